This design comes from an exercise in tuning for small area, a short achievable clock period and few clock cycles on the open sky130 flow, not from production work.
Where RTL was checked, it was by simulation tests only, not by an equivalence proof against the original.
Runs are listed by start time; runs that overlapped did not see each other's results, and the first one shown may already differ from the original design.
The series may have gaps, and a smaller design here may also do less where the tests do not look.
No functional check of the RTL was part of runs 2 to 6, 9 to 11, 13 and 16.

===== flow/config.mk =====
export PLATFORM = sky130hd
export DESIGN_NAME = a2_add_b2
export DESIGN_NICKNAME = a2_add_b2
export VERILOG_FILES = /design/flow/design.v
export SDC_FILE = /design/flow/constraint.sdc
export NUM_CORES = 4
export LEC_CHECK = 0
export CAP_MARGIN = 20
export CORE_MARGIN = 2
export CORE_UTILIZATION = 40
export PLACE_DENSITY = 0.6
export SLEW_MARGIN = 20

===== flow/constraint.sdc =====
create_clock -name core_clock -period 6.5 [get_ports {clk}]
set_input_delay 1.3000 -clock core_clock [delete_from_list [all_inputs] [get_ports {clk}]]
set_output_delay 1.3000 -clock core_clock [all_outputs]
set_load 0.01 [all_outputs]

===== flow/design.v =====
module sqrt(
	input				clk			,
	input				rst_n		,
	input 				sqrt_en		,  
	input   	[15:0]	din			,  
	output	reg 		valid		,
	output 	reg [7:0]  	sqrt_out	,
	output  reg [15:0]  remain_out
);
reg [3:0] state;
reg [15:0] remain_tmp;
reg [7:0] sqrt_tmp;
always@(posedge clk or negedge rst_n) begin
	if(~rst_n) begin
		state <= 'd0;
		sqrt_tmp <= 'd0;
		remain_tmp <= 'd0;
	end
	else if(sqrt_en) begin
		remain_tmp <= din;
		state <= 1'b1;
		sqrt_tmp <= 'd0;
	end
	else begin
		case(state)
			1 : begin 
				if(remain_tmp[15:14] >= 2'b01) begin  
					sqrt_tmp <= {sqrt_tmp[6:0],1'b1};
					remain_tmp <= remain_tmp - {2'b01,14'h0};
				end
				else begin
					sqrt_tmp <= {sqrt_tmp[6:0],1'b0};
					remain_tmp <= remain_tmp;
				end
				state <= state + 1'b1;
			end
			2 : begin 
				if(remain_tmp[15:12] >= {sqrt_tmp[0],2'b01}) begin  
					sqrt_tmp <= {sqrt_tmp[6:0],1'b1};
					remain_tmp <= remain_tmp - {sqrt_tmp[0],2'b01,12'h0};
				end
				else begin
					sqrt_tmp <= {sqrt_tmp[6:0],1'b0};
					remain_tmp <= remain_tmp;
				end
				state <= state + 1'b1;
			end
			3 : begin 
				if(remain_tmp[15:10] >= {sqrt_tmp[1:0],2'b01}) begin 
					sqrt_tmp <= {sqrt_tmp[6:0],1'b1};
					remain_tmp <= remain_tmp - {sqrt_tmp[1:0],2'b01,10'h0};
				end
				else begin
					sqrt_tmp <= {sqrt_tmp[6:0],1'b0};
					remain_tmp <= remain_tmp;
				end
				state <= state + 1'b1;
			end
			4 : begin 
				if(remain_tmp[15:8] >= {sqrt_tmp[2:0],2'b01}) begin 
					sqrt_tmp <= {sqrt_tmp[6:0],1'b1};
					remain_tmp <= remain_tmp - {sqrt_tmp[2:0],2'b01,8'h0};
				end
				else begin
					sqrt_tmp <= {sqrt_tmp[6:0],1'b0};
					remain_tmp <= remain_tmp;
				end
				state <= state + 1'b1;
			end
			5 : begin 
				if(remain_tmp[15:6] >= {sqrt_tmp[3:0],2'b01}) begin 
					sqrt_tmp <= {sqrt_tmp[6:0],1'b1};
					remain_tmp <= remain_tmp - {sqrt_tmp[3:0],2'b01,6'h0};
				end
				else begin
					sqrt_tmp <= {sqrt_tmp[6:0],1'b0};
					remain_tmp <= remain_tmp;
				end
				state <= state + 1'b1;
			end
			6 : begin 
				if(remain_tmp[15:4] >= {sqrt_tmp[4:0],2'b01}) begin 
					sqrt_tmp <= {sqrt_tmp[6:0],1'b1};
					remain_tmp <= remain_tmp - {sqrt_tmp[4:0],2'b01,4'h0};
				end
				else begin
					sqrt_tmp <= {sqrt_tmp[6:0],1'b0};
					remain_tmp <= remain_tmp;
				end
				state <= state + 1'b1;
			end
			7 : begin 
				if(remain_tmp[15:2] >= {sqrt_tmp[5:0],2'b01}) begin 
					sqrt_tmp <= {sqrt_tmp[6:0],1'b1};
					remain_tmp <= remain_tmp - {sqrt_tmp[5:0],2'b01,2'h0};
				end
				else begin
					sqrt_tmp <= {sqrt_tmp[6:0],1'b0};
					remain_tmp <= remain_tmp;
				end
				state <= state + 1'b1;
			end
			8: begin 
				if(remain_tmp[15:0] >= {sqrt_tmp[6:0],2'b01}) begin 
					sqrt_tmp <= {sqrt_tmp[6:0],1'b1};
					remain_tmp <= remain_tmp - {sqrt_tmp[6:0],2'b01};
				end
				else begin
					sqrt_tmp <= {sqrt_tmp[6:0],1'b0};
					remain_tmp <= remain_tmp;
				end
				state <= state + 1;
			end
			9: state <= 'd0;
		endcase
	end
end
always@(posedge clk or negedge rst_n) begin
	if(~rst_n) begin
		valid <= 1'b0;
		sqrt_out <= 'd0;
		remain_out <= 'd0;
	end
	else if(state == 'd9) begin
		valid <= 1'b1;
		sqrt_out <= sqrt_tmp;
		remain_out <= remain_tmp;
	end
	else begin
		valid <= 1'b0;
		sqrt_out <= 'd0;
		remain_out <= 'd0;
	end
end
endmodule
module a2_add_b2(
	input 				clk 	,
	input 				rst_n	,
	input 		[7:0]	a		,  
	input 		[7:0]	b		,  
	input 				i_vld	,
	output				o_vld	,
	output		[7:0]	sqrt	,
	output		[15:0]  remain
);
	reg [7:0] a_tmp;
	reg [7:0] b_tmp;
	wire [7:0] ua;
	wire [7:0] ub;
	wire [6:0] f_a;
	wire [6:0] f_b;
	reg [14:0] a_tmp_2;  
	reg [14:0] b_tmp_2;  
	wire [15:0] add;
	reg vld_d0;
	reg sqrt_en;
	assign ua = {1'b0,a_tmp[6:0]};
	assign ub = {1'b0,b_tmp[6:0]};
	assign f_a = ~(a_tmp[6:0])+1'b1;
	assign f_b = ~(b_tmp[6:0])+1'b1;
	always@(posedge clk or negedge rst_n) begin  
		if(~rst_n) begin
			a_tmp <= 'd0;
			b_tmp <= 'd0;
		end
		else if(i_vld) begin
			a_tmp <= a;
			b_tmp <= b;
		end	
	end
	always@(posedge clk or negedge rst_n) begin  
		if(~rst_n) begin
			a_tmp_2 <= 'd0;
			b_tmp_2 <= 'd0;
		end
		else begin  
			if(a_tmp == 8'b10000000 )
				a_tmp_2 <= ({1'b1,f_a}) * ({1'b1,f_a});
			else if(a_tmp[7] == 1)
				a_tmp_2 <= (f_a) * (f_a);
			else
				a_tmp_2 <= ua * ua;
			if(b_tmp == 8'b10000000 )
				b_tmp_2 <= ({1'b1,f_b}) * ({1'b1,f_b});
			else if(b_tmp[7] == 1)
				b_tmp_2 <= (f_b) * (f_b);
			else
				b_tmp_2 <= ub * ub;
		end	
	end
	always@(posedge clk or negedge rst_n) begin  
		if(~rst_n) begin
			vld_d0 <= 1'b0;
			sqrt_en <= 1'b0;
		end
		else begin
			vld_d0 <= i_vld;
			sqrt_en <= vld_d0;
		end		
	end
	assign add = a_tmp_2 + b_tmp_2;
	sqrt u_sqrt(
	.clk			(clk		),
	.rst_n			(rst_n		),
	.sqrt_en		(sqrt_en	),  
	.din			(add		),  
	.valid			(o_vld		),
	.sqrt_out		(sqrt	),
	.remain_out     (remain )
);
endmodule

===== flow/run.sh =====
#!/bin/bash
# synth_recipe.tcl (not shown) runs the flow's synth.tcl, then flattens the netlist and writes it again
# the make line also repeats each setting of config.mk as NAME=value (left out here)
make -C /OpenROAD-flow-scripts/flow DESIGN_CONFIG=/design/flow/config.mk WORK_HOME=/design/flow/orfs CLKGATE_MAP_FILE= SYNTH_SCRIPT=/design/flow/synth_recipe.tcl finish

==> out/results.ini, run 1 <==
[run_status]
outcome = complete, no violations

[cells_and_area]
layout.nets = 2081
fillers = 3625
design_area_sq_mm = 0.0159
multiInputGateArea_sq_mm = 0.0111
syn_to_final_growth_pct = 8.78
seq_area_sq_mm = 0.00248
drive_above_1_share = 0.0501
diodes = 0

[floorplan]
die_h_microns = 195
die_w_microns = 195
num_io_pins = 44
die_area_sq_mm = 0.0380
start_util = 0.408
rows = 69
core_sq_mm = 0.0357

[timing]
setup-violations-final = 0
tns_ns = 0
worst_pin_slew_ns = 1.08
period_share = 0.933
final_max_slew_viol_count = 0
final-hold-violation-count = 0
fin_skew_ns = 0.0161
finalHoldWorstSlack_ns = 0.371
max-slew-margin-rel = 0.279
finalCriticalPeriod_ns = 6.07
rsz0062_at_grt = no
max_freq_mhz = 165

[worst_setup_path]
slowest_delay_ns = 0.70
timing.rr.end = b_tmp_2[12]
crit_required_ns = 6.71
worstPathCellList = inv_1, ha_1, and2_1, inv_1, fa_1, fa_1, inv_1, fa_1, inv_1, fa_1, inv_1, ha_1, and2_1, o2111a_1, o31ai_1, a21oi_1, mux2i_1, a21oi_1, o21ai_0, o21ai_0
worstPathMaxFanout = 19
regToRegSetupSlack_ns = 0.43
reg2reg_from = b_tmp[0]
r2r_cells = 20
cp-start-kind = flip-flop
crit_top_cell = inv_1
critPathSlowestCell = dfrtp_1
crit_type = reg2reg
critPathArrivalTime_ns = 6.28
end_kind = flip-flop

[synth]
syn_area_sq_mm = 0.0146
ys_seq_area_frac = 0.170
syn_avg_cell_area_sq_um = 8.44
ys_ff_latch = 99
ys.flop_type = dfrtp_1
ys_async_sr_fraction = 1.00
synth_xor_area_frac = 0.0787
synth_edf_count = 0
synthAdderAreaFrac = 0.316
synthSimpleGateAreaFrac = 0.175
yosys.cell_types.count = 90
ys.warnings.count = 2
synth_compound_area_frac = 0.170
synth_top_family_by_area = adder cells
syn_inst = 1728
muxShareOfSynthArea = 0.0199

[routing]
dr.pass1.iters = 5
wl_per_cell_microns = 17.7
drt_wl_total_mm = 39.3
ant_nets = 0
drt-initial-drc-count = 854
vias = 12300
via_per_inst = 5.52
drc = 0

[min_path]
worstHoldStart = vld_d0
timing.hold.worst_endpoint = sqrt_en
hold_path_class = reg2reg
min_delay_path_depth = 0

[grt]
globalRouteTotalUtil = 0.212
grt_overflow = 0
antenna_found_initial = 0
grt_max_degree = 58
grt_pass1_vias = 12200
grt_pass1_wl_mm = 64.7

[clock_network]
clkSinkCount = 99
clk_path_buf_depth = 2
htree_num_levels = 3
cts_buffers = 9
cts_tree = built
cts.clk_slew.worst_paths_ns = 0.08
cts-root-buf = clkbuf_16
insertion_delay_ns = 0.39

[placed_design]
place.gp.congestion = 0.942
place_area_sq_mm = 0.0155
dp_hpwl_mm = 31.3
io_buffers = 43

[run]
max-cap-violations = 0

[worst max-delay path, delay by kind of cell, from the launching register on]
kind / cells / cell delay, ns
AOI/OAI and AO/OA: 6 / 1.06
DFF: 1 / 0.70
buffers and inverters: 5 / 0.42
and+or+nand+nor: 2 / 0.49
adders and majority gates: 6 / 3.06
muxes: 1 / 0.17
[metal layers]
metal,part of all wire,track usage,wire length (microns),up-vias
met5,0,0,0,-
met4,0.016,0.0461,610,0
met3,0.049,0.0307,1910,42
met2,0.47,0.355,18500,324
met1,0.47,0.291,18300,5908
li1,-,-,-,5976
[through the flow]
stage                     setup slack, ns  cells   util
after floorplan                     0.607   1731      -
after global placement              0.548   2202  0.435
after detailed placement            0.271   2202  0.435
after CTS                           0.258   2218  0.443
after global routing               0.0150   2218  0.444
final                               0.433   2218  0.444
[how the worst max path moves through the flow]
stage,from,to,slack (ns),cells past startpoint
6_report,b_tmp[0],b_tmp_2[12],0.43,20
5_1_grt,a_tmp[1],a_tmp_2[13],0.02,22
4_1_cts,a_tmp[1],a_tmp_2[13],0.26,22
3_5_place_dp,a_tmp[1],a_tmp_2[13],0.27,22
3_3_place_gp,b_tmp[0],b_tmp_2[12],0.55,20
2_1_floorplan,a_tmp[0],a_tmp_2[13],0.61,23
[timing repair]
| action | CTS | global route |
|---|---|---|
| setup endpoints to repair | 0 | 1 |
| resized for setup | 0 | 1 |
| hold buffers | 0 | 0 |
| setup buffers | 0 | 0 |
[cell usage after synthesis (all sizes together) (33+ instances only)]
| cell | number | share of area |
|---|---|---|
| nor3 | 37 | 0.013 |
| and2 | 57 | 0.024 |
| nand2b | 33 | 0.014 |
| a21oi | 104 | 0.036 |
| clkbuf | 42 | 0.011 |
| fa | 97 | 0.13 |
| xnor2 | 87 | 0.052 |
| ha | 213 | 0.18 |
| nor2 | 140 | 0.036 |
| xor2 | 44 | 0.026 |
| dfrtp | 99 | 0.17 |
| inv | 213 | 0.055 |
| o21ai | 85 | 0.030 |
| nand2 | 128 | 0.033 |
[cells by family after synthesis]
family,after synthesis
fa+ha+maj,310
buf+inv,269
mux,27
other cells,1
xor+xnor,131
flops,99
compound gates,376
simple gates,515
[state kept, by name, indices dropped and copies added (netlist names), 4 cells and up]
signal,count
a_tmp,8
a_tmp_2,14
u_sqrt.state,4
u_sqrt.sqrt_tmp,8
b_tmp,8
u_sqrt.sqrt_out,8
u_sqrt.remain_out,16
u_sqrt.remain_tmp,16
b_tmp_2,14
[cell usage in the layout, fill, tap and decap left out, types with 6 or more instances in the layout]
master | netlist | layout
or2_2 | 10 | 10
buf_4 | 3 | 24
xor2_1 | 44 | 44
dfrtp_1 | 99 | 99
fa_1 | 97 | 97
a31oi_1 | 20 | 20
o221ai_1 | 6 | 6
mux2i_1 | 11 | 11
a21o_1 | 14 | 14
a211oi_1 | 16 | 16
nor2b_1 | 22 | 22
o31ai_1 | 14 | 14
o21bai_1 | 8 | 8
o21ai_0 | 80 | 80
and2_1 | 57 | 57
nor3_1 | 35 | 35
nor2_1 | 140 | 140
clkbuf_16 | 0 | 9
xnor2_1 | 87 | 87
o21a_1 | 14 | 14
a21oi_1 | 104 | 104
nand3_1 | 31 | 31
a2111oi_0 | 7 | 6
mux2_2 | 15 | 15
nand2_1 | 128 | 128
ha_1 | 213 | 213
o211ai_1 | 15 | 15
o22ai_1 | 7 | 7
nor4_1 | 9 | 9
or3_1 | 18 | 18
clkdlybuf4s50_1 | 0 | 42
inv_1 | 212 | 212
nand2b_1 | 32 | 32
[layout make-up]
cell class / instances / area share
Timing Repair Buffer: 66 / 0.0379
Clock buffer: 9 / 0.0142
Tap cell: 461 / 0.0364
Sequential cell: 99 / 0.156
Inverter: 213 / 0.0504
Clock inverter: 7 / 0.00576
Multi-Input combinational cell: 1363 / 0.699
Testbench counts, summed over its fixed seeds: cycles 49,152.
Power of run 1 is not shown: the default activity estimate is doubtful for this run.
==> run 2, diff against run 1 <==
==> flow/design.v (replaced) <==
module sqrt #(parameter FIRST = 0, parameter LAST = 8) (
	input  [15:0] s,
	input  [7:0]  q_in,
	input  [9:0]  r_in,
	output [7:0]  q_out,
	output [9:0]  r_out
);
	wire [7:0] Q [0:8];
	wire [9:0] R [0:8];
	assign Q[FIRST] = q_in;
	assign R[FIRST] = r_in;
	genvar k;
	generate for (k = FIRST; k < LAST; k = k + 1) begin : stg
		wire [k+2:0] rr = {R[k][k:0], s[15-2*k:14-2*k]};
		wire [k+3:0] t;
		if (k == 0) begin : first
			assign t = {1'b0, rr} - 4'b0001;
		end else begin : next
			assign t = {1'b0, rr} - {2'b00, Q[k][k-1:0], 2'b01};
		end
		wire bit_ = ~t[k+3];
		wire [k+1:0] rn = bit_ ? t[k+1:0] : rr[k+1:0];
		assign Q[k+1] = {Q[k][6:0], bit_};
		assign R[k+1] = rn;
	end endgenerate
	assign q_out = Q[LAST];
	assign r_out = R[LAST];
endmodule
module a2_add_b2(
	input 				clk 	,
	input 				rst_n	,
	input 		[7:0]	a		,
	input 		[7:0]	b		,
	input 				i_vld	,
	output				o_vld	,
	output		[7:0]	sqrt	,
	output		[15:0]  remain
);
	localparam CUT = 3;
	wire signed [7:0] sa = a;
	wire signed [7:0] sb = b;
	wire [15:0] s_in = sa*sa + sb*sb;
	wire [7:0] q_mid;
	wire [9:0] r_mid;
	wire [15:0] s_mid;
	sqrt #(.FIRST(0), .LAST(CUT)) u_front (
		.s(s_in), .q_in(8'd0), .r_in(10'd0), .q_out(q_mid), .r_out(r_mid));
	reg [7:0] q_r;
	reg [9:0] r_r;
	reg [15:0] s_r;
	reg vld_r;
	always @(posedge clk) begin
		q_r <= q_mid;
		r_r <= r_mid;
		s_r <= s_in;
	end
	always @(posedge clk or negedge rst_n) begin
		if (~rst_n) vld_r <= 1'b0;
		else        vld_r <= i_vld;
	end
	wire [7:0] q_end;
	wire [9:0] r_end;
	sqrt #(.FIRST(CUT), .LAST(8)) u_back (
		.s(s_r), .q_in(q_r), .r_in(r_r), .q_out(q_end), .r_out(r_end));
	assign o_vld  = vld_r;
	assign sqrt   = q_end;
	assign remain = {7'd0, r_end[8:0]};
endmodule
==> run 2 against run 1 <==
Net effect:
- now fails the layout checks on negative setup slack
- synthesized cell count down 54%
- global-route usage down 1.8 points
- sequential share of layout area down 12 points
- critical path depth up 20
- first-iteration DRC count down 83%
==> out/results.ini, run 2 <==
[grt]
grt_max_degree = 11  ; -81%
grt_pass1_wl_mm = 29.5  ; -54%
antenna_found_initial = 0  ; unchanged
grt_pass1_vias = 6673  ; -45%
grt_overflow = 0  ; unchanged
globalRouteTotalUtil = 0.194  ; -0.0179

[worst_setup_path]
crit_top_cell = ha_4
slowest_delay_ns = 0.49  ; -0.21 ns
worstPathMaxFanout = 6  ; -13
crit_type = reg2out
end_kind = primary output
crit_required_ns = 5.20  ; -1.51 ns
cp-start-kind = flip-flop
critPathArrivalTime_ns = 7.97  ; +1.69 ns
critPathSlowestCell = or4_4

[cells_and_area]
diodes = 0  ; unchanged
seq_area_sq_um = 370  ; -85%
fin_cells = 1309  ; -41%
fillers = 1482  ; -59%
final_cell_mix = buf_4, inv_1, fa_1
largest_reg_flops = 10
final_common_cell = buf_4
syn_to_final_growth_pct = 49.9
drive_above_1_share = 0.431  ; +0.381
multiInputGateArea_sq_mm = 0.00671  ; -40%
layout.nets = 1303  ; -37%

[floorplan]
rows = 48  ; -30%
core_sq_mm = 0.0173  ; -52%
die_area_sq_mm = 0.0188  ; -51%
num_io_pins = 44  ; unchanged
die_w_microns = 137  ; -30%
die_h_microns = 137  ; -30%
start_util = 0.409  ; +0.00128

[clock_network]
clk_path_buf_depth = 2  ; unchanged
cts_buffers = 3  ; -6
cts.clk_slew.worst_paths_ns = 0.05  ; -0.03 ns
cts_tree = built
ctsHoldBuffers = 0  ; unchanged
clkSinkCount = 18  ; -82%
cts-root-buf = clkbuf_16
htree_num_levels = 1  ; -2

[run]
max-cap-violations = 0  ; unchanged

[synth]
yosysMostFrequentCell = inv_1
ys_async_sr_fraction = 0.0556  ; -0.944
syn_inst = 795  ; -54%
yosysTopAreaCellShare = 0.328  ; +0.145
ys.flop_type = dfxtp_1
synth_area_leader_cell = fa_1
synth_top_family_by_area = adder cells
syn_area_sq_mm = 0.00708  ; -51%
muxShareOfSynthArea = 0.0276  ; +0.00767
synthSimpleGateAreaFrac = 0.151  ; -0.0235
ys_ff_latch = 18  ; -82%
synth_edf_count = 0  ; unchanged
synth_compound_area_frac = 0.106  ; -0.0635
synthAdderAreaFrac = 0.475  ; +0.159
ys.warnings.count = 3  ; +1
yosys-top-cells-count = inv_1, fa_1, ha_1
ys_seq_area_frac = 0.0516  ; -0.118
syn_avg_cell_area_sq_um = 8.90  ; +5.5%
yosys.cell_types.count = 75  ; -17%
synth_xor_area_frac = 0.0693  ; -0.00940
synth.area.top_cells = fa_1, ha_1, inv_1, xnor2_1, dfxtp_1

[placed_design]
dp.cells = 1260  ; -43%
place.gp.congestion = 0.883  ; -6.3%
dp_hpwl_mm = 14.4  ; -54%
io_buffers = 36  ; -16%

[timing]
final_max_slew_viol_count = 0  ; unchanged
rsz0062_at_grt = yes
setup_slack_ns = -2.77  ; -3.21 ns
setup-violations-final = 18  ; +18
max_freq_mhz = 108  ; -35%
finalCriticalPeriod_ns = 9.27  ; +3.21 ns
period_share = 1.43  ; +0.493
final-hold-violation-count = 0  ; unchanged

[routing]
via_per_inst = 4.65  ; -16%
dr.pass1.iters = 4  ; -1
wl_per_cell_microns = 13.0  ; -27%
drt_wl_total_mm = 17.0  ; -57%
ant_nets = 0  ; unchanged
drt-initial-drc-count = 141  ; -83%
vias = 6083  ; -50%
drc = 0  ; unchanged

[run_status]
outcome = finished with violations
violations = negative setup slack

[min_path]
hold_path_class = in2async

## run 2: changes by cell type after synthesis, moves of 34 or more
| cell | before | now |
|---|---|---|
| ha_1 | 213 | 83 |
| nor2_1 | 140 | 23 |
| dfrtp_1 | 99 | 1 |
| nand2_1 | 128 | 47 |
| a21oi_1 | 104 | 30 |
| o21ai_0 | 80 | 16 |
| xnor2_1 | 87 | 40 |
| clkbuf_1 | 42 | 8 |
## run 2: cells by family (layout without fill, tap and decap cells)
| logic type | after synthesis | count (layout) |
|---|---|---|
| buffers and inverters | 209 | 492 |
| adders and majority gates | 199 | 199 |
| and+or+nand+nor | 193 | 193 |
| AOI/OAI and AO/OA | 102 | 102 |
| xor gates and xnor gates | 56 | 56 |
| DFF | 18 | 18 |
| muxes | 17 | 17 |
| other | 1 | 7 |
## run 2: area by class of cell
type | instances | area share
Multi-Input combinational cell | 574 | 0.632
Clock buffer | 4 | 0.00838
Tap cell | 225 | 0.0265
Inverter | 187 | 0.0678
Sequential cell | 18 | 0.0349
Timing Repair Buffer | 301 | 0.230
## run 2: repair_timing
item	CTS	global route
pin swaps	55	81
buffers inserted	30	21
gates resized for setup	146	128
setup endpoints to repair	18	19
endpoints found under the hold margin	0	0
## run 2: metrics by stage
stage	hold slack [ns]	instance area (sq um)	setup TNS, ns	util	setup WS (ns)
global route	1.19	10600	-41.15	0.613	-3.15
CTS	1.18	10000	-35.51	0.581	-2.71
global placement	1.45	9570	-40.10	0.553	-2.72
finish	1.19	10600	-35.13	0.613	-2.77
floorplan	1.00	7470	-33.37	-	-2.70
detailed placement	1.46	9570	-42.38	0.553	-2.91
## run 2: worst max path at each step
stage | from | end | slack, ns | cells past startpoint
floorplan | q_r[1] | remain[4] | -2.70 | 39
global placement | q_r[1] | remain[6] | -2.72 | 38
detailed placement | q_r[1] | remain[5] | -2.91 | 39
CTS | q_r[1] | remain[2] | -2.71 | 40
global route | q_r[1] | remain[7] | -3.15 | 40
finish | q_r[1] | remain[5] | -2.77 | 40
## run 2: layer usage
| metal | global-route usage | part of all wire | vias up |
|---|---|---|---|
| met5 | 0 | 0 | - |
| met4 | 0.0246 | 0.011 | 0 |
| met3 | 0.0189 | 0.015 | 18 |
| met2 | 0.364 | 0.53 | 55 |
| met1 | 0.247 | 0.44 | 2934 |
| li1 | - | - | 3076 |
## run 2: critical path: cells and delay by family, from the launching register on
family | cells | cell delay, ns
AO/OA/AOI/OAI | 12 | 2.23
XOR/XNOR | 1 | 0.07
adder cells (fa/ha/maj) | 5 | 1.38
buffers and inverters | 7 | 0.70
flip-flops | 1 | 0.35
multiplexers | 3 | 0.96
AND/OR/NAND/NOR | 12 | 2.02
Power of run 2 is not shown: default switching activity piles up to over one toggle a cycle in this logic, so the estimate is an artifact.
==> run 3, diff against run 2 <==
--- a/flow/design.v
+++ b/flow/design.v
@@ -38,3 +38,3 @@
 );
-	localparam CUT = 3;
+	localparam CUT = 0;
 	wire signed [7:0] sa = a;
==> run 3 against run 2 <==
Net effect:
- sequential share of layout area is essentially flat
- wire length fell by 0.39%
- synthesized cell count grew 0.63%
- critical path depth grew 15
- via count decreased by 2.2%
- critical endpoint is now remain[6]
- the layout still fails its checks (negative setup slack)
- highest routed layer unchanged
- non-clock buffer count down 14
- hold slack worse by 0.0082 ns
==> out/results.ini, run 3 <==
[cells_and_area]
final_common_cell = buf_4
multiInputGateArea_sq_mm = 0.00640  ; -4.5%
diodes = 0  ; unchanged
fin_cells = 1297  ; -0.92%
fillers = 1553  ; +4.8%
final_cell_mix = buf_4, inv_1, fa_1
layout.nets = 1295  ; -0.61%
utilization = 0.581  ; -0.0326
syn_to_final_growth_pct = 42.1
largest_reg_flops = 16  ; +6
design_area_sq_mm = 0.0100  ; -5.3%
drive_above_1_share = 0.376  ; -0.0549
seq_area_sq_um = 350  ; -5.4%

[timing]
final-hold-violation-count = 0  ; unchanged
period_share = 1.66  ; +0.235
worst_pin_slew_ns = 0.532
max_freq_mhz = 92.6  ; -14%
finalCriticalPeriod_ns = 10.80  ; +1.53 ns
setup-violations-final = 12  ; -6
setup_slack_ns = -4.30  ; -1.53 ns
max-slew-margin-rel = 0.644
final_max_slew_viol_count = 0  ; unchanged
finalHoldWorstSlack_ns = 1.18  ; -0.00821 ns
rsz0062_at_grt = yes

[min_path]
hold_path_class = in2async

[synth]
synth.area.top_cells = fa_1, ha_1, inv_1, xnor2_1, dfxtp_1
ys_ff_latch = 17  ; -1
ys.warnings.count = 3  ; unchanged
yosysMostFrequentCell = inv_1
yosys-top-cells-count = inv_1, fa_1, ha_1
syn_inst = 800  ; +0.63%
synth_area_leader_cell = fa_1
ys_seq_area_frac = 0.0489  ; -0.00274
ys_async_sr_fraction = 0.0588  ; +0.00327
yosys.cell_types.count = 67  ; -11%
ys.flop_type = dfxtp_1
syn_area_sq_mm = 0.00706  ; -0.18%
synth_edf_count = 0  ; unchanged
yosysTopAreaCellShare = 0.329  ; +0.000581
syn_avg_cell_area_sq_um = 8.83  ; -0.80%

[placed_design]
place_area_sq_mm = 0.00925  ; -3.3%
dp_hpwl_mm = 14.2  ; -1.2%
dp.cells = 1245  ; -1.2%
place.gp.congestion = 0.851  ; -3.6%
io_buffers = 36  ; unchanged

[grt]
globalRouteTotalUtil = 0.186  ; -0.00873
grt_pass1_vias = 6043  ; -9.4%
grt_pass1_wl_mm = 28.1  ; -4.9%
grt_max_degree = 13  ; +2
antenna_found_initial = 0  ; unchanged
grt_overflow = 0  ; unchanged

[clock_network]
cts_buffers = 3  ; unchanged
cts-root-buf = clkbuf_16
clkSinkCount = 17  ; -1
cts_tree = built
cts.clk_slew.worst_paths_ns = 0.06  ; about the same
htree_num_levels = 1  ; unchanged
clk_path_buf_depth = 2  ; unchanged

[floorplan]
num_io_pins = 44  ; unchanged
die_area_sq_mm = 0.0187  ; -0.17%
rows = 48  ; unchanged
start_util = 0.408  ; -0.000723
die_w_microns = 137  ; about the same
die_h_microns = 137  ; about the same
core_sq_mm = 0.0173  ; unchanged

[worst_setup_path]
critPathSlowestCell = or4b_4
crit_type = reg2out
crit_required_ns = 5.20  ; about the same
worstPathMaxFanout = 5  ; -1
cp-start-kind = flip-flop
critPathArrivalTime_ns = 9.50  ; +1.53 ns
slowest_delay_ns = 0.57  ; +0.08 ns
end_kind = primary output

[routing]
drt-initial-drc-count = 191  ; +35%
ant_nets = 0  ; unchanged
via_per_inst = 4.59  ; -1.3%
drt_wl_total_mm = 16.9  ; -0.39%
dr.pass1.iters = 4  ; unchanged
wl_per_cell_microns = 13.1  ; +0.53%
drc = 0  ; unchanged
vias = 5950  ; -2.2%

[run_status]
outcome = finished with violations
violations = negative setup slack

[run]
max-cap-violations = 0  ; unchanged

==> run 3: cell types whose count changed after synthesis, sizes merged, moves of 5 or more <==
| cell | previous run | this run |
|---|---|---|
| nand4 | 5 | 0 |
| mux2i | 9 | 3 |
| a21o | 5 | 10 |
| a21oi | 30 | 42 |
| o21bai | 4 | 11 |
| nor3 | 17 | 10 |
==> run 3: final cells by class <==
class,count,share of cell area
clock inverter,1,0.000498
clock buffer,3,0.00748
sequential,17,0.0349
multi-input combinational,573,0.638
tap,225,0.0280
timing repair buffer,287,0.219
inverter,191,0.0729
==> run 3: worst paths after layout <==
| path | cells after the start | slack [ns] | end | start |
|---|---|---|---|---|
| min in group core_clock | 1 | 1.48 | vld_r | i_vld |
| max in group asynchronous | 1 | 5.22 | vld_r | rst_n |
| max | 55 | -4.30 | remain[6] | s_r[12] |
| min | 1 | 1.18 | vld_r | rst_n |
==> run 3: per-stage QoR <==
stage,setup TNS (ns),worst slack (ns)
floorplan,-48.30,-4.51
global route,-51.31,-4.78
detailed placement,-50.73,-4.56
finish,-45.74,-4.30
CTS,-44.34,-4.19
global placement,-47.58,-4.35
==> run 3: timing repair <==
item | 4_1_cts | 5_1_grt
endpoints found under the setup margin | 16 | 17
hold endpoints to repair | 0 | 0
gates cloned | 1 | 1
gates resized for setup | 101 | 101
buffers inserted | 28 | 20
pin swaps | 66 | 88
hold buffers | 0 | 0
==> run 3: worst max-delay path: cells and delay by family (launching register included) <==
family / cells / cell delay [ns]
and+or+nand+nor: 14 / 1.82
adders and majority gates: 7 / 1.97
AOI/OAI and AO/OA: 21 / 3.23
buffers and inverters: 9 / 0.89
DFF: 1 / 0.35
muxes: 3 / 0.83
xor gates and xnor gates: 1 / 0.16
==> run 3: metal layers <==
metal	share of wire	GRT usage
met5	0	0
met4	0.010	0.0355
met3	0.0069	0.00519
met2	0.50	0.318
met1	0.49	0.265
==> run 3: kinds of logic after synthesis <==
family	after synthesis	share of synthesized area
multiplexers	7	0.0117
flip-flops	17	0.0489
adder cells (fa/ha/maj)	203	0.483
AND/OR/NAND/NOR	173	0.129
other	1	0.000531
buffers and inverters	216	0.125
XOR/XNOR	55	0.0693
AO/OA/AOI/OAI	128	0.133
Power of run 3 is left out for the same reason.
==> run 4, diff against run 3 <==
--- a/flow/design.v
+++ b/flow/design.v
@@ -38,3 +38,3 @@
 );
-	localparam CUT = 0;
+	localparam CUT = 8;
 	wire signed [7:0] sa = a;
==> run 4 against run 3 <==
Net effect:
- design area is 5.4% higher
- sequential share of layout area hardly changed
- fmax is 26% lower
- the layout still fails its checks (negative setup slack)
- setup slack worse by 3.8 ns
- core utilization is 3.1 points higher
==> out/results.ini, run 4 <==
[timing]
finalCriticalPeriod_ns = 14.57  ; +3.77 ns
rsz0062_at_grt = yes
worst_pin_slew_ns = 0.625  ; +0.0924 ns
tns_ns = -98.05  ; -52.32 ns
setup_slack_ns = -8.07  ; -3.77 ns
max-slew-margin-rel = 0.573  ; -0.0715
final_max_slew_viol_count = 0  ; unchanged
max_freq_mhz = 68.6  ; -26%
setup-violations-final = 15  ; +3
period_share = 2.24  ; +0.581
final-hold-violation-count = 0  ; unchanged

[clock_network]
cts_buffers = 3  ; unchanged
htree_num_levels = 1  ; unchanged
cts-root-buf = clkbuf_16
clk_path_buf_depth = 2  ; unchanged
cts_tree = built
cts.clk_slew.worst_paths_ns = 0.06  ; about the same
clkSinkCount = 18  ; +1

[worst_setup_path]
crit_buf_inv = 9  ; unchanged
slowest_delay_ns = 0.55  ; -0.02 ns
cp-start-kind = primary input
crit_type = in2reg
cp_top_family = adder cells
critPathSlowestCell = fa_2
worstPathMaxFanout = 8  ; +3
end_kind = flip-flop
crit_top_cell = ha_1
crit_required_ns = 6.64  ; +1.44 ns
critPathArrivalTime_ns = 14.71  ; +5.21 ns

[run_status]
outcome = finished with violations
violations = negative setup slack

[cells_and_area]
utilization = 0.612  ; +0.0315
layout.nets = 1312  ; +1.3%
syn_to_final_growth_pct = 49.8
largest_reg_flops = 9  ; -7
diodes = 0  ; unchanged
fillers = 1462  ; -5.9%
fin_cells = 1315  ; +1.4%
final_common_cell = buf_4
drive_above_1_share = 0.416  ; +0.0397
final_cell_mix = buf_4, inv_1, fa_1

[synth]
ys.warnings.count = 3  ; unchanged
synth_edf_count = 0  ; unchanged
ys_seq_area_frac = 0.0517  ; +0.00281
syn_avg_cell_area_sq_um = 8.99  ; +1.8%
yosysMostFrequentCell = inv_1
yosys.cell_types.count = 67  ; unchanged
yosys-top-cells-count = inv_1, fa_1, ha_1
yosysTopAreaCellShare = 0.314  ; -0.0143
ys_async_sr_fraction = 0.0556  ; -0.00327
syn_area_sq_mm = 0.00707  ; about the same
syn_inst = 786  ; -1.8%
synth.area.top_cells = fa_1, ha_1, inv_1, xnor2_1, dfxtp_1
ys_ff_latch = 18  ; +1
synth_area_leader_cell = fa_1
ys.flop_type = dfxtp_1

[routing]
vias = 6383  ; +7.3%
drt-initial-drc-count = 196  ; +2.6%
drc = 0  ; unchanged
drt_wl_total_mm = 17.2  ; +1.9%
wl_per_cell_microns = 13.1  ; +0.48%
ant_nets = 0  ; unchanged
via_per_inst = 4.85  ; +5.8%
dr.pass1.iters = 4  ; unchanged

[floorplan]
die_h_microns = 137  ; about the same
rows = 48  ; unchanged
num_io_pins = 44  ; unchanged
core_sq_mm = 0.0173  ; unchanged
die_w_microns = 137  ; about the same
die_area_sq_mm = 0.0187  ; about the same
start_util = 0.409  ; about the same

[grt]
globalRouteTotalUtil = 0.192  ; +0.00657
grt_pass1_wl_mm = 29.5  ; +5.0%
grt_overflow = 0  ; unchanged
grt_pass1_vias = 6737  ; +11%
grt_max_degree = 11  ; -2
antenna_found_initial = 0  ; unchanged

[placed_design]
dp.cells = 1242  ; -0.24%
io_buffers = 36  ; unchanged
place.gp.congestion = 0.872  ; +2.5%
preCtsSetupSlack_ns = -8.76  ; -4.20 ns
dp_hpwl_mm = 13.9  ; -2.3%

[run]
max-cap-violations = 0  ; unchanged

[min_path]
hold_path_class = in2async

-- run 4: layout make-up --
| cell class | instances | area, sq um | share of cell area |
|---|---|---|---|
| Multi-Input combinational cell | 585 | 6660 | 0.629 |
| Timing Repair Buffer | 314 | 2540 | 0.240 |
| Inverter | 169 | 657 | 0.0621 |
| Sequential cell | 18 | 365 | 0.0345 |
| Tap cell | 225 | 282 | 0.0266 |
| Clock buffer | 4 | 88.8 | 0.00839 |
-- run 4: worst max path at each step --
stage                     start  endpoint  slack [ns]  cells after the start
final                      b[2]  r_end[3]       -8.07                     69
after global routing       a[6]  r_end[3]       -8.76                     67
after CTS                  a[2]  r_end[7]       -7.88                     72
after detailed placement   a[6]  r_end[5]       -8.76                     71
after global placement     a[2]  r_end[5]       -8.53                     66
after floorplan            b[7]  r_end[5]       -8.45                     68
-- run 4: repair_timing --
action,4_1_cts,5_1_grt
resized for setup,126,78
setup endpoints to repair,17,17
hold buffers,0,0
cloned,1,0
setup buffers,46,26
pin swaps,55,65
-- run 4: cells by family (layout without fill, tap and decap cells) --
family / count (synthesis) / in the layout / share of synthesized area
XOR/XNOR: 52 / 52 / 0.0685
AND/OR/NAND/NOR: 171 / 171 / 0.128
buffers and inverters: 189 / 487 / 0.105
AO/OA/AOI/OAI: 132 / 132 / 0.138
flip-flops: 18 / 18 / 0.0517
other: 1 / 7 / 0.000531
adder cells (fa/ha/maj): 202 / 202 / 0.475
multiplexers: 21 / 21 / 0.0327
-- run 4: through the flow --
| step | area [sq um] | hold WS [ns] |
|---|---|---|
| 3_5_place_dp | 9470 | 1.46 |
| 6_report | 10600 | 1.18 |
| 5_1_grt | 10600 | 1.19 |
| 4_1_cts | 10100 | 1.18 |
| 3_3_place_gp | 9470 | 1.45 |
| 2_1_floorplan | 7450 | 1.00 |
-- run 4: metal layers --
metal	vias up	share of wire	GRT usage
met2	87	0.51	0.357
met4	0	0.014	0.0326
met3	22	0.024	0.0111
li1	3173	-	-
met1	3101	0.45	0.248
met5	-	0	0
Power of run 4 is left out for the same reason.
==> run 5, diff against run 4 <==
==> flow/design.v (replaced) <==
module sqtab(input [9:0] h, output reg [4:0] q, output reg [5:0] r);
always @(*) begin
	case (h)
	10'd0: begin q = 5'd0; r = 6'd0; end
	10'd1: begin q = 5'd1; r = 6'd0; end
	10'd2: begin q = 5'd1; r = 6'd1; end
	10'd3: begin q = 5'd1; r = 6'd2; end
	10'd4: begin q = 5'd2; r = 6'd0; end
	10'd5: begin q = 5'd2; r = 6'd1; end
	10'd6: begin q = 5'd2; r = 6'd2; end
	10'd7: begin q = 5'd2; r = 6'd3; end
	10'd8: begin q = 5'd2; r = 6'd4; end
	10'd9: begin q = 5'd3; r = 6'd0; end
	10'd10: begin q = 5'd3; r = 6'd1; end
	10'd11: begin q = 5'd3; r = 6'd2; end
	10'd12: begin q = 5'd3; r = 6'd3; end
	10'd13: begin q = 5'd3; r = 6'd4; end
	10'd14: begin q = 5'd3; r = 6'd5; end
	10'd15: begin q = 5'd3; r = 6'd6; end
	10'd16: begin q = 5'd4; r = 6'd0; end
	10'd17: begin q = 5'd4; r = 6'd1; end
	10'd18: begin q = 5'd4; r = 6'd2; end
	10'd19: begin q = 5'd4; r = 6'd3; end
	10'd20: begin q = 5'd4; r = 6'd4; end
	10'd21: begin q = 5'd4; r = 6'd5; end
	10'd22: begin q = 5'd4; r = 6'd6; end
	10'd23: begin q = 5'd4; r = 6'd7; end
	10'd24: begin q = 5'd4; r = 6'd8; end
	10'd25: begin q = 5'd5; r = 6'd0; end
	10'd26: begin q = 5'd5; r = 6'd1; end
	10'd27: begin q = 5'd5; r = 6'd2; end
	10'd28: begin q = 5'd5; r = 6'd3; end
	10'd29: begin q = 5'd5; r = 6'd4; end
	10'd30: begin q = 5'd5; r = 6'd5; end
	10'd31: begin q = 5'd5; r = 6'd6; end
	10'd32: begin q = 5'd5; r = 6'd7; end
	10'd33: begin q = 5'd5; r = 6'd8; end
	10'd34: begin q = 5'd5; r = 6'd9; end
	10'd35: begin q = 5'd5; r = 6'd10; end
	10'd36: begin q = 5'd6; r = 6'd0; end
	10'd37: begin q = 5'd6; r = 6'd1; end
	10'd38: begin q = 5'd6; r = 6'd2; end
	10'd39: begin q = 5'd6; r = 6'd3; end
	10'd40: begin q = 5'd6; r = 6'd4; end
	10'd41: begin q = 5'd6; r = 6'd5; end
	10'd42: begin q = 5'd6; r = 6'd6; end
	10'd43: begin q = 5'd6; r = 6'd7; end
	10'd44: begin q = 5'd6; r = 6'd8; end
	10'd45: begin q = 5'd6; r = 6'd9; end
	10'd46: begin q = 5'd6; r = 6'd10; end
	10'd47: begin q = 5'd6; r = 6'd11; end
	10'd48: begin q = 5'd6; r = 6'd12; end
	10'd49: begin q = 5'd7; r = 6'd0; end
	10'd50: begin q = 5'd7; r = 6'd1; end
	10'd51: begin q = 5'd7; r = 6'd2; end
	10'd52: begin q = 5'd7; r = 6'd3; end
	10'd53: begin q = 5'd7; r = 6'd4; end
	10'd54: begin q = 5'd7; r = 6'd5; end
	10'd55: begin q = 5'd7; r = 6'd6; end
	10'd56: begin q = 5'd7; r = 6'd7; end
	10'd57: begin q = 5'd7; r = 6'd8; end
	10'd58: begin q = 5'd7; r = 6'd9; end
	10'd59: begin q = 5'd7; r = 6'd10; end
	10'd60: begin q = 5'd7; r = 6'd11; end
	10'd61: begin q = 5'd7; r = 6'd12; end
	10'd62: begin q = 5'd7; r = 6'd13; end
	10'd63: begin q = 5'd7; r = 6'd14; end
	10'd64: begin q = 5'd8; r = 6'd0; end
	10'd65: begin q = 5'd8; r = 6'd1; end
	10'd66: begin q = 5'd8; r = 6'd2; end
	10'd67: begin q = 5'd8; r = 6'd3; end
	10'd68: begin q = 5'd8; r = 6'd4; end
	10'd69: begin q = 5'd8; r = 6'd5; end
	10'd70: begin q = 5'd8; r = 6'd6; end
	10'd71: begin q = 5'd8; r = 6'd7; end
	10'd72: begin q = 5'd8; r = 6'd8; end
	10'd73: begin q = 5'd8; r = 6'd9; end
	10'd74: begin q = 5'd8; r = 6'd10; end
	10'd75: begin q = 5'd8; r = 6'd11; end
	10'd76: begin q = 5'd8; r = 6'd12; end
	10'd77: begin q = 5'd8; r = 6'd13; end
	10'd78: begin q = 5'd8; r = 6'd14; end
	10'd79: begin q = 5'd8; r = 6'd15; end
	10'd80: begin q = 5'd8; r = 6'd16; end
	10'd81: begin q = 5'd9; r = 6'd0; end
	10'd82: begin q = 5'd9; r = 6'd1; end
	10'd83: begin q = 5'd9; r = 6'd2; end
	10'd84: begin q = 5'd9; r = 6'd3; end
	10'd85: begin q = 5'd9; r = 6'd4; end
	10'd86: begin q = 5'd9; r = 6'd5; end
	10'd87: begin q = 5'd9; r = 6'd6; end
	10'd88: begin q = 5'd9; r = 6'd7; end
	10'd89: begin q = 5'd9; r = 6'd8; end
	10'd90: begin q = 5'd9; r = 6'd9; end
	10'd91: begin q = 5'd9; r = 6'd10; end
	10'd92: begin q = 5'd9; r = 6'd11; end
	10'd93: begin q = 5'd9; r = 6'd12; end
	10'd94: begin q = 5'd9; r = 6'd13; end
	10'd95: begin q = 5'd9; r = 6'd14; end
	10'd96: begin q = 5'd9; r = 6'd15; end
	10'd97: begin q = 5'd9; r = 6'd16; end
	10'd98: begin q = 5'd9; r = 6'd17; end
	10'd99: begin q = 5'd9; r = 6'd18; end
	10'd100: begin q = 5'd10; r = 6'd0; end
	10'd101: begin q = 5'd10; r = 6'd1; end
	10'd102: begin q = 5'd10; r = 6'd2; end
	10'd103: begin q = 5'd10; r = 6'd3; end
	10'd104: begin q = 5'd10; r = 6'd4; end
	10'd105: begin q = 5'd10; r = 6'd5; end
	10'd106: begin q = 5'd10; r = 6'd6; end
	10'd107: begin q = 5'd10; r = 6'd7; end
	10'd108: begin q = 5'd10; r = 6'd8; end
	10'd109: begin q = 5'd10; r = 6'd9; end
	10'd110: begin q = 5'd10; r = 6'd10; end
	10'd111: begin q = 5'd10; r = 6'd11; end
	10'd112: begin q = 5'd10; r = 6'd12; end
	10'd113: begin q = 5'd10; r = 6'd13; end
	10'd114: begin q = 5'd10; r = 6'd14; end
	10'd115: begin q = 5'd10; r = 6'd15; end
	10'd116: begin q = 5'd10; r = 6'd16; end
	10'd117: begin q = 5'd10; r = 6'd17; end
	10'd118: begin q = 5'd10; r = 6'd18; end
	10'd119: begin q = 5'd10; r = 6'd19; end
	10'd120: begin q = 5'd10; r = 6'd20; end
	10'd121: begin q = 5'd11; r = 6'd0; end
	10'd122: begin q = 5'd11; r = 6'd1; end
	10'd123: begin q = 5'd11; r = 6'd2; end
	10'd124: begin q = 5'd11; r = 6'd3; end
	10'd125: begin q = 5'd11; r = 6'd4; end
	10'd126: begin q = 5'd11; r = 6'd5; end
	10'd127: begin q = 5'd11; r = 6'd6; end
	10'd128: begin q = 5'd11; r = 6'd7; end
	10'd129: begin q = 5'd11; r = 6'd8; end
	10'd130: begin q = 5'd11; r = 6'd9; end
	10'd131: begin q = 5'd11; r = 6'd10; end
	10'd132: begin q = 5'd11; r = 6'd11; end
	10'd133: begin q = 5'd11; r = 6'd12; end
	10'd134: begin q = 5'd11; r = 6'd13; end
	10'd135: begin q = 5'd11; r = 6'd14; end
	10'd136: begin q = 5'd11; r = 6'd15; end
	10'd137: begin q = 5'd11; r = 6'd16; end
	10'd138: begin q = 5'd11; r = 6'd17; end
	10'd139: begin q = 5'd11; r = 6'd18; end
	10'd140: begin q = 5'd11; r = 6'd19; end
	10'd141: begin q = 5'd11; r = 6'd20; end
	10'd142: begin q = 5'd11; r = 6'd21; end
	10'd143: begin q = 5'd11; r = 6'd22; end
	10'd144: begin q = 5'd12; r = 6'd0; end
	10'd145: begin q = 5'd12; r = 6'd1; end
	10'd146: begin q = 5'd12; r = 6'd2; end
	10'd147: begin q = 5'd12; r = 6'd3; end
	10'd148: begin q = 5'd12; r = 6'd4; end
	10'd149: begin q = 5'd12; r = 6'd5; end
	10'd150: begin q = 5'd12; r = 6'd6; end
	10'd151: begin q = 5'd12; r = 6'd7; end
	10'd152: begin q = 5'd12; r = 6'd8; end
	10'd153: begin q = 5'd12; r = 6'd9; end
	10'd154: begin q = 5'd12; r = 6'd10; end
	10'd155: begin q = 5'd12; r = 6'd11; end
	10'd156: begin q = 5'd12; r = 6'd12; end
	10'd157: begin q = 5'd12; r = 6'd13; end
	10'd158: begin q = 5'd12; r = 6'd14; end
	10'd159: begin q = 5'd12; r = 6'd15; end
	10'd160: begin q = 5'd12; r = 6'd16; end
	10'd161: begin q = 5'd12; r = 6'd17; end
	10'd162: begin q = 5'd12; r = 6'd18; end
	10'd163: begin q = 5'd12; r = 6'd19; end
	10'd164: begin q = 5'd12; r = 6'd20; end
	10'd165: begin q = 5'd12; r = 6'd21; end
	10'd166: begin q = 5'd12; r = 6'd22; end
	10'd167: begin q = 5'd12; r = 6'd23; end
	10'd168: begin q = 5'd12; r = 6'd24; end
	10'd169: begin q = 5'd13; r = 6'd0; end
	10'd170: begin q = 5'd13; r = 6'd1; end
	10'd171: begin q = 5'd13; r = 6'd2; end
	10'd172: begin q = 5'd13; r = 6'd3; end
	10'd173: begin q = 5'd13; r = 6'd4; end
	10'd174: begin q = 5'd13; r = 6'd5; end
	10'd175: begin q = 5'd13; r = 6'd6; end
	10'd176: begin q = 5'd13; r = 6'd7; end
	10'd177: begin q = 5'd13; r = 6'd8; end
	10'd178: begin q = 5'd13; r = 6'd9; end
	10'd179: begin q = 5'd13; r = 6'd10; end
	10'd180: begin q = 5'd13; r = 6'd11; end
	10'd181: begin q = 5'd13; r = 6'd12; end
	10'd182: begin q = 5'd13; r = 6'd13; end
	10'd183: begin q = 5'd13; r = 6'd14; end
	10'd184: begin q = 5'd13; r = 6'd15; end
	10'd185: begin q = 5'd13; r = 6'd16; end
	10'd186: begin q = 5'd13; r = 6'd17; end
	10'd187: begin q = 5'd13; r = 6'd18; end
	10'd188: begin q = 5'd13; r = 6'd19; end
	10'd189: begin q = 5'd13; r = 6'd20; end
	10'd190: begin q = 5'd13; r = 6'd21; end
	10'd191: begin q = 5'd13; r = 6'd22; end
	10'd192: begin q = 5'd13; r = 6'd23; end
	10'd193: begin q = 5'd13; r = 6'd24; end
	10'd194: begin q = 5'd13; r = 6'd25; end
	10'd195: begin q = 5'd13; r = 6'd26; end
	10'd196: begin q = 5'd14; r = 6'd0; end
	10'd197: begin q = 5'd14; r = 6'd1; end
	10'd198: begin q = 5'd14; r = 6'd2; end
	10'd199: begin q = 5'd14; r = 6'd3; end
	10'd200: begin q = 5'd14; r = 6'd4; end
	10'd201: begin q = 5'd14; r = 6'd5; end
	10'd202: begin q = 5'd14; r = 6'd6; end
	10'd203: begin q = 5'd14; r = 6'd7; end
	10'd204: begin q = 5'd14; r = 6'd8; end
	10'd205: begin q = 5'd14; r = 6'd9; end
	10'd206: begin q = 5'd14; r = 6'd10; end
	10'd207: begin q = 5'd14; r = 6'd11; end
	10'd208: begin q = 5'd14; r = 6'd12; end
	10'd209: begin q = 5'd14; r = 6'd13; end
	10'd210: begin q = 5'd14; r = 6'd14; end
	10'd211: begin q = 5'd14; r = 6'd15; end
	10'd212: begin q = 5'd14; r = 6'd16; end
	10'd213: begin q = 5'd14; r = 6'd17; end
	10'd214: begin q = 5'd14; r = 6'd18; end
	10'd215: begin q = 5'd14; r = 6'd19; end
	10'd216: begin q = 5'd14; r = 6'd20; end
	10'd217: begin q = 5'd14; r = 6'd21; end
	10'd218: begin q = 5'd14; r = 6'd22; end
	10'd219: begin q = 5'd14; r = 6'd23; end
	10'd220: begin q = 5'd14; r = 6'd24; end
	10'd221: begin q = 5'd14; r = 6'd25; end
	10'd222: begin q = 5'd14; r = 6'd26; end
	10'd223: begin q = 5'd14; r = 6'd27; end
	10'd224: begin q = 5'd14; r = 6'd28; end
	10'd225: begin q = 5'd15; r = 6'd0; end
	10'd226: begin q = 5'd15; r = 6'd1; end
	10'd227: begin q = 5'd15; r = 6'd2; end
	10'd228: begin q = 5'd15; r = 6'd3; end
	10'd229: begin q = 5'd15; r = 6'd4; end
	10'd230: begin q = 5'd15; r = 6'd5; end
	10'd231: begin q = 5'd15; r = 6'd6; end
	10'd232: begin q = 5'd15; r = 6'd7; end
	10'd233: begin q = 5'd15; r = 6'd8; end
	10'd234: begin q = 5'd15; r = 6'd9; end
	10'd235: begin q = 5'd15; r = 6'd10; end
	10'd236: begin q = 5'd15; r = 6'd11; end
	10'd237: begin q = 5'd15; r = 6'd12; end
	10'd238: begin q = 5'd15; r = 6'd13; end
	10'd239: begin q = 5'd15; r = 6'd14; end
	10'd240: begin q = 5'd15; r = 6'd15; end
	10'd241: begin q = 5'd15; r = 6'd16; end
	10'd242: begin q = 5'd15; r = 6'd17; end
	10'd243: begin q = 5'd15; r = 6'd18; end
	10'd244: begin q = 5'd15; r = 6'd19; end
	10'd245: begin q = 5'd15; r = 6'd20; end
	10'd246: begin q = 5'd15; r = 6'd21; end
	10'd247: begin q = 5'd15; r = 6'd22; end
	10'd248: begin q = 5'd15; r = 6'd23; end
	10'd249: begin q = 5'd15; r = 6'd24; end
	10'd250: begin q = 5'd15; r = 6'd25; end
	10'd251: begin q = 5'd15; r = 6'd26; end
	10'd252: begin q = 5'd15; r = 6'd27; end
	10'd253: begin q = 5'd15; r = 6'd28; end
	10'd254: begin q = 5'd15; r = 6'd29; end
	10'd255: begin q = 5'd15; r = 6'd30; end
	10'd256: begin q = 5'd16; r = 6'd0; end
	10'd257: begin q = 5'd16; r = 6'd1; end
	10'd258: begin q = 5'd16; r = 6'd2; end
	10'd259: begin q = 5'd16; r = 6'd3; end
	10'd260: begin q = 5'd16; r = 6'd4; end
	10'd261: begin q = 5'd16; r = 6'd5; end
	10'd262: begin q = 5'd16; r = 6'd6; end
	10'd263: begin q = 5'd16; r = 6'd7; end
	10'd264: begin q = 5'd16; r = 6'd8; end
	10'd265: begin q = 5'd16; r = 6'd9; end
	10'd266: begin q = 5'd16; r = 6'd10; end
	10'd267: begin q = 5'd16; r = 6'd11; end
	10'd268: begin q = 5'd16; r = 6'd12; end
	10'd269: begin q = 5'd16; r = 6'd13; end
	10'd270: begin q = 5'd16; r = 6'd14; end
	10'd271: begin q = 5'd16; r = 6'd15; end
	10'd272: begin q = 5'd16; r = 6'd16; end
	10'd273: begin q = 5'd16; r = 6'd17; end
	10'd274: begin q = 5'd16; r = 6'd18; end
	10'd275: begin q = 5'd16; r = 6'd19; end
	10'd276: begin q = 5'd16; r = 6'd20; end
	10'd277: begin q = 5'd16; r = 6'd21; end
	10'd278: begin q = 5'd16; r = 6'd22; end
	10'd279: begin q = 5'd16; r = 6'd23; end
	10'd280: begin q = 5'd16; r = 6'd24; end
	10'd281: begin q = 5'd16; r = 6'd25; end
	10'd282: begin q = 5'd16; r = 6'd26; end
	10'd283: begin q = 5'd16; r = 6'd27; end
	10'd284: begin q = 5'd16; r = 6'd28; end
	10'd285: begin q = 5'd16; r = 6'd29; end
	10'd286: begin q = 5'd16; r = 6'd30; end
	10'd287: begin q = 5'd16; r = 6'd31; end
	10'd288: begin q = 5'd16; r = 6'd32; end
	10'd289: begin q = 5'd17; r = 6'd0; end
	10'd290: begin q = 5'd17; r = 6'd1; end
	10'd291: begin q = 5'd17; r = 6'd2; end
	10'd292: begin q = 5'd17; r = 6'd3; end
	10'd293: begin q = 5'd17; r = 6'd4; end
	10'd294: begin q = 5'd17; r = 6'd5; end
	10'd295: begin q = 5'd17; r = 6'd6; end
	10'd296: begin q = 5'd17; r = 6'd7; end
	10'd297: begin q = 5'd17; r = 6'd8; end
	10'd298: begin q = 5'd17; r = 6'd9; end
	10'd299: begin q = 5'd17; r = 6'd10; end
	10'd300: begin q = 5'd17; r = 6'd11; end
	10'd301: begin q = 5'd17; r = 6'd12; end
	10'd302: begin q = 5'd17; r = 6'd13; end
	10'd303: begin q = 5'd17; r = 6'd14; end
	10'd304: begin q = 5'd17; r = 6'd15; end
	10'd305: begin q = 5'd17; r = 6'd16; end
	10'd306: begin q = 5'd17; r = 6'd17; end
	10'd307: begin q = 5'd17; r = 6'd18; end
	10'd308: begin q = 5'd17; r = 6'd19; end
	10'd309: begin q = 5'd17; r = 6'd20; end
	10'd310: begin q = 5'd17; r = 6'd21; end
	10'd311: begin q = 5'd17; r = 6'd22; end
	10'd312: begin q = 5'd17; r = 6'd23; end
	10'd313: begin q = 5'd17; r = 6'd24; end
	10'd314: begin q = 5'd17; r = 6'd25; end
	10'd315: begin q = 5'd17; r = 6'd26; end
	10'd316: begin q = 5'd17; r = 6'd27; end
	10'd317: begin q = 5'd17; r = 6'd28; end
	10'd318: begin q = 5'd17; r = 6'd29; end
	10'd319: begin q = 5'd17; r = 6'd30; end
	10'd320: begin q = 5'd17; r = 6'd31; end
	10'd321: begin q = 5'd17; r = 6'd32; end
	10'd322: begin q = 5'd17; r = 6'd33; end
	10'd323: begin q = 5'd17; r = 6'd34; end
	10'd324: begin q = 5'd18; r = 6'd0; end
	10'd325: begin q = 5'd18; r = 6'd1; end
	10'd326: begin q = 5'd18; r = 6'd2; end
	10'd327: begin q = 5'd18; r = 6'd3; end
	10'd328: begin q = 5'd18; r = 6'd4; end
	10'd329: begin q = 5'd18; r = 6'd5; end
	10'd330: begin q = 5'd18; r = 6'd6; end
	10'd331: begin q = 5'd18; r = 6'd7; end
	10'd332: begin q = 5'd18; r = 6'd8; end
	10'd333: begin q = 5'd18; r = 6'd9; end
	10'd334: begin q = 5'd18; r = 6'd10; end
	10'd335: begin q = 5'd18; r = 6'd11; end
	10'd336: begin q = 5'd18; r = 6'd12; end
	10'd337: begin q = 5'd18; r = 6'd13; end
	10'd338: begin q = 5'd18; r = 6'd14; end
	10'd339: begin q = 5'd18; r = 6'd15; end
	10'd340: begin q = 5'd18; r = 6'd16; end
	10'd341: begin q = 5'd18; r = 6'd17; end
	10'd342: begin q = 5'd18; r = 6'd18; end
	10'd343: begin q = 5'd18; r = 6'd19; end
	10'd344: begin q = 5'd18; r = 6'd20; end
	10'd345: begin q = 5'd18; r = 6'd21; end
	10'd346: begin q = 5'd18; r = 6'd22; end
	10'd347: begin q = 5'd18; r = 6'd23; end
	10'd348: begin q = 5'd18; r = 6'd24; end
	10'd349: begin q = 5'd18; r = 6'd25; end
	10'd350: begin q = 5'd18; r = 6'd26; end
	10'd351: begin q = 5'd18; r = 6'd27; end
	10'd352: begin q = 5'd18; r = 6'd28; end
	10'd353: begin q = 5'd18; r = 6'd29; end
	10'd354: begin q = 5'd18; r = 6'd30; end
	10'd355: begin q = 5'd18; r = 6'd31; end
	10'd356: begin q = 5'd18; r = 6'd32; end
	10'd357: begin q = 5'd18; r = 6'd33; end
	10'd358: begin q = 5'd18; r = 6'd34; end
	10'd359: begin q = 5'd18; r = 6'd35; end
	10'd360: begin q = 5'd18; r = 6'd36; end
	10'd361: begin q = 5'd19; r = 6'd0; end
	10'd362: begin q = 5'd19; r = 6'd1; end
	10'd363: begin q = 5'd19; r = 6'd2; end
	10'd364: begin q = 5'd19; r = 6'd3; end
	10'd365: begin q = 5'd19; r = 6'd4; end
	10'd366: begin q = 5'd19; r = 6'd5; end
	10'd367: begin q = 5'd19; r = 6'd6; end
	10'd368: begin q = 5'd19; r = 6'd7; end
	10'd369: begin q = 5'd19; r = 6'd8; end
	10'd370: begin q = 5'd19; r = 6'd9; end
	10'd371: begin q = 5'd19; r = 6'd10; end
	10'd372: begin q = 5'd19; r = 6'd11; end
	10'd373: begin q = 5'd19; r = 6'd12; end
	10'd374: begin q = 5'd19; r = 6'd13; end
	10'd375: begin q = 5'd19; r = 6'd14; end
	10'd376: begin q = 5'd19; r = 6'd15; end
	10'd377: begin q = 5'd19; r = 6'd16; end
	10'd378: begin q = 5'd19; r = 6'd17; end
	10'd379: begin q = 5'd19; r = 6'd18; end
	10'd380: begin q = 5'd19; r = 6'd19; end
	10'd381: begin q = 5'd19; r = 6'd20; end
	10'd382: begin q = 5'd19; r = 6'd21; end
	10'd383: begin q = 5'd19; r = 6'd22; end
	10'd384: begin q = 5'd19; r = 6'd23; end
	10'd385: begin q = 5'd19; r = 6'd24; end
	10'd386: begin q = 5'd19; r = 6'd25; end
	10'd387: begin q = 5'd19; r = 6'd26; end
	10'd388: begin q = 5'd19; r = 6'd27; end
	10'd389: begin q = 5'd19; r = 6'd28; end
	10'd390: begin q = 5'd19; r = 6'd29; end
	10'd391: begin q = 5'd19; r = 6'd30; end
	10'd392: begin q = 5'd19; r = 6'd31; end
	10'd393: begin q = 5'd19; r = 6'd32; end
	10'd394: begin q = 5'd19; r = 6'd33; end
	10'd395: begin q = 5'd19; r = 6'd34; end
	10'd396: begin q = 5'd19; r = 6'd35; end
	10'd397: begin q = 5'd19; r = 6'd36; end
	10'd398: begin q = 5'd19; r = 6'd37; end
	10'd399: begin q = 5'd19; r = 6'd38; end
	10'd400: begin q = 5'd20; r = 6'd0; end
	10'd401: begin q = 5'd20; r = 6'd1; end
	10'd402: begin q = 5'd20; r = 6'd2; end
	10'd403: begin q = 5'd20; r = 6'd3; end
	10'd404: begin q = 5'd20; r = 6'd4; end
	10'd405: begin q = 5'd20; r = 6'd5; end
	10'd406: begin q = 5'd20; r = 6'd6; end
	10'd407: begin q = 5'd20; r = 6'd7; end
	10'd408: begin q = 5'd20; r = 6'd8; end
	10'd409: begin q = 5'd20; r = 6'd9; end
	10'd410: begin q = 5'd20; r = 6'd10; end
	10'd411: begin q = 5'd20; r = 6'd11; end
	10'd412: begin q = 5'd20; r = 6'd12; end
	10'd413: begin q = 5'd20; r = 6'd13; end
	10'd414: begin q = 5'd20; r = 6'd14; end
	10'd415: begin q = 5'd20; r = 6'd15; end
	10'd416: begin q = 5'd20; r = 6'd16; end
	10'd417: begin q = 5'd20; r = 6'd17; end
	10'd418: begin q = 5'd20; r = 6'd18; end
	10'd419: begin q = 5'd20; r = 6'd19; end
	10'd420: begin q = 5'd20; r = 6'd20; end
	10'd421: begin q = 5'd20; r = 6'd21; end
	10'd422: begin q = 5'd20; r = 6'd22; end
	10'd423: begin q = 5'd20; r = 6'd23; end
	10'd424: begin q = 5'd20; r = 6'd24; end
	10'd425: begin q = 5'd20; r = 6'd25; end
	10'd426: begin q = 5'd20; r = 6'd26; end
	10'd427: begin q = 5'd20; r = 6'd27; end
	10'd428: begin q = 5'd20; r = 6'd28; end
	10'd429: begin q = 5'd20; r = 6'd29; end
	10'd430: begin q = 5'd20; r = 6'd30; end
	10'd431: begin q = 5'd20; r = 6'd31; end
	10'd432: begin q = 5'd20; r = 6'd32; end
	10'd433: begin q = 5'd20; r = 6'd33; end
	10'd434: begin q = 5'd20; r = 6'd34; end
	10'd435: begin q = 5'd20; r = 6'd35; end
	10'd436: begin q = 5'd20; r = 6'd36; end
	10'd437: begin q = 5'd20; r = 6'd37; end
	10'd438: begin q = 5'd20; r = 6'd38; end
	10'd439: begin q = 5'd20; r = 6'd39; end
	10'd440: begin q = 5'd20; r = 6'd40; end
	10'd441: begin q = 5'd21; r = 6'd0; end
	10'd442: begin q = 5'd21; r = 6'd1; end
	10'd443: begin q = 5'd21; r = 6'd2; end
	10'd444: begin q = 5'd21; r = 6'd3; end
	10'd445: begin q = 5'd21; r = 6'd4; end
	10'd446: begin q = 5'd21; r = 6'd5; end
	10'd447: begin q = 5'd21; r = 6'd6; end
	10'd448: begin q = 5'd21; r = 6'd7; end
	10'd449: begin q = 5'd21; r = 6'd8; end
	10'd450: begin q = 5'd21; r = 6'd9; end
	10'd451: begin q = 5'd21; r = 6'd10; end
	10'd452: begin q = 5'd21; r = 6'd11; end
	10'd453: begin q = 5'd21; r = 6'd12; end
	10'd454: begin q = 5'd21; r = 6'd13; end
	10'd455: begin q = 5'd21; r = 6'd14; end
	10'd456: begin q = 5'd21; r = 6'd15; end
	10'd457: begin q = 5'd21; r = 6'd16; end
	10'd458: begin q = 5'd21; r = 6'd17; end
	10'd459: begin q = 5'd21; r = 6'd18; end
	10'd460: begin q = 5'd21; r = 6'd19; end
	10'd461: begin q = 5'd21; r = 6'd20; end
	10'd462: begin q = 5'd21; r = 6'd21; end
	10'd463: begin q = 5'd21; r = 6'd22; end
	10'd464: begin q = 5'd21; r = 6'd23; end
	10'd465: begin q = 5'd21; r = 6'd24; end
	10'd466: begin q = 5'd21; r = 6'd25; end
	10'd467: begin q = 5'd21; r = 6'd26; end
	10'd468: begin q = 5'd21; r = 6'd27; end
	10'd469: begin q = 5'd21; r = 6'd28; end
	10'd470: begin q = 5'd21; r = 6'd29; end
	10'd471: begin q = 5'd21; r = 6'd30; end
	10'd472: begin q = 5'd21; r = 6'd31; end
	10'd473: begin q = 5'd21; r = 6'd32; end
	10'd474: begin q = 5'd21; r = 6'd33; end
	10'd475: begin q = 5'd21; r = 6'd34; end
	10'd476: begin q = 5'd21; r = 6'd35; end
	10'd477: begin q = 5'd21; r = 6'd36; end
	10'd478: begin q = 5'd21; r = 6'd37; end
	10'd479: begin q = 5'd21; r = 6'd38; end
	10'd480: begin q = 5'd21; r = 6'd39; end
	10'd481: begin q = 5'd21; r = 6'd40; end
	10'd482: begin q = 5'd21; r = 6'd41; end
	10'd483: begin q = 5'd21; r = 6'd42; end
	10'd484: begin q = 5'd22; r = 6'd0; end
	10'd485: begin q = 5'd22; r = 6'd1; end
	10'd486: begin q = 5'd22; r = 6'd2; end
	10'd487: begin q = 5'd22; r = 6'd3; end
	10'd488: begin q = 5'd22; r = 6'd4; end
	10'd489: begin q = 5'd22; r = 6'd5; end
	10'd490: begin q = 5'd22; r = 6'd6; end
	10'd491: begin q = 5'd22; r = 6'd7; end
	10'd492: begin q = 5'd22; r = 6'd8; end
	10'd493: begin q = 5'd22; r = 6'd9; end
	10'd494: begin q = 5'd22; r = 6'd10; end
	10'd495: begin q = 5'd22; r = 6'd11; end
	10'd496: begin q = 5'd22; r = 6'd12; end
	10'd497: begin q = 5'd22; r = 6'd13; end
	10'd498: begin q = 5'd22; r = 6'd14; end
	10'd499: begin q = 5'd22; r = 6'd15; end
	10'd500: begin q = 5'd22; r = 6'd16; end
	10'd501: begin q = 5'd22; r = 6'd17; end
	10'd502: begin q = 5'd22; r = 6'd18; end
	10'd503: begin q = 5'd22; r = 6'd19; end
	10'd504: begin q = 5'd22; r = 6'd20; end
	10'd505: begin q = 5'd22; r = 6'd21; end
	10'd506: begin q = 5'd22; r = 6'd22; end
	10'd507: begin q = 5'd22; r = 6'd23; end
	10'd508: begin q = 5'd22; r = 6'd24; end
	10'd509: begin q = 5'd22; r = 6'd25; end
	10'd510: begin q = 5'd22; r = 6'd26; end
	10'd511: begin q = 5'd22; r = 6'd27; end
	10'd512: begin q = 5'd22; r = 6'd28; end
	default: begin q = 5'bx; r = 6'bx; end
	endcase
end
endmodule
module sumsq(input [7:0] a, input [7:0] b, output [15:0] s);
	wire n1, n2;
	assign {n2, n1} = (a[1] & a[6]) + (a[2] & a[5]) + (a[3] & a[4]);
	wire n3, n4;
	assign {n4, n3} = a[4] + (a[7] & ~a[0]);
	wire n5, n6;
	assign {n6, n5} = (a[0] & a[5]) + (a[1] & a[4]) + (a[2] & a[3]);
	wire n7, n8;
	assign {n8, n7} = (a[0] & a[6]) + (a[1] & a[5]);
	wire n9, n10;
	assign {n10, n9} = a[7] + (b[1] & b[6]) + (b[2] & b[5]);
	wire n11, n12;
	assign {n12, n11} = (b[3] & b[4]) + b[4] + (b[7] & ~b[0]);
	wire n13, n14;
	assign {n14, n13} = (a[2] & a[6]) + (a[3] & a[5]) + (a[7] & ~a[1]);
	wire n15, n16;
	assign {n16, n15} = (b[2] & b[6]) + (b[3] & b[5]) + (b[7] & ~b[1]);
	wire n17, n18;
	assign {n18, n17} = (a[3] & a[6]) + (a[4] & a[5]) + a[5];
	wire n19, n20;
	assign {n20, n19} = (a[7] & ~a[2]) + (b[3] & b[6]) + (b[4] & b[5]);
	wire n21, n22;
	assign {n22, n21} = (a[0] & a[3]) + (a[1] & a[2]) + a[2];
	wire n23, n24;
	assign {n24, n23} = (a[0] & a[4]) + (a[1] & a[3]);
	wire n25, n26;
	assign {n26, n25} = a[3] + (b[0] & b[5]) + (b[1] & b[4]);
	wire n27, n28;
	assign {n28, n27} = (b[2] & b[3]) + b[3];
	wire n29, n30;
	assign {n30, n29} = (a[2] & a[4]) + (b[0] & b[6]) + (b[1] & b[5]);
	wire n31, n32;
	assign {n32, n31} = (b[2] & b[4]) + n6 + n7;
	wire n33, n34;
	assign {n34, n33} = b[7] + n1 + n3;
	wire n35, n36;
	assign {n36, n35} = n8 + n9 + n11;
	wire n37, n38;
	assign {n38, n37} = n2 + n4 + n10;
	wire n39, n40;
	assign {n40, n39} = n12 + n13 + n15;
	wire n41, n42;
	assign {n42, n41} = b[5] + (b[7] & ~b[2]) + n14;
	wire n43, n44;
	assign {n44, n43} = n16 + n17 + n19;
	wire n45, n46;
	assign {n46, n45} = (a[4] & a[6]) + (a[7] & ~a[3]) + (b[4] & b[6]);
	wire n47, n48;
	assign {n48, n47} = (b[7] & ~b[3]) + n18 + n20;
	wire n49, n50;
	assign {n50, n49} = (a[5] & a[6]) + a[6] + (a[7] & ~a[4]);
	wire n51, n52;
	assign {n52, n51} = (b[5] & b[6]) + b[6] + (b[7] & ~b[4]);
	wire n53, n54;
	assign {n54, n53} = (a[0] & a[1]) + a[1];
	wire n55, n56;
	assign {n56, n55} = (b[0] & b[3]) + (b[1] & b[2]);
	wire n57, n58;
	assign {n58, n57} = (b[0] & b[4]) + (b[1] & b[3]) + n22;
	wire n59, n60;
	assign {n60, n59} = n5 + n24 + n25;
	wire n61, n62;
	assign {n62, n61} = n26 + n28 + n29;
	wire n63, n64;
	assign {n64, n63} = n30 + n32 + n33;
	wire n65, n66;
	assign {n66, n65} = n34 + n36 + n37;
	wire n67, n68;
	assign {n68, n67} = n38 + n40 + n41;
	wire n69, n70;
	assign {n70, n69} = n42 + n44 + n45;
	wire n71, n72;
	assign {n72, n71} = n46 + n48 + n49;
	wire n73, n74;
	assign {n74, n73} = (a[7] & ~a[5]) + (b[7] & ~b[5]) + n50;
	wire n75, n76;
	assign {n76, n75} = (a[7] & ~a[6]) + a[7] + (b[7] & ~b[6]);
	wire n77, n78;
	assign {n78, n77} = (b[0] & b[1]) + b[1];
	wire n79, n80;
	assign {n80, n79} = (a[0] & a[2]) + (b[0] & b[2]) + n54;
	wire n81, n82;
	assign {n82, n81} = b[2] + n21 + n55;
	wire n83, n84;
	assign {n84, n83} = n23 + n56 + n57;
	wire n85, n86;
	assign {n86, n85} = n27 + n58 + n59;
	wire n87, n88;
	assign {n88, n87} = n31 + n60 + n61;
	wire n89, n90;
	assign {n90, n89} = n35 + n62 + n63;
	wire n91, n92;
	assign {n92, n91} = n39 + n64 + n65;
	wire n93, n94;
	assign {n94, n93} = n43 + n66 + n67;
	wire n95, n96;
	assign {n96, n95} = n47 + n68 + n69;
	wire n97, n98;
	assign {n98, n97} = n51 + n70 + n71;
	wire n99, n100;
	assign {n100, n99} = n52 + n72 + n73;
	wire n101, n102;
	assign {n102, n101} = b[7] + n74 + n75;
	wire n103, n104;
	assign {n104, n103} = a[7] + b[7] + n76;
	wire [15:0] r0 = {n102, n100, n98, n96, n94, n92, n90, n88, n86, n84, n82, n80, n78, n53, 1'b0, a[0]};
	wire [15:0] r1 = {n103, n101, n99, n97, n95, n93, n91, n89, n87, n85, n83, n81, n79, n77, 1'b0, b[0]};
	assign s = r0 + r1;
endmodule
module sqrt #(parameter FIRST = 0, parameter LAST = 8) (
	input  [15:0] s,
	input  [7:0]  q_in,
	input  [9:0]  r_in,
	output [7:0]  q_out,
	output [9:0]  r_out
);
	wire [7:0] Q [0:8];
	wire [9:0] R [0:8];
	assign Q[FIRST] = q_in;
	assign R[FIRST] = r_in;
	genvar k;
	generate for (k = FIRST; k < LAST; k = k + 1) begin : stg
		wire [k+2:0] rr = {R[k][k:0], s[15-2*k:14-2*k]};
		wire [k+3:0] t;
		if (k == 0) begin : first
			assign t = {1'b0, rr} - 4'b0001;
		end else begin : next
			assign t = {1'b0, rr} - {2'b00, Q[k][k-1:0], 2'b01};
		end
		wire bit_ = ~t[k+3];
		wire [k+1:0] rn = bit_ ? t[k+1:0] : rr[k+1:0];
		assign Q[k+1] = {Q[k][6:0], bit_};
		assign R[k+1] = rn;
	end endgenerate
	assign q_out = Q[LAST];
	assign r_out = R[LAST];
endmodule
module a2_add_b2(
	input 				clk 	,
	input 				rst_n	,
	input 		[7:0]	a		,
	input 		[7:0]	b		,
	input 				i_vld	,
	output				o_vld	,
	output		[7:0]	sqrt	,
	output		[15:0]  remain
);
	localparam N = 5;
	wire [15:0] s_in;
	sumsq u_sumsq (.a(a), .b(b), .s(s_in));
	wire [N-1:0] q_hi;
	wire [N:0] r_hi;
	sqtab u_tab (.h(s_in[15:16-2*N]), .q(q_hi), .r(r_hi));
	reg [N-1:0] q_r;
	reg [N:0] r_r;
	reg [15-2*N:0] s_r;
	reg vld_r;
	always @(posedge clk) begin
		q_r <= q_hi;
		r_r <= r_hi;
		s_r <= s_in[15-2*N:0];
	end
	always @(posedge clk or negedge rst_n) begin
		if (~rst_n) vld_r <= 1'b0;
		else        vld_r <= i_vld;
	end
	wire [7:0] q_end;
	wire [9:0] r_end;
	sqrt #(.FIRST(N), .LAST(8)) u_back (
		.s({{(2*N){1'b0}}, s_r}), .q_in({{(8-N){1'b0}}, q_r}), .r_in({{(9-N){1'b0}}, r_r}),
		.q_out(q_end), .r_out(r_end));
	assign o_vld  = vld_r;
	assign sqrt   = q_end;
	assign remain = {7'd0, r_end[8:0]};
endmodule
==> run 5 against run 4 <==
Net effect:
- the run now fails in synthesis (1_2_yosys)
==> out/results.ini, run 5 <==
[run_status]
run.stop_error = ERROR: TCL interpreter returned an error: Source files actually used in the design:
outcome = stopped before the end
lastStage = synthesis (1_2_yosys)

[synth]
ys.warnings.count = 3  ; unchanged

==> run 6, diff against run 5 <==
==> flow/design.v (replaced) <==
module sqtab(input [7:0] h, output reg [3:0] q, output reg [4:0] r);
always @(*) begin
	case (h)
	8'd0: begin q = 4'd0; r = 5'd0; end
	8'd1: begin q = 4'd1; r = 5'd0; end
	8'd2: begin q = 4'd1; r = 5'd1; end
	8'd3: begin q = 4'd1; r = 5'd2; end
	8'd4: begin q = 4'd2; r = 5'd0; end
	8'd5: begin q = 4'd2; r = 5'd1; end
	8'd6: begin q = 4'd2; r = 5'd2; end
	8'd7: begin q = 4'd2; r = 5'd3; end
	8'd8: begin q = 4'd2; r = 5'd4; end
	8'd9: begin q = 4'd3; r = 5'd0; end
	8'd10: begin q = 4'd3; r = 5'd1; end
	8'd11: begin q = 4'd3; r = 5'd2; end
	8'd12: begin q = 4'd3; r = 5'd3; end
	8'd13: begin q = 4'd3; r = 5'd4; end
	8'd14: begin q = 4'd3; r = 5'd5; end
	8'd15: begin q = 4'd3; r = 5'd6; end
	8'd16: begin q = 4'd4; r = 5'd0; end
	8'd17: begin q = 4'd4; r = 5'd1; end
	8'd18: begin q = 4'd4; r = 5'd2; end
	8'd19: begin q = 4'd4; r = 5'd3; end
	8'd20: begin q = 4'd4; r = 5'd4; end
	8'd21: begin q = 4'd4; r = 5'd5; end
	8'd22: begin q = 4'd4; r = 5'd6; end
	8'd23: begin q = 4'd4; r = 5'd7; end
	8'd24: begin q = 4'd4; r = 5'd8; end
	8'd25: begin q = 4'd5; r = 5'd0; end
	8'd26: begin q = 4'd5; r = 5'd1; end
	8'd27: begin q = 4'd5; r = 5'd2; end
	8'd28: begin q = 4'd5; r = 5'd3; end
	8'd29: begin q = 4'd5; r = 5'd4; end
	8'd30: begin q = 4'd5; r = 5'd5; end
	8'd31: begin q = 4'd5; r = 5'd6; end
	8'd32: begin q = 4'd5; r = 5'd7; end
	8'd33: begin q = 4'd5; r = 5'd8; end
	8'd34: begin q = 4'd5; r = 5'd9; end
	8'd35: begin q = 4'd5; r = 5'd10; end
	8'd36: begin q = 4'd6; r = 5'd0; end
	8'd37: begin q = 4'd6; r = 5'd1; end
	8'd38: begin q = 4'd6; r = 5'd2; end
	8'd39: begin q = 4'd6; r = 5'd3; end
	8'd40: begin q = 4'd6; r = 5'd4; end
	8'd41: begin q = 4'd6; r = 5'd5; end
	8'd42: begin q = 4'd6; r = 5'd6; end
	8'd43: begin q = 4'd6; r = 5'd7; end
	8'd44: begin q = 4'd6; r = 5'd8; end
	8'd45: begin q = 4'd6; r = 5'd9; end
	8'd46: begin q = 4'd6; r = 5'd10; end
	8'd47: begin q = 4'd6; r = 5'd11; end
	8'd48: begin q = 4'd6; r = 5'd12; end
	8'd49: begin q = 4'd7; r = 5'd0; end
	8'd50: begin q = 4'd7; r = 5'd1; end
	8'd51: begin q = 4'd7; r = 5'd2; end
	8'd52: begin q = 4'd7; r = 5'd3; end
	8'd53: begin q = 4'd7; r = 5'd4; end
	8'd54: begin q = 4'd7; r = 5'd5; end
	8'd55: begin q = 4'd7; r = 5'd6; end
	8'd56: begin q = 4'd7; r = 5'd7; end
	8'd57: begin q = 4'd7; r = 5'd8; end
	8'd58: begin q = 4'd7; r = 5'd9; end
	8'd59: begin q = 4'd7; r = 5'd10; end
	8'd60: begin q = 4'd7; r = 5'd11; end
	8'd61: begin q = 4'd7; r = 5'd12; end
	8'd62: begin q = 4'd7; r = 5'd13; end
	8'd63: begin q = 4'd7; r = 5'd14; end
	8'd64: begin q = 4'd8; r = 5'd0; end
	8'd65: begin q = 4'd8; r = 5'd1; end
	8'd66: begin q = 4'd8; r = 5'd2; end
	8'd67: begin q = 4'd8; r = 5'd3; end
	8'd68: begin q = 4'd8; r = 5'd4; end
	8'd69: begin q = 4'd8; r = 5'd5; end
	8'd70: begin q = 4'd8; r = 5'd6; end
	8'd71: begin q = 4'd8; r = 5'd7; end
	8'd72: begin q = 4'd8; r = 5'd8; end
	8'd73: begin q = 4'd8; r = 5'd9; end
	8'd74: begin q = 4'd8; r = 5'd10; end
	8'd75: begin q = 4'd8; r = 5'd11; end
	8'd76: begin q = 4'd8; r = 5'd12; end
	8'd77: begin q = 4'd8; r = 5'd13; end
	8'd78: begin q = 4'd8; r = 5'd14; end
	8'd79: begin q = 4'd8; r = 5'd15; end
	8'd80: begin q = 4'd8; r = 5'd16; end
	8'd81: begin q = 4'd9; r = 5'd0; end
	8'd82: begin q = 4'd9; r = 5'd1; end
	8'd83: begin q = 4'd9; r = 5'd2; end
	8'd84: begin q = 4'd9; r = 5'd3; end
	8'd85: begin q = 4'd9; r = 5'd4; end
	8'd86: begin q = 4'd9; r = 5'd5; end
	8'd87: begin q = 4'd9; r = 5'd6; end
	8'd88: begin q = 4'd9; r = 5'd7; end
	8'd89: begin q = 4'd9; r = 5'd8; end
	8'd90: begin q = 4'd9; r = 5'd9; end
	8'd91: begin q = 4'd9; r = 5'd10; end
	8'd92: begin q = 4'd9; r = 5'd11; end
	8'd93: begin q = 4'd9; r = 5'd12; end
	8'd94: begin q = 4'd9; r = 5'd13; end
	8'd95: begin q = 4'd9; r = 5'd14; end
	8'd96: begin q = 4'd9; r = 5'd15; end
	8'd97: begin q = 4'd9; r = 5'd16; end
	8'd98: begin q = 4'd9; r = 5'd17; end
	8'd99: begin q = 4'd9; r = 5'd18; end
	8'd100: begin q = 4'd10; r = 5'd0; end
	8'd101: begin q = 4'd10; r = 5'd1; end
	8'd102: begin q = 4'd10; r = 5'd2; end
	8'd103: begin q = 4'd10; r = 5'd3; end
	8'd104: begin q = 4'd10; r = 5'd4; end
	8'd105: begin q = 4'd10; r = 5'd5; end
	8'd106: begin q = 4'd10; r = 5'd6; end
	8'd107: begin q = 4'd10; r = 5'd7; end
	8'd108: begin q = 4'd10; r = 5'd8; end
	8'd109: begin q = 4'd10; r = 5'd9; end
	8'd110: begin q = 4'd10; r = 5'd10; end
	8'd111: begin q = 4'd10; r = 5'd11; end
	8'd112: begin q = 4'd10; r = 5'd12; end
	8'd113: begin q = 4'd10; r = 5'd13; end
	8'd114: begin q = 4'd10; r = 5'd14; end
	8'd115: begin q = 4'd10; r = 5'd15; end
	8'd116: begin q = 4'd10; r = 5'd16; end
	8'd117: begin q = 4'd10; r = 5'd17; end
	8'd118: begin q = 4'd10; r = 5'd18; end
	8'd119: begin q = 4'd10; r = 5'd19; end
	8'd120: begin q = 4'd10; r = 5'd20; end
	8'd121: begin q = 4'd11; r = 5'd0; end
	8'd122: begin q = 4'd11; r = 5'd1; end
	8'd123: begin q = 4'd11; r = 5'd2; end
	8'd124: begin q = 4'd11; r = 5'd3; end
	8'd125: begin q = 4'd11; r = 5'd4; end
	8'd126: begin q = 4'd11; r = 5'd5; end
	8'd127: begin q = 4'd11; r = 5'd6; end
	8'd128: begin q = 4'd11; r = 5'd7; end
	default: begin q = 4'bx; r = 5'bx; end
	endcase
end
endmodule
module sumsq(input [7:0] a, input [7:0] b, output [15:0] s);
	wire n1, n2;
	assign {n2, n1} = (a[1] & a[6]) + (a[2] & a[5]) + (a[3] & a[4]);
	wire n3, n4;
	assign {n4, n3} = a[4] + (a[7] & ~a[0]);
	wire n5, n6;
	assign {n6, n5} = (a[0] & a[5]) + (a[1] & a[4]) + (a[2] & a[3]);
	wire n7, n8;
	assign {n8, n7} = (a[0] & a[6]) + (a[1] & a[5]);
	wire n9, n10;
	assign {n10, n9} = a[7] + (b[1] & b[6]) + (b[2] & b[5]);
	wire n11, n12;
	assign {n12, n11} = (b[3] & b[4]) + b[4] + (b[7] & ~b[0]);
	wire n13, n14;
	assign {n14, n13} = (a[2] & a[6]) + (a[3] & a[5]) + (a[7] & ~a[1]);
	wire n15, n16;
	assign {n16, n15} = (b[2] & b[6]) + (b[3] & b[5]) + (b[7] & ~b[1]);
	wire n17, n18;
	assign {n18, n17} = (a[3] & a[6]) + (a[4] & a[5]) + a[5];
	wire n19, n20;
	assign {n20, n19} = (a[7] & ~a[2]) + (b[3] & b[6]) + (b[4] & b[5]);
	wire n21, n22;
	assign {n22, n21} = (a[0] & a[3]) + (a[1] & a[2]) + a[2];
	wire n23, n24;
	assign {n24, n23} = (a[0] & a[4]) + (a[1] & a[3]);
	wire n25, n26;
	assign {n26, n25} = a[3] + (b[0] & b[5]) + (b[1] & b[4]);
	wire n27, n28;
	assign {n28, n27} = (b[2] & b[3]) + b[3];
	wire n29, n30;
	assign {n30, n29} = (a[2] & a[4]) + (b[0] & b[6]) + (b[1] & b[5]);
	wire n31, n32;
	assign {n32, n31} = (b[2] & b[4]) + n6 + n7;
	wire n33, n34;
	assign {n34, n33} = b[7] + n1 + n3;
	wire n35, n36;
	assign {n36, n35} = n8 + n9 + n11;
	wire n37, n38;
	assign {n38, n37} = n2 + n4 + n10;
	wire n39, n40;
	assign {n40, n39} = n12 + n13 + n15;
	wire n41, n42;
	assign {n42, n41} = b[5] + (b[7] & ~b[2]) + n14;
	wire n43, n44;
	assign {n44, n43} = n16 + n17 + n19;
	wire n45, n46;
	assign {n46, n45} = (a[4] & a[6]) + (a[7] & ~a[3]) + (b[4] & b[6]);
	wire n47, n48;
	assign {n48, n47} = (b[7] & ~b[3]) + n18 + n20;
	wire n49, n50;
	assign {n50, n49} = (a[5] & a[6]) + a[6] + (a[7] & ~a[4]);
	wire n51, n52;
	assign {n52, n51} = (b[5] & b[6]) + b[6] + (b[7] & ~b[4]);
	wire n53, n54;
	assign {n54, n53} = (a[0] & a[1]) + a[1];
	wire n55, n56;
	assign {n56, n55} = (b[0] & b[3]) + (b[1] & b[2]);
	wire n57, n58;
	assign {n58, n57} = (b[0] & b[4]) + (b[1] & b[3]) + n22;
	wire n59, n60;
	assign {n60, n59} = n5 + n24 + n25;
	wire n61, n62;
	assign {n62, n61} = n26 + n28 + n29;
	wire n63, n64;
	assign {n64, n63} = n30 + n32 + n33;
	wire n65, n66;
	assign {n66, n65} = n34 + n36 + n37;
	wire n67, n68;
	assign {n68, n67} = n38 + n40 + n41;
	wire n69, n70;
	assign {n70, n69} = n42 + n44 + n45;
	wire n71, n72;
	assign {n72, n71} = n46 + n48 + n49;
	wire n73, n74;
	assign {n74, n73} = (a[7] & ~a[5]) + (b[7] & ~b[5]) + n50;
	wire n75, n76;
	assign {n76, n75} = (a[7] & ~a[6]) + a[7] + (b[7] & ~b[6]);
	wire n77, n78;
	assign {n78, n77} = (b[0] & b[1]) + b[1];
	wire n79, n80;
	assign {n80, n79} = (a[0] & a[2]) + (b[0] & b[2]) + n54;
	wire n81, n82;
	assign {n82, n81} = b[2] + n21 + n55;
	wire n83, n84;
	assign {n84, n83} = n23 + n56 + n57;
	wire n85, n86;
	assign {n86, n85} = n27 + n58 + n59;
	wire n87, n88;
	assign {n88, n87} = n31 + n60 + n61;
	wire n89, n90;
	assign {n90, n89} = n35 + n62 + n63;
	wire n91, n92;
	assign {n92, n91} = n39 + n64 + n65;
	wire n93, n94;
	assign {n94, n93} = n43 + n66 + n67;
	wire n95, n96;
	assign {n96, n95} = n47 + n68 + n69;
	wire n97, n98;
	assign {n98, n97} = n51 + n70 + n71;
	wire n99, n100;
	assign {n100, n99} = n52 + n72 + n73;
	wire n101, n102;
	assign {n102, n101} = b[7] + n74 + n75;
	wire n103, n104;
	assign {n104, n103} = a[7] + b[7] + n76;
	wire [15:0] r0 = {n102, n100, n98, n96, n94, n92, n90, n88, n86, n84, n82, n80, n78, n53, 1'b0, a[0]};
	wire [15:0] r1 = {n103, n101, n99, n97, n95, n93, n91, n89, n87, n85, n83, n81, n79, n77, 1'b0, b[0]};
	assign s = r0 + r1;
endmodule
module sqrt #(parameter FIRST = 0, parameter LAST = 8) (
	input  [15:0] s,
	input  [7:0]  q_in,
	input  [9:0]  r_in,
	output [7:0]  q_out,
	output [9:0]  r_out
);
	wire [7:0] Q [0:8];
	wire [9:0] R [0:8];
	assign Q[FIRST] = q_in;
	assign R[FIRST] = r_in;
	genvar k;
	generate for (k = FIRST; k < LAST; k = k + 1) begin : stg
		wire [k+2:0] rr = {R[k][k:0], s[15-2*k:14-2*k]};
		wire [k+3:0] t;
		if (k == 0) begin : first
			assign t = {1'b0, rr} - 4'b0001;
		end else begin : next
			assign t = {1'b0, rr} - {2'b00, Q[k][k-1:0], 2'b01};
		end
		wire bit_ = ~t[k+3];
		wire [k+1:0] rn = bit_ ? t[k+1:0] : rr[k+1:0];
		assign Q[k+1] = {Q[k][6:0], bit_};
		assign R[k+1] = rn;
	end endgenerate
	assign q_out = Q[LAST];
	assign r_out = R[LAST];
endmodule
module a2_add_b2(
	input 				clk 	,
	input 				rst_n	,
	input 		[7:0]	a		,
	input 		[7:0]	b		,
	input 				i_vld	,
	output				o_vld	,
	output		[7:0]	sqrt	,
	output		[15:0]  remain
);
	localparam N = 4;
	wire [15:0] s_in;
	sumsq u_sumsq (.a(a), .b(b), .s(s_in));
	wire [N-1:0] q_hi;
	wire [N:0] r_hi;
	sqtab u_tab (.h(s_in[15:16-2*N]), .q(q_hi), .r(r_hi));
	reg [N-1:0] q_r;
	reg [N:0] r_r;
	reg [15-2*N:0] s_r;
	reg vld_r;
	always @(posedge clk) begin
		q_r <= q_hi;
		r_r <= r_hi;
		s_r <= s_in[15-2*N:0];
	end
	always @(posedge clk or negedge rst_n) begin
		if (~rst_n) vld_r <= 1'b0;
		else        vld_r <= i_vld;
	end
	wire [7:0] q_end;
	wire [9:0] r_end;
	sqrt #(.FIRST(N), .LAST(8)) u_back (
		.s({{(2*N){1'b0}}, s_r}), .q_in({{(8-N){1'b0}}, q_r}), .r_in({{(9-N){1'b0}}, r_r}),
		.q_out(q_end), .r_out(r_end));
	assign o_vld  = vld_r;
	assign sqrt   = q_end;
	assign remain = {7'd0, r_end[8:0]};
endmodule
==> run 6 against run 5 <==
Net effect:
- the layout now fails its checks (negative setup slack)
==> out/results.ini, run 6 <==
[run_status]
outcome = finished with violations
violations = negative setup slack

[synth]
syn_inst = 603
synth.area.top_cells = fa_1, ha_1, dfxtp_1, inv_1, xnor2_1
ys_ff_latch = 18
ys_async_sr_fraction = 0.0556
ys.flop_type = dfxtp_1
ys.warnings.count = 3  ; unchanged
yosysTopAreaCellShare = 0.189
yosys-top-cells-count = inv_1, nor2_1, ha_1
syn_area_sq_mm = 0.00476
yosysMostFrequentCell = inv_1
yosys.cell_types.count = 75
ys_seq_area_frac = 0.0768
synth_area_leader_cell = fa_1
synth_edf_count = 0
syn_avg_cell_area_sq_um = 7.89

[routing]
dr.pass1.iters = 20
wl_per_cell_microns = 14.4
drt-initial-drc-count = 191
via_per_inst = 5.19
vias = 4866
drc = 0
drt_wl_total_mm = 13.5
ant_nets = 0

[cells_and_area]
drive_above_1_share = 0.331
final_common_cell = buf_4
syn_to_final_growth_pct = 45.3
layout.nets = 908
largest_reg_flops = 8
fillers = 1029
seq_area_sq_um = 369
final_cell_mix = buf_4, inv_1, nor2_1
multiInputGateArea_sq_mm = 0.00428
diodes = 0

[timing]
finalCriticalPeriod_ns = 7.60
worst_pin_slew_ns = 0.728
rsz0062_at_grt = yes
setup-violations-final = 10
max_freq_mhz = 132
final-hold-violation-count = 0
period_share = 1.17
final_max_slew_viol_count = 0
max-slew-margin-rel = 0.511
setup_slack_ns = -1.10

[floorplan]
die_area_sq_mm = 0.0128
die_w_microns = 113
core_sq_mm = 0.0115
rows = 39
start_util = 0.413
die_h_microns = 113
num_io_pins = 44

[worst_setup_path]
crit_type = reg2out
critPathSlowestCell = or4_4
slowest_delay_ns = 0.56
cp-start-kind = flip-flop
worstPathMaxFanout = 8
critPathArrivalTime_ns = 6.30
end_kind = primary output
crit_top_cell = a21o_1
crit_required_ns = 5.20

[grt]
grt_overflow = 0
grt_pass1_vias = 4946
globalRouteTotalUtil = 0.220
antenna_found_initial = 0
grt_pass1_wl_mm = 23.2
grt_max_degree = 21

[clock_network]
clk_path_buf_depth = 2
htree_num_levels = 1
cts-root-buf = clkbuf_16
clkSinkCount = 18
cts.clk_slew.worst_paths_ns = 0.05
cts_tree = built
cts_buffers = 3

[min_path]
hold_path_class = in2async

[placed_design]
io_buffers = 36
dp_hpwl_mm = 11.1
place.gp.congestion = 0.919
preCtsSetupSlack_ns = -1.33

[run]
max-cap-violations = 0

## run 6: per-stage QoR
stage | hold WS, ns | cells | TNS [ns] | util | cell area (sq um)
floorplan | 1.00 | 609 | -8.67 | - | 4910
global placement | 1.45 | 906 | -11.42 | 0.554 | 6380
detailed placement | 1.45 | 906 | -12.72 | 0.554 | 6380
CTS | 1.18 | 935 | -10.00 | 0.588 | 6770
global route | 1.19 | 938 | -13.04 | 0.600 | 6910
finish | 1.18 | 938 | -10.23 | 0.600 | 6910
## run 6: final timing paths
check,startpoint,end,slack (ns),cells past startpoint
max,q_r[2],remain[3],-1.10,32
min,rst_n,vld_r,1.18,1
max in group asynchronous,rst_n,vld_r,5.22,1
min in group core_clock,i_vld,vld_r,1.48,1
## run 6: what timing repair did
| item | 4_1_cts | 5_1_grt |
|---|---|---|
| setup buffers | 26 | 5 |
| hold buffers | 0 | 0 |
| setup endpoints to repair | 10 | 12 |
| pin swaps | 32 | 18 |
| gates resized for setup | 74 | 22 |
## run 6: kinds of logic (layout without fill, tap and decap cells)
logic type / after synthesis / count (layout) / share of synthesized area
compound gates: 135 / 135 / 0.202
xor+xnor: 43 / 43 / 0.0792
fa+ha+maj: 93 / 93 / 0.316
buf+inv: 106 / 292 / 0.0963
flops: 18 / 18 / 0.0768
mux: 12 / 12 / 0.0300
other cells: 1 / 7 / 0.000789
simple gates: 195 / 195 / 0.199
## run 6: layout make-up
cell class | count | share of cell area
multi-input combinational | 485 | 0.619
timing repair buffer | 208 | 0.243
sequential | 18 | 0.0534
inverter | 80 | 0.0453
tap | 143 | 0.0259
clock buffer | 4 | 0.0129
## run 6: worst max-delay path, delay by kind of cell, from the launching register on
| kind | cells | cell delay (ns) |
|---|---|---|
| DFF | 1 | 0.33 |
| xor gates and xnor gates | 1 | 0.14 |
| adders and majority gates | 4 | 1.01 |
| and+or+nand+nor | 5 | 1.06 |
| AOI/OAI and AO/OA | 16 | 2.81 |
| muxes | 1 | 0.29 |
| buffers and inverters | 5 | 0.39 |
## run 6: layer usage
layer,track usage,up-vias,wire length (microns),part of all wire
met5,0,-,0,0
met3,0.0171,18,379,0.028
met2,0.392,76,6760,0.50
met4,0.0423,0,167,0.012
li1,-,2416,-,-
met1,0.294,2356,6180,0.46
Power of run 6 is left out for the same reason.
==> run 7, diff against run 6 <==
--- a/flow/design.v
+++ b/flow/design.v
@@ -245,29 +245,18 @@
 endmodule
-module sqrt #(parameter FIRST = 0, parameter LAST = 8) (
-	input  [15:0] s,
-	input  [7:0]  q_in,
-	input  [9:0]  r_in,
-	output [7:0]  q_out,
-	output [9:0]  r_out
+module sq4 #(parameter J = 4) (
+	input  [J-1:0] q,
+	input  [J:0]   r,
+	input  [3:0]   s4,
+	output [J+1:0] qn,
+	output [J+2:0] rn
 );
-	wire [7:0] Q [0:8];
-	wire [9:0] R [0:8];
-	assign Q[FIRST] = q_in;
-	assign R[FIRST] = r_in;
-	genvar k;
-	generate for (k = FIRST; k < LAST; k = k + 1) begin : stg
-		wire [k+2:0] rr = {R[k][k:0], s[15-2*k:14-2*k]};
-		wire [k+3:0] t;
-		if (k == 0) begin : first
-			assign t = {1'b0, rr} - 4'b0001;
-		end else begin : next
-			assign t = {1'b0, rr} - {2'b00, Q[k][k-1:0], 2'b01};
-		end
-		wire bit_ = ~t[k+3];
-		wire [k+1:0] rn = bit_ ? t[k+1:0] : rr[k+1:0];
-		assign Q[k+1] = {Q[k][6:0], bit_};
-		assign R[k+1] = rn;
-	end endgenerate
-	assign q_out = Q[LAST];
-	assign r_out = R[LAST];
+	wire [J+4:0] rr = {r, s4};
+	wire [J+5:0] d1 = {1'b0, rr} - {q, 3'b001};
+	wire [J+5:0] d2 = {1'b0, rr} - {q, 4'b0100};
+	wire [J+5:0] d3 = {1'b0, rr} - {q, 4'b0000} - {q, 3'b000} - 9;
+	wire g1 = ~d1[J+5];
+	wire g2 = ~d2[J+5];
+	wire g3 = ~d3[J+5];
+	assign qn = {q, g2, g3 | (g1 & ~g2)};
+	assign rn = g3 ? d3[J+2:0] : g2 ? d2[J+2:0] : g1 ? d1[J+2:0] : rr[J+2:0];
 endmodule
@@ -283,11 +272,10 @@
 );
-	localparam N = 4;
 	wire [15:0] s_in;
 	sumsq u_sumsq (.a(a), .b(b), .s(s_in));
-	wire [N-1:0] q_hi;
-	wire [N:0] r_hi;
-	sqtab u_tab (.h(s_in[15:16-2*N]), .q(q_hi), .r(r_hi));
-	reg [N-1:0] q_r;
-	reg [N:0] r_r;
-	reg [15-2*N:0] s_r;
+	wire [3:0] q_hi;
+	wire [4:0] r_hi;
+	sqtab u_tab (.h(s_in[15:8]), .q(q_hi), .r(r_hi));
+	reg [3:0] q_r;
+	reg [4:0] r_r;
+	reg [7:0] s_r;
 	reg vld_r;
@@ -296,3 +284,3 @@
 		r_r <= r_hi;
-		s_r <= s_in[15-2*N:0];
+		s_r <= s_in[7:0];
 	end
@@ -302,10 +290,11 @@
 	end
-	wire [7:0] q_end;
-	wire [9:0] r_end;
-	sqrt #(.FIRST(N), .LAST(8)) u_back (
-		.s({{(2*N){1'b0}}, s_r}), .q_in({{(8-N){1'b0}}, q_r}), .r_in({{(9-N){1'b0}}, r_r}),
-		.q_out(q_end), .r_out(r_end));
+	wire [5:0] q6;
+	wire [6:0] r6;
+	sq4 #(.J(4)) u_s4 (.q(q_r), .r(r_r), .s4(s_r[7:4]), .qn(q6), .rn(r6));
+	wire [7:0] q8;
+	wire [8:0] r8;
+	sq4 #(.J(6)) u_s6 (.q(q6), .r(r6), .s4(s_r[3:0]), .qn(q8), .rn(r8));
 	assign o_vld  = vld_r;
-	assign sqrt   = q_end;
-	assign remain = {7'd0, r_end[8:0]};
+	assign sqrt   = q8;
+	assign remain = {7'd0, r8};
 endmodule
==> run 7 against run 6 <==
Net effect:
- the run now finishes clean
- design area is 0.72% lower
- critical path depth is 11 lower
- sequential share of layout area barely moved
- synthesized cell count is 17% higher
- via count increased by 8.7%
- setup slack improved by 1.3 ns
- first-iteration DRC count increased by 9.9%
- non-clock buffer count fell by 113
- global-route usage fell by 2.4 points
- largest cell class unchanged
- hold slack gained 0.0017 ns
- area after synthesis increased by 21%
- core utilization shrank 11 points
==> out/results.ini, run 7 <==
[worst_setup_path]
crit_required_ns = 5.20  ; about the same
cp-start-kind = flip-flop
crit_type = reg2out
critPathArrivalTime_ns = 5.03  ; -1.27 ns
end_kind = primary output
worstPathMaxFanout = 7  ; -1

[grt]
grt_pass1_wl_mm = 24.5  ; +5.8%
grt_pass1_vias = 5367  ; +8.5%
antenna_found_initial = 0  ; unchanged
globalRouteTotalUtil = 0.196  ; -0.0236
grt_overflow = 0  ; unchanged
grt_max_degree = 21  ; unchanged

[floorplan]
rows = 43  ; +10%
num_io_pins = 44  ; unchanged
core_sq_mm = 0.0139  ; +21%
die_area_sq_mm = 0.0153  ; +20%
start_util = 0.412  ; -0.000474
die_w_microns = 124  ; +9.6%
die_h_microns = 124  ; +9.6%

[min_path]
hold_path_class = in2async

[timing]
period_share = 0.974  ; -0.196
finalCriticalPeriod_ns = 6.33  ; -1.27 ns
final_max_slew_viol_count = 0  ; unchanged
setup_slack_ns = 0.172  ; +1.27 ns
setup-violations-final = 0  ; -10
max_freq_mhz = 158  ; +20%
worst_pin_slew_ns = 0.662  ; -0.0663 ns
final-hold-violation-count = 0  ; unchanged
max-slew-margin-rel = 0.556  ; +0.0445

[synth]
syn_inst = 704  ; +17%
ys_seq_area_frac = 0.0636  ; -0.0133
ys_async_sr_fraction = 0.0556  ; unchanged
yosys.cell_types.count = 81  ; +8.0%
synth_area_leader_cell = fa_1
synth.area.top_cells = fa_1, ha_1, inv_1, dfxtp_1, xnor2_1
yosys-top-cells-count = inv_1, ha_1, fa_1
syn_area_sq_mm = 0.00575  ; +21%
yosysTopAreaCellShare = 0.192  ; +0.00213
yosysMostFrequentCell = inv_1
ys.flop_type = dfxtp_1
syn_avg_cell_area_sq_um = 8.16  ; +3.5%
ys_ff_latch = 18  ; unchanged
synth_edf_count = 0  ; unchanged
ys.warnings.count = 2  ; -1

[run_status]
outcome = complete, no violations

[placed_design]
dp_hpwl_mm = 12.4  ; +12%
place.gp.congestion = 0.901  ; -2.0%
preCtsSetupSlack_ns = -0.330  ; +1.00 ns
io_buffers = 36  ; unchanged

[cells_and_area]
final_common_cell = inv_1
fillers = 1330  ; +29%
largest_reg_flops = 8  ; unchanged
multiInputGateArea_sq_mm = 0.00500  ; +17%
drive_above_1_share = 0.140  ; -0.191
final_cell_mix = inv_1, ha_1, buf_4
seq_area_sq_um = 365  ; -1.0%
layout.nets = 937  ; +3.2%
diodes = 0  ; unchanged
syn_to_final_growth_pct = 19.4

[routing]
ant_nets = 0  ; unchanged
drc = 0  ; unchanged
dr.pass1.iters = 4  ; -80%
drt-initial-drc-count = 210  ; +9.9%
vias = 5289  ; +8.7%
wl_per_cell_microns = 15.0  ; +4.2%
drt_wl_total_mm = 14.5  ; +7.2%
via_per_inst = 5.48  ; +5.7%

[clock_network]
clkSinkCount = 18  ; unchanged
cts.clk_slew.worst_paths_ns = 0.05  ; about the same
htree_num_levels = 1  ; unchanged
cts_buffers = 3  ; unchanged
clk_path_buf_depth = 2  ; unchanged
cts_tree = built
cts-root-buf = clkbuf_16

[run]
max-cap-violations = 0  ; unchanged

## run 7: cell count changes after synthesis, moves of 8 or more
cell / previous run / this run
fa_1: 45 / 55
nor2_1: 58 / 36
o21ai_0: 19 / 29
inv_1: 78 / 103
mux2i_1: 3 / 11
ha_1: 48 / 77
clkbuf_1: 11 / 3
## run 7: cells by family (layout without fill, tap and decap cells)
kind of cell	count (synthesis)	in the layout	synth area share
AND/OR/NAND/NOR	194	194	0.175
AO/OA/AOI/OAI	179	179	0.227
flip-flops	18	18	0.0636
XOR/XNOR	37	37	0.0564
buffers and inverters	129	204	0.0934
other	1	7	0.000652
multiplexers	13	13	0.0231
adder cells (fa/ha/maj)	133	133	0.361
## run 7: metal layers
layer	up-vias	track usage	routed length, microns
met3	37	0.0151	434
met4	0	0.0561	419
met5	-	0	0
li1	2587	-	-
met2	106	0.361	7330
met1	2559	0.244	6270
## run 7: area by class of cell
cell class / count / area share
multi-input combinational: 563 / 0.728
inverter: 105 / 0.0574
tap: 180 / 0.0328
timing repair buffer: 95 / 0.115
clock buffer: 4 / 0.0129
sequential: 18 / 0.0532
## run 7: what timing repair did
| item | in CTS | in global routing |
|---|---|---|
| resized for setup | 16 | 37 |
| setup endpoints to repair | 14 | 19 |
| setup buffers | 1 | 1 |
| hold buffers | 0 | 0 |
| pin swaps | 0 | 7 |
## run 7: worst max-delay path by stage
| stage | start | endpoint | slack (ns) | cells past startpoint |
|---|---|---|---|---|
| floorplan | q_r[2] | remain[5] | 0.03 | 21 |
| global placement | a[4] | q_r[2] | -0.05 | 18 |
| detailed placement | a[5] | q_r[2] | -0.33 | 18 |
| CTS | q_r[2] | sqrt[0] | 0.01 | 22 |
| global route | q_r[2] | remain[5] | -0.07 | 21 |
| finish | q_r[2] | remain[5] | 0.17 | 21 |
## run 7: worst max-delay path, cell delays in order, from the launching register on
cell and delay, ns:
dfxtp_1 0.33, inv_1 0.06, ha_1 0.33, fa_1 0.47, ha_1 0.26, nor4_2 0.33
a21oi_2 0.08, nand2_1 0.11, o21ai_2 0.08, buf_4 0.17, ha_1 0.28, ha_1 0.27
inv_1 0.04, ha_1 0.33, a21oi_2 0.18, o21bai_1 0.13, a21oi_2 0.19, nor2b_1 0.08
o31a_1 0.31, or4_1 0.48, o211ai_1 0.10, clkbuf_2 0.16
## run 7: through the flow
step / area, sq um / hold slack, ns / utilization / TNS, ns / instances
floorplan: 5770 / 1.00 / - / 0 / 710
global placement: 6640 / 1.45 / 0.477 / -0.201 / 959
detailed placement: 6640 / 1.45 / 0.477 / -2.43 / 959
CTS: 6750 / 1.18 / 0.485 / 0 / 964
global route: 6860 / 1.19 / 0.492 / -0.389 / 965
finish: 6860 / 1.19 / 0.492 / 0 / 965
Testbench counts for the RTL of run 7, summed over its fixed seeds: cycles 4,096.
Power of run 7 is left out for the same reason.
==> run 8, diff against run 7 <==
--- a/flow/config.mk
+++ b/flow/config.mk
@@ -7,2 +7,3 @@
 export LEC_CHECK = 0
+export ABC_AREA = 1
 export CAP_MARGIN = 20
==> run 8 against run 7 <==
Net effect:
- still clean on timing, DRC and antenna
- die area grew 3.8%
- synthesized cell count is 30% higher
- area after synthesis up 3.9%
- non-clock buffer count down 36
- setup slack gained 0.16 ns
- largest cell class unchanged
- highest routed layer unchanged
==> out/results.ini, run 8 <==
[worst_setup_path]
critPathArrivalTime_ns = 4.87  ; -0.16 ns
crit_buf_inv = 6  ; +2
crit_top_cell = nand2_1
cp_top_family = adder cells
end_kind = primary output
critPathSlowestCell = clkdlybuf4s50_1
slowest_delay_ns = 0.53  ; +0.05 ns
cp-start-kind = flip-flop
worstPathMaxFanout = 10  ; +3
crit_required_ns = 5.20  ; about the same
crit_type = reg2out

[synth]
syn_inst = 912  ; +30%
yosys.cell_types.count = 45  ; -44%
ys.flop_type = dfxtp_1
ys.warnings.count = 2  ; unchanged
yosysMostFrequentCell = nand2_1
synth_area_leader_cell = fa_1
synth.area.top_cells = fa_1, ha_1, nand2_1, inv_1, nand3_1
syn_avg_cell_area_sq_um = 6.55  ; -20%
syn_area_sq_mm = 0.00597  ; +3.9%
synth_edf_count = 0  ; unchanged
yosys-top-cells-count = nand2_1, inv_1, ha_1
ys_async_sr_fraction = 0.0556  ; unchanged
yosysTopAreaCellShare = 0.184  ; -0.00722
ys_seq_area_frac = 0.0612  ; -0.00240
ys_ff_latch = 18  ; unchanged

[cells_and_area]
diodes = 0  ; unchanged
fin_cells = 1147  ; +19%
syn_to_final_growth_pct = 13.4
largest_reg_flops = 8  ; unchanged
utilization = 0.464  ; -0.0283
layout.nets = 1115  ; +19%
design_area_sq_mm = 0.00677  ; -1.3%
drive_above_1_share = 0.0820  ; -0.0581
final_cell_mix = nand2_1, inv_1, ha_1
final_common_cell = nand2_1

[grt]
grt_max_degree = 17  ; -19%
grt_pass1_wl_mm = 25.4  ; +3.6%
globalRouteTotalUtil = 0.189  ; -0.00705
grt_pass1_vias = 5359  ; -0.15%
grt_overflow = 0  ; unchanged
antenna_found_initial = 0  ; unchanged

[timing]
final_max_slew_viol_count = 0  ; unchanged
max_freq_mhz = 162  ; +2.5%
rsz0062_at_grt = yes
period_share = 0.950  ; -0.0239
setup-violations-final = 0  ; unchanged
setup_slack_ns = 0.327  ; +0.155 ns
finalCriticalPeriod_ns = 6.17  ; -0.155 ns
final-hold-violation-count = 0  ; unchanged

[floorplan]
die_w_microns = 126  ; +1.9%
core_sq_mm = 0.0146  ; +4.7%
die_h_microns = 126  ; +1.9%
die_area_sq_mm = 0.0159  ; +3.8%
rows = 44  ; +2.3%
start_util = 0.409  ; -0.00306
num_io_pins = 44  ; unchanged

[clock_network]
clk_path_buf_depth = 2  ; unchanged
clkSinkCount = 18  ; unchanged
cts.clk_slew.worst_paths_ns = 0.05  ; about the same
htree_num_levels = 1  ; unchanged
ctsHoldBuffers = 0  ; unchanged
cts_buffers = 3  ; unchanged
cts_tree = built
cts-root-buf = clkbuf_16

[placed_design]
preCtsSetupSlack_ns = 0.244  ; +0.575 ns
place_area_sq_mm = 0.00664  ; about the same
place.gp.congestion = 0.853  ; -5.3%
dp.cells = 1142  ; +19%
io_buffers = 36  ; unchanged
dp_hpwl_mm = 12.6  ; +1.2%

[min_path]
hold_path_class = in2async

[routing]
drc = 0  ; unchanged
dr.pass1.iters = 5  ; +1
wl_per_cell_microns = 12.6  ; -16%
drt_wl_total_mm = 14.5  ; +0.26%
ant_nets = 0  ; unchanged
vias = 5585  ; +5.6%
via_per_inst = 4.87  ; -11%
drt-initial-drc-count = 315  ; +50%

[run_status]
outcome = complete, no violations

[run]
max-cap-violations = 0  ; unchanged

## run 8: per-stage QoR
stage               hold WS, ns  TNS [ns]
floorplan                  1.00         0
global placement           1.45         0
detailed placement         1.45         0
CTS                        1.19         0
global route               1.19   -0.0218
finish                     1.19         0
## run 8: final cells by class
type,instances,area [sq um]
clock buffer,4,88.8
fill,1520,7820
inverter,201,754
multi-input combinational,681,4790
sequential,18,367
tap,184,230
timing repair buffer,59,541
## run 8: worst max path at each step
stage / start / end / slack [ns] / cells after the start
floorplan: q_r[2] / remain[4] / 0.50 / 23
global placement: a[1] / r_r[1] / 0.27 / 26
detailed placement: a[1] / r_r[1] / 0.24 / 26
CTS: q_r[2] / remain[5] / 0.10 / 22
global route: q_r[2] / remain[8] / -0.02 / 24
finish: q_r[2] / remain[5] / 0.33 / 25
## run 8: kinds of logic (layout without fill, tap and decap cells)
logic type,Yosys count,in the layout,share of synthesized area
AND/OR/NAND/NOR,417,417,0.306
buffers and inverters,219,264,0.145
adder cells (fa/ha/maj),132,132,0.346
AO/OA/AOI/OAI,91,91,0.0911
XOR/XNOR,34,34,0.0499
flip-flops,18,18,0.0612
other,1,7,0.000628
## run 8: repair_timing
item                                    CTS  global route
resized for setup                         0            12
endpoints found under the setup margin    0             9
setup buffers                             0             1
## run 8: routing by layer
metal | track usage | part of all wire | vias to the layer above
met5 | 0 | 0 | -
met4 | 0.0252 | 0.0077 | 0
met3 | 0.0106 | 0.038 | 10
met2 | 0.313 | 0.46 | 127
met1 | 0.279 | 0.49 | 2535
li1 | - | - | 2913
Power of run 8 is left out for the same reason.
==> run 9, diff against run 8 <==
--- a/flow/design.v
+++ b/flow/design.v
@@ -243,3 +243,57 @@
 	wire [15:0] r1 = {n103, n101, n99, n97, n95, n93, n91, n89, n87, n85, n83, n81, n79, n77, 1'b0, b[0]};
-	assign s = r0 + r1;
+	wire [15:0] g0 = r0 & r1, p0 = r0 ^ r1;
+	wire bg1 = g0[1] | (p0[1] & g0[0]);
+	wire bp1 = p0[1] & p0[0];
+	wire bg2 = g0[3] | (p0[3] & g0[2]);
+	wire bp2 = p0[3] & p0[2];
+	wire bg3 = g0[5] | (p0[5] & g0[4]);
+	wire bp3 = p0[5] & p0[4];
+	wire bg4 = g0[7] | (p0[7] & g0[6]);
+	wire bp4 = p0[7] & p0[6];
+	wire bg5 = g0[9] | (p0[9] & g0[8]);
+	wire bp5 = p0[9] & p0[8];
+	wire bg6 = g0[11] | (p0[11] & g0[10]);
+	wire bp6 = p0[11] & p0[10];
+	wire bg7 = g0[13] | (p0[13] & g0[12]);
+	wire bp7 = p0[13] & p0[12];
+	wire bg8 = g0[15] | (p0[15] & g0[14]);
+	wire bp8 = p0[15] & p0[14];
+	wire bg9 = bg2 | (bp2 & bg1);
+	wire bp9 = bp2 & bp1;
+	wire bg10 = bg4 | (bp4 & bg3);
+	wire bp10 = bp4 & bp3;
+	wire bg11 = bg6 | (bp6 & bg5);
+	wire bp11 = bp6 & bp5;
+	wire bg12 = bg8 | (bp8 & bg7);
+	wire bp12 = bp8 & bp7;
+	wire bg13 = bg10 | (bp10 & bg9);
+	wire bp13 = bp10 & bp9;
+	wire bg14 = bg12 | (bp12 & bg11);
+	wire bp14 = bp12 & bp11;
+	wire bg15 = bg14 | (bp14 & bg13);
+	wire bp15 = bp14 & bp13;
+	wire bg16 = bg11 | (bp11 & bg13);
+	wire bp16 = bp11 & bp13;
+	wire bg17 = bg3 | (bp3 & bg9);
+	wire bp17 = bp3 & bp9;
+	wire bg18 = bg5 | (bp5 & bg13);
+	wire bp18 = bp5 & bp13;
+	wire bg19 = bg7 | (bp7 & bg16);
+	wire bp19 = bp7 & bp16;
+	wire bg20 = g0[2] | (p0[2] & bg1);
+	wire bp20 = p0[2] & bp1;
+	wire bg21 = g0[4] | (p0[4] & bg9);
+	wire bp21 = p0[4] & bp9;
+	wire bg22 = g0[6] | (p0[6] & bg17);
+	wire bp22 = p0[6] & bp17;
+	wire bg23 = g0[8] | (p0[8] & bg13);
+	wire bp23 = p0[8] & bp13;
+	wire bg24 = g0[10] | (p0[10] & bg18);
+	wire bp24 = p0[10] & bp18;
+	wire bg25 = g0[12] | (p0[12] & bg16);
+	wire bp25 = p0[12] & bp16;
+	wire bg26 = g0[14] | (p0[14] & bg19);
+	wire bp26 = p0[14] & bp19;
+	wire [15:0] c = {bg26, bg19, bg25, bg16, bg24, bg18, bg23, bg13, bg22, bg17, bg21, bg9, bg20, bg1, g0[0], 1'b0};
+	assign s = p0 ^ c;
 endmodule
==> run 9 against run 8 <==
Net effect:
- wire length down 6.9%
- largest cell class unchanged
- first-iteration DRC count down 43%
- area after synthesis down 6.1%
- critical path depth down 3
- flip-flop and latch count unchanged
- fmax down 0.59%
- setup slack worse by 0.037 ns
- critical path type unchanged
- hold slack worse by 0.0049 ns
- via count down 8.7%
- synthesized cell count down 10%
- die area down 5.9%
- design area down 1.9%
==> out/results.ini, run 9 <==
[clock_network]
cts-root-buf = clkbuf_16
cts_tree = built
clkSinkCount = 18  ; unchanged
htree_num_levels = 1  ; unchanged
ctsHoldBuffers = 0  ; unchanged
cts.clk_slew.worst_paths_ns = 0.05  ; about the same
cts_buffers = 3  ; unchanged
clk_path_buf_depth = 2  ; unchanged

[cells_and_area]
drive_above_1_share = 0.0990  ; +0.0170
diodes = 0  ; unchanged
syn_to_final_growth_pct = 18.5
largest_reg_flops = 8  ; unchanged
fillers = 1426  ; -6.2%
design_area_sq_mm = 0.00664  ; -1.9%
layout.nets = 1046  ; -6.2%
final_cell_mix = inv_1, nand2_1, ha_1
final_common_cell = inv_1

[worst_setup_path]
crit_required_ns = 5.20  ; about the same
critPathArrivalTime_ns = 4.91  ; +0.04 ns
worstPathMaxFanout = 6  ; -4
crit_type = reg2out
cp-start-kind = flip-flop
end_kind = primary output

[floorplan]
num_io_pins = 44  ; unchanged
die_w_microns = 122  ; -3.0%
core_sq_mm = 0.0138  ; -5.6%
start_util = 0.407  ; -0.00228
rows = 43  ; -2.3%
die_h_microns = 122  ; -3.0%
die_area_sq_mm = 0.0150  ; -5.9%

[routing]
dr.pass1.iters = 4  ; -1
wl_per_cell_microns = 12.6  ; about the same
drt-initial-drc-count = 181  ; -43%
drt_wl_total_mm = 13.5  ; -6.9%
via_per_inst = 4.77  ; -2.1%
drc = 0  ; unchanged
ant_nets = 0  ; unchanged
vias = 5098  ; -8.7%

[placed_design]
place_area_sq_mm = 0.00643  ; -3.1%
io_buffers = 36  ; unchanged
place.gp.congestion = 0.854  ; about the same
dp_hpwl_mm = 11.8  ; -5.9%

[timing]
period_share = 0.955  ; +0.00563
rsz0062_at_grt = no
setup-violations-final = 0  ; unchanged
final_max_slew_viol_count = 0  ; unchanged
tns_ns = 0  ; unchanged
finalHoldWorstSlack_ns = 1.18  ; -0.00492 ns
finalCriticalPeriod_ns = 6.21  ; +0.0366 ns
final-hold-violation-count = 0  ; unchanged
max_freq_mhz = 161  ; -0.59%

[synth]
ys_seq_area_frac = 0.0651  ; +0.00398
yosys-top-cells-count = nand2_1, inv_1, ha_1
syn_area_sq_mm = 0.00561  ; -6.1%
synth_area_leader_cell = fa_1
syn_avg_cell_area_sq_um = 6.85  ; +4.5%
synth.area.top_cells = fa_1, ha_1, nand2_1, inv_1, dfxtp_1
ys_ff_latch = 18  ; unchanged
synth_edf_count = 0  ; unchanged
yosysMostFrequentCell = nand2_1
ys.warnings.count = 2  ; unchanged
ys_async_sr_fraction = 0.0556  ; unchanged
yosysTopAreaCellShare = 0.218  ; +0.0334
syn_inst = 819  ; -10%
ys.flop_type = dfxtp_1
yosys.cell_types.count = 46  ; +2.2%

[grt]
grt_busiest_layer = met2
grt_util_met1 = 0.245  ; -0.0348
grt_pass1_vias = 4949  ; -7.7%
grt_use_met2 = 0.340  ; +0.0272
antenna_found_initial = 0  ; unchanged
grt_pass1_wl_mm = 22.6  ; -11%
use_met3 = 0.00836  ; -0.00226
grt_max_degree = 16  ; -1
grt_overflow = 0  ; unchanged
globalRouteTotalUtil = 0.187  ; -0.00234

[min_path]
hold_path_class = in2async

[run]
max-cap-violations = 0  ; unchanged

[run_status]
outcome = complete, no violations

run 9: final timing paths:
kind                           end   start  slack, ns
min                          vld_r   rst_n       1.18
max in group asynchronous    vld_r   rst_n       5.22
min in group core_clock      vld_r   i_vld       1.53
max                        sqrt[0]  q_r[1]       0.29
run 9: layout make-up:
type | count | area [sq um] | share of cell area
multi-input cells | 595 | 4510 | 0.679
inverters | 193 | 733 | 0.110
flip-flops and latches | 18 | 368 | 0.0554
clock buffers | 4 | 88.8 | 0.0134
repair buffers | 79 | 719 | 0.108
well taps | 180 | 225 | 0.0339
run 9: worst max-delay path, cell delays in order, from the launching register on:
cell and delay, ns:
dfxtp_2 0.35, ha_1 0.30, inv_1 0.13, fa_1 0.44
ha_2 0.39, inv_2 0.05, nor3_2 0.13, nand2_1 0.10
nand3_4 0.07, inv_2 0.05, nand2_2 0.15, o21ai_2 0.10
fa_1 0.53, inv_1 0.05, ha_1 0.32, inv_1 0.12
o31ai_2 0.32, nand2_1 0.08, nand2_1 0.11, a31oi_4 0.06
buf_6 0.16, o21ai_4 0.07, clkdlybuf4s50_1 0.56
run 9: repair_timing:
action	in CTS	in global routing
pin swaps	0	1
buffers inserted	0	0
gates resized for setup	1	31
endpoints found under the setup margin	2	17
run 9: per-stage QoR:
step,instances,util,worst slack [ns]
2_1_floorplan,825,-,0.557
6_report,1069,0.482,0.291
3_3_place_gp,1065,0.467,-0.0365
4_1_cts,1069,0.474,0.0416
3_5_place_dp,1065,0.467,-0.0428
5_1_grt,1069,0.482,0.0127
run 9: layer usage:
metal / share of wire / routed length, microns / vias to the layer above
met2: 0.51 / 6850 / 55
li1: - / - / 2652
met5: 0 / 0 / -
met1: 0.46 / 6260 / 2382
met3: 0.017 / 228 / 9
met4: 0.012 / 161 / 0
run 9: logic make-up after synthesis:
kind of cell	Yosys count	share of synthesized area
simple gates	309	0.237
buf+inv	212	0.149
fa+ha+maj	137	0.387
compound gates	112	0.114
xor+xnor	30	0.0469
flops	18	0.0651
other cells	1	0.000669
Power of run 9 is left out for the same reason.
==> run 10, diff against run 9 <==
==> flow/flow/run.sh (new file) <==
#!/bin/bash
# The standard layout flow, with one change: synthesis leaves adders as
# plain gates for ABC instead of mapping them to the library's full- and
# half-adder cells (ADDER_MAP_FILE empty). Registers are unaffected.
set -o pipefail
bash standard.sh ADDER_MAP_FILE= finish 2>&1 | tee standard.log
==> flow/standard.sh (new file) <==
#!/bin/bash
# synth_recipe.tcl (not shown) runs the flow's synth.tcl, then flattens the netlist and writes it again
# the make line also repeats each setting of config.mk as NAME=value (left out here)
make -C /OpenROAD-flow-scripts/flow DESIGN_CONFIG=/design/flow/config.mk WORK_HOME=/design/flow/orfs CLKGATE_MAP_FILE= SYNTH_SCRIPT=/design/flow/synth_recipe.tcl "${@:-finish}"
removed: flow/run.sh
==> run 10 against run 9 <==
Net effect:
- count of clock-buffer cells in the layout did not move
- area after synthesis rose by 12%
- core utilization fell by 4.4 points
- synthesized cell count rose by 50%
- wire length rose by 23%
- final cell count rose by 36%
- critical path depth did not move
- design area rose by 1.1%
- fmax rose by 4.3%
- still clean on timing, DRC and antenna
- first-iteration DRC count rose by 130%
- die area rose by 12%
- non-clock buffer count fell by 42
==> out/results.ini, run 10 <==
[placed_design]
dp_hpwl_mm = 13.7  ; +16%
place.gp.congestion = 0.915  ; +7.2%
io_buffers = 36  ; unchanged

[worst_setup_path]
crit_type = reg2out
cp-start-kind = flip-flop
worstPathMaxFanout = 15  ; +9
end_kind = primary output
crit_required_ns = 5.20  ; about the same
critPathArrivalTime_ns = 4.66  ; -0.25 ns

[grt]
grt_max_degree = 17  ; +1
grt_overflow = 0  ; unchanged
antenna_found_initial = 0  ; unchanged
grt_pass1_vias = 6618  ; +34%
globalRouteTotalUtil = 0.204  ; +0.0173
grt_pass1_wl_mm = 29.2  ; +29%

[cells_and_area]
utilization = 0.439  ; -0.0436
largest_reg_flops = 8  ; unchanged
syn_to_final_growth_pct = 6.80
drive_above_1_share = 0.136  ; +0.0367
fillers = 1740  ; +22%
diodes = 0  ; unchanged
seq_area_sq_um = 365  ; -0.68%
final_common_cell = nand2_1
multiInputGateArea_sq_mm = 0.00497  ; +10%
layout.nets = 1258  ; +20%
final_cell_mix = nand2_1, nand3_1, inv_1

[run_status]
outcome = complete, no violations

[routing]
via_per_inst = 4.95  ; +3.7%
vias = 7166  ; +41%
drt-initial-drc-count = 410  ; +130%
drc = 0  ; unchanged
drt_wl_total_mm = 16.5  ; +23%
wl_per_cell_microns = 11.4  ; -9.6%
dr.pass1.iters = 5  ; +1
ant_nets = 0  ; unchanged

[synth]
ys.flop_type = dfxtp_1
yosysMostFrequentCell = nand2_1
syn_area_sq_mm = 0.00629  ; +12%
synth_edf_count = 0  ; unchanged
syn_avg_cell_area_sq_um = 5.12  ; -25%
syn_inst = 1229  ; +50%
synth.area.top_cells = nand2_1, nand3_1, inv_1, dfxtp_1, nand2_2
ys_seq_area_frac = 0.0581  ; -0.00709
synth_area_leader_cell = nand2_1
yosys.cell_types.count = 53  ; +15%
ys_ff_latch = 18  ; unchanged
ys_async_sr_fraction = 0.0556  ; unchanged
yosysTopAreaCellShare = 0.281  ; +0.0632
yosys-top-cells-count = nand2_1, nand3_1, inv_1
ys.warnings.count = 2  ; unchanged

[timing]
period_share = 0.916  ; -0.0390
rsz0062_at_grt = no
max_freq_mhz = 168  ; +4.3%
setup-violations-final = 0  ; unchanged
max-slew-margin-rel = 0.631
tns_ns = 0  ; unchanged
worst_pin_slew_ns = 0.553
final_max_slew_viol_count = 0  ; unchanged
final-hold-violation-count = 0  ; unchanged
finalCriticalPeriod_ns = 5.96  ; -0.254 ns

[floorplan]
rows = 45  ; +4.7%
core_sq_mm = 0.0153  ; +11%
die_h_microns = 129  ; +5.7%
die_w_microns = 129  ; +5.7%
start_util = 0.411  ; +0.00371
num_io_pins = 44  ; unchanged
die_area_sq_mm = 0.0167  ; +12%

[clock_network]
cts_buffers = 3  ; unchanged
cts_resized = 0  ; -1
ctsHoldBuffers = 0  ; unchanged
htree_num_levels = 1  ; unchanged
clkSinkCount = 18  ; unchanged
cts-root-buf = clkbuf_16
clk_path_buf_depth = 2  ; unchanged
cts.clk_slew.worst_paths_ns = 0.06  ; about the same
postCtsSetupBuffers = 0  ; unchanged
cts_tree = built

[run]
max-cap-violations = 0  ; unchanged

[min_path]
hold_path_class = in2async

==> run 10: cell types whose count changed in the layout (fill, tap and decap cells not counted), sizes merged, moves of 12 or more <==
cell / delta
o21ai: +21
nand4: +20
clkdlybuf4s50: +13
nand3: +126
buf: -42
ha: -76
a21oi: -12
nand2: +335
dlymetal6s2s: -13
inv: -20
fa: -61
nor2: +53
==> run 10: worst paths after layout <==
kind	cells after the start	slack (ns)	to	start
setup / recovery	22	0.54	remain[0]	q_r[0]
hold / removal	1	1.18	vld_r	rst_n
max in group asynchronous	1	5.22	vld_r	rst_n
min in group core_clock	1	1.48	vld_r	i_vld
==> run 10: final cells by class <==
class / instances / area share
Timing Repair Buffer: 37 / 0.0547
Clock buffer: 4 / 0.0132
Tap cell: 211 / 0.0393
Multi-Input combinational cell: 1006 / 0.740
Sequential cell: 18 / 0.0544
Inverter: 173 / 0.0983
==> run 10: critical path, cell delays in order (launching register included) <==
cell and delay [ns]:
dfxtp_1 0.64, inv_4 0.09, nor2_1 0.17, o21bai_2 0.09
inv_2 0.07, nor2_2 0.03, nor2_1 0.20, nand2_1 0.08
nand3_1 0.06, and2_1 0.47, inv_2 0.24, nand2_1 0.10
o31ai_1 0.07, o21ai_1 0.35, nand2_1 0.24, nor3_4 0.28
nand2_2 0.18, nand3_4 0.16, nand2_2 0.10, nand4_2 0.12
nand2_1 0.06, nand2_1 0.05, clkdlybuf4s50_1 0.52
==> run 10: layer usage <==
layer / global-route usage / share of wire / up-vias
li1: - / - / 3895
met1: 0.273 / 0.49 / 3110
met2: 0.372 / 0.47 / 144
met3: 0.00867 / 0.033 / 17
met4: 0.0291 / 0.0074 / 0
met5: 0 / 0 / -
==> run 10: cells by family (layout without fill, tap and decap cells) <==
| group | count (synthesis) | count (layout) | synth area share |
|---|---|---|---|
| AO/OA/AOI/OAI | 125 | 125 | 0.119 |
| XOR/XNOR | 28 | 28 | 0.0390 |
| buffers and inverters | 211 | 214 | 0.155 |
| flip-flops | 18 | 18 | 0.0581 |
| other | 1 | 7 | 0.000596 |
| AND/OR/NAND/NOR | 846 | 846 | 0.628 |
==> run 10: per-stage QoR <==
step / cell area, sq um / std cells / setup slack, ns / hold WS [ns]
4_1_cts: 6720 / 1449 / 0.523 / 1.18
3_5_place_dp: 6630 / 1445 / 0.812 / 1.45
3_3_place_gp: 6630 / 1445 / 0.839 / 1.45
6_report: 6720 / 1449 / 0.544 / 1.18
2_1_floorplan: 6310 / 1235 / 2.31 / 1.00
5_1_grt: 6720 / 1449 / 0.0237 / 1.19
Power of run 10 is left out for the same reason.
==> run 11, diff against run 10 <==
--- a/flow/design.v
+++ b/flow/design.v
@@ -299,2 +299,20 @@
 endmodule
+module sq2 #(parameter J = 4) (
+	input  [J-1+(J==0):0] q,
+	input  [J:0]   r,
+	input  [1:0]   s2,
+	output [J:0]   qn,
+	output [J+1:0] rn
+);
+	wire [J+2:0] rr = {r, s2};
+	wire [J+3:0] d;
+	generate if (J == 0) begin : first
+		assign d = {1'b0, rr} - 4'b0001;
+		assign qn = ~d[J+3];
+	end else begin : next
+		assign d = {1'b0, rr} - {q, 2'b01};
+		assign qn = {q, ~d[J+3]};
+	end endgenerate
+	assign rn = d[J+3] ? rr[J+1:0] : d[J+1:0];
+endmodule
 module sq4 #(parameter J = 4) (
@@ -328,5 +346,6 @@
 	sumsq u_sumsq (.a(a), .b(b), .s(s_in));
-	wire [3:0] q_hi;
-	wire [4:0] r_hi;
-	sqtab u_tab (.h(s_in[15:8]), .q(q_hi), .r(r_hi));
+	wire [3:0] q4;
+	wire [4:0] r4;
+	sqtab u_tab (.h(s_in[15:8]), .q(q4), .r(r4));
+	reg vld_r;
 	reg [3:0] q_r;
@@ -334,6 +353,5 @@
 	reg [7:0] s_r;
-	reg vld_r;
 	always @(posedge clk) begin
-		q_r <= q_hi;
-		r_r <= r_hi;
+		q_r <= q4;
+		r_r <= r4;
 		s_r <= s_in[7:0];
@@ -344,11 +362,13 @@
 	end
-	wire [5:0] q6;
-	wire [6:0] r6;
-	sq4 #(.J(4)) u_s4 (.q(q_r), .r(r_r), .s4(s_r[7:4]), .qn(q6), .rn(r6));
-	wire [7:0] q8;
-	wire [8:0] r8;
-	sq4 #(.J(6)) u_s6 (.q(q6), .r(r6), .s4(s_r[3:0]), .qn(q8), .rn(r8));
+	wire [3:0] p4 = q_r;
+	wire [4:0] t4 = r_r;
+	wire [5:0] p6;
+	wire [6:0] t6;
+	sq4 #(.J(4)) u_t4 (.q(p4), .r(t4), .s4(s_r[7:4]), .qn(p6), .rn(t6));
+	wire [7:0] p8;
+	wire [8:0] t8;
+	sq4 #(.J(6)) u_t6 (.q(p6), .r(t6), .s4(s_r[3:0]), .qn(p8), .rn(t8));
 	assign o_vld  = vld_r;
-	assign sqrt   = q8;
-	assign remain = {7'd0, r8};
+	assign sqrt   = p8;
+	assign remain = {7'd0, t8[8:0]};
 endmodule
==> flow/flow/run.sh (replaced) <==
#!/bin/bash
# The standard layout flow (standard.sh), with two changes:
#  - synthesis leaves adders as plain gates for ABC instead of mapping them
#    to the library's full- and half-adder cells (ADDER_MAP_FILE empty);
#  - the port buffers that placement inserts on every input and output are
#    sky130_fd_sc_hd__buf_2 cells.
# Registers, constraints and every other step are the standard ones.
set -o pipefail
bash standard.sh ADDER_MAP_FILE= "BUFFER_PORTS_ARGS=-buffer_cell sky130_fd_sc_hd__buf_2" finish > standard.log 2>&1
==> run 11 against run 10 <==
Net effect:
- sequential share of layout area up 0.16 points
- global-route usage down 0.47 points
- final cell count about the same
- synthesized cell count stayed put
- non-clock buffer count fell by 1
- critical path depth rose by 2
- largest cell class unchanged
- area after synthesis is the same
- via count fell by 0.43%
==> out/results.ini, run 11 <==
[grt]
globalRouteTotalUtil = 0.199  ; -0.00475
grt_pass1_wl_mm = 28.4  ; -2.6%
grt_pass1_vias = 6461  ; -2.4%
grt_max_degree = 17  ; unchanged
antenna_found_initial = 0  ; unchanged
grt_overflow = 0  ; unchanged

[cells_and_area]
drive_above_1_share = 0.164  ; +0.0284
fin_cells = 1448  ; -0.069%
seq_area_sq_um = 365  ; unchanged
final_cell_mix = nand2_1, nand3_1, inv_1
largest_reg_flops = 8  ; unchanged
layout.nets = 1257  ; -0.079%
fillers = 1726  ; -0.80%
final_common_cell = nand2_1
multiInputGateArea_sq_mm = 0.00497  ; unchanged
diodes = 0  ; unchanged
syn_to_final_growth_pct = 3.82

[timing]
rsz0062_at_grt = no
worst_pin_slew_ns = 0.549  ; -0.00370 ns
period_share = 0.846  ; -0.0701
final_max_slew_viol_count = 0  ; unchanged
finalCriticalPeriod_ns = 5.50  ; -0.455 ns
setup-violations-final = 0  ; unchanged
tns_ns = 0  ; unchanged
final-hold-violation-count = 0  ; unchanged
max-slew-margin-rel = 0.633  ; +0.00197
finalHoldWorstSlack_ns = 0.808  ; -0.372 ns
max_freq_mhz = 182  ; +8.3%
setup_slack_ns = 1.00  ; +0.455 ns

[placed_design]
dp.cells = 1444  ; -0.069%
dp_hpwl_mm = 13.6  ; -1.1%
io_buffers = 36  ; unchanged
place.gp.congestion = 0.912  ; -0.37%
preCtsSetupSlack_ns = 1.26  ; +0.452 ns

[routing]
via_per_inst = 4.93  ; -0.36%
drt-initial-drc-count = 363  ; -11%
drc = 0  ; unchanged
vias = 7135  ; -0.43%
wl_per_cell_microns = 11.1  ; -2.3%
ant_nets = 0  ; unchanged
drt_wl_total_mm = 16.1  ; -2.4%
dr.pass1.iters = 5  ; unchanged

[synth]
syn_inst = 1229  ; unchanged
ys.flop_type = dfxtp_1
ys_ff_latch = 18  ; unchanged
ys.warnings.count = 2  ; unchanged
syn_avg_cell_area_sq_um = 5.12  ; unchanged
ys_seq_area_frac = 0.0581  ; unchanged
synthAdderAreaFrac = 0  ; unchanged
synth_area_leader_cell = nand2_1
yosys.cell_types.count = 53  ; unchanged
yosysMostFrequentCell = nand2_1
syn_area_sq_mm = 0.00629  ; unchanged
muxShareOfSynthArea = 0  ; unchanged
synth_edf_count = 0  ; unchanged
yosys-top-cells-count = nand2_1, nand3_1, inv_1
ys_async_sr_fraction = 0.0556  ; unchanged
synthSimpleGateAreaFrac = 0.628  ; unchanged
yosysTopAreaCellShare = 0.281  ; unchanged
synth.area.top_cells = nand2_1, nand3_1, inv_1, dfxtp_1, nand2_2
synth_compound_area_frac = 0.119  ; unchanged
synth_top_family_by_area = simple AND/OR/NAND/NOR gates
synth_xor_area_frac = 0.0390  ; unchanged

[clock_network]
cts_buffers = 3  ; unchanged
cts.clk_slew.worst_paths_ns = 0.05  ; about the same
clk_path_buf_depth = 2  ; unchanged
postCtsSetupBuffers = 0  ; unchanged
clkSinkCount = 18  ; unchanged
cts_resized = 0  ; unchanged
cts_tree = built
ctsHoldBuffers = 0  ; unchanged
htree_num_levels = 1  ; unchanged
cts-root-buf = clkbuf_16

[floorplan]
core_sq_mm = 0.0153  ; unchanged
num_io_pins = 44  ; unchanged
rows = 45  ; unchanged
die_area_sq_mm = 0.0167  ; unchanged
start_util = 0.411  ; unchanged
die_h_microns = 129  ; unchanged
die_w_microns = 129  ; unchanged

[worst_setup_path]
worstPathCellList = inv_4, nor2_1, o21bai_2, inv_2, nor2_2, nor2_1, nand2_1, nand3_1, and2_1, inv_2, nand2_1, o31ai_1, o21ai_1, inv_1, nand3_1, nand2_1, nand3_2, nor2_1, a21oi_2, nand2_2, nor2_8, nand3_1, nand2_1, buf_2
crit_type = reg2out
worstPathMaxFanout = 15  ; unchanged
critPathSlowestCell = dfxtp_1
crit_required_ns = 5.20  ; about the same
slowest_delay_ns = 0.66  ; +0.02 ns
cp-start-kind = flip-flop
end_kind = primary output
crit_top_cell = nand2_1
critPathArrivalTime_ns = 4.20  ; -0.46 ns

[min_path]
hold_path_class = in2async

[run_status]
outcome = complete, no violations

[run]
max-cap-violations = 0  ; unchanged

run 11: cell types whose count changed in the layout (fill, tap and decap cells not counted), sizes merged:
cell | previous run | this run
buf | 1 | 36
clkdlybuf4s50 | 36 | 0
run 11: stage by stage:
| step | instance area (sq um) | utilization |
|---|---|---|
| after floorplan | 6310 | - |
| after detailed placement | 6440 | 0.421 |
| after global routing | 6530 | 0.427 |
| after global placement | 6440 | 0.421 |
| final | 6530 | 0.427 |
| after CTS | 6530 | 0.427 |
run 11: cell type report:
| class | count | share of cell area |
|---|---|---|
| tap | 211 | 0.0404 |
| clock buffer | 4 | 0.0136 |
| timing repair buffer | 36 | 0.0276 |
| multi-input combinational | 1006 | 0.761 |
| inverter | 173 | 0.101 |
| sequential | 18 | 0.0559 |
run 11: layer usage:
| metal | GRT usage | vias to the layer above | share of wire |
|---|---|---|---|
| met5 | 0 | - | 0 |
| met4 | 0.0348 | 0 | 0.010 |
| met3 | 0.0182 | 14 | 0.045 |
| met2 | 0.359 | 132 | 0.46 |
| met1 | 0.262 | 3089 | 0.48 |
| li1 | - | 3900 | - |
run 11: final timing paths:
check                      slack, ns         to  startpoint  cells after the start
min in group core_clock         1.16      vld_r       i_vld                      1
setup / recovery                 1.0  remain[7]      q_r[0]                     24
max in group asynchronous       5.61      vld_r       rst_n                      1
hold / removal                  0.81      vld_r       rst_n                      1
run 11: critical path: cells and delay by family (launching register included):
kind | cells | cell delay, ns
AOI/OAI and AO/OA | 4 | 0.76
DFF | 1 | 0.66
buffers and inverters | 5 | 0.62
and+or+nand+nor | 15 | 1.90
run 11: logic make-up (layout without fill, tap and decap cells):
family                    Yosys count  after routing
xor gates and xnor gates           28             28
and+or+nand+nor                   846            846
other                               1              7
AOI/OAI and AO/OA                 125            125
DFF                                18             18
buffers and inverters             211            213
Power of run 11 is left out for the same reason.
==> run 12, diff against run 11 <==
--- a/flow/design.v
+++ b/flow/design.v
@@ -364,8 +364,14 @@
 	wire [4:0] t4 = r_r;
+	wire [4:0] p5;
+	wire [5:0] t5;
+	sq2 #(.J(4)) u_t4 (.q(p4), .r(t4), .s2(s_r[7:6]), .qn(p5), .rn(t5));
 	wire [5:0] p6;
 	wire [6:0] t6;
-	sq4 #(.J(4)) u_t4 (.q(p4), .r(t4), .s4(s_r[7:4]), .qn(p6), .rn(t6));
+	sq2 #(.J(5)) u_t5 (.q(p5), .r(t5), .s2(s_r[5:4]), .qn(p6), .rn(t6));
+	wire [6:0] p7;
+	wire [7:0] t7;
+	sq2 #(.J(6)) u_t6 (.q(p6), .r(t6), .s2(s_r[3:2]), .qn(p7), .rn(t7));
 	wire [7:0] p8;
 	wire [8:0] t8;
-	sq4 #(.J(6)) u_t6 (.q(p6), .r(t6), .s4(s_r[3:0]), .qn(p8), .rn(t8));
+	sq2 #(.J(7)) u_t7 (.q(p7), .r(t7), .s2(s_r[1:0]), .qn(p8), .rn(t8));
 	assign o_vld  = vld_r;
==> run 12 against run 11 <==
Net effect:
- area after synthesis decreased by 21%
- wire length is 21% lower
- first-iteration DRC count grew 6.1%
- critical path type unchanged
==> out/results.ini, run 12 <==
[routing]
drc = 0  ; unchanged
ant_nets = 0  ; unchanged
wl_per_cell_microns = 10.7  ; -3.7%
drt-initial-drc-count = 385  ; +6.1%
via_per_inst = 4.99  ; +1.2%
dr.pass1.iters = 7  ; +2
drt_wl_total_mm = 12.7  ; -21%
vias = 5883  ; -18%

[synth]
ys_seq_area_frac = 0.0734  ; +0.0153
syn_area_sq_mm = 0.00498  ; -21%
ys_async_sr_fraction = 0.0556  ; unchanged
synth_edf_count = 0  ; unchanged
yosysMostFrequentCell = nand2_1
yosys.cell_types.count = 49  ; -7.5%
syn_inst = 989  ; -20%
yosysTopAreaCellShare = 0.311  ; +0.0297
ys.flop_type = dfxtp_1
ys_ff_latch = 18  ; unchanged
ys.warnings.count = 2  ; unchanged
yosys-top-cells-count = nand2_1, nand3_1, inv_1
synth_area_leader_cell = nand2_1
syn_avg_cell_area_sq_um = 5.03  ; -1.7%
synth.area.top_cells = nand2_1, nand3_1, inv_1, dfxtp_1, xor2_1

[worst_setup_path]
slowest_delay_ns = 0.52  ; -0.14 ns
worstPathMaxFanout = 15  ; unchanged
critPathArrivalTime_ns = 4.49  ; +0.29 ns
crit_top_cell = nand2_1
end_kind = primary output
crit_required_ns = 5.20  ; about the same
cp-start-kind = flip-flop
critPathSlowestCell = dfxtp_1
crit_type = reg2out
crit_start = q_r[1]

[placed_design]
dp_hpwl_mm = 10.7  ; -21%
place.gp.congestion = 0.918  ; +0.66%
io_buffers = 36  ; unchanged

[clock_network]
clkSinkCount = 18  ; unchanged
cts.clk_slew.worst_paths_ns = 0.06  ; about the same
cts_buffers = 3  ; unchanged
htree_num_levels = 1  ; unchanged
cts_resized = 0  ; unchanged
postCtsSetupBuffers = 0  ; unchanged
cts-root-buf = clkbuf_16
ctsHoldBuffers = 0  ; unchanged
clk_path_buf_depth = 2  ; unchanged
cts_tree = built

[grt]
globalRouteTotalUtil = 0.197  ; -0.00273
grt_overflow = 0  ; unchanged
grt_pass1_vias = 5133  ; -21%
grt_pass1_wl_mm = 22.5  ; -21%
grt_max_degree = 20  ; +3
antenna_found_initial = 0  ; unchanged

[cells_and_area]
final_common_cell = nand2_1
syn_to_final_growth_pct = 7.04
layout.nets = 1032  ; -18%
diodes = 0  ; unchanged
drive_above_1_share = 0.0988  ; -0.0653
largest_reg_flops = 8  ; unchanged
final_cell_mix = nand2_1, nand3_1, inv_1

[run_status]
outcome = complete, no violations

[timing]
max_freq_mhz = 173  ; -5.0%
finalHoldWorstSlack_ns = 0.806  ; -0.00168 ns
period_share = 0.891  ; +0.0448
finalCriticalPeriod_ns = 5.79  ; +0.291 ns
final-hold-violation-count = 0  ; unchanged
final_max_slew_viol_count = 0  ; unchanged
tns_ns = 0  ; unchanged
setup-violations-final = 0  ; unchanged
rsz0062_at_grt = no

[floorplan]
num_io_pins = 44  ; unchanged
die_area_sq_mm = 0.0134  ; -20%
core_sq_mm = 0.0121  ; -21%
die_h_microns = 116  ; -11%
rows = 40  ; -11%
start_util = 0.413  ; +0.00179
die_w_microns = 116  ; -11%

[run]
max-cap-violations = 0  ; unchanged

[min_path]
hold_path_class = in2async

## run 12: layer usage
layer	wire, microns	GRT usage	up-vias	part of all wire
li1	-	-	3161	-
met1	6180	0.270	2569	0.49
met3	644	0.0120	16	0.051
met2	5670	0.338	137	0.45
met4	180	0.0442	0	0.014
met5	0	0	-	0
## run 12: metrics by stage
step / worst slack (ns) / utilization / area, sq um / std cells
floorplan: 1.71 / - / 5000 / 995
detailed placement: 0.997 / 0.434 / 5240 / 1176
global placement: 1.07 / 0.434 / 5240 / 1176
CTS: 0.700 / 0.442 / 5330 / 1180
finish: 0.709 / 0.442 / 5330 / 1180
global route: 0.155 / 0.442 / 5330 / 1180
## run 12: worst paths after layout
kind	end	slack (ns)	depth (start not counted)
worst max-delay path	remain[8]	0.71	30
worst min-delay path	vld_r	0.81	1
max in group asynchronous	vld_r	5.61	1
min in group core_clock	vld_r	1.15	1
## run 12: layout make-up
| class | count | area (sq um) |
|---|---|---|
| fill | 1367 | 6730 |
| inverter | 141 | 532 |
| clock buffer | 4 | 88.8 |
| tap | 168 | 210 |
| sequential | 18 | 365 |
| multi-input combinational | 813 | 3950 |
| timing repair buffer | 36 | 180 |
## run 12: cells by family after synthesis
logic type,count (synthesis),share of synthesized area
simple gates,680,0.608
buf+inv,164,0.137
compound gates,90,0.118
xor+xnor,36,0.0633
flops,18,0.0734
other cells,1,0.000753
## run 12: critical path, delay by kind of cell (launching register included)
kind	cells	cell delay [ns]
AND/OR/NAND/NOR	22	2.51
AO/OA/AOI/OAI	3	0.68
flip-flops	1	0.52
buffers and inverters	5	0.50
Testbench counts for the RTL of run 12, summed over its fixed seeds: cycles 4,096.
Power of run 12 is left out for the same reason.
==> run 13, diff against run 12 <==
--- a/flow/design.v
+++ b/flow/design.v
@@ -1,137 +1 @@
-module sqtab(input [7:0] h, output reg [3:0] q, output reg [4:0] r);
-always @(*) begin
-	case (h)
-	8'd0: begin q = 4'd0; r = 5'd0; end
-	8'd1: begin q = 4'd1; r = 5'd0; end
-	8'd2: begin q = 4'd1; r = 5'd1; end
-	8'd3: begin q = 4'd1; r = 5'd2; end
-	8'd4: begin q = 4'd2; r = 5'd0; end
-	8'd5: begin q = 4'd2; r = 5'd1; end
-	8'd6: begin q = 4'd2; r = 5'd2; end
-	8'd7: begin q = 4'd2; r = 5'd3; end
-	8'd8: begin q = 4'd2; r = 5'd4; end
-	8'd9: begin q = 4'd3; r = 5'd0; end
-	8'd10: begin q = 4'd3; r = 5'd1; end
-	8'd11: begin q = 4'd3; r = 5'd2; end
-	8'd12: begin q = 4'd3; r = 5'd3; end
-	8'd13: begin q = 4'd3; r = 5'd4; end
-	8'd14: begin q = 4'd3; r = 5'd5; end
-	8'd15: begin q = 4'd3; r = 5'd6; end
-	8'd16: begin q = 4'd4; r = 5'd0; end
-	8'd17: begin q = 4'd4; r = 5'd1; end
-	8'd18: begin q = 4'd4; r = 5'd2; end
-	8'd19: begin q = 4'd4; r = 5'd3; end
-	8'd20: begin q = 4'd4; r = 5'd4; end
-	8'd21: begin q = 4'd4; r = 5'd5; end
-	8'd22: begin q = 4'd4; r = 5'd6; end
-	8'd23: begin q = 4'd4; r = 5'd7; end
-	8'd24: begin q = 4'd4; r = 5'd8; end
-	8'd25: begin q = 4'd5; r = 5'd0; end
-	8'd26: begin q = 4'd5; r = 5'd1; end
-	8'd27: begin q = 4'd5; r = 5'd2; end
-	8'd28: begin q = 4'd5; r = 5'd3; end
-	8'd29: begin q = 4'd5; r = 5'd4; end
-	8'd30: begin q = 4'd5; r = 5'd5; end
-	8'd31: begin q = 4'd5; r = 5'd6; end
-	8'd32: begin q = 4'd5; r = 5'd7; end
-	8'd33: begin q = 4'd5; r = 5'd8; end
-	8'd34: begin q = 4'd5; r = 5'd9; end
-	8'd35: begin q = 4'd5; r = 5'd10; end
-	8'd36: begin q = 4'd6; r = 5'd0; end
-	8'd37: begin q = 4'd6; r = 5'd1; end
-	8'd38: begin q = 4'd6; r = 5'd2; end
-	8'd39: begin q = 4'd6; r = 5'd3; end
-	8'd40: begin q = 4'd6; r = 5'd4; end
-	8'd41: begin q = 4'd6; r = 5'd5; end
-	8'd42: begin q = 4'd6; r = 5'd6; end
-	8'd43: begin q = 4'd6; r = 5'd7; end
-	8'd44: begin q = 4'd6; r = 5'd8; end
-	8'd45: begin q = 4'd6; r = 5'd9; end
-	8'd46: begin q = 4'd6; r = 5'd10; end
-	8'd47: begin q = 4'd6; r = 5'd11; end
-	8'd48: begin q = 4'd6; r = 5'd12; end
-	8'd49: begin q = 4'd7; r = 5'd0; end
-	8'd50: begin q = 4'd7; r = 5'd1; end
-	8'd51: begin q = 4'd7; r = 5'd2; end
-	8'd52: begin q = 4'd7; r = 5'd3; end
-	8'd53: begin q = 4'd7; r = 5'd4; end
-	8'd54: begin q = 4'd7; r = 5'd5; end
-	8'd55: begin q = 4'd7; r = 5'd6; end
-	8'd56: begin q = 4'd7; r = 5'd7; end
-	8'd57: begin q = 4'd7; r = 5'd8; end
-	8'd58: begin q = 4'd7; r = 5'd9; end
-	8'd59: begin q = 4'd7; r = 5'd10; end
-	8'd60: begin q = 4'd7; r = 5'd11; end
-	8'd61: begin q = 4'd7; r = 5'd12; end
-	8'd62: begin q = 4'd7; r = 5'd13; end
-	8'd63: begin q = 4'd7; r = 5'd14; end
-	8'd64: begin q = 4'd8; r = 5'd0; end
-	8'd65: begin q = 4'd8; r = 5'd1; end
-	8'd66: begin q = 4'd8; r = 5'd2; end
-	8'd67: begin q = 4'd8; r = 5'd3; end
-	8'd68: begin q = 4'd8; r = 5'd4; end
-	8'd69: begin q = 4'd8; r = 5'd5; end
-	8'd70: begin q = 4'd8; r = 5'd6; end
-	8'd71: begin q = 4'd8; r = 5'd7; end
-	8'd72: begin q = 4'd8; r = 5'd8; end
-	8'd73: begin q = 4'd8; r = 5'd9; end
-	8'd74: begin q = 4'd8; r = 5'd10; end
-	8'd75: begin q = 4'd8; r = 5'd11; end
-	8'd76: begin q = 4'd8; r = 5'd12; end
-	8'd77: begin q = 4'd8; r = 5'd13; end
-	8'd78: begin q = 4'd8; r = 5'd14; end
-	8'd79: begin q = 4'd8; r = 5'd15; end
-	8'd80: begin q = 4'd8; r = 5'd16; end
-	8'd81: begin q = 4'd9; r = 5'd0; end
-	8'd82: begin q = 4'd9; r = 5'd1; end
-	8'd83: begin q = 4'd9; r = 5'd2; end
-	8'd84: begin q = 4'd9; r = 5'd3; end
-	8'd85: begin q = 4'd9; r = 5'd4; end
-	8'd86: begin q = 4'd9; r = 5'd5; end
-	8'd87: begin q = 4'd9; r = 5'd6; end
-	8'd88: begin q = 4'd9; r = 5'd7; end
-	8'd89: begin q = 4'd9; r = 5'd8; end
-	8'd90: begin q = 4'd9; r = 5'd9; end
-	8'd91: begin q = 4'd9; r = 5'd10; end
-	8'd92: begin q = 4'd9; r = 5'd11; end
-	8'd93: begin q = 4'd9; r = 5'd12; end
-	8'd94: begin q = 4'd9; r = 5'd13; end
-	8'd95: begin q = 4'd9; r = 5'd14; end
-	8'd96: begin q = 4'd9; r = 5'd15; end
-	8'd97: begin q = 4'd9; r = 5'd16; end
-	8'd98: begin q = 4'd9; r = 5'd17; end
-	8'd99: begin q = 4'd9; r = 5'd18; end
-	8'd100: begin q = 4'd10; r = 5'd0; end
-	8'd101: begin q = 4'd10; r = 5'd1; end
-	8'd102: begin q = 4'd10; r = 5'd2; end
-	8'd103: begin q = 4'd10; r = 5'd3; end
-	8'd104: begin q = 4'd10; r = 5'd4; end
-	8'd105: begin q = 4'd10; r = 5'd5; end
-	8'd106: begin q = 4'd10; r = 5'd6; end
-	8'd107: begin q = 4'd10; r = 5'd7; end
-	8'd108: begin q = 4'd10; r = 5'd8; end
-	8'd109: begin q = 4'd10; r = 5'd9; end
-	8'd110: begin q = 4'd10; r = 5'd10; end
-	8'd111: begin q = 4'd10; r = 5'd11; end
-	8'd112: begin q = 4'd10; r = 5'd12; end
-	8'd113: begin q = 4'd10; r = 5'd13; end
-	8'd114: begin q = 4'd10; r = 5'd14; end
-	8'd115: begin q = 4'd10; r = 5'd15; end
-	8'd116: begin q = 4'd10; r = 5'd16; end
-	8'd117: begin q = 4'd10; r = 5'd17; end
-	8'd118: begin q = 4'd10; r = 5'd18; end
-	8'd119: begin q = 4'd10; r = 5'd19; end
-	8'd120: begin q = 4'd10; r = 5'd20; end
-	8'd121: begin q = 4'd11; r = 5'd0; end
-	8'd122: begin q = 4'd11; r = 5'd1; end
-	8'd123: begin q = 4'd11; r = 5'd2; end
-	8'd124: begin q = 4'd11; r = 5'd3; end
-	8'd125: begin q = 4'd11; r = 5'd4; end
-	8'd126: begin q = 4'd11; r = 5'd5; end
-	8'd127: begin q = 4'd11; r = 5'd6; end
-	8'd128: begin q = 4'd11; r = 5'd7; end
-	default: begin q = 4'bx; r = 5'bx; end
-	endcase
-end
-endmodule
 module sumsq(input [7:0] a, input [7:0] b, output [15:0] s);
@@ -346,13 +210,19 @@
 	sumsq u_sumsq (.a(a), .b(b), .s(s_in));
-	wire [3:0] q4;
-	wire [4:0] r4;
-	sqtab u_tab (.h(s_in[15:8]), .q(q4), .r(r4));
+	wire [0:0] q1;
+	wire [1:0] r1;
+	sq2 #(.J(0)) u_s0 (.q(1'b0), .r(1'b0), .s2(s_in[15:14]), .qn(q1), .rn(r1));
+	wire [1:0] q2;
+	wire [2:0] r2;
+	sq2 #(.J(1)) u_s1 (.q(q1), .r(r1), .s2(s_in[13:12]), .qn(q2), .rn(r2));
+	wire [2:0] q3;
+	wire [3:0] r3;
+	sq2 #(.J(2)) u_s2 (.q(q2), .r(r2), .s2(s_in[11:10]), .qn(q3), .rn(r3));
 	reg vld_r;
-	reg [3:0] q_r;
-	reg [4:0] r_r;
-	reg [7:0] s_r;
+	reg [2:0] q_r;
+	reg [3:0] r_r;
+	reg [9:0] s_r;
 	always @(posedge clk) begin
-		q_r <= q4;
-		r_r <= r4;
-		s_r <= s_in[7:0];
+		q_r <= q3;
+		r_r <= r3;
+		s_r <= s_in[9:0];
 	end
@@ -362,4 +232,7 @@
 	end
-	wire [3:0] p4 = q_r;
-	wire [4:0] t4 = r_r;
+	wire [2:0] p3 = q_r;
+	wire [3:0] t3 = r_r;
+	wire [3:0] p4;
+	wire [4:0] t4;
+	sq2 #(.J(3)) u_t3 (.q(p3), .r(t3), .s2(s_r[9:8]), .qn(p4), .rn(t4));
 	wire [4:0] p5;
==> run 13 against run 12 <==
Net effect:
- sequential share of layout area grew 0.19 points
- wire length about the same
- non-clock buffer count is 14 higher
- still clean on timing, DRC and antenna
- final cell count shrank 8.5%
- core utilization rose by 1.4 points
- highest routed layer unchanged
- hold slack gained 0.0053 ns
- first-iteration DRC count shrank 19%
- largest cell class unchanged
- die area fell by 5.9%
- flip-flop and latch count is the same
- setup slack got worse by 0.25 ns
- critical endpoint is now remain[1]
- critical path depth rose by 6
==> out/results.ini, run 13 <==
[routing]
via_per_inst = 4.92  ; -1.3%
drc = 0  ; unchanged
ant_nets = 0  ; unchanged
wl_per_cell_microns = 11.7  ; +9.3%
drt_wl_total_mm = 12.7  ; about the same
vias = 5317  ; -9.6%
dr.pass1.iters = 5  ; -2
drt-initial-drc-count = 310  ; -19%

[cells_and_area]
design_area_sq_mm = 0.00520  ; -2.4%
seq_area_sq_um = 367  ; +0.34%
utilization = 0.455  ; +0.0137
diodes = 0  ; unchanged
fillers = 1307  ; -4.4%
final_common_cell = nand2_1
largest_reg_flops = 10  ; +2
drive_above_1_share = 0.140  ; +0.0410
layout.nets = 957  ; -7.3%
multiInputGateArea_sq_mm = 0.00377  ; -4.6%
syn_to_final_growth_pct = 11.2
final_cell_mix = nand2_1, inv_1, nand3_1

[synth]
yosysMostFrequentCell = nand2_1
ys.flop_type = dfxtp_1
synth_edf_count = 0  ; unchanged
syn_area_sq_mm = 0.00467  ; -6.1%
ys_ff_latch = 18  ; unchanged
syn_avg_cell_area_sq_um = 5.24  ; +4.1%
yosys-top-cells-count = nand2_1, inv_1, nand3_1
yosysTopAreaCellShare = 0.277  ; -0.0337
ys_seq_area_frac = 0.0782  ; +0.00475
synth_area_leader_cell = nand2_1
yosys.cell_types.count = 47  ; -4.1%
syn_inst = 892  ; -9.8%
ys_async_sr_fraction = 0.0556  ; unchanged
synth.area.top_cells = nand2_1, nand3_1, inv_1, xor2_1, dfxtp_1
ys.warnings.count = 1  ; -1

[clock_network]
cts.clk_slew.worst_paths_ns = 0.05  ; about the same
cts_tree = built
clkSinkCount = 18  ; unchanged
cts-root-buf = clkbuf_16
cts_buffers = 3  ; unchanged
clk_path_buf_depth = 2  ; unchanged
htree_num_levels = 1  ; unchanged

[timing]
setup-violations-final = 0  ; unchanged
final_max_slew_viol_count = 0  ; unchanged
period_share = 0.930  ; +0.0387
max_freq_mhz = 165  ; -4.2%
final-hold-violation-count = 0  ; unchanged
setup_slack_ns = 0.457  ; -0.251 ns
finalCriticalPeriod_ns = 6.04  ; +0.251 ns

[floorplan]
core_sq_mm = 0.0114  ; -5.3%
die_h_microns = 112  ; -3.0%
start_util = 0.409  ; -0.00328
rows = 39  ; -2.5%
die_w_microns = 112  ; -3.0%
die_area_sq_mm = 0.0126  ; -5.9%
num_io_pins = 44  ; unchanged

[worst_setup_path]
critPathSlowestCell = dfxtp_1
end_kind = primary output
crit_required_ns = 5.20  ; about the same
critPathArrivalTime_ns = 4.74  ; +0.25 ns
worstPathMaxFanout = 14  ; -1
crit_start = q_r[2]
crit_top_cell = nand2_1
slowest_delay_ns = 0.34  ; -0.18 ns
cp-start-kind = flip-flop
crit_type = reg2out

[grt]
grt_pass1_wl_mm = 21.2  ; -5.7%
grt_overflow = 0  ; unchanged
antenna_found_initial = 0  ; unchanged
globalRouteTotalUtil = 0.197  ; +0.000882
grt_max_degree = 15  ; -25%
grt_pass1_vias = 4674  ; -8.9%

[placed_design]
place.gp.congestion = 0.900  ; -2.0%
io_buffers = 36  ; unchanged
dp_hpwl_mm = 10.4  ; -3.4%
preCtsSetupSlack_ns = 0.450  ; -0.546 ns
place_area_sq_mm = 0.00495  ; -5.5%

[run]
max-cap-violations = 0  ; unchanged

[min_path]
hold_path_class = in2async

[run_status]
outcome = complete, no violations

run 13: cell count changes in the layout (fill, tap and decap cells not counted), sizes merged, moves of 6 or more:
cell / delta
a21oi: +6
buf: +14
nand2: -51
xor2: +18
nor2: -10
nand3: -35
inv: -10
run 13: critical path, delay by kind of cell, from the launching register on:
family	cells	cell delay (ns)
buf+inv	4	0.51
flops	1	0.34
simple gates	30	3.23
compound gates	2	0.39
run 13: final cells by class:
type,count,area share
flip-flops and latches,18,0.0705
inverters,130,0.0958
multi-input cells,735,0.725
well taps,143,0.0344
repair buffers,50,0.0573
clock buffers,4,0.0171
run 13: worst max-delay path by stage:
stage          slack [ns]  depth (start not counted)   endpoint
6_report             0.46                         36  remain[1]
3_3_place_gp         0.50                         39  remain[8]
5_1_grt             -0.03                         39  remain[0]
3_5_place_dp         0.45                         35  remain[3]
4_1_cts              0.17                         39  remain[3]
2_1_floorplan        1.23                         35  remain[6]
run 13: through the flow:
step | std cells | TNS (ns) | hold WS [ns]
3_3_place_gp | 1063 | 0 | 1.08
4_1_cts | 1067 | 0 | 0.807
2_1_floorplan | 898 | 0 | 1.00
5_1_grt | 1080 | -0.106 | 0.807
6_report | 1080 | 0 | 0.811
3_5_place_dp | 1063 | 0 | 1.08
run 13: kinds of logic (layout without fill, tap and decap cells):
group                    Yosys count  count (layout)  synth area share
AND/OR/NAND/NOR                  577             579             0.558
buffers and inverters            147             184             0.134
AO/OA/AOI/OAI                     90              90             0.119
XOR/XNOR                          58              58             0.109
flip-flops                        18              18            0.0782
adder cells (fa/ha/maj)            1               1           0.00214
other                              1               7          0.000802
run 13: layer usage:
metal / up-vias / GRT usage / part of all wire
met5: - / 0 / 0
met4: 0 / 0.0341 / 0.013
met3: 15 / 0.0113 / 0.033
met2: 102 / 0.349 / 0.48
met1: 2308 / 0.269 / 0.48
li1: 2892 / - / -
run 13: timing repair:
item                                    4_1_cts  5_1_grt
resized for setup                             0       11
hold buffers                                  0        0
setup buffers                                 0       11
endpoints found under the setup margin        0       10
Power of run 13 is left out for the same reason.
==> run 14, diff against run 13 <==
==> flow/design.v: back to that of run 12 <==
--- a/flow/config.mk
+++ b/flow/config.mk
@@ -10,4 +10,4 @@
 export CORE_MARGIN = 2
-export CORE_UTILIZATION = 40
-export PLACE_DENSITY = 0.6
+export CORE_UTILIZATION = 60
+export PLACE_DENSITY = 0.7
 export SLEW_MARGIN = 20
==> run 14 against run 13 <==
Net effect:
- design area is 0.29% higher
- sequential share of layout area is essentially flat
- synthesized cell count rose by 11%
- wire length shrank 4.8%
- hold slack got worse by 0.0066 ns
- via count grew 9.5%
- critical endpoint is now remain[7]
- largest cell class unchanged
==> out/results.ini, run 14 <==
[clock_network]
clkSinkCount = 18  ; unchanged
cts_resized = 0  ; unchanged
cts_buffers = 3  ; unchanged
cts_tree = built
cts.clk_slew.worst_paths_ns = 0.07  ; +0.02 ns
postCtsSetupBuffers = 0  ; unchanged
cts-root-buf = clkbuf_8
htree_num_levels = 1  ; unchanged
clk_path_buf_depth = 2  ; unchanged
ctsHoldBuffers = 0  ; unchanged

[synth]
ys.warnings.count = 2  ; +1
ys_seq_area_frac = 0.0734  ; -0.00475
synthSimpleGateAreaFrac = 0.608  ; +0.0498
yosysMostFrequentCell = nand2_1
muxShareOfSynthArea = 0  ; unchanged
ys.flop_type = dfxtp_1
yosys-top-cells-count = nand2_1, nand3_1, inv_1
yosysTopAreaCellShare = 0.311  ; +0.0337
syn_inst = 989  ; +11%
synth_compound_area_frac = 0.118  ; -0.000929
yosys.cell_types.count = 49  ; +4.3%
synth_xor_area_frac = 0.0633  ; -0.0453
syn_avg_cell_area_sq_um = 5.03  ; -4.0%
ys_async_sr_fraction = 0.0556  ; unchanged
synth_top_family_by_area = simple AND/OR/NAND/NOR gates
synthAdderAreaFrac = 0  ; -0.00214
synth.area.top_cells = nand2_1, nand3_1, inv_1, dfxtp_1, xor2_1
synth_edf_count = 0  ; unchanged
synth_area_leader_cell = nand2_1
ys_ff_latch = 18  ; unchanged
syn_area_sq_mm = 0.00498  ; +6.5%

[grt]
grt_util_met1 = 0.370  ; +0.101
grt_busiest_layer = met2
grt_use_met2 = 0.512  ; +0.163
antenna_found_initial = 0  ; unchanged
globalRouteTotalUtil = 0.282  ; +0.0845
grt_pass1_vias = 5128  ; +9.7%
grt_pass1_wl_mm = 21.4  ; +0.94%
grt_max_degree = 20  ; +5
use_met3 = 0.0190  ; +0.00763
grt_overflow = 0  ; unchanged

[min_path]
hold_path_class = in2async

[worst_setup_path]
end_kind = primary output
critPathArrivalTime_ns = 4.59  ; -0.15 ns
slowest_delay_ns = 0.56  ; +0.22 ns
crit_required_ns = 5.20  ; about the same
crit_buf_inv = 5  ; +1
cp-start-kind = flip-flop
crit_top_cell = nand2_1
worstPathMaxFanout = 15  ; +1
crit_type = reg2out
critPathSlowestCell = dfxtp_1
cp_top_family = simple AND/OR/NAND/NOR gates
crit_start = q_r[2]

[placed_design]
dp_hpwl_mm = 10.1  ; -2.6%
place.gp.congestion = 0.919  ; +2.2%
io_buffers = 36  ; unchanged
dp.cells = 1113  ; +4.7%

[routing]
drc = 0  ; unchanged
vias = 5821  ; +9.5%
wl_per_cell_microns = 10.8  ; -7.9%
dr.pass1.iters = 5  ; unchanged
via_per_inst = 5.21  ; +5.9%
ant_nets = 0  ; unchanged
drt_wl_total_mm = 12.1  ; -4.8%
drt-initial-drc-count = 306  ; -1.3%

[cells_and_area]
largest_reg_flops = 8  ; -2
drive_above_1_share = 0.0988  ; -0.0410
fillers = 881  ; -33%
final_common_cell = nand2_1
final_cell_mix = nand2_1, nand3_1, inv_1
diodes = 0  ; unchanged
syn_to_final_growth_pct = 4.78
utilization = 0.641  ; +0.186
fin_cells = 1117  ; +3.4%
layout.nets = 1032  ; +7.8%

[timing]
finalHoldWorstSlack_ns = 0.805  ; -0.00661 ns
final_max_slew_viol_count = 0  ; unchanged
rsz0062_at_grt = no
tns_ns = 0  ; unchanged
max_freq_mhz = 170  ; +2.6%
setup-violations-final = 0  ; unchanged
final-hold-violation-count = 0  ; unchanged
period_share = 0.906  ; -0.0232
finalCriticalPeriod_ns = 5.89  ; -0.151 ns

[run_status]
outcome = complete, no violations

[floorplan]
start_util = 0.612  ; +0.203
die_h_microns = 95.1  ; -15%
num_io_pins = 44  ; unchanged
rows = 33  ; -15%
die_area_sq_mm = 0.00904  ; -28%
die_w_microns = 95.1  ; -15%
core_sq_mm = 0.00813  ; -29%

[run]
max-cap-violations = 0  ; unchanged

-- run 14: cell types whose count changed after synthesis, sizes merged, moves of 3 or more --
cell / delta
nor2: +10
nand3: +35
xnor2: -4
nand3b: +4
nand2: +52
nand4: +4
inv: +10
xor2: -18
clkbuf: +4
a21boi: +4
a21oi: -6
o21ai: -3
-- run 14: final timing paths --
path	to	slack, ns	cells past startpoint
worst max-delay path	remain[7]	0.61	30
min in group core_clock	vld_r	1.15	1
worst min-delay path	vld_r	0.80	1
max in group asynchronous	vld_r	5.61	1
-- run 14: cell families after synthesis --
logic type / after synthesis
compound gates: 90
buf+inv: 164
other cells: 1
simple gates: 680
flops: 18
xor+xnor: 36
-- run 14: metal layers --
layer	wire [microns]	part of all wire
met1	5770	0.48
met2	5680	0.47
met3	508	0.042
met4	110	0.0091
met5	0	0
-- run 14: final cells by class --
class                      instances  area (sq um)  share of cell area
multi-input combinational        813          3950               0.758
inverter                         141           532               0.102
clock buffer                       4          55.1              0.0106
timing repair buffer              36           180              0.0345
sequential                        18           365              0.0701
tap                              105           131              0.0252
-- run 14: stage by stage --
stage / cell area (sq um) / setup WS, ns
after floorplan: 5000 / 1.71
after global placement: 5160 / 0.935
after detailed placement: 5160 / 0.918
after CTS: 5220 / 0.630
after global routing: 5220 / 0.115
final: 5220 / 0.608
Testbench counts for the RTL of run 14, summed over its fixed seeds: cycles 4,096.
Power of run 14 is left out for the same reason.
==> run 15, diff against run 14 <==
--- a/flow/config.mk
+++ b/flow/config.mk
@@ -10,4 +10,4 @@
 export CORE_MARGIN = 2
-export CORE_UTILIZATION = 60
-export PLACE_DENSITY = 0.7
+export CORE_UTILIZATION = 75
+export PLACE_DENSITY = 0.85
 export SLEW_MARGIN = 20
==> run 15 against run 14 <==
Net effect:
- sequential share of layout area barely moved
- critical path depth stayed put
- final cell count shrank 2.5%
- fmax grew 0.85%
- hold slack is essentially flat
- core utilization up 17 points
- area after synthesis unchanged
- critical path type unchanged
- highest routed layer unchanged
==> out/results.ini, run 15 <==
[worst_setup_path]
critPathSlowestCell = dfxtp_1
end_kind = primary output
crit_top_cell = nand2_1
crit_required_ns = 5.20  ; about the same
crit_buf_inv = 4  ; -1
crit_type = reg2out
slowest_delay_ns = 0.54  ; -0.02 ns
worstPathMaxFanout = 15  ; unchanged
cp-start-kind = flip-flop
cp_top_family = simple AND/OR/NAND/NOR gates
critPathArrivalTime_ns = 4.54  ; -0.05 ns

[timing]
setup-violations-final = 0  ; unchanged
final-hold-violation-count = 0  ; unchanged
max_freq_mhz = 171  ; +0.85%
setup_slack_ns = 0.658  ; +0.0499 ns
finalCriticalPeriod_ns = 5.84  ; -0.0499 ns
tns_ns = 0  ; unchanged
rsz0062_at_grt = no
finalHoldWorstSlack_ns = 0.804  ; -0.000400 ns
final_max_slew_viol_count = 0  ; unchanged
period_share = 0.899  ; -0.00767

[grt]
use_met3 = 0.0302  ; +0.0112
antenna_found_initial = 0  ; unchanged
grt_util_met1 = 0.430  ; +0.0600
grt_max_degree = 20  ; unchanged
grt_overflow = 0  ; unchanged
grt_busiest_layer = met2
grt_pass1_wl_mm = 21.6  ; +0.84%
globalRouteTotalUtil = 0.341  ; +0.0591
grt_pass1_vias = 5324  ; +3.8%
grt_use_met2 = 0.621  ; +0.108

[cells_and_area]
syn_to_final_growth_pct = 4.07
drive_above_1_share = 0.0988  ; unchanged
largest_reg_flops = 8  ; unchanged
seq_area_sq_um = 365  ; unchanged
diodes = 0  ; unchanged
fillers = 543  ; -38%
layout.nets = 1032  ; unchanged
final_cell_mix = nand2_1, nand3_1, inv_1
multiInputGateArea_sq_mm = 0.00395  ; unchanged
final_common_cell = nand2_1
fin_cells = 1089  ; -2.5%

[floorplan]
core_sq_mm = 0.00639  ; -21%
rows = 29  ; -12%
die_area_sq_mm = 0.00730  ; -19%
num_io_pins = 44  ; unchanged
start_util = 0.779  ; +0.167
die_w_microns = 85.5  ; -10%
die_h_microns = 85.5  ; -10%

[synth]
syn_avg_cell_area_sq_um = 5.03  ; unchanged
ys_seq_area_frac = 0.0734  ; unchanged
yosysMostFrequentCell = nand2_1
ys.flop_type = dfxtp_1
syn_inst = 989  ; unchanged
synth_edf_count = 0  ; unchanged
synth_area_leader_cell = nand2_1
syn_area_sq_mm = 0.00498  ; unchanged
ys_ff_latch = 18  ; unchanged
yosys-top-cells-count = nand2_1, nand3_1, inv_1
ys_async_sr_fraction = 0.0556  ; unchanged
ys.warnings.count = 2  ; unchanged
yosys.cell_types.count = 49  ; unchanged
yosysTopAreaCellShare = 0.311  ; unchanged
synth.area.top_cells = nand2_1, nand3_1, inv_1, dfxtp_1, xor2_1

[clock_network]
cts.clk_slew.worst_paths_ns = 0.07  ; about the same
clkSinkCount = 18  ; unchanged
htree_num_levels = 1  ; unchanged
cts_resized = 0  ; unchanged
ctsHoldBuffers = 0  ; unchanged
cts_buffers = 3  ; unchanged
cts-root-buf = clkbuf_8
cts_tree = built
clk_path_buf_depth = 2  ; unchanged
postCtsSetupBuffers = 0  ; unchanged

[placed_design]
dp.cells = 1085  ; -2.5%
dp_hpwl_mm = 10.0  ; -1.0%
preCtsSetupSlack_ns = 1.02  ; +0.0992 ns
place.gp.congestion = 1.04  ; +13%
io_buffers = 36  ; unchanged

[routing]
vias = 6024  ; +3.5%
ant_nets = 0  ; unchanged
drt-initial-drc-count = 425  ; +39%
drt_wl_total_mm = 12.1  ; +0.24%
dr.pass1.iters = 5  ; unchanged
wl_per_cell_microns = 11.1  ; +2.8%
drc = 0  ; unchanged
via_per_inst = 5.53  ; +6.1%

[run_status]
outcome = complete, no violations

[min_path]
hold_path_class = in2async

[run]
max-cap-violations = 0  ; unchanged

run 15: worst paths after layout:
path	from	endpoint	slack [ns]	cells after the start
max in group asynchronous	rst_n	vld_r	5.61	1
min in group core_clock	i_vld	vld_r	1.15	1
worst min-delay path	rst_n	vld_r	0.80	1
worst max-delay path	q_r[2]	remain[7]	0.66	30
run 15: final cells by class:
class,count,area share
clock buffers,4,0.0106
inverters,141,0.103
multi-input cells,813,0.763
flip-flops and latches,18,0.0705
well taps,77,0.0186
repair buffers,36,0.0348
run 15: cell families after synthesis:
kind of cell / after synthesis / synth area share
DFF: 18 / 0.0734
AOI/OAI and AO/OA: 90 / 0.118
other: 1 / 0.000753
buffers and inverters: 164 / 0.137
and+or+nand+nor: 680 / 0.608
xor gates and xnor gates: 36 / 0.0633
run 15: routing by layer:
layer  wire length, microns  share of wire  up-vias
li1                       -              -     3170
met3                    813          0.067       18
met4                    171          0.014        0
met1                   5340           0.44     2629
met2                   5780           0.48      207
met5                      0              0        -
run 15: through the flow:
stage,utilization,instance area (sq um)
floorplan,-,5000
global placement,0.803,5120
detailed placement,0.803,5120
CTS,0.811,5180
global route,0.811,5180
finish,0.811,5180
Power of run 15 is left out for the same reason.
==> run 16, diff against run 15 <==
--- a/flow/design.v
+++ b/flow/design.v
@@ -1,134 +1,38 @@
-module sqtab(input [7:0] h, output reg [3:0] q, output reg [4:0] r);
+module sqtab(input [5:0] h, output reg [2:0] q, output reg [3:0] r);
 always @(*) begin
 	case (h)
-	8'd0: begin q = 4'd0; r = 5'd0; end
-	8'd1: begin q = 4'd1; r = 5'd0; end
-	8'd2: begin q = 4'd1; r = 5'd1; end
-	8'd3: begin q = 4'd1; r = 5'd2; end
-	8'd4: begin q = 4'd2; r = 5'd0; end
-	8'd5: begin q = 4'd2; r = 5'd1; end
-	8'd6: begin q = 4'd2; r = 5'd2; end
-	8'd7: begin q = 4'd2; r = 5'd3; end
-	8'd8: begin q = 4'd2; r = 5'd4; end
-	8'd9: begin q = 4'd3; r = 5'd0; end
-	8'd10: begin q = 4'd3; r = 5'd1; end
-	8'd11: begin q = 4'd3; r = 5'd2; end
-	8'd12: begin q = 4'd3; r = 5'd3; end
-	8'd13: begin q = 4'd3; r = 5'd4; end
-	8'd14: begin q = 4'd3; r = 5'd5; end
-	8'd15: begin q = 4'd3; r = 5'd6; end
-	8'd16: begin q = 4'd4; r = 5'd0; end
-	8'd17: begin q = 4'd4; r = 5'd1; end
-	8'd18: begin q = 4'd4; r = 5'd2; end
-	8'd19: begin q = 4'd4; r = 5'd3; end
-	8'd20: begin q = 4'd4; r = 5'd4; end
-	8'd21: begin q = 4'd4; r = 5'd5; end
-	8'd22: begin q = 4'd4; r = 5'd6; end
-	8'd23: begin q = 4'd4; r = 5'd7; end
-	8'd24: begin q = 4'd4; r = 5'd8; end
-	8'd25: begin q = 4'd5; r = 5'd0; end
-	8'd26: begin q = 4'd5; r = 5'd1; end
-	8'd27: begin q = 4'd5; r = 5'd2; end
-	8'd28: begin q = 4'd5; r = 5'd3; end
-	8'd29: begin q = 4'd5; r = 5'd4; end
-	8'd30: begin q = 4'd5; r = 5'd5; end
-	8'd31: begin q = 4'd5; r = 5'd6; end
-	8'd32: begin q = 4'd5; r = 5'd7; end
-	8'd33: begin q = 4'd5; r = 5'd8; end
-	8'd34: begin q = 4'd5; r = 5'd9; end
-	8'd35: begin q = 4'd5; r = 5'd10; end
-	8'd36: begin q = 4'd6; r = 5'd0; end
-	8'd37: begin q = 4'd6; r = 5'd1; end
-	8'd38: begin q = 4'd6; r = 5'd2; end
-	8'd39: begin q = 4'd6; r = 5'd3; end
-	8'd40: begin q = 4'd6; r = 5'd4; end
-	8'd41: begin q = 4'd6; r = 5'd5; end
-	8'd42: begin q = 4'd6; r = 5'd6; end
-	8'd43: begin q = 4'd6; r = 5'd7; end
-	8'd44: begin q = 4'd6; r = 5'd8; end
-	8'd45: begin q = 4'd6; r = 5'd9; end
-	8'd46: begin q = 4'd6; r = 5'd10; end
-	8'd47: begin q = 4'd6; r = 5'd11; end
-	8'd48: begin q = 4'd6; r = 5'd12; end
-	8'd49: begin q = 4'd7; r = 5'd0; end
-	8'd50: begin q = 4'd7; r = 5'd1; end
-	8'd51: begin q = 4'd7; r = 5'd2; end
-	8'd52: begin q = 4'd7; r = 5'd3; end
-	8'd53: begin q = 4'd7; r = 5'd4; end
-	8'd54: begin q = 4'd7; r = 5'd5; end
-	8'd55: begin q = 4'd7; r = 5'd6; end
-	8'd56: begin q = 4'd7; r = 5'd7; end
-	8'd57: begin q = 4'd7; r = 5'd8; end
-	8'd58: begin q = 4'd7; r = 5'd9; end
-	8'd59: begin q = 4'd7; r = 5'd10; end
-	8'd60: begin q = 4'd7; r = 5'd11; end
-	8'd61: begin q = 4'd7; r = 5'd12; end
-	8'd62: begin q = 4'd7; r = 5'd13; end
-	8'd63: begin q = 4'd7; r = 5'd14; end
-	8'd64: begin q = 4'd8; r = 5'd0; end
-	8'd65: begin q = 4'd8; r = 5'd1; end
-	8'd66: begin q = 4'd8; r = 5'd2; end
-	8'd67: begin q = 4'd8; r = 5'd3; end
-	8'd68: begin q = 4'd8; r = 5'd4; end
-	8'd69: begin q = 4'd8; r = 5'd5; end
-	8'd70: begin q = 4'd8; r = 5'd6; end
-	8'd71: begin q = 4'd8; r = 5'd7; end
-	8'd72: begin q = 4'd8; r = 5'd8; end
-	8'd73: begin q = 4'd8; r = 5'd9; end
-	8'd74: begin q = 4'd8; r = 5'd10; end
-	8'd75: begin q = 4'd8; r = 5'd11; end
-	8'd76: begin q = 4'd8; r = 5'd12; end
-	8'd77: begin q = 4'd8; r = 5'd13; end
-	8'd78: begin q = 4'd8; r = 5'd14; end
-	8'd79: begin q = 4'd8; r = 5'd15; end
-	8'd80: begin q = 4'd8; r = 5'd16; end
-	8'd81: begin q = 4'd9; r = 5'd0; end
-	8'd82: begin q = 4'd9; r = 5'd1; end
-	8'd83: begin q = 4'd9; r = 5'd2; end
-	8'd84: begin q = 4'd9; r = 5'd3; end
-	8'd85: begin q = 4'd9; r = 5'd4; end
-	8'd86: begin q = 4'd9; r = 5'd5; end
-	8'd87: begin q = 4'd9; r = 5'd6; end
-	8'd88: begin q = 4'd9; r = 5'd7; end
-	8'd89: begin q = 4'd9; r = 5'd8; end
-	8'd90: begin q = 4'd9; r = 5'd9; end
-	8'd91: begin q = 4'd9; r = 5'd10; end
-	8'd92: begin q = 4'd9; r = 5'd11; end
-	8'd93: begin q = 4'd9; r = 5'd12; end
-	8'd94: begin q = 4'd9; r = 5'd13; end
-	8'd95: begin q = 4'd9; r = 5'd14; end
-	8'd96: begin q = 4'd9; r = 5'd15; end
-	8'd97: begin q = 4'd9; r = 5'd16; end
-	8'd98: begin q = 4'd9; r = 5'd17; end
-	8'd99: begin q = 4'd9; r = 5'd18; end
-	8'd100: begin q = 4'd10; r = 5'd0; end
-	8'd101: begin q = 4'd10; r = 5'd1; end
-	8'd102: begin q = 4'd10; r = 5'd2; end
-	8'd103: begin q = 4'd10; r = 5'd3; end
-	8'd104: begin q = 4'd10; r = 5'd4; end
-	8'd105: begin q = 4'd10; r = 5'd5; end
-	8'd106: begin q = 4'd10; r = 5'd6; end
-	8'd107: begin q = 4'd10; r = 5'd7; end
-	8'd108: begin q = 4'd10; r = 5'd8; end
-	8'd109: begin q = 4'd10; r = 5'd9; end
-	8'd110: begin q = 4'd10; r = 5'd10; end
-	8'd111: begin q = 4'd10; r = 5'd11; end
-	8'd112: begin q = 4'd10; r = 5'd12; end
-	8'd113: begin q = 4'd10; r = 5'd13; end
-	8'd114: begin q = 4'd10; r = 5'd14; end
-	8'd115: begin q = 4'd10; r = 5'd15; end
-	8'd116: begin q = 4'd10; r = 5'd16; end
-	8'd117: begin q = 4'd10; r = 5'd17; end
-	8'd118: begin q = 4'd10; r = 5'd18; end
-	8'd119: begin q = 4'd10; r = 5'd19; end
-	8'd120: begin q = 4'd10; r = 5'd20; end
-	8'd121: begin q = 4'd11; r = 5'd0; end
-	8'd122: begin q = 4'd11; r = 5'd1; end
-	8'd123: begin q = 4'd11; r = 5'd2; end
-	8'd124: begin q = 4'd11; r = 5'd3; end
-	8'd125: begin q = 4'd11; r = 5'd4; end
-	8'd126: begin q = 4'd11; r = 5'd5; end
-	8'd127: begin q = 4'd11; r = 5'd6; end
-	8'd128: begin q = 4'd11; r = 5'd7; end
-	default: begin q = 4'bx; r = 5'bx; end
+	6'd0: begin q = 3'd0; r = 4'd0; end
+	6'd1: begin q = 3'd1; r = 4'd0; end
+	6'd2: begin q = 3'd1; r = 4'd1; end
+	6'd3: begin q = 3'd1; r = 4'd2; end
+	6'd4: begin q = 3'd2; r = 4'd0; end
+	6'd5: begin q = 3'd2; r = 4'd1; end
+	6'd6: begin q = 3'd2; r = 4'd2; end
+	6'd7: begin q = 3'd2; r = 4'd3; end
+	6'd8: begin q = 3'd2; r = 4'd4; end
+	6'd9: begin q = 3'd3; r = 4'd0; end
+	6'd10: begin q = 3'd3; r = 4'd1; end
+	6'd11: begin q = 3'd3; r = 4'd2; end
+	6'd12: begin q = 3'd3; r = 4'd3; end
+	6'd13: begin q = 3'd3; r = 4'd4; end
+	6'd14: begin q = 3'd3; r = 4'd5; end
+	6'd15: begin q = 3'd3; r = 4'd6; end
+	6'd16: begin q = 3'd4; r = 4'd0; end
+	6'd17: begin q = 3'd4; r = 4'd1; end
+	6'd18: begin q = 3'd4; r = 4'd2; end
+	6'd19: begin q = 3'd4; r = 4'd3; end
+	6'd20: begin q = 3'd4; r = 4'd4; end
+	6'd21: begin q = 3'd4; r = 4'd5; end
+	6'd22: begin q = 3'd4; r = 4'd6; end
+	6'd23: begin q = 3'd4; r = 4'd7; end
+	6'd24: begin q = 3'd4; r = 4'd8; end
+	6'd25: begin q = 3'd5; r = 4'd0; end
+	6'd26: begin q = 3'd5; r = 4'd1; end
+	6'd27: begin q = 3'd5; r = 4'd2; end
+	6'd28: begin q = 3'd5; r = 4'd3; end
+	6'd29: begin q = 3'd5; r = 4'd4; end
+	6'd30: begin q = 3'd5; r = 4'd5; end
+	6'd31: begin q = 3'd5; r = 4'd6; end
+	6'd32: begin q = 3'd5; r = 4'd7; end
+	default: begin q = 3'bx; r = 4'bx; end
 	endcase
@@ -346,5 +250,8 @@
 	sumsq u_sumsq (.a(a), .b(b), .s(s_in));
+	wire [2:0] q3;
+	wire [3:0] r3;
+	sqtab u_tab (.h(s_in[15:10]), .q(q3), .r(r3));
 	wire [3:0] q4;
 	wire [4:0] r4;
-	sqtab u_tab (.h(s_in[15:8]), .q(q4), .r(r4));
+	sq2 #(.J(3)) u_s3 (.q(q3), .r(r3), .s2(s_in[9:8]), .qn(q4), .rn(r4));
 	reg vld_r;
--- a/flow/config.mk
+++ b/flow/config.mk
@@ -10,4 +10,4 @@
 export CORE_MARGIN = 2
-export CORE_UTILIZATION = 75
-export PLACE_DENSITY = 0.85
+export CORE_UTILIZATION = 40
+export PLACE_DENSITY = 0.6
 export SLEW_MARGIN = 20
==> run 16 against run 15 <==
Net effect:
- area after synthesis shrank 3.6%
- die area grew 76%
- final cell count grew 4.2%
- hold slack gained 0.0043 ns
- global-route usage shrank 16 points
- sequential share of layout area grew 0.11 points
- critical endpoint is now remain[8]
==> out/results.ini, run 16 <==
[run_status]
outcome = complete, no violations

[timing]
final_max_slew_viol_count = 0  ; unchanged
rsz0062_at_grt = no
period_share = 0.899  ; about the same
setup-violations-final = 0  ; unchanged
max-slew-margin-rel = 0.658
worst_pin_slew_ns = 0.512
finalCriticalPeriod_ns = 5.84  ; +0.0000270 ns
setup_slack_ns = 0.658  ; -0.0000270 ns
tns_ns = 0  ; unchanged
finalHoldWorstSlack_ns = 0.809  ; +0.00434 ns
final-hold-violation-count = 0  ; unchanged
max_freq_mhz = 171  ; about the same

[routing]
wl_per_cell_microns = 10.2  ; -8.0%
drt_wl_total_mm = 11.6  ; -4.1%
via_per_inst = 4.81  ; -13%
drt-initial-drc-count = 262  ; -38%
vias = 5461  ; -9.3%
dr.pass1.iters = 5  ; unchanged
ant_nets = 0  ; unchanged
drc = 0  ; unchanged

[synth]
ys.warnings.count = 2  ; unchanged
yosysMostFrequentCell = nand2_1
syn_avg_cell_area_sq_um = 4.94  ; -1.9%
yosys.cell_types.count = 44  ; -10%
ys_async_sr_fraction = 0.0556  ; unchanged
yosys-top-cells-count = nand2_1, inv_1, nand3_1
ys.flop_type = dfxtp_1
synth.area.top_cells = nand2_1, nand3_1, inv_1, dfxtp_1, nor2_1
yosysTopAreaCellShare = 0.319  ; +0.00854
ys_ff_latch = 18  ; unchanged
ys_seq_area_frac = 0.0762  ; +0.00276
syn_inst = 972  ; -1.7%
synth_edf_count = 0  ; unchanged
syn_area_sq_mm = 0.00480  ; -3.6%
synth_area_leader_cell = nand2_1

[worst_setup_path]
crit_required_ns = 5.20  ; about the same
crit_type = reg2out
crit_top_cell = nand2_1
crit_start = q_r[0]
worstPathMaxFanout = 13  ; -2
cp-start-kind = flip-flop
critPathArrivalTime_ns = 4.54  ; about the same
end_kind = primary output
slowest_delay_ns = 0.42  ; -0.12 ns
critPathSlowestCell = dfxtp_1
endpoint = remain[8]

[floorplan]
start_util = 0.415  ; -0.365
rows = 39  ; +34%
die_area_sq_mm = 0.0129  ; +76%
core_sq_mm = 0.0116  ; +81%
num_io_pins = 44  ; unchanged
die_w_microns = 114  ; +33%
die_h_microns = 114  ; +33%

[grt]
globalRouteTotalUtil = 0.185  ; -0.156
grt_max_degree = 14  ; -30%
grt_overflow = 0  ; unchanged
grt_pass1_vias = 4798  ; -9.9%
grt_pass1_wl_mm = 20.4  ; -5.4%
antenna_found_initial = 0  ; unchanged

[clock_network]
htree_num_levels = 1  ; unchanged
cts.clk_slew.worst_paths_ns = 0.06  ; about the same
cts_tree = built
ctsHoldBuffers = 0  ; unchanged
cts_buffers = 3  ; unchanged
cts_resized = 0  ; unchanged
postCtsSetupBuffers = 0  ; unchanged
cts-root-buf = clkbuf_16
clk_path_buf_depth = 2  ; unchanged
clkSinkCount = 18  ; unchanged

[cells_and_area]
diodes = 0  ; unchanged
drive_above_1_share = 0.107  ; +0.00804
final_common_cell = nand2_1
final_cell_mix = nand2_1, inv_1, nand3_1
syn_to_final_growth_pct = 6.31
layout.nets = 1012  ; -1.9%
utilization = 0.441  ; -0.370
largest_reg_flops = 8  ; unchanged

[placed_design]
preCtsSetupSlack_ns = 0.882  ; -0.136 ns
dp_hpwl_mm = 9.98  ; -0.30%
io_buffers = 36  ; unchanged
place.gp.congestion = 0.881  ; -15%

[min_path]
hold_path_class = in2async

[run]
max-cap-violations = 0  ; unchanged

run 16: logic make-up (layout without fill, tap and decap cells):
| logic type | Yosys count | in the layout | share of synthesized area |
|---|---|---|---|
| buffers and inverters | 170 | 184 | 0.148 |
| and+or+nand+nor | 671 | 671 | 0.614 |
| DFF | 18 | 18 | 0.0762 |
| other | 1 | 7 | 0.000782 |
| xor gates and xnor gates | 29 | 29 | 0.0529 |
| AOI/OAI and AO/OA | 83 | 83 | 0.108 |
run 16: how the worst min path moves through the flow:
stage / startpoint / endpoint / depth (start not counted)
2_1_floorplan: rst_n / vld_r / 0
3_3_place_gp: rst_n / vld_r / 1
3_5_place_dp: rst_n / vld_r / 1
4_1_cts: rst_n / vld_r / 1
5_1_grt: rst_n / vld_r / 1
6_report: rst_n / vld_r / 1
run 16: worst max-delay path: cells and delay by family (launching register included):
family | cells | cell delay [ns]
buffers and inverters | 5 | 0.53
AOI/OAI and AO/OA | 1 | 0.18
DFF | 1 | 0.42
and+or+nand+nor | 30 | 3.14
run 16: final cells by class:
cell class | count | area [sq um]
fill | 1300 | 6460
timing repair buffer | 36 | 180
inverter | 144 | 542
multi-input combinational | 790 | 3740
sequential | 18 | 365
clock buffer | 4 | 88.8
tap | 143 | 179
run 16: per-layer routing:
metal | global-route usage | vias up | part of all wire
met2 | 0.321 | 102 | 0.44
met5 | 0 | - | 0
li1 | - | 3060 | -
met1 | 0.253 | 2293 | 0.50
met3 | 0.0175 | 6 | 0.043
met4 | 0.0317 | 0 | 0.0090
run 16: per-stage QoR:
stage / cells / instance area, sq um
after floorplan: 978 / 4820
after global placement: 1131 / 5010
after detailed placement: 1131 / 5010
after CTS: 1135 / 5100
after global routing: 1135 / 5100
final: 1135 / 5100
Power of run 16 is left out for the same reason.
==> run 17, diff against run 16 <==
--- a/flow/design.v
+++ b/flow/design.v
@@ -1,38 +1,134 @@
-module sqtab(input [5:0] h, output reg [2:0] q, output reg [3:0] r);
+module sqtab(input [7:0] h, output reg [3:0] q, output reg [4:0] r);
 always @(*) begin
 	case (h)
-	6'd0: begin q = 3'd0; r = 4'd0; end
-	6'd1: begin q = 3'd1; r = 4'd0; end
-	6'd2: begin q = 3'd1; r = 4'd1; end
-	6'd3: begin q = 3'd1; r = 4'd2; end
-	6'd4: begin q = 3'd2; r = 4'd0; end
-	6'd5: begin q = 3'd2; r = 4'd1; end
-	6'd6: begin q = 3'd2; r = 4'd2; end
-	6'd7: begin q = 3'd2; r = 4'd3; end
-	6'd8: begin q = 3'd2; r = 4'd4; end
-	6'd9: begin q = 3'd3; r = 4'd0; end
-	6'd10: begin q = 3'd3; r = 4'd1; end
-	6'd11: begin q = 3'd3; r = 4'd2; end
-	6'd12: begin q = 3'd3; r = 4'd3; end
-	6'd13: begin q = 3'd3; r = 4'd4; end
-	6'd14: begin q = 3'd3; r = 4'd5; end
-	6'd15: begin q = 3'd3; r = 4'd6; end
-	6'd16: begin q = 3'd4; r = 4'd0; end
-	6'd17: begin q = 3'd4; r = 4'd1; end
-	6'd18: begin q = 3'd4; r = 4'd2; end
-	6'd19: begin q = 3'd4; r = 4'd3; end
-	6'd20: begin q = 3'd4; r = 4'd4; end
-	6'd21: begin q = 3'd4; r = 4'd5; end
-	6'd22: begin q = 3'd4; r = 4'd6; end
-	6'd23: begin q = 3'd4; r = 4'd7; end
-	6'd24: begin q = 3'd4; r = 4'd8; end
-	6'd25: begin q = 3'd5; r = 4'd0; end
-	6'd26: begin q = 3'd5; r = 4'd1; end
-	6'd27: begin q = 3'd5; r = 4'd2; end
-	6'd28: begin q = 3'd5; r = 4'd3; end
-	6'd29: begin q = 3'd5; r = 4'd4; end
-	6'd30: begin q = 3'd5; r = 4'd5; end
-	6'd31: begin q = 3'd5; r = 4'd6; end
-	6'd32: begin q = 3'd5; r = 4'd7; end
-	default: begin q = 3'bx; r = 4'bx; end
+	8'd0: begin q = 4'd0; r = 5'd0; end
+	8'd1: begin q = 4'd1; r = 5'd0; end
+	8'd2: begin q = 4'd1; r = 5'd1; end
+	8'd3: begin q = 4'd1; r = 5'd2; end
+	8'd4: begin q = 4'd2; r = 5'd0; end
+	8'd5: begin q = 4'd2; r = 5'd1; end
+	8'd6: begin q = 4'd2; r = 5'd2; end
+	8'd7: begin q = 4'd2; r = 5'd3; end
+	8'd8: begin q = 4'd2; r = 5'd4; end
+	8'd9: begin q = 4'd3; r = 5'd0; end
+	8'd10: begin q = 4'd3; r = 5'd1; end
+	8'd11: begin q = 4'd3; r = 5'd2; end
+	8'd12: begin q = 4'd3; r = 5'd3; end
+	8'd13: begin q = 4'd3; r = 5'd4; end
+	8'd14: begin q = 4'd3; r = 5'd5; end
+	8'd15: begin q = 4'd3; r = 5'd6; end
+	8'd16: begin q = 4'd4; r = 5'd0; end
+	8'd17: begin q = 4'd4; r = 5'd1; end
+	8'd18: begin q = 4'd4; r = 5'd2; end
+	8'd19: begin q = 4'd4; r = 5'd3; end
+	8'd20: begin q = 4'd4; r = 5'd4; end
+	8'd21: begin q = 4'd4; r = 5'd5; end
+	8'd22: begin q = 4'd4; r = 5'd6; end
+	8'd23: begin q = 4'd4; r = 5'd7; end
+	8'd24: begin q = 4'd4; r = 5'd8; end
+	8'd25: begin q = 4'd5; r = 5'd0; end
+	8'd26: begin q = 4'd5; r = 5'd1; end
+	8'd27: begin q = 4'd5; r = 5'd2; end
+	8'd28: begin q = 4'd5; r = 5'd3; end
+	8'd29: begin q = 4'd5; r = 5'd4; end
+	8'd30: begin q = 4'd5; r = 5'd5; end
+	8'd31: begin q = 4'd5; r = 5'd6; end
+	8'd32: begin q = 4'd5; r = 5'd7; end
+	8'd33: begin q = 4'd5; r = 5'd8; end
+	8'd34: begin q = 4'd5; r = 5'd9; end
+	8'd35: begin q = 4'd5; r = 5'd10; end
+	8'd36: begin q = 4'd6; r = 5'd0; end
+	8'd37: begin q = 4'd6; r = 5'd1; end
+	8'd38: begin q = 4'd6; r = 5'd2; end
+	8'd39: begin q = 4'd6; r = 5'd3; end
+	8'd40: begin q = 4'd6; r = 5'd4; end
+	8'd41: begin q = 4'd6; r = 5'd5; end
+	8'd42: begin q = 4'd6; r = 5'd6; end
+	8'd43: begin q = 4'd6; r = 5'd7; end
+	8'd44: begin q = 4'd6; r = 5'd8; end
+	8'd45: begin q = 4'd6; r = 5'd9; end
+	8'd46: begin q = 4'd6; r = 5'd10; end
+	8'd47: begin q = 4'd6; r = 5'd11; end
+	8'd48: begin q = 4'd6; r = 5'd12; end
+	8'd49: begin q = 4'd7; r = 5'd0; end
+	8'd50: begin q = 4'd7; r = 5'd1; end
+	8'd51: begin q = 4'd7; r = 5'd2; end
+	8'd52: begin q = 4'd7; r = 5'd3; end
+	8'd53: begin q = 4'd7; r = 5'd4; end
+	8'd54: begin q = 4'd7; r = 5'd5; end
+	8'd55: begin q = 4'd7; r = 5'd6; end
+	8'd56: begin q = 4'd7; r = 5'd7; end
+	8'd57: begin q = 4'd7; r = 5'd8; end
+	8'd58: begin q = 4'd7; r = 5'd9; end
+	8'd59: begin q = 4'd7; r = 5'd10; end
+	8'd60: begin q = 4'd7; r = 5'd11; end
+	8'd61: begin q = 4'd7; r = 5'd12; end
+	8'd62: begin q = 4'd7; r = 5'd13; end
+	8'd63: begin q = 4'd7; r = 5'd14; end
+	8'd64: begin q = 4'd8; r = 5'd0; end
+	8'd65: begin q = 4'd8; r = 5'd1; end
+	8'd66: begin q = 4'd8; r = 5'd2; end
+	8'd67: begin q = 4'd8; r = 5'd3; end
+	8'd68: begin q = 4'd8; r = 5'd4; end
+	8'd69: begin q = 4'd8; r = 5'd5; end
+	8'd70: begin q = 4'd8; r = 5'd6; end
+	8'd71: begin q = 4'd8; r = 5'd7; end
+	8'd72: begin q = 4'd8; r = 5'd8; end
+	8'd73: begin q = 4'd8; r = 5'd9; end
+	8'd74: begin q = 4'd8; r = 5'd10; end
+	8'd75: begin q = 4'd8; r = 5'd11; end
+	8'd76: begin q = 4'd8; r = 5'd12; end
+	8'd77: begin q = 4'd8; r = 5'd13; end
+	8'd78: begin q = 4'd8; r = 5'd14; end
+	8'd79: begin q = 4'd8; r = 5'd15; end
+	8'd80: begin q = 4'd8; r = 5'd16; end
+	8'd81: begin q = 4'd9; r = 5'd0; end
+	8'd82: begin q = 4'd9; r = 5'd1; end
+	8'd83: begin q = 4'd9; r = 5'd2; end
+	8'd84: begin q = 4'd9; r = 5'd3; end
+	8'd85: begin q = 4'd9; r = 5'd4; end
+	8'd86: begin q = 4'd9; r = 5'd5; end
+	8'd87: begin q = 4'd9; r = 5'd6; end
+	8'd88: begin q = 4'd9; r = 5'd7; end
+	8'd89: begin q = 4'd9; r = 5'd8; end
+	8'd90: begin q = 4'd9; r = 5'd9; end
+	8'd91: begin q = 4'd9; r = 5'd10; end
+	8'd92: begin q = 4'd9; r = 5'd11; end
+	8'd93: begin q = 4'd9; r = 5'd12; end
+	8'd94: begin q = 4'd9; r = 5'd13; end
+	8'd95: begin q = 4'd9; r = 5'd14; end
+	8'd96: begin q = 4'd9; r = 5'd15; end
+	8'd97: begin q = 4'd9; r = 5'd16; end
+	8'd98: begin q = 4'd9; r = 5'd17; end
+	8'd99: begin q = 4'd9; r = 5'd18; end
+	8'd100: begin q = 4'd10; r = 5'd0; end
+	8'd101: begin q = 4'd10; r = 5'd1; end
+	8'd102: begin q = 4'd10; r = 5'd2; end
+	8'd103: begin q = 4'd10; r = 5'd3; end
+	8'd104: begin q = 4'd10; r = 5'd4; end
+	8'd105: begin q = 4'd10; r = 5'd5; end
+	8'd106: begin q = 4'd10; r = 5'd6; end
+	8'd107: begin q = 4'd10; r = 5'd7; end
+	8'd108: begin q = 4'd10; r = 5'd8; end
+	8'd109: begin q = 4'd10; r = 5'd9; end
+	8'd110: begin q = 4'd10; r = 5'd10; end
+	8'd111: begin q = 4'd10; r = 5'd11; end
+	8'd112: begin q = 4'd10; r = 5'd12; end
+	8'd113: begin q = 4'd10; r = 5'd13; end
+	8'd114: begin q = 4'd10; r = 5'd14; end
+	8'd115: begin q = 4'd10; r = 5'd15; end
+	8'd116: begin q = 4'd10; r = 5'd16; end
+	8'd117: begin q = 4'd10; r = 5'd17; end
+	8'd118: begin q = 4'd10; r = 5'd18; end
+	8'd119: begin q = 4'd10; r = 5'd19; end
+	8'd120: begin q = 4'd10; r = 5'd20; end
+	8'd121: begin q = 4'd11; r = 5'd0; end
+	8'd122: begin q = 4'd11; r = 5'd1; end
+	8'd123: begin q = 4'd11; r = 5'd2; end
+	8'd124: begin q = 4'd11; r = 5'd3; end
+	8'd125: begin q = 4'd11; r = 5'd4; end
+	8'd126: begin q = 4'd11; r = 5'd5; end
+	8'd127: begin q = 4'd11; r = 5'd6; end
+	8'd128: begin q = 4'd11; r = 5'd7; end
+	default: begin q = 4'bx; r = 5'bx; end
 	endcase
@@ -250,16 +346,16 @@
 	sumsq u_sumsq (.a(a), .b(b), .s(s_in));
-	wire [2:0] q3;
-	wire [3:0] r3;
-	sqtab u_tab (.h(s_in[15:10]), .q(q3), .r(r3));
 	wire [3:0] q4;
 	wire [4:0] r4;
-	sq2 #(.J(3)) u_s3 (.q(q3), .r(r3), .s2(s_in[9:8]), .qn(q4), .rn(r4));
+	sqtab u_tab (.h(s_in[15:8]), .q(q4), .r(r4));
+	wire [4:0] q5;
+	wire [5:0] r5;
+	sq2 #(.J(4)) u_s4 (.q(q4), .r(r4), .s2(s_in[7:6]), .qn(q5), .rn(r5));
 	reg vld_r;
-	reg [3:0] q_r;
-	reg [4:0] r_r;
-	reg [7:0] s_r;
+	reg [4:0] q_r;
+	reg [5:0] r_r;
+	reg [5:0] s_r;
 	always @(posedge clk) begin
-		q_r <= q4;
-		r_r <= r4;
-		s_r <= s_in[7:0];
+		q_r <= q5;
+		r_r <= r5;
+		s_r <= s_in[5:0];
 	end
@@ -269,7 +365,4 @@
 	end
-	wire [3:0] p4 = q_r;
-	wire [4:0] t4 = r_r;
-	wire [4:0] p5;
-	wire [5:0] t5;
-	sq2 #(.J(4)) u_t4 (.q(p4), .r(t4), .s2(s_r[7:6]), .qn(p5), .rn(t5));
+	wire [4:0] p5 = q_r;
+	wire [5:0] t5 = r_r;
 	wire [5:0] p6;
==> run 17 against run 16 <==
Net effect:
- hold slack improved by 0.0050 ns
- fmax increased by 2.3%
- die area increased by 2.7%
- critical endpoint is now remain[2]
- highest routed layer unchanged
==> out/results.ini, run 17 <==
[worst_setup_path]
critPathSlowestCell = dfxtp_1
crit_top_cell = nand2_1
crit_required_ns = 5.20  ; about the same
slowest_delay_ns = 0.33  ; -0.09 ns
crit_type = reg2out
crit_start = q_r[0]
worstPathMaxFanout = 14  ; +1
cp-start-kind = flip-flop
critPathArrivalTime_ns = 4.41  ; -0.13 ns
end_kind = primary output
endpoint = remain[2]

[floorplan]
num_io_pins = 44  ; unchanged
die_area_sq_mm = 0.0132  ; +2.7%
die_h_microns = 115  ; +1.4%
start_util = 0.411  ; -0.00407
core_sq_mm = 0.0120  ; +3.9%
rows = 40  ; +2.6%
die_w_microns = 115  ; +1.4%

[clock_network]
ctsHoldBuffers = 0  ; unchanged
cts_tree = built
postCtsSetupBuffers = 0  ; unchanged
cts_buffers = 3  ; unchanged
htree_num_levels = 1  ; unchanged
cts-root-buf = clkbuf_16
cts.clk_slew.worst_paths_ns = 0.05  ; about the same
clkSinkCount = 18  ; unchanged
cts_resized = 0  ; unchanged
clk_path_buf_depth = 2  ; unchanged

[timing]
tns_ns = 0  ; unchanged
finalCriticalPeriod_ns = 5.71  ; -0.130 ns
setup-violations-final = 0  ; unchanged
final_max_slew_viol_count = 0  ; unchanged
period_share = 0.879  ; -0.0199
finalHoldWorstSlack_ns = 0.814  ; +0.00497 ns
rsz0062_at_grt = no
final-hold-violation-count = 0  ; unchanged
max_freq_mhz = 175  ; +2.3%

[cells_and_area]
final_cell_mix = nand2_1, nand3_1, inv_1
diodes = 0  ; unchanged
drive_above_1_share = 0.145  ; +0.0382
multiInputGateArea_sq_mm = 0.00386  ; +3.2%
fin_cells = 1140  ; +0.44%
design_area_sq_mm = 0.00521  ; +2.2%
syn_to_final_growth_pct = 5.68
fillers = 1390  ; +6.9%
seq_area_sq_um = 365  ; unchanged
final_common_cell = nand2_1
layout.nets = 1013  ; +0.099%

[synth]
yosys.cell_types.count = 49  ; +11%
syn_inst = 974  ; +0.21%
synth_area_leader_cell = nand2_1
syn_avg_cell_area_sq_um = 5.07  ; +2.6%
ys.warnings.count = 2  ; unchanged
synth.area.top_cells = nand2_1, nand3_1, inv_1, dfxtp_1, nor2_1
synth_edf_count = 0  ; unchanged
ys.flop_type = dfxtp_1
yosysMostFrequentCell = nand2_1
yosysTopAreaCellShare = 0.289  ; -0.0301
ys_ff_latch = 18  ; unchanged
yosys-top-cells-count = nand2_1, nand3_1, inv_1
syn_area_sq_mm = 0.00493  ; +2.8%
ys_async_sr_fraction = 0.0556  ; unchanged
ys_seq_area_frac = 0.0741  ; -0.00211

[routing]
drc = 0  ; unchanged
via_per_inst = 4.92  ; +2.2%
vias = 5608  ; +2.7%
wl_per_cell_microns = 10.3  ; +1.0%
drt-initial-drc-count = 264  ; +0.76%
drt_wl_total_mm = 11.8  ; +1.4%
ant_nets = 0  ; unchanged
dr.pass1.iters = 5  ; unchanged

[placed_design]
dp.cells = 1136  ; +0.44%
dp_hpwl_mm = 9.86  ; -1.2%
place.gp.congestion = 0.862  ; -2.2%
place_area_sq_mm = 0.00512  ; +2.2%
io_buffers = 36  ; unchanged

[grt]
globalRouteTotalUtil = 0.183  ; -0.00175
grt_pass1_wl_mm = 20.8  ; +2.0%
grt_pass1_vias = 5007  ; +4.4%
grt_overflow = 0  ; unchanged
antenna_found_initial = 0  ; unchanged
grt_max_degree = 15  ; +1

[min_path]
hold_path_class = in2async

[run_status]
outcome = complete, no violations

[run]
max-cap-violations = 0  ; unchanged

-- run 17: cell types whose count changed in the layout (fill, tap and decap cells not counted), sizes merged, moves of 4 or more --
cell / before / now
a21o: 2 / 6
inv: 143 / 139
nand2: 435 / 421
nand3: 116 / 144
nand3b: 11 / 7
nand4: 15 / 10
nor2: 83 / 68
o21ai: 35 / 42
-- run 17: worst min-delay path by stage --
| stage | from | end | depth (start not counted) | slack [ns] |
|---|---|---|---|---|
| finish | rst_n | vld_r | 1 | 0.81 |
| global placement | rst_n | vld_r | 1 | 1.08 |
| floorplan | rst_n | vld_r | 0 | 1.00 |
| CTS | rst_n | vld_r | 1 | 0.81 |
| detailed placement | rst_n | vld_r | 1 | 1.08 |
| global route | rst_n | vld_r | 1 | 0.81 |
-- run 17: metal layers --
metal  share of wire  routed length [microns]  global-route usage
met1            0.51                     5980               0.248
met2            0.45                     5250               0.327
met3           0.033                      392             0.00843
met4           0.012                      140              0.0321
met5               0                        0                   0
-- run 17: worst max-delay path, delay by kind of cell (launching register included) --
family,cells,cell delay [ns]
AO/OA/AOI/OAI,2,0.32
flip-flops,1,0.33
XOR/XNOR,2,0.34
AND/OR/NAND/NOR,31,2.95
buffers and inverters,2,0.23
-- run 17: logic make-up (layout without fill, tap and decap cells) --
group,count (synthesis),count (layout),share of synthesized area
and+or+nand+nor,665,665,0.610
DFF,18,18,0.0741
buffers and inverters,168,181,0.148
xor gates and xnor gates,29,29,0.0545
other,1,7,0.000760
AOI/OAI and AO/OA,93,93,0.113
-- run 17: through the flow --
stage	setup slack [ns]	util
6_report	0.788	0.434
5_1_grt	0.0712	0.434
4_1_cts	0.590	0.434
3_5_place_dp	0.881	0.426
3_3_place_gp	1.01	0.426
2_1_floorplan	1.59	-
-- run 17: area by class of cell --
type	count	area share
clock buffer	4	0.0170
inverter	141	0.102
tap	147	0.0353
multi-input combinational	794	0.741
sequential	18	0.0701
timing repair buffer	36	0.0346
Power of run 17 is not shown: the default activity estimate is doubtful for this run.

==> afterwards: timing with drivers on the ports <==
Ports are ideal in the flow. The routed layouts listed here were re-timed in OpenROAD. Step 1 (the two cells are an assumption about what drives the block):
set clk [get_ports {clk}]
set_driving_cell -lib_cell sky130_fd_sc_hd__clkbuf_16 $clk
set_driving_cell -lib_cell sky130_fd_sc_hd__buf_2 [delete_from_list [all_inputs] $clk]
Step 2, shift: input delay + t, output delay - t, t = (earliest + latest rising clock arrival at the registers) / 2. This alone moves slack from input paths to output paths. Slacks: ideal ports / drivers / drivers and shift; pairs: ideal ports / drivers.
run | t (ns) | slack for setup (ns) | hold slack, ns | worst slew at a driven data input, ns | pins driven straight from the clock port
run 1 | 0.430 | 0.433 / 0.433 / 0.433 | 0.371 / 0.371 / 0.371 | 0.05 | 1
run 2 | 0.292 | -2.774 / -2.812 / -2.520 | 1.188 / 1.174 / 1.466 | 0.05 | 1
run 3 | 0.293 | -4.300 / -4.338 / -4.045 | 1.180 / 1.170 / 1.463 | 0.04 | 1
run 4 | 0.286 | -8.074 / -8.074 / -8.360 | 1.184 / 1.173 / 1.459 | 0.07 | 1
run 6 | 0.286 | -1.100 / -1.134 / -0.848 | 1.184 / 1.179 / 1.465 | 0.04 | 1
run 7 | 0.281 | 0.172 / 0.139 / 0.021 | 1.186 / 1.178 / 1.459 | 0.04 | 1
run 8 | 0.284 | 0.327 / 0.293 / 0.206 | 1.185 / 1.174 / 1.458 | 0.03 | 1
run 9 | 0.288 | 0.291 / 0.258 / 0.101 | 1.180 / 1.173 / 1.461 | 0.05 | 1
run 10 | 0.286 | 0.544 / 0.512 / 0.798 | 1.179 / 1.170 / 1.456 | 0.03 | 1
run 11 | 0.283 | 1.000 / 0.967 / 1.250 | 0.808 / 0.798 / 1.081 | 0.06 | 1
run 12 | 0.286 | 0.709 / 0.675 / 0.961 | 0.806 / 0.793 / 1.079 | 0.03 | 1
run 13 | 0.281 | 0.457 / 0.424 / 0.705 | 0.811 / 0.799 / 1.080 | 0.03 | 1
run 14 | 0.280 | 0.608 / 0.578 / 0.858 | 0.805 / 0.796 / 1.076 | 0.03 | 1
run 15 | 0.280 | 0.658 / 0.630 / 0.910 | 0.804 / 0.805 / 1.085 | 0.03 | 1
run 16 | 0.282 | 0.658 / 0.625 / 0.907 | 0.809 / 0.808 / 1.090 | 0.04 | 1
run 17 | 0.280 | 0.788 / 0.756 / 1.036 | 0.814 / 0.806 / 1.085 | 0.03 | 1
The setup slack of run 4, which loses most, moves by 0.000 ns with the drivers and by -0.286 ns with both steps.
